From an optimization exercise on the open Yosys and OpenROAD flow, aimed at small area and a short achievable clock period; shortcuts taken in it are not production practice.
Where RTL was checked, it was by simulation tests only, not by an equivalence proof against the original.
Runs are listed by start time; runs that overlapped did not see each other's results, and the first one shown may already differ from the original design.
Some runs may be left out. An edit can pass the tests and still lose a function that they never use.
For runs 3 to 8, only the layout was checked, not whether the RTL still works.

==> design/flow/design.v <==
module ALU( clk, rst, sw, c, d, led, dp );
  input [15:0] sw;  
  input clk;
  input rst;
  output reg dp;
  output reg [0:6] c;
  output reg [3:0] d;
  output [15:0] led;  
  reg [2:0] cmd;
  reg signed [5:0] A, B;
  reg [15:0] out;  
  reg [15:0] res;      
  reg [15:0] nxt;      
  reg        nxt_set;
  reg [15:0] out_d;
  reg [5:0] temp;
  reg [13:0] factorial;
  reg [5:0] i;
  reg negFlag;
  reg led15, led14, led13;
  reg led15_d, led14_d, led13_d;
  reg [31:0] count;
  reg [31:0] num;
  reg [1:0] cycle;
  reg [31:0] digit;
  reg [31:0] aboveRadix;
  reg [31:0] belowRadix;
  assign led = {led15, led14, led13, 13'b0};
  always @* begin
    A = sw[15:10];
    B = sw[9:4];
    cmd = sw[3:1];
    factorial = 1;
    negFlag = 0;
    temp = 0;
    aboveRadix = 0;
    belowRadix = 0;
    res = out;
    nxt = 0;
    nxt_set = 0;
    if( (cmd == 3'b010 || cmd == 3'b011) && sw[0] == 1 ) begin
        if( sw[15] == 1 && sw[9] == 1 ) begin
            negFlag = 0;
            A = A * -1;
            B = B * -1;
        end
        if( sw[15] == 1 && sw[9] == 0 ) begin
            negFlag = 1;
            A = A * -1;
        end
        if( sw[15] == 0 && sw[9] == 1 ) begin
            negFlag = 1;
            B = B * -1;
        end
    end
    case(cmd)
      3'b000 : begin  
        nxt = A + B; nxt_set = 1;
      end
      3'b001 : begin  
        nxt = A - B; nxt_set = 1;
      end
      3'b010 : begin  
        nxt = A * B; nxt_set = 1;
        if( sw[0] == 1 )
            res = out >>> 3;
      end
      3'b011 : begin  
        if( B != 0 )
            nxt = A / B;
        nxt_set = 1;
        if( sw[0] == 1 )
            res = out <<< 3;
      end
      3'b100 : begin  
        if( B != 0 )
            nxt = A % B;
        nxt_set = 1;
      end
      3'b101 : begin  
        nxt = A >>> B; nxt_set = 1;
        if( B == 0 )
            res = A;
      end
      3'b110 : begin  
        nxt = A <<< B; nxt_set = 1;
        if( B == 0 )
            res = A;
      end
      default : begin  
        temp = A;
        for( i = 0; i < 50; i=i+1 ) begin
            if( i < A-1 ) begin
               factorial = factorial*temp;
               temp = temp - 1;
            end
        end
        if( A == 0 )
           factorial = 1;
        if( A < 8 )
            res = factorial;
        else
            res = 10000;
      end
    endcase
    if( res[15] == 1 ) begin
        res = (res*-1);
        negFlag = 1;
    end
    led13_d = negFlag;
    if( res > 9999 ) begin
        led15_d = 1;
        nxt = 0; nxt_set = 1;
    end
    else
        led15_d = 0;
    if( cmd == 3'b011 && B == 0 ) begin
        led14_d = 1;
        nxt = 0; nxt_set = 1;
    end
    else
        led14_d = 0;
    if( sw[0] == 1 ) begin
        aboveRadix = res >> 3;
        case(res[2:0])
            3'b000 : belowRadix = 0;
            3'b001 : belowRadix = 12;
            3'b010 : belowRadix = 25;
            3'b011 : belowRadix = 37;
            3'b100 : belowRadix = 50;
            3'b101 : belowRadix = 52;
            3'b110 : belowRadix = 75;
            3'b111 : belowRadix = 87;
            default : belowRadix = 0;
        endcase
        res = aboveRadix*100 + belowRadix;
    end
    out_d = nxt_set ? nxt : res;
  end
  function [0:6] seg( input [31:0] n );
        case( n )
            32'd0: seg = 7'b0000001;
            32'd1: seg = 7'b1001111;
            32'd2: seg = 7'b0010010;
            32'd3: seg = 7'b0000110;
            32'd4: seg = 7'b1001100;
            32'd5: seg = 7'b0100100;
            32'd6: seg = 7'b0100000;
            32'd7: seg = 7'b0001111;
            32'd8: seg = 7'b0000000;
            32'd9: seg = 7'b0000100;
            default: seg = 7'b0000001;
        endcase
  endfunction
  always @ ( posedge clk ) begin
    if( rst ) begin
        out <= 0;
        num <= 0;
        led15 <= 0;
        led14 <= 0;
        led13 <= 0;
        count <= 0;
        cycle <= 0;
        c <= 0;
        d <= 4'b1111;
        dp <= 1;
    end
    else begin
        out <= out_d;
        num <= res;
        led15 <= led15_d;
        led14 <= led14_d;
        led13 <= led13_d;
        count <= count + 32'd1;
        cycle <= count[5:4];
        if( (count%32'd10 == 0) ) begin
            case( cycle )
                2'b00: begin
                    digit = num%32'd10;
                    c <= seg( digit );
                    d <= 4'b1110;
                    dp <= 1;
                end
                2'b01: begin
                    digit = ( num%32'd100 )/32'd10;
                    c <= seg( digit );
                    d <= 4'b1101;
                    dp <= 1;
                end
                2'b10: begin
                    digit = ( num%32'd1000 )/32'd100;
                    c <= seg( digit );
                    d <= 4'b1011;
                    dp <= (sw[0]==1) ? 0 : 1;
                end
                default: begin
                    digit = ( num%32'd10000 )/32'd1000;
                    c <= seg( digit );
                    d <= 4'b0111;
                    dp <= 1;
                end
            endcase
        end
    end
  end
endmodule
==> design/flow/run.sh <==
#!/bin/bash
# synth_recipe.tcl (not shown) runs the flow's synth.tcl, then flattens the netlist and writes it again
# the make line also repeats each setting of config.mk as NAME=value (left out here)
make -C /OpenROAD-flow-scripts/flow DESIGN_CONFIG=/design/flow/config.mk WORK_HOME=/design/flow/orfs CLKGATE_MAP_FILE= SYNTH_SCRIPT=/design/flow/synth_recipe.tcl finish
==> design/flow/config.mk <==
export PLATFORM = sky130hd
export DESIGN_NAME = ALU
export DESIGN_NICKNAME = ALU
export VERILOG_FILES = /design/flow/design.v
export SDC_FILE = /design/flow/constraint.sdc
export NUM_CORES = 4
export LEC_CHECK = 0
export CAP_MARGIN = 20
export CORE_MARGIN = 2
export CORE_UTILIZATION = 40
export SLEW_MARGIN = 20
==> design/flow/constraint.sdc <==
create_clock -name core_clock -period 180.0 [get_ports {clk}]
set_input_delay 36.0000 -clock core_clock [delete_from_list [all_inputs] [get_ports {clk}]]
set_output_delay 36.0000 -clock core_clock [all_outputs]
set_load 0.01 [all_outputs]
==> qor.yml, run 1 <==
clocking:
  clk_pin_slew_ns: 0.07
  cts_tree: "built"
  cts_root_buffer: "clkbuf_16"
  cts.sinks: 81
  insertion_delay_ns: 0.39
  htree_levels: 3
  numCtsBuffers: 9
  ctsLongestPathBuffers: 2
final_layout:
  finalCoreUtilization: 0.426
  fin_nets: 20647
  multiInputGateArea_um2: 122000
  n_fill_cell: 34170
  syn2layout_area_growth_pct: 5.79
  ff_latch_area_um2: 1620
  layout-drive-gt1-share: 0.0587
drt:
  routed_wl_um: 415000
  route.detailed.drc: 0
  met3_length_um: 23000
  wl_per_cell_um: 18.9
  vias: 122038
  firstDrtPassIters: 8
  dr.max_layer_used: "met5"
  drt_iter0_markers: 9535
  met1_length_um: 186000
  viasPerCell: 5.55
  wl_met2_um: 193000
  postRouteAntennaNets: 0
min_path:
  min_delay_path_depth: 2
  hp-class: "flip-flop to flip-flop"
  hp-start: "c[6]$_SDFFE_PP0N_"
  min_to: "c[6]$_SDFFE_PP0N_"
synth:
  synthDominantCellAreaShare: 0.282
  yosysMostFrequentCell: "nor2_1"
  ys_types: 134
  ys_seq_area_frac: 0.0122
  ys.flop_type: "dfxtp_1"
  ys_ff_latch: 81
  synth_area_um2: 133000
  yosys_warnings: 1
  synth-edff-count: 0
  ys_top_cells_by_area: "fa_1 (28%), ha_1 (11%), xnor2_1 (7.5%)"
  async_flop_share: 0
  syn_avg_cell_area_um2: 7.52
  synth_common_cells: "nor2_1 (2415), nand2_1 (2284), inv_1 (2115)"
  synth_area_leader_cell: "fa_1"
  synthCells: 17705
timing:
  final-hold-violation-count: 0
  slew_headroom: 0.223
  skew_ns: 0.00954
  fin_crit_ns: 173.55
  maxSlewViolCount: 0
  worstMarginPinSlew_ns: 1.15
  period_share: 0.964
  rsz0062_at_grt: "false"
  fmax_mhz: 5.76
  fin_ws_ns: 6.45
  setup_viol: 0
placed_design:
  dp_hpwl_um: 342000
  place_congestion: 0.922
  dp_slack_ns: -0.398
  portBuffers: 32
critical_path:
  timing.rr.end: "c[4]$_SDFFE_PP0N_"
  crit_required_ns: 180.26
  path_max_fanout: 28
  end_kind: "flip-flop"
  path_common_cell: "fa_1"
  reg2reg_slack_ns: 161.81
  path_class: "input port to flip-flop"
  cp_slowest_stage_delay_ns: 0.81
  r2r-start: "num[11]$_SDFF_PP0_"
  cpMaxStageDelayCell: "clkdlybuf4s50_1"
  r2r_cells: 55
  critical_path_arrival_ns: 173.81
  worstSetupStartpointType: "input port"
outcome:
  status: "finished clean"
global_route:
  grt_start_max_net_pins: 64
  grt_use_total: 0.245
  grt-ovfl-total: 0
  grt_first_pass_wirelength_um: 678000
  antenna_found_initial: 5
  grt_pass1_vias: 122260
floorplan:
  io-pin-count: 46
  dieArea_um2: 338000
  die_x_um: 581
  initial_core_util: 0.403
  rows: 211
  core_area_um2: 331000
  dieHeight_um: 581
flow_run:
  maxCapViolCount: 0
## worst max path at each step
stage / startpoint / cells past startpoint / end / slack, ns
floorplan: sw[10] / 515 / num[15]$_SDFF_PP0_ / 13.64
global placement: sw[10] / 502 / num[15]$_SDFF_PP0_ / 0.19
detailed placement: sw[10] / 502 / num[15]$_SDFF_PP0_ / -0.40
CTS: sw[10] / 502 / num[15]$_SDFF_PP0_ / 0.21
global route: sw[10] / 546 / out[14]$_SDFF_PP0_ / 0.04
finish: sw[9] / 497 / num[15]$_SDFF_PP0_ / 6.45
## cell usage in the layout, fill, tap and decap left out, drive strengths merged, types with 130 or more instances in the layout
cell type / Yosys / layout
nor2: 2417 / 2417
nand2: 2288 / 2288
inv: 2143 / 2145
fa: 1874 / 1874
xnor2: 1205 / 1205
ha: 1143 / 1143
a21oi: 948 / 948
o21ai: 613 / 613
buf: 129 / 352
nor3: 344 / 344
nand2b: 330 / 330
o21bai: 264 / 264
nand3: 255 / 255
xor2: 254 / 254
and2: 233 / 233
a21o: 227 / 227
o21a: 211 / 211
conb: 2 / 181
or2: 167 / 167
nor2b: 139 / 139
mux2i: 130 / 130
## layout make-up
| cell class | count | share of cell area |
|---|---|---|
| antenna | 1 | 0.0000178 |
| clock buffer | 10 | 0.00162 |
| clock inverter | 6 | 0.000364 |
| inverter | 2170 | 0.0579 |
| multi-input combinational | 14968 | 0.869 |
| sequential | 81 | 0.0115 |
| tap | 4366 | 0.0388 |
| timing repair buffer | 382 | 0.0211 |
## sequential cells by signal, summed over array words and instances (netlist names)
name,count
led15,1
out,16
count,32
c,7
d,4
num,16
dp,1
led13,1
led14,1
cycle,2
## kinds of logic after synthesis
kind of cell / count (synthesis) / synth area share
other cells: 2 / 0.0000564
xor+xnor: 1482 / 0.108
compound gates: 3401 / 0.170
mux: 217 / 0.0173
fa+ha+maj: 3045 / 0.391
simple gates: 6642 / 0.221
flops: 81 / 0.0122
buf+inv: 2835 / 0.0811
## routing by layer
layer  track usage  up-vias
met1         0.339    59787
met5             0        -
met3        0.0196      649
li1              -    58045
met4        0.0706        8
met2         0.407     3549
## through the flow
step                area (µm²)  TNS, ns  hold slack, ns  std cells
floorplan               134000        0           0.441      17884
global placement        140000        0           0.477      21952
detailed placement      140000    -1.30           0.474      21952
CTS                     140000        0           0.484      21968
global route            141000        0           0.515      21983
finish                  141000        0           0.486      21984
## repair_timing
item / in CTS / in global routing
resized for setup: 2 / 157
buffers inserted: 0 / 15
hold buffers: 0 / 0
endpoints found under the setup margin: 4 / 28
pin swaps: 0 / 6
## worst max-delay path, delay by kind of cell
kind | cells | cell delay (ns)
adders and majority gates | 206 | 93.07
and+or+nand+nor | 115 | 17.60
AOI/OAI and AO/OA | 54 | 12.14
xor gates and xnor gates | 54 | 9.41
buffers and inverters | 64 | 4.10
muxes | 4 | 1.14
Power of run 1 is not shown: default switching activity piles up to over one toggle a cycle in this logic, so the estimate is an artifact.
==> inputs of run 2 (changes only) <==
==> design/flow/design.v (replaced) <==
module ALU( clk, rst, sw, c, d, led, dp );
  input [15:0] sw;
  input clk;
  input rst;
  output reg dp;
  output reg [0:6] c;
  output reg [3:0] d;
  output [15:0] led;
  reg led15, led14, led13;
  assign led = {led15, led14, led13, 13'b0};
  reg [15:0] s;       
  reg [15:0] p;       
  reg [3:0]  m;       
  reg [4:0]  k;       
  wire first = (m == 4'd10);
  function [16:0] addc(input [15:0] a, input [15:0] b, input ci);
    integer i;
    reg cy;
    begin
      cy = ci;
      for (i = 0; i < 16; i = i + 1) begin
        addc[i] = a[i] ^ b[i] ^ cy;
        cy = (a[i] & b[i]) | (cy & (a[i] ^ b[i]));
      end
      addc[16] = cy;
    end
  endfunction
  function [11:0] cneg12(input [11:0] a, input ng);
    integer i;
    reg cy;
    begin
      cy = ng;
      for (i = 0; i < 12; i = i + 1) begin
        cneg12[i] = (a[i] ^ ng) ^ cy;
        cy = cy & (a[i] ^ ng);
      end
    end
  endfunction
  function [15:0] cneg16(input [15:0] a, input ng);
    integer i;
    reg cy;
    begin
      cy = ng;
      for (i = 0; i < 16; i = i + 1) begin
        cneg16[i] = (a[i] ^ ng) ^ cy;
        cy = cy & (a[i] ^ ng);
      end
    end
  endfunction
  function ovf(input [15:0] x);
    begin
      if (x[15])
        ovf = (x[14:0] <= 15'd22768);
      else
        ovf = (x[14:0] >= 15'd10000);
    end
  endfunction
  wire [5:0] sa = s[15:10];
  wire [5:0] sb = s[9:4];
  wire [2:0] scmd = s[3:1];
  wire       sfp  = s[0];
  wire       fpmd = sfp & (scmd[2:1] == 2'b01);
  wire [5:0] ua = cneg12({6'b0, sa}, sa[5]);    
  wire [5:0] ub = cneg12({6'b0, sb}, sb[5]);
  wire sa32 = (sa == 6'b100000);
  wire sb32 = (sb == 6'b100000);
  wire qneg = fpmd ? (sa32 ^ sb32) : (sa[5] ^ sb[5]);
  reg [10:0] mag_mul;
  always @* begin : mulblk
    reg [10:0] acc;
    integer i;
    acc = 0;
    for (i = 0; i < 5; i = i + 1)
      if (ub[i]) acc = addc({5'b0, acc}, {11'b0, ua[4:0]} << i, 1'b0);
    if (ua[5]) acc = {ub[4:0], 5'b0} | {ub[5], 10'b0};
    else if (ub[5]) acc = {ua[4:0], 5'b0};
    mag_mul = acc;
  end
  reg [5:0] uq;
  reg [5:0] ur;
  always @* begin : divblk
    reg [6:0] r;
    reg [16:0 ] t;
    integer j;
    r = 0;
    for (j = 5; j >= 0; j = j - 1) begin
      r = {r[5:0], ua[j]};
      t = addc({9'b0, r}, {9'h1ff, ~{1'b0, ub}}, 1'b1);    
      uq[j] = t[16];
      if (t[16]) r = t[6:0];
    end
    ur = r[5:0];
  end
  wire [11:0] mag = (scmd == 3'd2) ? {1'b0, mag_mul} :
                    (scmd == 3'd3) ? {6'b0, uq} :
                    (sb == 6'd0)   ? 12'd0 : {6'b0, ur};
  wire        mneg = (scmd == 3'd4) ? sa[5] : qneg;
  wire [11:0] mres = cneg12(mag, mneg);
  wire [16:0] as_full = addc({{10{sa[5]}}, sa}, {{10{sb[5]}}, sb} ^ {16{scmd[0]}}, scmd[0]);
  wire [6:0]  asr = as_full[6:0];
  reg [5:0] shr;
  always @* begin : shrblk
    integer i;
    for (i = 0; i < 6; i = i + 1)
      shr[i] = ({26'b0, sb} + i <= 5) ? sa[i + sb] : sa[5];
  end
  wire [15:0] sxa = {{10{sa[5]}}, sa};
  wire [15:0] shl = sxa << sb;
  reg [15:0] fct;
  always @* begin
    case (sa[2:0])
      3'd0, 3'd1: fct = sfp ? 16'd12    : 16'd1;
      3'd2: fct = sfp ? 16'd25    : 16'd2;
      3'd3: fct = sfp ? 16'd75    : 16'd6;
      3'd4: fct = sfp ? 16'd300   : 16'd24;
      3'd5: fct = sfp ? 16'd1500  : 16'd120;
      3'd6: fct = sfp ? 16'd9000  : 16'd720;
      default: fct = sfp ? 16'd63000 : 16'd5040;
    endcase
  end
  reg [15:0] arith;
  always @* begin
    case (scmd)
      3'd0, 3'd1: arith = {{9{asr[6]}}, asr};
      3'd2, 3'd3, 3'd4: arith = {{4{mres[11]}}, mres};
      3'd5: arith = {{10{shr[5]}}, shr};
      3'd6: arith = shl;
      default: arith = (sa[5:3] == 3'b000) ? fct : 16'd0;
    endcase
  end
  wire [15:0] out = (first | led15 | led14) ? 16'd0 : arith;
  wire [5:0] A = sw[15:10];
  wire [5:0] B = sw[9:4];
  wire [2:0] cmd = sw[3:1];
  wire fp = sw[0];
  wire ov_out  = ovf(out);
  wire ov_outl = ovf({out[12:0], 3'b000});
  wire bz = (B == 6'd0);
  wire sgn = A[5] ^ B[5];
  reg ov, neg;
  always @* begin
    ov  = ov_out;
    neg = out[15];
    case (cmd)
      3'd7: begin ov = ~A[5] & (A[4] | A[3]); neg = 1'b0; end
      3'd5, 3'd6: if (bz) begin ov = 1'b0; neg = A[5]; end
      3'd2: if (fp) begin ov = 1'b0; neg = sgn; end
      3'd3: if (fp) begin ov = ov_outl; neg = sgn | out[12]; end
      default: ;
    endcase
  end
  reg [15:0] res;
  always @* begin
    res = p;
    case (scmd)
      3'd7: res = sa[5] ? 16'd0 : (sa[4:3] != 2'b00) ? 16'd10000 :
                  (sa[2:0] == 3'd0 || sa[2:0] == 3'd1) ? 16'd1 :
                  (sa[2:0] == 3'd2) ? 16'd2 : (sa[2:0] == 3'd3) ? 16'd6 :
                  (sa[2:0] == 3'd4) ? 16'd24 : (sa[2:0] == 3'd5) ? 16'd120 :
                  (sa[2:0] == 3'd6) ? 16'd720 : 16'd5040;
      3'd5, 3'd6: if (sb == 6'd0) res = {{10{sa[5]}}, sa};
      3'd2: if (sfp) res = {3'b000, p[15:3]};
      3'd3: if (sfp) res = {p[12:0], 3'b000};
      default: ;
    endcase
  end
  wire [15:0] ab = cneg16(res, res[15]);
  reg [4:0] fq;    
  always @* begin
    case (ab[2:0])
      3'd0: fq = 5'd0;     
      3'd1: fq = 5'd3;     
      3'd2: fq = 5'd6;     
      3'd3: fq = 5'd9;     
      3'd4: fq = 5'd12;    
      3'd5: fq = 5'd13;    
      3'd6: fq = 5'd18;    
      default: fq = 5'd21;  
    endcase
  end
  reg [1:0] f01;   
  always @* begin
    case (ab[2:0])
      3'd2, 3'd3: f01 = 2'd1;
      3'd4: f01 = 2'd2;
      3'd6, 3'd7: f01 = 2'd3;
      default: f01 = 2'd0;
    endcase
  end
  wire [15:0] y = {3'b000, ab[15:3]};
  wire [16:0] t1 = addc(y, {y[11:0], 4'b0}, 1'b0);
  wire [16:0] t2 = addc(t1[15:0], {y[12:0], 3'b0}, 1'b0);
  wire [16:0] t3 = addc(t2[15:0], {11'b0, fq}, 1'b0);
  wire [15:0] num = sfp ? {t3[13:0], f01} : ab;
  function [4:0] dcell(input [3:0] r, input b);
    begin
      dcell[4] = r[3] | (r[2] & (r[1] | r[0]));
      dcell[3] = (r[2] & ~r[1] & ~r[0]) | (r[3] & r[0]);
      dcell[2] = (r[1] & (~r[2] | r[0])) | (r[3] & ~r[0]);
      dcell[1] = (~r[3] & ~r[2] & r[0]) | (r[2] & r[1] & ~r[0]) | (r[3] & ~r[0]);
      dcell[0] = b;
    end
  endfunction
  reg [3:0] r0, r1, r2, r3;
  always @* begin : bcdblk
    reg [12:0] q1;
    reg [9:0] q2;
    reg [6:0] q3;
    reg [4:0] o;
    integer i;
    r0 = {1'b0, num[15:13]};
    for (i = 12; i >= 0; i = i - 1) begin o = dcell(r0, num[i]); q1[i] = o[4]; r0 = o[3:0]; end
    r1 = {1'b0, q1[12:10]};
    for (i = 9; i >= 0; i = i - 1) begin o = dcell(r1, q1[i]); q2[i] = o[4]; r1 = o[3:0]; end
    r2 = {1'b0, q2[9:7]};
    for (i = 6; i >= 0; i = i - 1) begin o = dcell(r2, q2[i]); q3[i] = o[4]; r2 = o[3:0]; end
    r3 = {1'b0, q3[6:4]};
    for (i = 3; i >= 0; i = i - 1) begin o = dcell(r3, q3[i]); r3 = o[3:0]; end
  end
  reg [1:0] sel;
  always @* begin
    case (k)
      5'd0, 5'd5, 5'd6, 5'd12, 5'd18, 5'd19, 5'd25, 5'd31: sel = 2'd3;
      5'd4, 5'd10, 5'd11, 5'd17, 5'd23, 5'd24, 5'd29, 5'd30: sel = 2'd2;
      5'd2, 5'd3, 5'd9, 5'd15, 5'd16, 5'd21, 5'd22, 5'd28: sel = 2'd1;
      default: sel = 2'd0;
    endcase
    if (first) sel = 2'd0;
  end
  wire [3:0] dig = first ? 4'd0 :
                   (sel == 2'd0) ? r0 : (sel == 2'd1) ? r1 : (sel == 2'd2) ? r2 : r3;
  function [0:6] seg( input [3:0] x );
    case( x )
      4'd0: seg = 7'b0000001;
      4'd1: seg = 7'b1001111;
      4'd2: seg = 7'b0010010;
      4'd3: seg = 7'b0000110;
      4'd4: seg = 7'b1001100;
      4'd5: seg = 7'b0100100;
      4'd6: seg = 7'b0100000;
      4'd7: seg = 7'b0001111;
      4'd8: seg = 7'b0000000;
      4'd9: seg = 7'b0000100;
      default: seg = 7'b0000001;
    endcase
  endfunction
  wire refresh = (m == 4'd0) | first;
  always @(posedge clk) begin
    s <= sw;
    p <= out;
    if (rst) begin
      led15 <= 0;
      led14 <= 0;
      led13 <= 0;
      m <= 4'd10;
      k <= 5'd0;
      c <= 0;
      d <= 4'b1111;
      dp <= 1;
    end else begin
      led15 <= ov;
      led14 <= (cmd == 3'd3) & bz;
      led13 <= neg;
      m <= (m == 4'd9) ? 4'd0 : (first ? 4'd1 : m + 4'd1);
      if (m == 4'd9) k <= k + 5'd1;
      if (refresh) begin
        c <= seg(dig);
        d <= ~(4'b0001 << sel);
        dp <= ~((sel == 2'd2) & fp);
      end
    end
  end
endmodule
--- a/design/flow/config.mk
+++ b/design/flow/config.mk
@@ -6,4 +6,5 @@
 export NUM_CORES = 4
 export LEC_CHECK = 0
+export ABC_AREA = 1
 export CAP_MARGIN = 20
 export CORE_MARGIN = 2
==> run 2 against run 1 <==
Net effect: fmax grew to 4.6 times the previous value; setup slack better by 140 ns; via count fell by 90%; first-iteration DRC count decreased by 92%; global-route usage is 3.7 points lower; hold slack worse by 0.034 ns; cell count down 90%; wire length shrank 93%; largest cell class unchanged; die area decreased by 91%; area after synthesis down 92%; clock-buffer cell count is 1 lower; synthesized cell count shrank 90%; still clean on timing, DRC and antenna.
==> qor.yml, run 2 <==
global_route:
  grt_use_met1: 0.261
  grt-ovfl-total: 0
  grtUsageMet2: 0.380
  grt_use_total: 0.208
  grt_start_max_net_pins: 49
  grt_first_pass_wirelength_um: 50600
  antenna_found_initial: 0
  grt_pass1_vias: 10970
  busiest_layer: "met2"
  grt_use_met3: 0.0197
synth:
  synth-edff-count: 0
  syn_avg_cell_area_um2: 6.22
  ys.flop_type: "dfxtp_1"
  synth_common_cells: "nand2_1 (463), inv_1 (217), nor2_1 (170)"
  async_flop_share: 0
  synthDominantCellAreaShare: 0.154
  ys_types: 58
  synth_area_um2: 11300
  ys_top_cells_by_area: "nand2_1 (15%), fa_1 (12%), ha_1 (11%)"
  synth_area_leader_cell: "nand2_1"
  ys_seq_area_frac: 0.103
  synthCells: 1816
  yosysMostFrequentCell: "nand2_1"
  ys_ff_latch: 58
  yosys_warnings: 1
final_layout:
  layout-drive-gt1-share: 0.0750
  finish.instance_area_um2: 12200
  layout_commonest_cell: "nand2_1"
  mostFrequentLayoutCells: "nand2_1 (463), inv_1 (217), nor2_1 (170)"
  top_regs: "p x16, s x16, c x7"
  n_antenna_cell: 0
  syn2layout_area_growth_pct: 8.18
  n_fill_cell: 2952
  fin_nets: 2003
critical_path:
  end_kind: "flip-flop"
  r2r-start: "s[4]$_DFF_P_"
  reg2reg_slack_ns: 160.66
  startpoint: "rst"
  critical_path_arrival_ns: 38.20
  crit_required_ns: 180.21
  worstSetupStartpointType: "input port"
  path_class: "input port to flip-flop"
  path_max_fanout: 16
timing:
  fin_crit_ns: 37.99
  fin_ws_ns: 142.01
  worstMarginPinSlew_ns: 1.03
  maxSlewViolCount: 0
  setup_viol: 0
  skew_ns: 0.00726
  rsz0062_at_grt: "false"
  slew_headroom: 0.308
  final-hold-violation-count: 0
  fmax_mhz: 26.3
  period_share: 0.211
  final.setup.tns_ns: 0
drt:
  routed_wl_um: 30500
  wl_per_cell_um: 13.8
  drt_iter0_markers: 738
  firstDrtPassIters: 6
  vias: 11628
  viasPerCell: 5.27
  postRouteAntennaNets: 0
  route.detailed.drc: 0
placed_design:
  dp_slack_ns: 141.69
  place_congestion: 0.952
  portBuffers: 32
  placed_area_um2: 11900
  dp_hpwl_um: 24600
clocking:
  ctsLongestPathBuffers: 2
  cts_tree: "built"
  cts.sinks: 58
  insertion_delay_ns: 0.33
  postCtsHoldBufs: 0
  numCtsBuffers: 9
  cts_resized: 0
  htree_levels: 3
  post-cts-setup-buffers: 0
  cts_root_buffer: "clkbuf_16"
  clk_pin_slew_ns: 0.05
floorplan:
  dieArea_um2: 29600
  core_area_um2: 27800
  io-pin-count: 46
  rows: 61
  initial_core_util: 0.406
  dieHeight_um: 172
  die_x_um: 172
outcome:
  status: "finished clean"
min_path:
  hp-start: "d[2]$_SDFFE_PP1P_"
  hp-class: "flip-flop to flip-flop"
flow_run:
  maxCapViolCount: 0
run 2: changes by cell type after synthesis, sizes merged, moves of 330 or more:
cell,delta
nand2b,-330
xnor2,-1183
fa,-1808
ha,-1046
o21ai,-456
clkbuf,-500
a21oi,-864
nand2,-1794
nor2,-2232
inv,-1899
run 2: path summary, 6_finish.rpt:
kind	endpoint	cells past startpoint
setup / recovery	flip-flop	11
hold reg to reg	d[2]$_SDFFE_PP1P_	2
setup reg to reg	led15$_SDFF_PP0_	86
hold / removal	d[2]$_SDFFE_PP1P_	2
run 2: logic make-up after synthesis:
family	synth area share
adder cells (fa/ha/maj)	0.225
XOR/XNOR	0.0341
other	0.000332
AO/OA/AOI/OAI	0.180
AND/OR/NAND/NOR	0.349
multiplexers	0.000887
flip-flops	0.103
buffers and inverters	0.108
run 2: through the flow:
stage	cells	util	hold slack, ns
2_1_floorplan	1828	-	0.474
3_3_place_gp	2189	0.429	0.444
3_5_place_dp	2189	0.429	0.441
4_1_cts	2205	0.440	0.452
5_1_grt	2205	0.440	0.481
6_report	2205	0.440	0.452
run 2: critical path: stages:
cell	delay [ns]
clkdlybuf4s50_1	0.89
clkinv_1	0.46
nand2_1	0.17
nor2_1	0.06
inv_1	0.10
nor2_1	0.07
inv_1	0.08
nand2_1	0.05
a21oi_1	0.10
o21ai_0	0.08
and3_1	0.14
run 2: final cells by class:
| cell class | count | area (µm²) | area share |
|---|---|---|---|
| clock buffers | 9 | 225 | 0.0184 |
| clock inverters | 7 | 77.6 | 0.00635 |
| inverters | 252 | 946 | 0.0775 |
| multi-input cells | 1461 | 8950 | 0.733 |
| flip-flops and latches | 58 | 1160 | 0.0951 |
| well taps | 378 | 473 | 0.0387 |
| repair buffers | 40 | 380 | 0.0312 |
run 2: layer usage:
| layer | wire, µm | part of all wire |
|---|---|---|
| met1 | 13500 | 0.44 |
| met2 | 15000 | 0.49 |
| met3 | 1300 | 0.042 |
| met4 | 756 | 0.025 |
| met5 | 0 | 0 |
Power of run 2 is left out for the same reason.
==> inputs of run 3 (changes only) <==
--- a/design/flow/design.v
+++ b/design/flow/design.v
@@ -6,7 +6,7 @@
   output reg [0:6] c;
   output reg [3:0] d;
-  output [15:0] led;
-  reg led15, led14, led13;
-  assign led = {led15, led14, led13, 13'b0};
+  output reg [15:0] led;    
+  wire led15 = led[15];
+  wire led14 = led[14];
   reg [15:0] s;       
   reg [15:0] p;       
@@ -250,7 +250,5 @@
     p <= out;
     if (rst) begin
-      led15 <= 0;
-      led14 <= 0;
-      led13 <= 0;
+      led <= 16'd0;
       m <= 4'd10;
       k <= 5'd0;
@@ -259,7 +257,5 @@
       dp <= 1;
     end else begin
-      led15 <= ov;
-      led14 <= (cmd == 3'd3) & bz;
-      led13 <= neg;
+      led <= {ov, (cmd == 3'd3) & bz, neg, 13'b0};
       m <= (m == 4'd9) ? 4'd0 : (first ? 4'd1 : m + 4'd1);
       if (m == 4'd9) k <= k + 5'd1;
==> design/flow/flow/run.sh (new file) <==
#!/bin/bash
# Own layout flow: the standard synthesis, then the combinational logic
# re-mapped with a stronger ABC script (registers and their names kept),
# then the standard layout from the re-mapped netlist.
set -euo pipefail
W=$(pwd)
R=$W/orfs/results/$FLOW_PLATFORM/ALU/base
YOSYS=$(command -v yosys || echo "$FLOW_HOME/../tools/install/yosys/bin/yosys")
bash standard.sh synth > "$W/std_synth.log" 2>&1
cp "$R/1_2_yosys.v" "$W/std_1_2_yosys.v"
export REMAP_LIB=$FLOW_HOME/platforms/$FLOW_PLATFORM/lib/sky130_fd_sc_hd__tt_025C_1v80.lib
export REMAP_IN=$W/std_1_2_yosys.v
export REMAP_OUT=$W/remap_1_2_yosys.v
export REMAP_SCRIPT=$W/flow/abc.script
export REMAP_TOP=$FLOW_TOP
export REMAP_DONT_USE="$(sed -n '/DONT_USE_CELLS += /,/^#/p' "$FLOW_HOME/platforms/$FLOW_PLATFORM/config.mk" | grep -o 'sky130_fd_sc_hd__[a-z0-9_]*' | tr '\n' ' ')"
"$YOSYS" -c "$W/flow/remap.tcl" > "$W/remap.log" 2>&1
cp "$REMAP_OUT" "$R/1_2_yosys.v"
rm -f "$R/1_synth.odb" "$R/1_synth.sdc"
bash standard.sh > "$W/layout.log" 2>&1
==> design/flow/flow/abc.script (new file) <==
strash
balance
rewrite
refactor
balance
rewrite
rewrite -z
balance
refactor -z
rewrite -z
balance
dch -f
amap
==> design/flow/flow/remap.tcl (new file) <==
# Re-map the combinational logic of the standard synthesis netlist with a
# stronger ABC script. Registers (and their instance names) are kept as is.
set lib $::env(REMAP_LIB)
set in  $::env(REMAP_IN)
set out $::env(REMAP_OUT)
set scr $::env(REMAP_SCRIPT)
set dont_use {}
foreach c $::env(REMAP_DONT_USE) { lappend dont_use -dont_use $c }
yosys read_liberty -ignore_miss_func $lib
yosys read_verilog $in
yosys hierarchy -top $::env(REMAP_TOP)
# keep sequential and tie cells as they are
set fh [open $in r]
set text [read $fh]
close $fh
set keep {}
foreach name [lsort -unique [regexp -all -inline {sky130_fd_sc_hd__[a-z0-9_]+} $text]] {
  if {[regexp {__(e?s?df|dl)} $name]} { lappend keep $name }
}
foreach m $keep { yosys blackbox $m }
yosys stat -liberty $lib
yosys flatten
yosys rename -hide {w:*.*}
yosys opt_clean -purge
yosys techmap
yosys opt -fast
yosys abc -liberty $lib {*}$dont_use -script $scr
yosys opt_clean -purge
yosys read_liberty -lib -ignore_redef $lib
yosys hilomap -hicell sky130_fd_sc_hd__conb_1 HI -locell sky130_fd_sc_hd__conb_1 LO
yosys splitnets
yosys opt_clean -purge
yosys insbuf -buf sky130_fd_sc_hd__buf_4 A X
yosys opt_clean -purge
yosys opt_clean -purge
yosys stat -liberty $lib
yosys check -assert
yosys write_verilog -noattr -noexpr -nohex -nodec $out
==> design/flow/standard.sh (new file) <==
#!/bin/bash
# synth_recipe.tcl (not shown) runs the flow's synth.tcl, then flattens the netlist and writes it again
# the make line also repeats each setting of config.mk as NAME=value (left out here)
make -C /OpenROAD-flow-scripts/flow DESIGN_CONFIG=/design/flow/config.mk WORK_HOME=/design/flow/orfs CLKGATE_MAP_FILE= SYNTH_SCRIPT=/design/flow/synth_recipe.tcl "${@:-finish}"
removed: design/flow/run.sh
==> run 3 against run 2 <==
Net effect: still clean; non-clock buffer count increased by 1; flip-flop and latch count did not move; sequential share of layout area up 3.0 points; critical path depth fell by 4; first-iteration DRC count is 21% higher; cell count is 15% lower; fmax up 0.62%; global-route usage up 2.6 points; largest cell class unchanged; highest routed layer unchanged.
==> qor.yml, run 3 <==
clocking:
  cts_tree: "built"
  post-cts-setup-buffers: 0
  clk_pin_slew_ns: 0.05
  numCtsBuffers: 9
  htree_levels: 3
  postCtsHoldBufs: 0
  cts_root_buffer: "clkbuf_16"
  insertion_delay_ns: 0.33
  cts.sinks: 58
  cts_resized: 0
  ctsLongestPathBuffers: 2
drt:
  drt_iter0_markers: 894
  viasPerCell: 5.74
  met3_length_um: 2000
  postRouteAntennaNets: 0
  route.detailed.drc: 0
  wl_met2_um: 11000
  vias: 10708
  firstDrtPassIters: 5
  wl_per_cell_um: 14.0
  dr.max_layer_used: "met4"
  met1_length_um: 12500
  routed_wl_um: 26200
synth:
  synthCells: 1540
  synth_area_um2: 8300
  yosys_warnings: 1
  syn_avg_cell_area_um2: 5.39
critical_path:
  crit_required_ns: 180.21
  critical_path_arrival_ns: 37.96
  end_kind: "flip-flop"
  path_class: "input port to flip-flop"
  path_max_fanout: 12
  worstSetupStartpointType: "input port"
global_route:
  grt-ovfl-total: 0
  grt_start_max_net_pins: 33
  grt_pass1_vias: 9115
  grt_first_pass_wirelength_um: 43400
  grt_use_total: 0.234
  antenna_found_initial: 0
timing:
  fin_crit_ns: 37.75
  final-hold-violation-count: 0
  rsz0062_at_grt: "false"
  fmax_mhz: 26.5
  worstMarginPinSlew_ns: 0.903
  slew_headroom: 0.398
  skew_ns: 0.0103
  setup_viol: 0
  period_share: 0.210
  maxSlewViolCount: 0
  final.setup.tns_ns: 0
flow_run:
  maxCapViolCount: 0
floorplan:
  initial_core_util: 0.409
  dieHeight_um: 148
  rows: 52
  dieArea_um2: 21900
  die_x_um: 148
  core_area_um2: 20300
  io-pin-count: 46
min_path:
  hp-class: "flip-flop to flip-flop"
final_layout:
  layout_commonest_cell: "nor2_1"
  n_antenna_cell: 0
  mostFrequentLayoutCells: "nor2_1 (449), clkinv_1 (179), a21oi_1 (156)"
  n_fill_cell: 2193
  top_regs: "p x16, s x16, c x7"
  layout-drive-gt1-share: 0.0150
  syn2layout_area_growth_pct: 12.0
  fin_nets: 1608
placed_design:
  place_congestion: 0.991
  portBuffers: 32
  dp_hpwl_um: 20600
outcome:
  status: "finished clean"
## run 3: cell type report
type	count	area [µm²]	share of cell area
Timing Repair Buffer	41	388	0.0417
Multi-Input combinational cell	1301	6450	0.694
Inverter	179	672	0.0723
Clock buffer	10	229	0.0246
Sequential cell	58	1160	0.125
Tap cell	270	338	0.0363
Clock inverter	6	57.6	0.00619
## run 3: metal layers
layer | track usage | vias to the layer above
met2 | 0.365 | 445
met1 | 0.338 | 4645
met4 | 0.0714 | 0
li1 | - | 5558
met3 | 0.0282 | 60
met5 | 0 | -
## run 3: worst paths after layout
| kind | slack (ns) | end | cells past startpoint | start |
|---|---|---|---|---|
| worst max-delay path | 142.25 | flip-flop | 7 | rst |
| worst min-delay path | 0.45 | m[0]$_SDFF_PP0_ | 1 | m[0]$_SDFF_PP0_ |
| worst max register to register | 163.70 | c[3]$_SDFFE_PP0P_ | 78 | s[1]$_DFF_P_ |
| worst min register to register | 0.45 | m[0]$_SDFF_PP0_ | 1 | m[0]$_SDFF_PP0_ |
## run 3: per-stage QoR
| stage | util | cells | hold WS (ns) | worst slack, ns | cell area [µm²] |
|---|---|---|---|---|---|
| final | 0.458 | 1865 | 0.449 | 142.25 | 9300 |
| after detailed placement | 0.444 | 1849 | 0.440 | 141.91 | 9010 |
| after global routing | 0.458 | 1865 | 0.487 | 142.05 | 9300 |
| after CTS | 0.458 | 1865 | 0.448 | 142.24 | 9300 |
| after global placement | 0.444 | 1849 | 0.428 | 141.87 | 9010 |
| after floorplan | - | 1540 | 0.415 | 142.77 | 8300 |
## run 3: critical path: stages
cell             delay [ns]
clkdlybuf4s50_1        0.68
clkinv_1               0.42
o211ai_1               0.31
or2_0                  0.18
o21ai_0                0.09
a211oi_1               0.18
nor3_1                 0.09
Power of run 3 is left out for the same reason.
==> inputs of run 4 (changes only) <==
--- a/design/flow/design.v
+++ b/design/flow/design.v
@@ -165,9 +165,12 @@
     endcase
   end
-  wire [15:0] ab = cneg16(res, res[15]);
+  wire        ng = res[15];
+  wire [15:0] v  = res ^ {16{ng}};
+  wire [2:0]  x3 = v[2:0] + {2'b00, ng};           
+  wire        cy = ng & (v[2:0] == 3'b111);        
   reg [4:0] fq;    
   always @* begin
-    case (ab[2:0])
-      3'd0: fq = 5'd0;     
+    case (x3)
+      3'd0: fq = cy ? 5'd25 : 5'd0;   
       3'd1: fq = 5'd3;     
       3'd2: fq = 5'd6;     
@@ -181,5 +184,5 @@
   reg [1:0] f01;   
   always @* begin
-    case (ab[2:0])
+    case (x3)
       3'd2, 3'd3: f01 = 2'd1;
       3'd4: f01 = 2'd2;
@@ -188,34 +191,56 @@
     endcase
   end
-  wire [15:0] y = {3'b000, ab[15:3]};
+  wire [15:0] y = {3'b000, v[15:3]};
   wire [16:0] t1 = addc(y, {y[11:0], 4'b0}, 1'b0);
   wire [16:0] t2 = addc(t1[15:0], {y[12:0], 3'b0}, 1'b0);
   wire [16:0] t3 = addc(t2[15:0], {11'b0, fq}, 1'b0);
-  wire [15:0] num = sfp ? {t3[13:0], f01} : ab;
-  function [4:0] dcell(input [3:0] r, input b);
-    begin
-      dcell[4] = r[3] | (r[2] & (r[1] | r[0]));
-      dcell[3] = (r[2] & ~r[1] & ~r[0]) | (r[3] & r[0]);
-      dcell[2] = (r[1] & (~r[2] | r[0])) | (r[3] & ~r[0]);
-      dcell[1] = (~r[3] & ~r[2] & r[0]) | (r[2] & r[1] & ~r[0]) | (r[3] & ~r[0]);
-      dcell[0] = b;
-    end
-  endfunction
-  reg [3:0] r0, r1, r2, r3;
+  wire [15:0] num = sfp ? {t3[13:0], f01} : v;
+  wire        inc = ~sfp & ng;                     
+  function [2:0] mupd(input [2:0] m, input b);    
+    begin
+      mupd[0] = (m[1] ^ b) | m[2];
+      mupd[1] = (m[0] & ~m[1] & ~b) | (m[0] & ~m[2] & b);
+      mupd[2] = (~m[0] & m[1] & ~b) | (m[2] & b);
+    end
+  endfunction
+  function par(input [2:0] m);                     
+    par = m[0] & ~m[2];
+  endfunction
+  function [2:0] enc(input [2:0] x);               
+    case (x)
+      3'd0, 3'd5: enc = 3'b000;
+      3'd1, 3'd6: enc = 3'b001;
+      3'd2, 3'd7: enc = 3'b010;
+      3'd3: enc = 3'b011;
+      default: enc = 3'b101;
+    endcase
+  endfunction
+  function [2:0] minc(input [2:0] m);              
+    case (m)
+      3'b000: minc = 3'b001;
+      3'b001: minc = 3'b010;
+      3'b010: minc = 3'b011;
+      3'b011: minc = 3'b101;
+      default: minc = 3'b000;
+    endcase
+  endfunction
+  reg [2:0] M0, M1, M2, M3;
+  reg [12:0] q1;
+  reg [9:0] q2;
+  reg [6:0] q3;
   always @* begin : bcdblk
-    reg [12:0] q1;
-    reg [9:0] q2;
-    reg [6:0] q3;
-    reg [4:0] o;
-    integer i;
-    r0 = {1'b0, num[15:13]};
-    for (i = 12; i >= 0; i = i - 1) begin o = dcell(r0, num[i]); q1[i] = o[4]; r0 = o[3:0]; end
-    r1 = {1'b0, q1[12:10]};
-    for (i = 9; i >= 0; i = i - 1) begin o = dcell(r1, q1[i]); q2[i] = o[4]; r1 = o[3:0]; end
-    r2 = {1'b0, q2[9:7]};
-    for (i = 6; i >= 0; i = i - 1) begin o = dcell(r2, q2[i]); q3[i] = o[4]; r2 = o[3:0]; end
-    r3 = {1'b0, q3[6:4]};
-    for (i = 3; i >= 0; i = i - 1) begin o = dcell(r3, q3[i]); r3 = o[3:0]; end
-  end
+    integer i;
+    M0 = enc(num[15:13]);
+    for (i = 12; i >= 0; i = i - 1) begin q1[i] = par(M0) ^ num[i+1]; M0 = mupd(M0, num[i]); end
+    M1 = enc(q1[12:10]);
+    for (i = 9; i >= 0; i = i - 1) begin q2[i] = par(M1) ^ q1[i+1]; M1 = mupd(M1, q1[i]); end
+    M2 = enc(q2[9:7]);
+    for (i = 6; i >= 0; i = i - 1) begin q3[i] = par(M2) ^ q2[i+1]; M2 = mupd(M2, q2[i]); end
+    M3 = enc(q3[6:4]);
+    for (i = 3; i >= 0; i = i - 1) M3 = mupd(M3, q3[i]);
+  end
+  wire n0 = (M0 == 3'b101) & num[0];    
+  wire n1 = (M1 == 3'b101) & q1[0];
+  wire n2 = (M2 == 3'b101) & q2[0];
   reg [1:0] sel;
   always @* begin
@@ -228,19 +253,30 @@
     if (first) sel = 2'd0;
   end
-  wire [3:0] dig = first ? 4'd0 :
-                   (sel == 2'd0) ? r0 : (sel == 2'd1) ? r1 : (sel == 2'd2) ? r2 : r3;
-  function [0:6] seg( input [3:0] x );
-    case( x )
-      4'd0: seg = 7'b0000001;
-      4'd1: seg = 7'b1001111;
-      4'd2: seg = 7'b0010010;
-      4'd3: seg = 7'b0000110;
-      4'd4: seg = 7'b1001100;
-      4'd5: seg = 7'b0100100;
-      4'd6: seg = 7'b0100000;
-      4'd7: seg = 7'b0001111;
-      4'd8: seg = 7'b0000000;
-      4'd9: seg = 7'b0000100;
-      default: seg = 7'b0000001;
+  reg [2:0] Ms;
+  reg ps, cs;
+  always @* begin
+    case (sel)
+      2'd0: begin Ms = M0; ps = num[0]; cs = 1'b1; end
+      2'd1: begin Ms = M1; ps = q1[0];  cs = n0; end
+      2'd2: begin Ms = M2; ps = q2[0];  cs = n0 & n1; end
+      default: begin Ms = M3; ps = q3[0]; cs = n0 & n1 & n2; end
+    endcase
+  end
+  wire       up = inc & cs;
+  wire [2:0] Md = first ? 3'b000 : up ? minc(Ms) : Ms;
+  wire       pd = ~first & (ps ^ up);
+  function [0:6] segm( input [2:0] m, input p );
+    case ({m, p})
+      4'b0000: segm = 7'b0000001;   
+      4'b0011: segm = 7'b1001111;   
+      4'b0100: segm = 7'b0010010;   
+      4'b0111: segm = 7'b0000110;   
+      4'b1010: segm = 7'b1001100;   
+      4'b0001: segm = 7'b0100100;   
+      4'b0010: segm = 7'b0100000;   
+      4'b0101: segm = 7'b0001111;   
+      4'b0110: segm = 7'b0000000;   
+      4'b1011: segm = 7'b0000100;   
+      default: segm = 7'b0000001;
     endcase
   endfunction
@@ -261,5 +297,5 @@
       if (m == 4'd9) k <= k + 5'd1;
       if (refresh) begin
-        c <= seg(dig);
+        c <= segm(Md, pd);
         d <= ~(4'b0001 << sel);
         dp <= ~((sel == 2'd2) & fp);
--- a/design/flow/flow/run.sh
+++ b/design/flow/flow/run.sh
@@ -13,4 +13,5 @@
 export REMAP_OUT=$W/remap_1_2_yosys.v
 export REMAP_SCRIPT=$W/flow/abc.script
+export REMAP_SCRIPT_IN=$W/flow/abc_in.script
 export REMAP_TOP=$FLOW_TOP
 export REMAP_DONT_USE="$(sed -n '/DONT_USE_CELLS += /,/^#/p' "$FLOW_HOME/platforms/$FLOW_PLATFORM/config.mk" | grep -o 'sky130_fd_sc_hd__[a-z0-9_]*' | tr '\n' ' ')"
@@ -18,3 +19,3 @@
 cp "$REMAP_OUT" "$R/1_2_yosys.v"
 rm -f "$R/1_synth.odb" "$R/1_synth.sdc"
-bash standard.sh > "$W/layout.log" 2>&1
+bash standard.sh BUFFER_PORTS_ARGS="-buffer_cell sky130_fd_sc_hd__buf_1" finish > "$W/layout.log" 2>&1
==> design/flow/flow/abc_in.script (new file) <==
strash
dch -f
map
topo
--- a/design/flow/flow/remap.tcl
+++ b/design/flow/flow/remap.tcl
@@ -25,4 +25,10 @@
 yosys techmap
 yosys opt -fast
+# logic fed by the input ports (up to the registers) is mapped on its own,
+# so that the inputs stay close to the registers they feed
+set ffsel {}
+foreach m $keep { lappend ffsel -$m }
+yosys select -set incone i:* %co*:[join $ffsel :]
+yosys abc -liberty $lib {*}$dont_use -script $::env(REMAP_SCRIPT_IN) @incone
 yosys abc -liberty $lib {*}$dont_use -script $scr
 yosys opt_clean -purge
--- a/design/flow/config.mk
+++ b/design/flow/config.mk
@@ -10,3 +10,4 @@
 export CORE_MARGIN = 2
 export CORE_UTILIZATION = 40
+export CTS_BUF_LIST = sky130_fd_sc_hd__clkbuf_4
 export SLEW_MARGIN = 20
==> run 4 against run 3 <==
Net effect: die area decreased by 1.4%; highest routed layer unchanged; fmax rose by 2.2%; sequential share of layout area up 0.57 points; clock skew rose by 0.0090 ns; flip-flop and latch count is the same; wire length shrank 0.35%.
==> qor.yml, run 4 <==
final_layout:
  syn2layout_area_growth_pct: 8.70
  layout-drive-gt1-share: 0.0208
  layout_commonest_cell: "nor2_1"
  mostFrequentLayoutCells: "nor2_1 (409), clkinv_1 (161), nand2_1 (159)"
  finalCoreUtilization: 0.441
  top_regs: "p x16, s x16, c x7"
  fin_nets: 1554
drt:
  wl_per_cell_um: 14.4
  firstDrtPassIters: 7
  postRouteAntennaNets: 0
  routed_wl_um: 26100
  viasPerCell: 5.79
  vias: 10494
  route.detailed.drc: 0
  drt_iter0_markers: 1038
floorplan:
  io-pin-count: 46
  dieArea_um2: 21600
  dieHeight_um: 147
  die_x_um: 147
  rows: 52
  initial_core_util: 0.406
  core_area_um2: 20200
global_route:
  grt_first_pass_wirelength_um: 43400
  grt-ovfl-total: 0
  grt_pass1_vias: 9076
  antenna_found_initial: 1
  grt_start_max_net_pins: 44
  grt_use_total: 0.236
clocking:
  postCtsHoldBufs: 0
  cts_tree: "built"
  htree_levels: 3
  numCtsBuffers: 9
  post-cts-setup-buffers: 0
  cts_root_buffer: "clkbuf_4"
  cts.sinks: 58
  clk_pin_slew_ns: 0.12
  cts_resized: 0
  ctsLongestPathBuffers: 2
  insertion_delay_ns: 0.42
timing:
  fmax_mhz: 27.1
  fin_crit_ns: 36.93
  maxSlewViolCount: 0
  whs_ns: 0.514
  skew_ns: 0.0194
  worstMarginPinSlew_ns: 0.933
  final.setup.tns_ns: 0
  fin_ws_ns: 143.07
  final-hold-violation-count: 0
  slew_headroom: 0.374
  setup_viol: 0
  rsz0062_at_grt: "false"
  period_share: 0.205
placed_design:
  dp_hpwl_um: 20100
  dp_slack_ns: 142.66
  portBuffers: 32
  place_congestion: 0.978
min_path:
  hp-class: "flip-flop to flip-flop"
synth:
  yosys_warnings: 1
  syn_avg_cell_area_um2: 5.52
  synth_area_um2: 8180
  synthCells: 1483
critical_path:
  critical_path_arrival_ns: 0.93
  end_kind: "primary output"
  worstSetupStartpointType: "flip-flop"
  cp_cell_sequence: "buf_1"
  cpMaxStageDelayCell: "dfxtp_1"
  cp_slowest_stage_delay_ns: 0.36
  path_max_fanout: 2
  crit_required_ns: 144.00
  critPathBufInv: 1
  crit_family: "flip-flops"
  path_class: "flip-flop to primary output"
outcome:
  status: "finished clean"
flow_run:
  maxCapViolCount: 0
## run 4: path summary, 6_finish.rpt
path / start / to / slack (ns) / cells after the start
worst min register to register: c[0]$_SDFFE_PP0P_ / c[0]$_SDFFE_PP0P_ / 0.51 / 2
worst max register to register: s[6]$_DFF_P_ / c[3]$_SDFFE_PP0P_ / 164.12 / 73
worst max-delay path: d[1]$_SDFFE_PP1P_ / d[1] / 143.07 / 1
worst min-delay path: c[0]$_SDFFE_PP0P_ / c[0]$_SDFFE_PP0P_ / 0.51 / 2
## run 4: final cells by class
type / instances / area (µm²)
Antenna cell: 1 / 2.50
Clock buffer: 9 / 67.6
Clock inverter: 7 / 101
Fill cell: 2248 / 11300
Inverter: 161 / 604
Multi-Input combinational cell: 1262 / 6410
Sequential cell: 58 / 1160
Tap cell: 270 / 338
Timing Repair Buffer: 44 / 210
## run 4: metal layers
layer	global-route usage	vias up	wire, µm
met5	0	-	0
met4	0.0625	0	444
met3	0.0304	49	2080
met2	0.373	414	11200
met1	0.341	4605	12400
li1	-	5426	-
## run 4: per-stage QoR
stage / cells / area (µm²)
2_1_floorplan: 1483 / 8180
3_3_place_gp: 1795 / 8720
3_5_place_dp: 1795 / 8720
4_1_cts: 1811 / 8890
5_1_grt: 1812 / 8890
6_report: 1812 / 8890
Power of run 4 is left out for the same reason.
==> inputs of run 5 (changes only) <==
--- a/design/flow/flow/run.sh
+++ b/design/flow/flow/run.sh
@@ -19,3 +19,3 @@
 cp "$REMAP_OUT" "$R/1_2_yosys.v"
 rm -f "$R/1_synth.odb" "$R/1_synth.sdc"
-bash standard.sh BUFFER_PORTS_ARGS="-buffer_cell sky130_fd_sc_hd__buf_1" finish > "$W/layout.log" 2>&1
+bash standard.sh BUFFER_PORTS_ARGS="-buffer_cell sky130_fd_sc_hd__buf_1" CTS_ARGS="-sink_clustering_enable -repair_clock_nets -buf_list {sky130_fd_sc_hd__clkbuf_4 sky130_fd_sc_hd__clkbuf_8} -dont_use_dummy_load" finish > "$W/layout.log" 2>&1
==> design/flow/flow/abc.script (replaced) <==
strash
balance
rewrite
refactor
balance
rewrite
rewrite -z
balance
refactor -z
rewrite -z
balance
&get -n
&deepsyn -T 120
&put
dch -f
amap
--- a/design/flow/config.mk
+++ b/design/flow/config.mk
@@ -10,4 +10,5 @@
 export CORE_MARGIN = 2
 export CORE_UTILIZATION = 40
-export CTS_BUF_LIST = sky130_fd_sc_hd__clkbuf_4
+export CTS_BUF_LIST = sky130_fd_sc_hd__clkbuf_4 sky130_fd_sc_hd__clkbuf_8
+export GPL_TIMING_DRIVEN = 0
 export SLEW_MARGIN = 20
==> run 5 against run 4 <==
Net effect: wire length is 5.3% lower; via count is 6.8% lower; non-clock buffer count is 10 lower; global-route usage hardly changed; critical path type is now input port to flip-flop.
==> qor.yml, run 5 <==
timing:
  fmax_mhz: 26.6
  setup_viol: 0
  maxSlewViolCount: 0
  period_share: 0.209
  rsz0062_at_grt: "false"
  fin_crit_ns: 37.61
  skew_ns: 0.0245
  final.setup.tns_ns: 0
  slew_headroom: 0.259
  final-hold-violation-count: 0
  worstMarginPinSlew_ns: 1.08
clocking:
  cts_tree: "built"
  cts.sinks: 58
  clk_pin_slew_ns: 0.08
  cts_root_buffer: "clkbuf_8"
  insertion_delay_ns: 0.36
  htree_levels: 3
  postCtsHoldBufs: 0
  ctsLongestPathBuffers: 2
  post-cts-setup-buffers: 0
  numCtsBuffers: 9
  cts_resized: 0
final_layout:
  mostFrequentLayoutCells: "nor2_1 (365), clkinv_1 (174), nand2_1 (158)"
  finish.instance_area_um2: 8330
  finalCoreUtilization: 0.441
  syn2layout_area_growth_pct: 7.42
  fin_nets: 1466
  n_antenna_cell: 0
  layout_commonest_cell: "nor2_1"
  top_regs: "p x16, s x16, c x7"
  layout-drive-gt1-share: 0.0104
global_route:
  grt_pass1_vias: 8200
  grt_start_max_net_pins: 26
  antenna_found_initial: 0
  grtUsageMet2: 0.357
  grt_use_met3: 0.0369
  grt_first_pass_wirelength_um: 39800
  grt-ovfl-total: 0
  busiest_layer: "met2"
  grt_use_met1: 0.344
  grt_use_total: 0.236
placed_design:
  placed_area_um2: 8200
  place_congestion: 1.02
  portBuffers: 32
  dp_hpwl_um: 19200
floorplan:
  die_x_um: 143
  dieArea_um2: 20500
  dieHeight_um: 143
  io-pin-count: 46
  core_area_um2: 18900
  rows: 50
  initial_core_util: 0.411
drt:
  wl_per_cell_um: 14.5
  vias: 9777
  route.detailed.drc: 0
  postRouteAntennaNets: 0
  routed_wl_um: 24700
  firstDrtPassIters: 6
  drt_iter0_markers: 771
  viasPerCell: 5.73
critical_path:
  worstSetupStartpointType: "input port"
  end_kind: "flip-flop"
  path_class: "input port to flip-flop"
  timing.rr.end: "c[6]$_SDFFE_PP0P_"
  cp_cell_sequence: "buf_1, clkinv_1, nand3b_1, nand2_1, o2111ai_1, o2111a_1"
  cpMaxStageDelayCell: "buf_1"
  startpoint: "rst"
  reg2reg_slack_ns: 161.15
  r2r-start: "s[6]$_DFF_P_"
  path_max_fanout: 22
  crit_required_ns: 180.30
  r2r_cells: 97
  critical_path_arrival_ns: 37.91
  cp_slowest_stage_delay_ns: 0.71
synth:
  synth_area_um2: 7760
  synthCells: 1405
  syn_avg_cell_area_um2: 5.52
  yosys_warnings: 1
outcome:
  status: "finished clean"
min_path:
  min_delay_path_depth: 2
  hp-class: "flip-flop to flip-flop"
flow_run:
  maxCapViolCount: 0
-- run 5: area by class of cell --
type                    instances  area (µm²)
multi-input cells            1171        5930
repair buffers                 32         120
inverters                     174         653
well taps                     260         325
flip-flops and latches         58        1160
fillers                      2091       10600
clock buffers                   9         124
plain buffers                   2        15.0
-- run 5: critical path: cells and delay by family --
kind | cells | cell delay [ns]
compound gates | 2 | 0.32
buf+inv | 2 | 1.22
simple gates | 2 | 0.36
-- run 5: worst min path at each step --
| stage | startpoint | end | slack, ns |
|---|---|---|---|
| 2_1_floorplan | m[0]$_SDFF_PP0_ | m[0]$_SDFF_PP0_ | 0.51 |
| 3_3_place_gp | c[0]$_SDFFE_PP0P_ | c[0]$_SDFFE_PP0P_ | 0.49 |
| 3_5_place_dp | c[0]$_SDFFE_PP0P_ | c[0]$_SDFFE_PP0P_ | 0.49 |
| 4_1_cts | c[0]$_SDFFE_PP0P_ | c[0]$_SDFFE_PP0P_ | 0.50 |
| 5_1_grt | c[0]$_SDFFE_PP0P_ | c[0]$_SDFFE_PP0P_ | 0.52 |
| 6_report | c[0]$_SDFFE_PP0P_ | c[0]$_SDFFE_PP0P_ | 0.50 |
-- run 5: through the flow --
stage / setup WS (ns) / cells / hold WS [ns]
2_1_floorplan: 143.13 / 1405 / 0.510
3_3_place_gp: 142.02 / 1697 / 0.490
3_5_place_dp: 142.01 / 1697 / 0.489
4_1_cts: 142.39 / 1706 / 0.501
5_1_grt: 142.25 / 1706 / 0.524
6_report: 142.39 / 1706 / 0.496
-- run 5: metal layers --
| metal | up-vias | routed length (µm) | share of wire |
|---|---|---|---|
| met3 | 36 | 1950 | 0.079 |
| met5 | - | 0 | 0 |
| li1 | 5063 | - | - |
| met2 | 388 | 10200 | 0.41 |
| met4 | 0 | 448 | 0.018 |
| met1 | 4290 | 12100 | 0.49 |
Power of run 5 is left out for the same reason.
==> inputs of run 6 (changes only) <==
--- a/design/flow/flow/run.sh
+++ b/design/flow/flow/run.sh
@@ -13,5 +13,4 @@
 export REMAP_OUT=$W/remap_1_2_yosys.v
 export REMAP_SCRIPT=$W/flow/abc.script
-export REMAP_SCRIPT_IN=$W/flow/abc_in.script
 export REMAP_TOP=$FLOW_TOP
 export REMAP_DONT_USE="$(sed -n '/DONT_USE_CELLS += /,/^#/p' "$FLOW_HOME/platforms/$FLOW_PLATFORM/config.mk" | grep -o 'sky130_fd_sc_hd__[a-z0-9_]*' | tr '\n' ' ')"
--- a/design/flow/flow/remap.tcl
+++ b/design/flow/flow/remap.tcl
@@ -25,10 +25,4 @@
 yosys techmap
 yosys opt -fast
-# logic fed by the input ports (up to the registers) is mapped on its own,
-# so that the inputs stay close to the registers they feed
-set ffsel {}
-foreach m $keep { lappend ffsel -$m }
-yosys select -set incone i:* %co*:[join $ffsel :]
-yosys abc -liberty $lib {*}$dont_use -script $::env(REMAP_SCRIPT_IN) @incone
 yosys abc -liberty $lib {*}$dont_use -script $scr
 yosys opt_clean -purge
removed: design/flow/flow/abc_in.script
==> run 6 against run 5 <==
Net effect: core utilization is 0.088 points higher; cell count fell by 5.5%; die area down 3.6%; critical path depth up 3; setup slack worse by 0.032 ns; wire length fell by 2.0%; first-iteration DRC count down 2.7%; synthesized cell count is 4.5% lower; still clean on timing, DRC and antenna; via count shrank 2.7%.
==> qor.yml, run 6 <==
outcome:
  status: "finished clean"
clocking:
  insertion_delay_ns: 0.34
  clk_pin_slew_ns: 0.07
  ctsLongestPathBuffers: 2
  post-cts-setup-buffers: 0
  numCtsBuffers: 9
  cts_root_buffer: "clkbuf_8"
  htree_levels: 3
  cts_tree: "built"
  postCtsHoldBufs: 0
  cts_resized: 0
  cts.sinks: 58
final_layout:
  layout-drive-gt1-share: 0.0101
  ff_latch_area_um2: 1160
  layout_commonest_cell: "nor2_1"
  top_regs: "p x16, s x16, c x7"
  mostFrequentLayoutCells: "nor2_1 (306), clkinv_1 (174), o21ai_0 (164)"
  finalCoreUtilization: 0.442
  fin_nets: 1404
  n_antenna_cell: 0
  fin_cells: 1613
  n_fill_cell: 1995
  syn2layout_area_growth_pct: 7.32
  multiInputGateArea_um2: 5650
timing:
  fmax_mhz: 26.6
  setup_viol: 0
  period_share: 0.209
  final.setup.tns_ns: 0
  final-hold-violation-count: 0
  fin_crit_ns: 37.64
  worstMarginPinSlew_ns: 0.976
  slew_headroom: 0.333
  rsz0062_at_grt: "false"
  skew_ns: 0.0181
  maxSlewViolCount: 0
critical_path:
  critPathBufInv: 2
  timing.rr.end: "c[6]$_SDFFE_PP0P_"
  path_max_fanout: 4
  critical_path_arrival_ns: 37.82
  cp-endpoint: "led[15]$_SDFF_PP0_"
  path_class: "input port to flip-flop"
  crit_family: "compound AO/OA/AOI/OAI gates"
  reg2reg_slack_ns: 162.09
  worstSetupStartpointType: "input port"
  r2r_cells: 92
  crit_required_ns: 180.18
  cpMaxStageDelayCell: "a2111oi_0"
  r2r-start: "s[4]$_DFF_P_"
  cp_slowest_stage_delay_ns: 0.61
  cp.depth: 9
  startpoint: "sw[9]"
  path_common_cell: "a21oi_1"
  end_kind: "flip-flop"
  cp_cell_sequence: "buf_1, nor4_1, nand2_1, a2111oi_0, clkinv_1, nand3_1, nor3_1, a21oi_1, a21oi_1"
placed_design:
  dp_cells: 1604
  portBuffers: 32
  dp_hpwl_um: 19100
  place_congestion: 0.991
global_route:
  antenna_found_initial: 0
  grt_use_total: 0.237
  grt_first_pass_wirelength_um: 39300
  grt-ovfl-total: 0
  grt_pass1_vias: 8157
  grt_start_max_net_pins: 28
drt:
  vias: 9510
  postRouteAntennaNets: 0
  viasPerCell: 5.90
  route.detailed.drc: 0
  firstDrtPassIters: 6
  drt_iter0_markers: 750
  routed_wl_um: 24200
  wl_per_cell_um: 15.0
floorplan:
  dieHeight_um: 141
  io-pin-count: 46
  initial_core_util: 0.412
  rows: 49
  die_x_um: 141
  core_area_um2: 18100
  dieArea_um2: 19800
synth:
  syn_avg_cell_area_um2: 5.57
  synthCells: 1342
  synth_area_um2: 7470
  yosys_warnings: 1
min_path:
  hp-class: "flip-flop to flip-flop"
flow_run:
  maxCapViolCount: 0
[run 6: through the flow]
step | hold WS [ns] | worst slack [ns] | cell area, µm²
2_1_floorplan | 0.437 | 142.67 | 7470
3_3_place_gp | 0.446 | 142.11 | 7880
3_5_place_dp | 0.462 | 142.09 | 7880
4_1_cts | 0.471 | 142.41 | 8010
5_1_grt | 0.498 | 142.10 | 8020
6_report | 0.468 | 142.36 | 8020
[run 6: worst min-delay path: stages, from the launching register on]
cell and delay, ns:
dfxtp_1 0.32, nand2_1 0.05, o31ai_1 0.05
[run 6: how the worst min path moves through the flow]
stage                       from           endpoint  slack (ns)  cells after the start
6_report       c[1]$_SDFFE_PP0P_  c[1]$_SDFFE_PP0P_        0.47                      2
3_3_place_gp   c[2]$_SDFFE_PP0P_  c[2]$_SDFFE_PP0P_        0.45                      2
4_1_cts        c[1]$_SDFFE_PP0P_  c[1]$_SDFFE_PP0P_        0.47                      2
5_1_grt        c[1]$_SDFFE_PP0P_  c[1]$_SDFFE_PP0P_        0.50                      2
3_5_place_dp   c[1]$_SDFFE_PP0P_  c[1]$_SDFFE_PP0P_        0.46                      2
2_1_floorplan    m[0]$_SDFF_PP0_    m[0]$_SDFF_PP0_        0.44                      1
[run 6: layer usage]
| layer | vias up | routed length, µm | part of all wire | GRT usage |
|---|---|---|---|---|
| met5 | - | 0 | 0 | 0 |
| met4 | 0 | 537 | 0.022 | 0.0732 |
| met3 | 46 | 1780 | 0.074 | 0.0306 |
| met2 | 397 | 10500 | 0.43 | 0.374 |
| met1 | 4177 | 11400 | 0.47 | 0.335 |
| li1 | 4890 | - | - | - |
[run 6: cell type report]
| type | count | area share |
|---|---|---|
| timing repair buffer | 33 | 0.0156 |
| tap | 229 | 0.0357 |
| sequential | 58 | 0.145 |
| inverter | 174 | 0.0814 |
| buffer | 2 | 0.00187 |
| multi-input combinational | 1108 | 0.705 |
| clock buffer | 9 | 0.0154 |
Power of run 6 is left out for the same reason.
==> inputs of run 7 (changes only) <==
--- a/design/flow/flow/run.sh
+++ b/design/flow/flow/run.sh
@@ -18,3 +18,3 @@
 cp "$REMAP_OUT" "$R/1_2_yosys.v"
 rm -f "$R/1_synth.odb" "$R/1_synth.sdc"
-bash standard.sh BUFFER_PORTS_ARGS="-buffer_cell sky130_fd_sc_hd__buf_1" CTS_ARGS="-sink_clustering_enable -repair_clock_nets -buf_list {sky130_fd_sc_hd__clkbuf_4 sky130_fd_sc_hd__clkbuf_8} -dont_use_dummy_load" finish > "$W/layout.log" 2>&1
+bash standard.sh BUFFER_PORTS_ARGS="-buffer_cell sky130_fd_sc_hd__buf_2" CTS_ARGS="-sink_clustering_enable -repair_clock_nets -buf_list {sky130_fd_sc_hd__clkbuf_4 sky130_fd_sc_hd__clkbuf_8} -dont_use_dummy_load" finish > "$W/layout.log" 2>&1
==> run 7 against run 6 <==
Net effect: still clean; global-route usage grew 0.25 points; via count increased by 0.17%; hold slack worse by 0.015 ns; wire length rose by 0.24%; area after synthesis is the same; critical path depth is the same; cell count unchanged; fmax rose by 0.64%; cell area grew 0.42%.
==> qor.yml, run 7 <==
global_route:
  grt-ovfl-total: 0
  grt_pass1_vias: 8383
  grt_first_pass_wirelength_um: 39900
  antenna_found_initial: 0
  grt_use_total: 0.239
  grt_start_max_net_pins: 28
placed_design:
  place_congestion: 0.966
  dp_cells: 1604
  dp_hpwl_um: 19300
  portBuffers: 32
clocking:
  cts.sinks: 58
  ctsLongestPathBuffers: 2
  post-cts-setup-buffers: 0
  htree_levels: 3
  cts_resized: 0
  cts_tree: "built"
  postCtsHoldBufs: 0
  clk_pin_slew_ns: 0.06
  cts_root_buffer: "clkbuf_8"
  numCtsBuffers: 9
  insertion_delay_ns: 0.34
drt:
  drt_iter0_markers: 754
  route.detailed.drc: 0
  routed_wl_um: 24300
  postRouteAntennaNets: 0
  wl_per_cell_um: 15.0
  vias: 9526
  firstDrtPassIters: 6
  viasPerCell: 5.91
critical_path:
  path_max_fanout: 4
  timing.rr.end: "c[6]$_SDFFE_PP0P_"
  startpoint: "sw[9]"
  critPathBufInv: 2
  reg2reg_slack_ns: 162.03
  path_common_cell: "a21oi_1"
  end_kind: "flip-flop"
  cp_slowest_stage_delay_ns: 0.48
  r2r_cells: 94
  critical_path_arrival_ns: 37.59
  cpMaxStageDelayCell: "a2111oi_0"
  crit_required_ns: 180.19
  cp.depth: 9
  cp_cell_sequence: "buf_2, nor4_1, nand2_1, a2111oi_0, clkinv_1, nand3_1, nor3_1, a21oi_1, a21oi_1"
  cp-endpoint: "led[15]$_SDFF_PP0_"
  path_class: "input port to flip-flop"
  worstSetupStartpointType: "input port"
  r2r-start: "s[4]$_DFF_P_"
  crit_family: "compound AO/OA/AOI/OAI gates"
synth:
  synthCells: 1342
  yosys_warnings: 1
  synth_area_um2: 7470
  syn_avg_cell_area_um2: 5.57
timing:
  final-hold-violation-count: 0
  rsz0062_at_grt: "false"
  fin_crit_ns: 37.40
  final.setup.tns_ns: 0
  maxSlewViolCount: 0
  skew_ns: 0.0240
  fmax_mhz: 26.7
  slew_headroom: 0.254
  period_share: 0.208
  worstMarginPinSlew_ns: 1.12
  setup_viol: 0
  whs_ns: 0.453
final_layout:
  syn2layout_area_growth_pct: 7.77
  layout_commonest_cell: "nor2_1"
  n_antenna_cell: 0
  top_regs: "p x16, s x16, c x7"
  finalCoreUtilization: 0.444
  fin_nets: 1404
  fin_cells: 1613
  layout-drive-gt1-share: 0.0325
  mostFrequentLayoutCells: "nor2_1 (306), clkinv_1 (174), o21ai_0 (164)"
min_path:
  hp-class: "flip-flop to flip-flop"
  hp-start: "c[2]$_SDFFE_PP0P_"
floorplan:
  rows: 49
  die_x_um: 141
  dieArea_um2: 19800
  io-pin-count: 46
  dieHeight_um: 141
  initial_core_util: 0.412
  core_area_um2: 18100
outcome:
  status: "finished clean"
flow_run:
  maxCapViolCount: 0
[run 7: changes by cell type in the layout (fill, tap and decap cells not counted)]
cell / change
buf_1: -32
o22ai_1: +1
o22ai_2: -1
buf_2: +32
[run 7: layout make-up]
| cell class | instances | area, µm² |
|---|---|---|
| plain buffers | 2 | 15.0 |
| clock buffers | 9 | 124 |
| fillers | 1976 | 10100 |
| inverters | 174 | 653 |
| multi-input cells | 1108 | 5650 |
| flip-flops and latches | 58 | 1160 |
| well taps | 229 | 287 |
| repair buffers | 33 | 165 |
[run 7: worst register-to-register path, delay by kind of cell, from the launching register on]
family / cells / cell delay [ns]
compound gates: 38 / 8.20
buf+inv: 12 / 2.24
flops: 1 / 0.55
simple gates: 44 / 6.86
[run 7: layer usage]
metal | up-vias | wire length [µm] | track usage
met2 | 376 | 10600 | 0.387
met4 | 0 | 611 | 0.0795
met1 | 4203 | 11300 | 0.334
li1 | 4892 | - | -
met3 | 55 | 1740 | 0.0234
met5 | - | 0 | 0
[run 7: how the worst min path moves through the flow]
| stage | to | slack, ns | depth (start not counted) |
|---|---|---|---|
| floorplan | m[0]$_SDFF_PP0_ | 0.44 | 1 |
| global placement | c[2]$_SDFFE_PP0P_ | 0.44 | 2 |
| detailed placement | c[2]$_SDFFE_PP0P_ | 0.45 | 2 |
| CTS | c[2]$_SDFFE_PP0P_ | 0.46 | 2 |
| global route | m[0]$_SDFF_PP0_ | 0.50 | 1 |
| finish | c[2]$_SDFFE_PP0P_ | 0.45 | 2 |
[run 7: metrics by stage]
step                area (µm²)  setup slack, ns
detailed placement        7920           142.26
floorplan                 7470           142.67
global placement          7920           142.19
global route              8050           142.32
finish                    8050           142.60
CTS                       8050           142.57
Power of run 7 is left out for the same reason.
==> inputs of run 8 (changes only) <==
--- a/design/flow/flow/run.sh
+++ b/design/flow/flow/run.sh
@@ -18,3 +18,3 @@
 cp "$REMAP_OUT" "$R/1_2_yosys.v"
 rm -f "$R/1_synth.odb" "$R/1_synth.sdc"
-bash standard.sh BUFFER_PORTS_ARGS="-buffer_cell sky130_fd_sc_hd__buf_2" CTS_ARGS="-sink_clustering_enable -repair_clock_nets -buf_list {sky130_fd_sc_hd__clkbuf_4 sky130_fd_sc_hd__clkbuf_8} -dont_use_dummy_load" finish > "$W/layout.log" 2>&1
+bash standard.sh BUFFER_PORTS_ARGS="-buffer_cell sky130_fd_sc_hd__buf_1" CTS_ARGS="-sink_clustering_enable -repair_clock_nets -buf_list {sky130_fd_sc_hd__clkbuf_4 sky130_fd_sc_hd__clkbuf_8} -dont_use_dummy_load" SETUP_SLACK_MARGIN=143.0 finish > "$W/layout.log" 2>&1
==> run 8 against run 7 <==
Net effect: non-clock buffer count up 2; global-route usage decreased by 0.41 points; clock skew rose by 0.00059 ns; hold slack gained 0.013 ns; synthesized cell count unchanged; wire length fell by 1.9%; core utilization up 0.35 points; first-iteration DRC count is 1.9% lower; sequential share of layout area fell by 0.11 points; clock-buffer cell count stayed put.
==> qor.yml, run 8 <==
timing:
  fmax_mhz: 27.0
  final.setup.tns_ns: 0
  period_share: 0.206
  worstMarginPinSlew_ns: 1.09
  skew_ns: 0.0246
  maxSlewViolCount: 0
  final-hold-violation-count: 0
  slew_headroom: 0.274
  setup_viol: 0
  fin_crit_ns: 37.00
  rsz0062_at_grt: "true"
critical_path:
  critical_path_arrival_ns: 37.22
  r2r_cells: 96
  timing.rr.end: "c[6]$_SDFFE_PP0P_"
  startpoint: "sw[5]"
  path_max_fanout: 2
  worstSetupStartpointType: "input port"
  end_kind: "flip-flop"
  r2r-start: "s[4]$_DFF_P_"
  cp-endpoint: "led[15]$_SDFF_PP0_"
  crit_required_ns: 180.22
  path_class: "input port to flip-flop"
  reg2reg_slack_ns: 162.14
floorplan:
  dieArea_um2: 19800
  rows: 49
  dieHeight_um: 141
  core_area_um2: 18100
  die_x_um: 141
  io-pin-count: 46
  initial_core_util: 0.412
drt:
  route.detailed.drc: 0
  routed_wl_um: 23800
  postRouteAntennaNets: 0
  viasPerCell: 5.88
  firstDrtPassIters: 5
  drt_iter0_markers: 740
  vias: 9493
  wl_per_cell_um: 14.7
clocking:
  cts_tree: "built"
  postCtsHoldBufs: 0
  cts.sinks: 58
  cts_root_buffer: "clkbuf_8"
  numCtsBuffers: 9
  insertion_delay_ns: 0.34
  clk_pin_slew_ns: 0.08
  ctsLongestPathBuffers: 2
  htree_levels: 3
global_route:
  grt-ovfl-total: 0
  grt_start_max_net_pins: 28
  grt_first_pass_wirelength_um: 39300
  grt_use_total: 0.235
  antenna_found_initial: 0
  grt_pass1_vias: 8285
synth:
  yosys_warnings: 1
  syn_avg_cell_area_um2: 5.57
  synth_area_um2: 7470
  synthCells: 1342
final_layout:
  n_antenna_cell: 0
  top_regs: "p x16, s x16, c x7"
  layout-drive-gt1-share: 0.0209
  fin_nets: 1406
  n_fill_cell: 1996
  syn2layout_area_growth_pct: 8.62
  mostFrequentLayoutCells: "nor2_1 (304), clkinv_1 (171), o21ai_0 (164)"
  layout_commonest_cell: "nor2_1"
flow_run:
  maxCapViolCount: 0
min_path:
  hp-start: "c[2]$_SDFFE_PP0P_"
  hp-class: "flip-flop to flip-flop"
  min_delay_path_depth: 2
outcome:
  status: "finished clean"
placed_design:
  portBuffers: 32
  dp_hpwl_um: 19000
  place_congestion: 1.00
run 8: cell type report:
class	count	area (µm²)	share of cell area
well taps	229	287	0.0353
repair buffers	35	165	0.0203
flip-flops and latches	58	1160	0.143
inverters	174	654	0.0806
plain buffers	2	15.0	0.00185
clock buffers	9	124	0.0153
multi-input cells	1108	5710	0.704
run 8: per-layer routing:
metal	up-vias	routed length, µm	GRT usage
met5	-	0	0
met4	0	512	0.0632
met3	44	1510	0.0262
met2	363	10400	0.380
met1	4188	11400	0.333
li1	4898	-	-
run 8: repair_timing:
action | 4_1_cts | 5_1_grt
buffers inserted | 2 | 1
resized for setup | 10 | 12
pin swaps | 0 | 7
endpoints found under the setup margin | 8 | 5
cloned | 0 | 0
hold endpoints to repair | 0 | 0
run 8: per-stage QoR:
| stage | instance area (µm²) | util | setup slack [ns] | std cells | hold slack (ns) |
|---|---|---|---|---|---|
| after floorplan | 7490 | - | 142.88 | 1342 | 0.437 |
| after global placement | 7900 | 0.435 | 142.08 | 1603 | 0.450 |
| after detailed placement | 7900 | 0.435 | 142.14 | 1603 | 0.450 |
| after CTS | 8070 | 0.444 | 142.97 | 1614 | 0.468 |
| after global routing | 8120 | 0.447 | 142.90 | 1615 | 0.498 |
| final | 8120 | 0.447 | 143.00 | 1615 | 0.465 |
run 8: critical path, cell delays in order:
cell and delay [ns]:
buf_6 0.10, nor4_4 0.27, nand2_2 0.11, a2111oi_4 0.32
inv_2 0.07, nand3_2 0.07, nor3_2 0.04, a21oi_1 0.15
a21oi_1 0.08
run 8: worst min-delay path by stage:
stage / to / slack, ns
floorplan: m[0]$_SDFF_PP0_ / 0.44
global placement: c[2]$_SDFFE_PP0P_ / 0.45
detailed placement: c[2]$_SDFFE_PP0P_ / 0.45
CTS: c[2]$_SDFFE_PP0P_ / 0.47
global route: c[2]$_SDFFE_PP0P_ / 0.50
finish: c[2]$_SDFFE_PP0P_ / 0.47
Power of run 8 is left out for the same reason.
==> inputs of run 9 (changes only) <==
--- a/design/flow/design.v
+++ b/design/flow/design.v
@@ -288,5 +288,4 @@
       led <= 16'd0;
       m <= 4'd10;
-      k <= 5'd0;
       c <= 0;
       d <= 4'b1111;
@@ -295,5 +294,6 @@
       led <= {ov, (cmd == 3'd3) & bz, neg, 13'b0};
       m <= (m == 4'd9) ? 4'd0 : (first ? 4'd1 : m + 4'd1);
-      if (m == 4'd9) k <= k + 5'd1;
+      if (first) k <= 5'd0;
+      else if (m == 4'd9) k <= k + 5'd1;
       if (refresh) begin
         c <= segm(Md, pd);
--- a/design/flow/flow/run.sh
+++ b/design/flow/flow/run.sh
@@ -18,3 +18,3 @@
 cp "$REMAP_OUT" "$R/1_2_yosys.v"
 rm -f "$R/1_synth.odb" "$R/1_synth.sdc"
-bash standard.sh BUFFER_PORTS_ARGS="-buffer_cell sky130_fd_sc_hd__buf_1" CTS_ARGS="-sink_clustering_enable -repair_clock_nets -buf_list {sky130_fd_sc_hd__clkbuf_4 sky130_fd_sc_hd__clkbuf_8} -dont_use_dummy_load" SETUP_SLACK_MARGIN=143.0 finish > "$W/layout.log" 2>&1
+bash standard.sh BUFFER_PORTS_ARGS="-buffer_cell sky130_fd_sc_hd__buf_1" CTS_ARGS="-sink_clustering_enable -repair_clock_nets -buf_list {sky130_fd_sc_hd__clkbuf_4 sky130_fd_sc_hd__clkbuf_8} -dont_use_dummy_load" SETUP_SLACK_MARGIN=143.1 finish > "$W/layout.log" 2>&1
==> run 9 against run 8 <==
Net effect: clock skew rose by 0.0013 ns; via count rose by 1.8%; fmax rose by 0.31%; area after synthesis rose by 1.1%; highest routed layer unchanged; wire length rose by 3.6%; hold slack got worse by 0.011 ns; register-to-register slack got worse by 0.11 ns; clock-buffer cell count did not move; critical path depth fell by 7.
==> qor.yml, run 9 <==
outcome:
  status: "finished clean"
synth:
  synth_area_um2: 7560
  yosys_warnings: 1
  synthCells: 1359
  syn_avg_cell_area_um2: 5.56
clocking:
  cts.sinks: 58
  cts_root_buffer: "clkbuf_8"
  numCtsBuffers: 9
  ctsLongestPathBuffers: 2
  postCtsHoldBufs: 0
  insertion_delay_ns: 0.34
  cts_tree: "built"
  htree_levels: 3
  clk_pin_slew_ns: 0.07
flow_run:
  maxCapViolCount: 0
floorplan:
  dieHeight_um: 141
  dieArea_um2: 20000
  core_area_um2: 18600
  die_x_um: 141
  initial_core_util: 0.405
  rows: 50
  io-pin-count: 46
drt:
  met3_length_um: 1580
  route.detailed.drc: 0
  vias: 9668
  postRouteAntennaNets: 0
  wl_per_cell_um: 15.1
  dr.max_layer_used: "met4"
  met1_length_um: 10800
  wl_met2_um: 11300
  routed_wl_um: 24700
  viasPerCell: 5.91
  firstDrtPassIters: 6
  drt_iter0_markers: 961
critical_path:
  r2r_cells: 86
  crit_required_ns: 144.00
  cp_slowest_stage_delay_ns: 0.33
  critical_path_arrival_ns: 0.89
  worstSetupStartpointType: "flip-flop"
  cpMaxStageDelayCell: "dfxtp_2"
  end_kind: "primary output"
  cp_cell_sequence: "buf_6, buf_6"
  path_common_cell: "buf_6"
  reg2reg_slack_ns: 162.03
  path_class: "flip-flop to primary output"
  path_max_fanout: 2
final_layout:
  top_regs: "p x16, s x16, c x7"
  fin_nets: 1423
  syn2layout_area_growth_pct: 8.64
  layout_commonest_cell: "nor2_1"
  n_fill_cell: 2033
  layout-drive-gt1-share: 0.0214
  n_antenna_cell: 0
  mostFrequentLayoutCells: "nor2_1 (370), clkinv_1 (179), nand2_1 (136)"
timing:
  rsz0062_at_grt: "true"
  period_share: 0.205
  fin_crit_ns: 36.89
  final.setup.tns_ns: 0
  setup_viol: 0
  final-hold-violation-count: 0
  slew_headroom: 0.273
  skew_ns: 0.0259
  worstMarginPinSlew_ns: 1.08
  maxSlewViolCount: 0
  fmax_mhz: 27.1
min_path:
  min_delay_path_depth: 1
  hp-class: "flip-flop to flip-flop"
global_route:
  grt_use_total: 0.242
  grt_first_pass_wirelength_um: 40200
  antenna_found_initial: 0
  grt_pass1_vias: 8501
  grt-ovfl-total: 0
  grt_start_max_net_pins: 24
placed_design:
  dp_hpwl_um: 19400
  portBuffers: 32
  place_congestion: 0.996
==> run 9: critical path, delay by kind of cell (launching register included) <==
kind / cells / cell delay, ns
buf+inv: 2 / 0.22
flops: 1 / 0.33
==> run 9: layer usage <==
layer | GRT usage | vias to the layer above
li1 | - | 4951
met1 | 0.309 | 4249
met2 | 0.417 | 396
met3 | 0.0300 | 72
met4 | 0.0937 | 0
met5 | 0 | -
==> run 9: through the flow <==
stage	setup slack [ns]	area, µm²	hold WS (ns)	instances	utilization
floorplan	143.11	7560	0.417	1359	-
global placement	142.33	7970	0.433	1625	0.428
detailed placement	142.31	7980	0.445	1626	0.428
CTS	143.10	8150	0.457	1637	0.437
global route	143.07	8210	0.478	1637	0.440
finish	143.11	8210	0.454	1637	0.440
==> run 9: area by class of cell <==
type	instances	area, µm²	share of cell area
plain buffers	2	22.5	0.00274
repair buffers	35	168	0.0204
inverters	181	682	0.0831
well taps	234	293	0.0357
multi-input cells	1118	5710	0.695
flip-flops and latches	58	1210	0.148
clock buffers	9	124	0.0151
==> run 9: timing repair <==
| item | in CTS | in global routing |
|---|---|---|
| gates resized for setup | 9 | 13 |
| setup endpoints to repair | 14 | 6 |
| hold endpoints to repair | 0 | 0 |
| setup buffers | 2 | 0 |
| pin swaps | 1 | 5 |
==> run 9: worst paths after layout <==
path                           start                end
setup / recovery  led[14]$_SDFF_PP0_            led[14]
hold / removal       m[0]$_SDFF_PP0_    m[0]$_SDFF_PP0_
setup reg to reg        s[6]$_DFF_P_  c[6]$_SDFFE_PP0P_
hold reg to reg      m[0]$_SDFF_PP0_    m[0]$_SDFF_PP0_
Power of run 9 is left out for the same reason.
==> inputs of run 10 (changes only) <==
--- a/design/flow/flow/run.sh
+++ b/design/flow/flow/run.sh
@@ -18,3 +18,3 @@
 cp "$REMAP_OUT" "$R/1_2_yosys.v"
 rm -f "$R/1_synth.odb" "$R/1_synth.sdc"
-bash standard.sh BUFFER_PORTS_ARGS="-buffer_cell sky130_fd_sc_hd__buf_1" CTS_ARGS="-sink_clustering_enable -repair_clock_nets -buf_list {sky130_fd_sc_hd__clkbuf_4 sky130_fd_sc_hd__clkbuf_8} -dont_use_dummy_load" SETUP_SLACK_MARGIN=143.1 finish > "$W/layout.log" 2>&1
+bash standard.sh BUFFER_PORTS_ARGS="-buffer_cell sky130_fd_sc_hd__buf_1" CTS_ARGS="-sink_clustering_enable -repair_clock_nets -buf_list {sky130_fd_sc_hd__clkbuf_4 sky130_fd_sc_hd__clkbuf_8} -dont_use_dummy_load" SETUP_SLACK_MARGIN=143.4 finish > "$W/layout.log" 2>&1
==> run 10 against run 9 <==
Net effect: core utilization is 0.93 points higher; cell count hardly changed; still clean on timing, DRC and antenna; critical endpoint is now led[15]; global-route usage is 0.44 points lower; sequential share of layout area is 0.13 points lower; clock-buffer cell count stayed put; wire length is 0.42% higher.
==> qor.yml, run 10 <==
outcome:
  status: "finished clean"
drt:
  firstDrtPassIters: 8
  drt_iter0_markers: 921
  vias: 9608
  viasPerCell: 5.87
  wl_per_cell_um: 15.1
  routed_wl_um: 24800
  route.detailed.drc: 0
  postRouteAntennaNets: 0
placed_design:
  dp_hpwl_um: 19500
  dp_cells: 1626
  place_congestion: 1.03
  dp_slack_ns: 142.59
  portBuffers: 32
critical_path:
  crit_required_ns: 144.00
  cp_cell_sequence: "buf_6, buf_6"
  path_common_cell: "buf_6"
  critPathBufInv: 2
  worstSetupStartpointType: "flip-flop"
  r2r-start: "s[6]$_DFF_P_"
  cpMaxStageDelayCell: "dfxtp_2"
  path_class: "flip-flop to primary output"
  startpoint: "led[15]$_SDFF_PP0_"
  crit_family: "flip-flops"
  critical_path_arrival_ns: 0.87
  path_max_fanout: 2
  cp_slowest_stage_delay_ns: 0.32
  end_kind: "primary output"
global_route:
  grt_first_pass_wirelength_um: 39500
  grt-ovfl-total: 0
  grt_start_max_net_pins: 24
  grt_use_total: 0.238
  grt_pass1_vias: 8344
  antenna_found_initial: 0
clocking:
  ctsLongestPathBuffers: 2
  postCtsHoldBufs: 0
  numCtsBuffers: 9
  cts_tree: "built"
  insertion_delay_ns: 0.34
  cts_root_buffer: "clkbuf_8"
  htree_levels: 3
  cts.sinks: 58
  clk_pin_slew_ns: 0.06
timing:
  fmax_mhz: 27.1
  final-hold-violation-count: 0
  skew_ns: 0.0145
  period_share: 0.205
  final.setup.tns_ns: 0
  fin_ws_ns: 143.13
  maxSlewViolCount: 0
  whs_ns: 0.474
  slew_headroom: 0.377
  fin_crit_ns: 36.87
  setup_viol: 0
  rsz0062_at_grt: "true"
  worstMarginPinSlew_ns: 0.928
final_layout:
  fin_nets: 1424
  layout_commonest_cell: "nor2_1"
  mostFrequentLayoutCells: "nor2_1 (369), clkinv_1 (179), nand2_1 (136)"
  n_antenna_cell: 0
  top_regs: "p x16, s x16, c x7"
  fin_cells: 1638
  layout-drive-gt1-share: 0.0427
  syn2layout_area_growth_pct: 10.9
flow_run:
  maxCapViolCount: 0
min_path:
  hp-class: "flip-flop to flip-flop"
  hp-start: "m[0]$_SDFF_PP0_"
synth:
  yosys_warnings: 1
  synth_area_um2: 7560
  syn_avg_cell_area_um2: 5.56
  synthCells: 1359
floorplan:
  io-pin-count: 46
  core_area_um2: 18600
  dieHeight_um: 141
  rows: 50
  initial_core_util: 0.405
  die_x_um: 141
  dieArea_um2: 20000
## run 10: layer usage
layer	vias up	global-route usage	part of all wire
met2	329	0.412	0.47
met5	-	0	0
met1	4289	0.303	0.45
met4	0	0.0789	0.030
li1	4926	-	-
met3	64	0.0344	0.054
## run 10: layout make-up
class                   instances  area (µm²)
fillers                      2041       10300
multi-input cells            1119        5740
flip-flops and latches         58        1230
inverters                     181         707
well taps                     234         293
repair buffers                 35         270
clock buffers                   9         124
plain buffers                   2        22.5
## run 10: per-stage QoR
| stage | util | instance area [µm²] |
|---|---|---|
| after floorplan | - | 7610 |
| after global placement | 0.431 | 8030 |
| after detailed placement | 0.431 | 8040 |
| after CTS | 0.448 | 8350 |
| after global routing | 0.450 | 8380 |
| final | 0.450 | 8380 |
## run 10: final timing paths
check | to | slack [ns] | cells past startpoint
setup / recovery | led[15] | 143.13 | 2
hold / removal | m[0]$_SDFF_PP0_ | 0.47 | 1
setup reg to reg | c[1]$_SDFFE_PP0P_ | 162.61 | 86
hold reg to reg | m[0]$_SDFF_PP0_ | 0.47 | 1
## run 10: repair_timing
action	CTS	global route
cloned	0	1
resized for setup	59	4
buffers inserted	1	0
pin swaps	7	6
endpoints found under the setup margin	37	20
Power of run 10 is left out for the same reason.
==> inputs of run 11 (changes only) <==
--- a/design/flow/flow/run.sh
+++ b/design/flow/flow/run.sh
@@ -18,3 +18,3 @@
 cp "$REMAP_OUT" "$R/1_2_yosys.v"
 rm -f "$R/1_synth.odb" "$R/1_synth.sdc"
-bash standard.sh BUFFER_PORTS_ARGS="-buffer_cell sky130_fd_sc_hd__buf_1" CTS_ARGS="-sink_clustering_enable -repair_clock_nets -buf_list {sky130_fd_sc_hd__clkbuf_4 sky130_fd_sc_hd__clkbuf_8} -dont_use_dummy_load" SETUP_SLACK_MARGIN=143.4 finish > "$W/layout.log" 2>&1
+bash standard.sh BUFFER_PORTS_ARGS="-buffer_cell sky130_fd_sc_hd__buf_1" CTS_ARGS="-sink_clustering_enable -repair_clock_nets -buf_list {sky130_fd_sc_hd__clkbuf_4 sky130_fd_sc_hd__clkbuf_8} -dont_use_dummy_load" SETUP_SLACK_MARGIN=143.1 finish > "$W/layout.log" 2>&1
--- a/design/flow/config.mk
+++ b/design/flow/config.mk
@@ -9,5 +9,5 @@
 export CAP_MARGIN = 20
 export CORE_MARGIN = 2
-export CORE_UTILIZATION = 40
+export CORE_UTILIZATION = 65
 export CTS_BUF_LIST = sky130_fd_sc_hd__clkbuf_4 sky130_fd_sc_hd__clkbuf_8
 export GPL_TIMING_DRIVEN = 0
==> run 11 against run 10 <==
Net effect: largest cell class unchanged; die area down 38%; non-clock buffer count increased by 2; cell area decreased by 3.6%; global-route usage grew 14 points; wire length is 2.3% lower; clock-buffer cell count unchanged; sequential share of layout area increased by 0.39 points; via count rose by 3.9%.
==> qor.yml, run 11 <==
critical_path:
  path_class: "flip-flop to primary output"
  path_max_fanout: 2
  cp.depth: 2
  crit_required_ns: 144.00
  path_common_cell: "buf_6"
  crit_family: "flip-flops"
  critPathBufInv: 2
  critical_path_arrival_ns: 0.88
  cp_cell_sequence: "buf_6, buf_6"
  cpMaxStageDelayCell: "dfxtp_2"
  r2r_cells: 86
  end_kind: "primary output"
  cp_slowest_stage_delay_ns: 0.32
  worstSetupStartpointType: "flip-flop"
drt:
  postRouteAntennaNets: 0
  routed_wl_um: 24200
  drt_iter0_markers: 1177
  wl_per_cell_um: 15.6
  route.detailed.drc: 0
  firstDrtPassIters: 9
  viasPerCell: 6.45
  vias: 9980
final_layout:
  mostFrequentLayoutCells: "nor2_1 (370), clkinv_1 (180), nand2_1 (137)"
  n_antenna_cell: 0
  fin_nets: 1425
  ff_latch_area_um2: 1220
  multiInputGateArea_um2: 5680
  finalCoreUtilization: 0.711
  layout-drive-gt1-share: 0.0249
  layout_commonest_cell: "nor2_1"
  n_fill_cell: 1083
  top_regs: "p x16, s x16, c x7"
  syn2layout_area_growth_pct: 6.92
global_route:
  grt_pass1_vias: 8695
  grt_start_max_net_pins: 24
  grt_use_total: 0.375
  grt-ovfl-total: 0
  grt_first_pass_wirelength_um: 39500
  antenna_found_initial: 0
timing:
  fin_crit_ns: 36.88
  maxSlewViolCount: 0
  fmax_mhz: 27.1
  final-hold-violation-count: 0
  skew_ns: 0.0160
  final.setup.tns_ns: 0
  slew_headroom: 0.249
  worstMarginPinSlew_ns: 1.12
  setup_viol: 0
  period_share: 0.205
  rsz0062_at_grt: "true"
clocking:
  cts_tree: "built"
  numCtsBuffers: 9
  cts.sinks: 58
  insertion_delay_ns: 0.35
  postCtsHoldBufs: 0
  clk_pin_slew_ns: 0.06
  cts_root_buffer: "clkbuf_8"
  ctsLongestPathBuffers: 2
  htree_levels: 3
floorplan:
  rows: 39
  dieHeight_um: 112
  die_x_um: 112
  dieArea_um2: 12500
  initial_core_util: 0.665
  io-pin-count: 46
  core_area_um2: 11400
synth:
  yosys_warnings: 1
  synthCells: 1359
  synth_area_um2: 7560
  syn_avg_cell_area_um2: 5.56
outcome:
  status: "finished clean"
placed_design:
  place_congestion: 1.05
  dp_hpwl_um: 18700
  portBuffers: 32
flow_run:
  maxCapViolCount: 0
min_path:
  hp-class: "flip-flop to flip-flop"
  min_delay_path_depth: 1
## run 11: worst paths after layout
kind                       from                end  slack, ns
max          led[14]$_SDFF_PP0_            led[14]     143.12
min             m[0]$_SDFF_PP0_    m[0]$_SDFF_PP0_       0.46
max reg2reg        s[6]$_DFF_P_  c[0]$_SDFFE_PP0P_     162.14
min reg2reg     m[0]$_SDFF_PP0_    m[0]$_SDFF_PP0_       0.46
## run 11: metrics by stage
stage          std cells  setup WS (ns)  cell area, µm²  hold WS (ns)
2_1_floorplan       1359         143.11            7560         0.417
3_3_place_gp        1534         142.47            7860         0.430
3_5_place_dp        1535         142.44            7870         0.452
4_1_cts             1544         143.10            8000         0.467
5_1_grt             1548         143.10            8080         0.518
6_report            1548         143.12            8080         0.461
## run 11: repair_timing
| item | 4_1_cts | 5_1_grt |
|---|---|---|
| pin swaps | 0 | 2 |
| endpoints found under the setup margin | 9 | 12 |
| gates resized for setup | 4 | 17 |
| hold endpoints to repair | 0 | 0 |
| setup buffers | 0 | 3 |
## run 11: final cells by class
cell class	instances	area share
Buffer	2	0.00279
Tap cell	143	0.0221
Inverter	181	0.0844
Multi-Input combinational cell	1118	0.703
Timing Repair Buffer	37	0.0221
Clock buffer	9	0.0153
Sequential cell	58	0.151
## run 11: per-layer routing
metal / wire length, µm / track usage / up-vias / share of wire
met3: 1920 / 0.0577 / 109 / 0.079
met1: 9830 / 0.470 / 4396 / 0.41
met5: 0 / 0 / - / 0
met2: 11400 / 0.635 / 526 / 0.47
met4: 1070 / 0.174 / 0 / 0.044
li1: - / - / 4949 / -
Power of run 11 is left out for the same reason.
==> inputs of run 12 (changes only) <==
--- a/design/flow/design.v
+++ b/design/flow/design.v
@@ -134,6 +134,8 @@
   wire [2:0] cmd = sw[3:1];
   wire fp = sw[0];
-  wire ov_out  = ovf(out);
-  wire ov_outl = ovf({out[12:0], 3'b000});
+  wire zo = first | led15 | led14;
+  wire ov_out  = ~zo & (scmd == 3'd6) & ovf(shl);
+  wire ov_outl = ~zo & (((scmd == 3'd6) & ovf({shl[12:0], 3'b000})) |
+                        ((scmd == 3'd7) & (sa == 6'd7 || (sfp && sa == 6'd5))));
   wire bz = (B == 6'd0);
   wire sgn = A[5] ^ B[5];
@@ -288,4 +290,5 @@
       led <= 16'd0;
       m <= 4'd10;
+      k <= 5'd0;
       c <= 0;
       d <= 4'b1111;
@@ -294,6 +297,5 @@
       led <= {ov, (cmd == 3'd3) & bz, neg, 13'b0};
       m <= (m == 4'd9) ? 4'd0 : (first ? 4'd1 : m + 4'd1);
-      if (first) k <= 5'd0;
-      else if (m == 4'd9) k <= k + 5'd1;
+      if (m == 4'd9) k <= k + 5'd1;
       if (refresh) begin
         c <= segm(Md, pd);
--- a/design/flow/config.mk
+++ b/design/flow/config.mk
@@ -9,5 +9,5 @@
 export CAP_MARGIN = 20
 export CORE_MARGIN = 2
-export CORE_UTILIZATION = 65
+export CORE_UTILIZATION = 40
 export CTS_BUF_LIST = sky130_fd_sc_hd__clkbuf_4 sky130_fd_sc_hd__clkbuf_8
 export GPL_TIMING_DRIVEN = 0
==> run 12 against run 11 <==
Net effect: global-route usage fell by 13 points; sequential share of layout area fell by 0.87 points; setup slack got worse by 0.23 ns; cell count rose by 1.9%; fmax fell by 0.61%; wire length rose by 2.2%; die area rose by 55%; synthesized cell count fell by 5.0%.
==> qor.yml, run 12 <==
global_route:
  grt_start_max_net_pins: 24
  grt-ovfl-total: 0
  grt_use_total: 0.245
  grt_pass1_vias: 8166
  grt_first_pass_wirelength_um: 39800
  antenna_found_initial: 0
critical_path:
  path_max_fanout: 3
  critPathBufInv: 2
  path_class: "input port to flip-flop"
  crit_required_ns: 180.29
  worstSetupStartpointType: "input port"
  end_kind: "flip-flop"
  cp_cell_sequence: "buf_16, clkinv_16, o21ai_4, nor3_4, nor3_4, nor3_2, o21a_1, o21ai_2, nor2_2, o21a_1, a211o_1"
  cpMaxStageDelayCell: "nor3_4"
  critical_path_arrival_ns: 37.39
  cp_slowest_stage_delay_ns: 0.27
  crit_family: "simple AND/OR/NAND/NOR gates"
drt:
  route.detailed.drc: 0
  firstDrtPassIters: 5
  drt_iter0_markers: 803
  routed_wl_um: 24700
  viasPerCell: 5.91
  postRouteAntennaNets: 0
  wl_per_cell_um: 15.7
  vias: 9321
final_layout:
  n_antenna_cell: 0
  layout_commonest_cell: "nor2_1"
  mostFrequentLayoutCells: "nor2_1 (307), clkinv_1 (150), o21ai_0 (138)"
  layout-drive-gt1-share: 0.0445
  top_regs: "p x16, s x16, c x7"
  n_fill_cell: 1951
  syn2layout_area_growth_pct: 12.4
  fin_nets: 1368
floorplan:
  rows: 49
  dieHeight_um: 139
  core_area_um2: 17900
  io-pin-count: 46
  dieArea_um2: 19300
  die_x_um: 139
  initial_core_util: 0.407
placed_design:
  dp_slack_ns: 141.49
  dp_hpwl_um: 19300
  portBuffers: 32
  place_congestion: 0.997
timing:
  slew_headroom: 0.215
  final-hold-violation-count: 0
  fmax_mhz: 27.0
  worstMarginPinSlew_ns: 1.16
  fin_ws_ns: 142.90
  rsz0062_at_grt: "true"
  setup_viol: 0
  skew_ns: 0.0183
  final.setup.tns_ns: 0
  fin_crit_ns: 37.10
  period_share: 0.206
  maxSlewViolCount: 0
clocking:
  insertion_delay_ns: 0.35
  cts_root_buffer: "clkbuf_8"
  htree_levels: 3
  numCtsBuffers: 9
  cts_tree: "built"
  ctsLongestPathBuffers: 2
  cts.sinks: 58
  clk_pin_slew_ns: 0.06
synth:
  synthCells: 1291
  yosys_warnings: 1
  syn_avg_cell_area_um2: 5.65
  synth_area_um2: 7290
min_path:
  hp-class: "flip-flop to flip-flop"
flow_run:
  maxCapViolCount: 0
outcome:
  status: "finished clean"
run 12: timing repair:
item / in CTS / in global routing
gates cloned: 0 / 0
pin swaps: 7 / 8
hold buffers: 0 / 0
resized for setup: 21 / 26
buffers inserted: 9 / 6
endpoints found under the setup margin: 16 / 17
run 12: metrics by stage:
stage	util	hold slack, ns	instances	cell area (µm²)
5_1_grt	0.458	0.481	1577	8190
2_1_floorplan	-	0.425	1291	7380
4_1_cts	0.451	0.450	1571	8070
6_report	0.458	0.455	1577	8190
3_3_place_gp	0.435	0.439	1552	7790
3_5_place_dp	0.436	0.441	1553	7810
run 12: path summary, 6_finish.rpt:
path / startpoint / end / slack [ns] / cells past startpoint
setup / recovery: rst / c[3]$_SDFFE_PP0P_ / 142.90 / 11
hold / removal: c[2]$_SDFFE_PP0P_ / c[2]$_SDFFE_PP0P_ / 0.45 / 2
setup reg to reg: s[2]$_DFF_P_ / c[3]$_SDFFE_PP0P_ / 162.06 / 89
hold reg to reg: c[2]$_SDFFE_PP0P_ / c[2]$_SDFFE_PP0P_ / 0.45 / 2
run 12: metal layers:
| layer | track usage | up-vias | part of all wire | wire length, µm |
|---|---|---|---|---|
| met4 | 0.0835 | 0 | 0.027 | 667 |
| met2 | 0.419 | 358 | 0.47 | 11700 |
| li1 | - | 4754 | - | - |
| met1 | 0.321 | 4154 | 0.44 | 10800 |
| met3 | 0.0269 | 55 | 0.063 | 1560 |
| met5 | 0 | - | 0 | 0 |
run 12: cell type report:
type / count / area, µm² / area share
clock buffers: 9 / 124 / 0.0151
inverters: 153 / 604 / 0.0738
multi-input cells: 1078 / 5690 / 0.694
well taps: 229 / 287 / 0.0350
plain buffers: 2 / 18.8 / 0.00229
flip-flops and latches: 58 / 1160 / 0.142
repair buffers: 48 / 309 / 0.0377
run 12: worst reg2reg max path: cells and delay by family, from the launching register on:
kind,cells,cell delay [ns]
AND/OR/NAND/NOR,46,7.23
AO/OA/AOI/OAI,32,7.72
flip-flops,1,0.49
buffers and inverters,11,2.36
Power of run 12 is left out for the same reason.
==> inputs of run 13 (changes only) <==
==> design/flow/flow/abc.script (replaced) <==
strash
balance
rewrite
refactor
balance
rewrite
rewrite -z
balance
refactor -z
rewrite -z
balance
&get -n
&deepsyn -I 3 -T 200
&put
dch -f
amap
==> run 13 against run 12 <==
Net effect: largest cell class unchanged; synthesized cell count did not move; global-route usage did not move; die area unchanged; clock skew unchanged; wire length unchanged; cell area stayed put; clock-buffer cell count stayed put; via count unchanged; non-clock buffer count did not move; still clean on timing, DRC and antenna; hold slack unchanged; first-iteration DRC count unchanged; highest routed layer unchanged; register-to-register slack is essentially flat.
==> qor.yml, run 13 <==
clocking:
  ctsLongestPathBuffers: 2
  cts_tree: "built"
  cts_root_buffer: "clkbuf_8"
  insertion_delay_ns: 0.35
  cts.sinks: 58
  numCtsBuffers: 9
  htree_levels: 3
  clk_pin_slew_ns: 0.06
  postCtsHoldBufs: 0
timing:
  slew_headroom: 0.215
  fmax_mhz: 27.0
  final.setup.tns_ns: 0
  rsz0062_at_grt: "true"
  skew_ns: 0.0183
  fin_crit_ns: 37.10
  final-hold-violation-count: 0
  setup_viol: 0
  period_share: 0.206
  maxSlewViolCount: 0
  worstMarginPinSlew_ns: 1.16
floorplan:
  io-pin-count: 46
  core_area_um2: 17900
  dieHeight_um: 139
  die_x_um: 139
  rows: 49
  dieArea_um2: 19300
  initial_core_util: 0.407
critical_path:
  path_max_fanout: 3
  cp_slowest_stage_delay_ns: 0.27
  cpMaxStageDelayCell: "nor3_4"
  crit_required_ns: 180.29
  cp_cell_sequence: "buf_16, clkinv_16, o21ai_4, nor3_4, nor3_4, nor3_2, o21a_1, o21ai_2, nor2_2, o21a_1, a211o_1"
  end_kind: "flip-flop"
  worstSetupStartpointType: "input port"
  critical_path_arrival_ns: 37.39
  path_class: "input port to flip-flop"
  reg2reg_slack_ns: 162.06
min_path:
  hp-class: "flip-flop to flip-flop"
global_route:
  grt_first_pass_wirelength_um: 39800
  antenna_found_initial: 0
  grt_use_total: 0.245
  grt-ovfl-total: 0
  grt_pass1_vias: 8166
  grt_start_max_net_pins: 24
final_layout:
  fin_nets: 1368
  n_antenna_cell: 0
  layout_commonest_cell: "nor2_1"
  top_regs: "p x16, s x16, c x7"
  syn2layout_area_growth_pct: 12.4
  layout-drive-gt1-share: 0.0445
  mostFrequentLayoutCells: "nor2_1 (307), clkinv_1 (150), o21ai_0 (138)"
placed_design:
  portBuffers: 32
  place_congestion: 0.997
  dp_hpwl_um: 19300
drt:
  drt_iter0_markers: 803
  dr.max_layer_used: "met4"
  wl_per_cell_um: 15.7
  route.detailed.drc: 0
  routed_wl_um: 24700
  met3_length_um: 1560
  met1_length_um: 10800
  firstDrtPassIters: 5
  vias: 9321
  postRouteAntennaNets: 0
  wl_met2_um: 11700
  viasPerCell: 5.91
outcome:
  status: "finished clean"
flow_run:
  maxCapViolCount: 0
synth:
  yosys_warnings: 1
  syn_avg_cell_area_um2: 5.65
  synthCells: 1291
  synth_area_um2: 7290
## run 13: cell type report
| class | instances | area [µm²] |
|---|---|---|
| buffer | 2 | 18.8 |
| clock buffer | 9 | 124 |
| fill | 1951 | 9710 |
| inverter | 153 | 604 |
| multi-input combinational | 1078 | 5690 |
| sequential | 58 | 1160 |
| tap | 229 | 287 |
| timing repair buffer | 48 | 309 |
## run 13: metrics by stage
stage,setup WS (ns),cells,hold slack (ns),area (µm²),utilization
final,142.90,1577,0.455,8190,0.458
after global routing,142.82,1577,0.481,8190,0.458
after CTS,142.96,1571,0.450,8070,0.451
after detailed placement,141.49,1553,0.441,7810,0.436
after global placement,141.45,1552,0.439,7790,0.435
after floorplan,142.62,1291,0.425,7380,-
## run 13: worst max-delay path, delay by kind of cell
kind | cells | cell delay (ns)
buffers and inverters | 2 | 0.16
AOI/OAI and AO/OA | 5 | 0.55
and+or+nand+nor | 4 | 0.65
## run 13: worst paths after layout
kind,startpoint,to,depth (start not counted)
worst max-delay path,rst,c[3]$_SDFFE_PP0P_,11
worst min-delay path,c[2]$_SDFFE_PP0P_,c[2]$_SDFFE_PP0P_,2
worst max register to register,s[2]$_DFF_P_,c[3]$_SDFFE_PP0P_,89
worst min register to register,c[2]$_SDFFE_PP0P_,c[2]$_SDFFE_PP0P_,2
## run 13: routing by layer
layer,vias up,track usage
met4,0,0.0835
li1,4754,-
met1,4154,0.321
met5,-,0
met3,55,0.0269
met2,358,0.419
## run 13: timing repair
action	4_1_cts	5_1_grt
setup endpoints to repair	16	17
gates resized for setup	21	26
pin swaps	7	8
setup buffers	9	6
Power of run 13 is left out for the same reason.
==> inputs of run 14 (changes only) <==
--- a/design/flow/design.v
+++ b/design/flow/design.v
@@ -134,8 +134,6 @@
   wire [2:0] cmd = sw[3:1];
   wire fp = sw[0];
-  wire zo = first | led15 | led14;
-  wire ov_out  = ~zo & (scmd == 3'd6) & ovf(shl);
-  wire ov_outl = ~zo & (((scmd == 3'd6) & ovf({shl[12:0], 3'b000})) |
-                        ((scmd == 3'd7) & (sa == 6'd7 || (sfp && sa == 6'd5))));
+  wire ov_out  = ovf(out);
+  wire ov_outl = ovf({out[12:0], 3'b000});
   wire bz = (B == 6'd0);
   wire sgn = A[5] ^ B[5];
@@ -290,5 +288,4 @@
       led <= 16'd0;
       m <= 4'd10;
-      k <= 5'd0;
       c <= 0;
       d <= 4'b1111;
@@ -297,5 +294,6 @@
       led <= {ov, (cmd == 3'd3) & bz, neg, 13'b0};
       m <= (m == 4'd9) ? 4'd0 : (first ? 4'd1 : m + 4'd1);
-      if (m == 4'd9) k <= k + 5'd1;
+      if (first) k <= 5'd0;
+      else if (m == 4'd9) k <= k + 5'd1;
       if (refresh) begin
         c <= segm(Md, pd);
--- a/design/flow/flow/run.sh
+++ b/design/flow/flow/run.sh
@@ -18,3 +18,3 @@
 cp "$REMAP_OUT" "$R/1_2_yosys.v"
 rm -f "$R/1_synth.odb" "$R/1_synth.sdc"
-bash standard.sh BUFFER_PORTS_ARGS="-buffer_cell sky130_fd_sc_hd__buf_1" CTS_ARGS="-sink_clustering_enable -repair_clock_nets -buf_list {sky130_fd_sc_hd__clkbuf_4 sky130_fd_sc_hd__clkbuf_8} -dont_use_dummy_load" SETUP_SLACK_MARGIN=143.1 finish > "$W/layout.log" 2>&1
+bash standard.sh BUFFER_PORTS_ARGS="-buffer_cell sky130_fd_sc_hd__buf_1" CTS_ARGS="-sink_clustering_enable -repair_clock_nets -buf_list {sky130_fd_sc_hd__clkbuf_4 sky130_fd_sc_hd__clkbuf_8} -dont_use_dummy_load -sink_clustering_size 30 -sink_clustering_max_diameter 300" SETUP_SLACK_MARGIN=143.1 finish > "$W/layout.log" 2>&1
==> design/flow/flow/abc.script (replaced) <==
strash
balance
rewrite
refactor
balance
rewrite
rewrite -z
balance
refactor -z
rewrite -z
balance
&get -n
&deepsyn -T 120
&put
dch -f
amap
==> run 14 against run 13 <==
Net effect: still clean on timing, DRC and antenna; flip-flop and latch count unchanged; via count increased by 3.7%; setup slack improved by 0.21 ns; cell area increased by 0.20%; hold slack about the same; global-route usage decreased by 0.27 points; critical path depth decreased by 9.
==> qor.yml, run 14 <==
drt:
  drt_iter0_markers: 961
  firstDrtPassIters: 6
  vias: 9668
  postRouteAntennaNets: 0
  wl_per_cell_um: 15.1
  viasPerCell: 5.91
  routed_wl_um: 24700
  route.detailed.drc: 0
final_layout:
  ff_latch_area_um2: 1210
  top_regs: "p x16, s x16, c x7"
  multiInputGateArea_um2: 5710
  layout-drive-gt1-share: 0.0214
  n_antenna_cell: 0
  fin_nets: 1423
  n_fill_cell: 2033
  syn2layout_area_growth_pct: 8.64
  mostFrequentLayoutCells: "nor2_1 (370), clkinv_1 (179), nand2_1 (136)"
  layout_commonest_cell: "nor2_1"
synth:
  syn_avg_cell_area_um2: 5.56
  synthCells: 1359
  yosys_warnings: 1
  synth_area_um2: 7560
clocking:
  ctsLongestPathBuffers: 2
  cts_root_buffer: "clkbuf_8"
  cts.sinks: 58
  cts_tree: "built"
  clk_pin_slew_ns: 0.07
  postCtsHoldBufs: 0
  htree_levels: 3
  numCtsBuffers: 9
  insertion_delay_ns: 0.34
timing:
  fin_crit_ns: 36.89
  final-hold-violation-count: 0
  skew_ns: 0.0259
  final.setup.tns_ns: 0
  period_share: 0.205
  rsz0062_at_grt: "true"
  maxSlewViolCount: 0
  setup_viol: 0
  worstMarginPinSlew_ns: 1.08
  slew_headroom: 0.273
  fmax_mhz: 27.1
global_route:
  grt_start_max_net_pins: 24
  antenna_found_initial: 0
  grt_first_pass_wirelength_um: 40200
  grt_pass1_vias: 8501
  grt_use_met1: 0.309
  grt_use_met3: 0.0300
  grt-ovfl-total: 0
  grtUsageMet2: 0.417
  busiest_layer: "met2"
  grt_use_total: 0.242
placed_design:
  place_congestion: 0.996
  dp_hpwl_um: 19400
  portBuffers: 32
critical_path:
  path_max_fanout: 2
  path_common_cell: "buf_6"
  cp_slowest_stage_delay_ns: 0.33
  path_class: "flip-flop to primary output"
  critical_path_arrival_ns: 0.89
  cp_cell_sequence: "buf_6, buf_6"
  cpMaxStageDelayCell: "dfxtp_2"
  end_kind: "primary output"
  crit_required_ns: 144.00
  worstSetupStartpointType: "flip-flop"
floorplan:
  dieHeight_um: 141
  rows: 50
  core_area_um2: 18600
  io-pin-count: 46
  dieArea_um2: 20000
  initial_core_util: 0.405
  die_x_um: 141
flow_run:
  maxCapViolCount: 0
min_path:
  hp-class: "flip-flop to flip-flop"
outcome:
  status: "finished clean"
run 14: critical path, delay by kind of cell, from the launching register on:
kind     cells  cell delay, ns
flops        1            0.33
buf+inv      2            0.22
run 14: final timing paths:
path / start / cells after the start / to / slack, ns
max: led[14]$_SDFF_PP0_ / 2 / led[14] / 143.11
min: m[0]$_SDFF_PP0_ / 1 / m[0]$_SDFF_PP0_ / 0.45
max reg2reg: s[6]$_DFF_P_ / 86 / c[6]$_SDFFE_PP0P_ / 162.03
min reg2reg: m[0]$_SDFF_PP0_ / 1 / m[0]$_SDFF_PP0_ / 0.45
run 14: metrics by stage:
stage	std cells	area [µm²]	utilization	hold WS (ns)	setup slack, ns
after global routing	1637	8210	0.440	0.478	143.07
after floorplan	1359	7560	-	0.417	143.11
after global placement	1625	7970	0.428	0.433	142.33
final	1637	8210	0.440	0.454	143.11
after detailed placement	1626	7980	0.428	0.445	142.31
after CTS	1637	8150	0.437	0.457	143.10
run 14: what timing repair did:
action / in CTS / in global routing
buffers inserted: 2 / 0
endpoints found under the setup margin: 14 / 6
gates resized for setup: 9 / 13
pin swaps: 1 / 5
hold endpoints to repair: 0 / 0
run 14: cell type report:
type	count	share of cell area
buffer	2	0.00274
tap	234	0.0357
inverter	181	0.0831
multi-input combinational	1118	0.695
timing repair buffer	35	0.0204
sequential	58	0.148
clock buffer	9	0.0151
run 14: layer usage:
layer,up-vias,share of wire
met5,-,0
met4,0,0.041
met3,72,0.064
met2,396,0.46
met1,4249,0.44
li1,4951,-
Power of run 14 is left out for the same reason.
==> inputs of run 15 (changes only) <==
--- a/design/flow/design.v
+++ b/design/flow/design.v
@@ -134,6 +134,8 @@
   wire [2:0] cmd = sw[3:1];
   wire fp = sw[0];
-  wire ov_out  = ovf(out);
-  wire ov_outl = ovf({out[12:0], 3'b000});
+  wire zo = first | led15 | led14;
+  wire ov_out  = ~zo & (scmd == 3'd6) & ovf(shl);
+  wire ov_outl = ~zo & (((scmd == 3'd6) & ovf({shl[12:0], 3'b000})) |
+                        ((scmd == 3'd7) & (sa == 6'd7 || (sfp && sa == 6'd5))));
   wire bz = (B == 6'd0);
   wire sgn = A[5] ^ B[5];
@@ -288,4 +290,5 @@
       led <= 16'd0;
       m <= 4'd10;
+      k <= 5'd0;
       c <= 0;
       d <= 4'b1111;
@@ -294,6 +297,5 @@
       led <= {ov, (cmd == 3'd3) & bz, neg, 13'b0};
       m <= (m == 4'd9) ? 4'd0 : (first ? 4'd1 : m + 4'd1);
-      if (first) k <= 5'd0;
-      else if (m == 4'd9) k <= k + 5'd1;
+      if (m == 4'd9) k <= k + 5'd1;
       if (refresh) begin
         c <= segm(Md, pd);
==> run 15 against run 14 <==
Net effect: clock skew decreased by 0.0076 ns; register-to-register slack improved by 0.03 ns; via count decreased by 3.6%; hold slack about the same; synthesized cell count decreased by 5.0%; flip-flop and latch count unchanged; die area decreased by 3.4%; first-iteration DRC count decreased by 16%; largest cell class unchanged; still clean on timing, DRC and antenna.
==> qor.yml, run 15 <==
outcome:
  status: "finished clean"
critical_path:
  r2r-start: "s[2]$_DFF_P_"
  path_max_fanout: 3
  cpMaxStageDelayCell: "nor3_4"
  crit_required_ns: 180.29
  path_class: "input port to flip-flop"
  timing.rr.end: "c[3]$_SDFFE_PP0P_"
  worstSetupStartpointType: "input port"
  r2r_cells: 89
  critPathBufInv: 2
  crit_family: "simple AND/OR/NAND/NOR gates"
  cp_cell_sequence: "buf_16, clkinv_16, o21ai_4, nor3_4, nor3_4, nor3_2, o21a_1, o21ai_2, nor2_2, o21a_1, a211o_1"
  cp_slowest_stage_delay_ns: 0.27
  critical_path_arrival_ns: 37.39
  reg2reg_slack_ns: 162.06
  end_kind: "flip-flop"
timing:
  slew_headroom: 0.215
  setup_viol: 0
  period_share: 0.206
  fmax_mhz: 27.0
  rsz0062_at_grt: "true"
  skew_ns: 0.0183
  fin_crit_ns: 37.10
  worstMarginPinSlew_ns: 1.16
  final-hold-violation-count: 0
  maxSlewViolCount: 0
  final.setup.tns_ns: 0
  whs_ns: 0.455
global_route:
  antenna_found_initial: 0
  grt_use_total: 0.245
  grt-ovfl-total: 0
  grt_first_pass_wirelength_um: 39800
  grt_pass1_vias: 8166
  grt_start_max_net_pins: 24
synth:
  synth_area_um2: 7290
  synthCells: 1291
  syn_avg_cell_area_um2: 5.65
  yosys_warnings: 1
min_path:
  hp-class: "flip-flop to flip-flop"
  min_delay_path_depth: 2
  min_to: "c[2]$_SDFFE_PP0P_"
  hp-start: "c[2]$_SDFFE_PP0P_"
floorplan:
  die_x_um: 139
  rows: 49
  initial_core_util: 0.407
  io-pin-count: 46
  dieHeight_um: 139
  core_area_um2: 17900
  dieArea_um2: 19300
final_layout:
  n_antenna_cell: 0
  finalCoreUtilization: 0.458
  syn2layout_area_growth_pct: 12.4
  top_regs: "p x16, s x16, c x7"
  mostFrequentLayoutCells: "nor2_1 (307), clkinv_1 (150), o21ai_0 (138)"
  fin_nets: 1368
  layout-drive-gt1-share: 0.0445
  layout_commonest_cell: "nor2_1"
clocking:
  htree_levels: 3
  cts_root_buffer: "clkbuf_8"
  numCtsBuffers: 9
  ctsLongestPathBuffers: 2
  cts_tree: "built"
  insertion_delay_ns: 0.35
  cts.sinks: 58
  postCtsHoldBufs: 0
  clk_pin_slew_ns: 0.06
drt:
  drt_iter0_markers: 803
  route.detailed.drc: 0
  firstDrtPassIters: 5
  routed_wl_um: 24700
  viasPerCell: 5.91
  postRouteAntennaNets: 0
  wl_per_cell_um: 15.7
  vias: 9321
placed_design:
  place_congestion: 0.997
  dp_hpwl_um: 19300
  portBuffers: 32
flow_run:
  maxCapViolCount: 0
==> run 15: per-stage QoR <==
step                      setup slack (ns)  std cells  instance area [µm²]
after floorplan                     142.62       1291                 7380
after global placement              141.45       1552                 7790
after detailed placement            141.49       1553                 7810
after CTS                           142.96       1571                 8070
after global routing                142.82       1577                 8190
final                               142.90       1577                 8190
==> run 15: layout make-up <==
cell class              count  area, µm²
well taps                 229        287
repair buffers             48        309
fillers                  1951       9710
clock buffers               9        124
plain buffers               2       18.8
flip-flops and latches     58       1160
multi-input cells        1078       5690
inverters                 153        604
==> run 15: routing by layer <==
| layer | global-route usage | share of wire |
|---|---|---|
| met3 | 0.0269 | 0.063 |
| met2 | 0.419 | 0.47 |
| met1 | 0.321 | 0.44 |
| met5 | 0 | 0 |
| met4 | 0.0835 | 0.027 |
==> run 15: worst max path at each step <==
stage	start	endpoint	slack (ns)	cells past startpoint
after detailed placement	rst	c[3]$_SDFFE_PP0P_	141.49	11
after floorplan	rst	c[3]$_SDFFE_PP0P_	142.62	10
after CTS	rst	c[3]$_SDFFE_PP0P_	142.96	11
after global routing	rst	c[3]$_SDFFE_PP0P_	142.82	11
after global placement	rst	c[3]$_SDFFE_PP0P_	141.45	11
final	rst	c[3]$_SDFFE_PP0P_	142.90	11
==> run 15: repair_timing <==
| action | CTS | global route |
|---|---|---|
| gates resized for setup | 21 | 26 |
| gates cloned | 0 | 0 |
| setup endpoints to repair | 16 | 17 |
| pin swaps | 7 | 8 |
| buffers inserted | 9 | 6 |
==> run 15: tightest hold or removal path: stages (launching register included) <==
cell and delay, ns:
dfxtp_1 0.33, nand2_1 0.06, o21ai_2 0.04
Power of run 15 is left out for the same reason.
==> inputs of run 16 (changes only) <==
--- a/design/flow/design.v
+++ b/design/flow/design.v
@@ -134,8 +134,6 @@
   wire [2:0] cmd = sw[3:1];
   wire fp = sw[0];
-  wire zo = first | led15 | led14;
-  wire ov_out  = ~zo & (scmd == 3'd6) & ovf(shl);
-  wire ov_outl = ~zo & (((scmd == 3'd6) & ovf({shl[12:0], 3'b000})) |
-                        ((scmd == 3'd7) & (sa == 6'd7 || (sfp && sa == 6'd5))));
+  wire ov_out  = ovf(out);
+  wire ov_outl = ovf({out[12:0], 3'b000});
   wire bz = (B == 6'd0);
   wire sgn = A[5] ^ B[5];
@@ -290,5 +288,4 @@
       led <= 16'd0;
       m <= 4'd10;
-      k <= 5'd0;
       c <= 0;
       d <= 4'b1111;
@@ -297,5 +294,6 @@
       led <= {ov, (cmd == 3'd3) & bz, neg, 13'b0};
       m <= (m == 4'd9) ? 4'd0 : (first ? 4'd1 : m + 4'd1);
-      if (m == 4'd9) k <= k + 5'd1;
+      if (first) k <= 5'd0;
+      else if (m == 4'd9) k <= k + 5'd1;
       if (refresh) begin
         c <= segm(Md, pd);
--- a/design/flow/flow/run.sh
+++ b/design/flow/flow/run.sh
@@ -18,3 +18,3 @@
 cp "$REMAP_OUT" "$R/1_2_yosys.v"
 rm -f "$R/1_synth.odb" "$R/1_synth.sdc"
-bash standard.sh BUFFER_PORTS_ARGS="-buffer_cell sky130_fd_sc_hd__buf_1" CTS_ARGS="-sink_clustering_enable -repair_clock_nets -buf_list {sky130_fd_sc_hd__clkbuf_4 sky130_fd_sc_hd__clkbuf_8} -dont_use_dummy_load -sink_clustering_size 30 -sink_clustering_max_diameter 300" SETUP_SLACK_MARGIN=143.1 finish > "$W/layout.log" 2>&1
+bash standard.sh BUFFER_PORTS_ARGS="-buffer_cell sky130_fd_sc_hd__buf_1" CTS_ARGS="-sink_clustering_enable -repair_clock_nets -buf_list {sky130_fd_sc_hd__clkbuf_4 sky130_fd_sc_hd__clkbuf_8} -dont_use_dummy_load" SETUP_SLACK_MARGIN=143.1 finish > "$W/layout.log" 2>&1
==> design/flow/flow/abc.script (replaced) <==
strash
balance
rewrite
refactor
balance
rewrite
rewrite -z
balance
refactor -z
rewrite -z
balance
&get -n
&deepsyn -I 5 -T 300
&put
dch -f
amap
==> run 16 against run 15 <==
Net effect: first-iteration DRC count is 10% higher; critical path type unchanged; fmax is 0.43% higher; clock skew is 0.00068 ns lower; register-to-register slack better by 0.50 ns; hold slack better by 0.0018 ns; flip-flop and latch count stayed put; highest routed layer unchanged; setup slack better by 0.16 ns.
==> qor.yml, run 16 <==
timing:
  fmax_mhz: 27.1
  period_share: 0.205
  rsz0062_at_grt: "true"
  setup_viol: 0
  slew_headroom: 0.216
  final-hold-violation-count: 0
  worstMarginPinSlew_ns: 1.15
  maxSlewViolCount: 0
  skew_ns: 0.0176
  final.setup.tns_ns: 0
  fin_crit_ns: 36.94
clocking:
  htree_levels: 3
  numCtsBuffers: 9
  cts_tree: "built"
  cts.sinks: 58
  clk_pin_slew_ns: 0.06
  insertion_delay_ns: 0.33
  cts_root_buffer: "clkbuf_8"
  ctsLongestPathBuffers: 2
synth:
  yosys_warnings: 1
  synthCells: 1286
  syn_avg_cell_area_um2: 5.74
  synth_area_um2: 7380
drt:
  firstDrtPassIters: 5
  route.detailed.drc: 0
  vias: 9276
  postRouteAntennaNets: 0
  routed_wl_um: 23900
  drt_iter0_markers: 884
  viasPerCell: 5.95
  wl_per_cell_um: 15.3
critical_path:
  worstSetupStartpointType: "input port"
  critical_path_arrival_ns: 37.16
  path_class: "input port to flip-flop"
  path_max_fanout: 2
  crit_required_ns: 180.22
  end_kind: "flip-flop"
global_route:
  grt_use_total: 0.241
  antenna_found_initial: 0
  grt_first_pass_wirelength_um: 40100
  grt_pass1_vias: 8238
  grt_start_max_net_pins: 29
  grt-ovfl-total: 0
floorplan:
  die_x_um: 140
  dieArea_um2: 19500
  core_area_um2: 18000
  initial_core_util: 0.409
  dieHeight_um: 140
  rows: 49
  io-pin-count: 46
final_layout:
  top_regs: "p x16, s x16, c x7"
  n_antenna_cell: 0
  mostFrequentLayoutCells: "nor2_1 (304), clkinv_1 (164), o21ai_0 (135)"
  n_fill_cell: 1950
  fin_nets: 1350
  syn2layout_area_growth_pct: 8.72
  layout-drive-gt1-share: 0.0241
  layout_commonest_cell: "nor2_1"
placed_design:
  dp_hpwl_um: 18700
  place_congestion: 0.971
  portBuffers: 32
min_path:
  hp-class: "flip-flop to flip-flop"
outcome:
  status: "finished clean"
flow_run:
  maxCapViolCount: 0
==> run 16: worst paths after layout <==
kind                                            to  cells past startpoint  slack, ns       startpoint
worst max-delay path            led[15]$_SDFF_PP0_                      9     143.06            sw[8]
worst min-delay path               m[0]$_SDFF_PP0_                      1       0.46  m[0]$_SDFF_PP0_
worst max register to register   c[1]$_SDFFE_PP0P_                     81     162.56     s[0]$_DFF_P_
worst min register to register     m[0]$_SDFF_PP0_                      1       0.46  m[0]$_SDFF_PP0_
==> run 16: per-stage QoR <==
step	hold slack, ns	util	setup WS (ns)	instances	instance area (µm²)
floorplan	0.417	-	143.00	1286	7410
global placement	0.439	0.433	142.55	1547	7810
detailed placement	0.443	0.434	142.55	1548	7830
CTS	0.456	0.443	143.01	1559	7990
global route	0.475	0.445	142.94	1559	8020
finish	0.456	0.445	143.06	1559	8020
==> run 16: cell type report <==
type | instances | area (µm²) | area share
multi-input combinational | 1060 | 5580 | 0.696
sequential | 58 | 1210 | 0.151
inverter | 166 | 626 | 0.0780
tap | 229 | 287 | 0.0357
timing repair buffer | 35 | 173 | 0.0215
clock buffer | 9 | 124 | 0.0154
buffer | 2 | 18.8 | 0.00234
==> run 16: what timing repair did <==
| item | 4_1_cts | 5_1_grt |
|---|---|---|
| hold buffers | 0 | 0 |
| resized for setup | 10 | 11 |
| cloned | 0 | 0 |
| buffers inserted | 2 | 0 |
| setup endpoints to repair | 12 | 3 |
| pin swaps | 3 | 6 |
==> run 16: layer usage <==
metal | global-route usage | part of all wire | vias to the layer above
met3 | 0.0317 | 0.076 | 55
met5 | 0 | 0 | -
met1 | 0.349 | 0.48 | 4057
met2 | 0.369 | 0.42 | 409
met4 | 0.0784 | 0.025 | 0
li1 | - | - | 4755
==> run 16: worst max-delay path: stages <==
cell and delay, ns:
buf_8 0.10, nor4_4 0.27, nand2_2 0.10, o21ai_2 0.17, nor2_2 0.07, o31ai_2 0.06, a31oi_1 0.07, a311oi_1 0.25
nor2_1 0.08
Power of run 16 is left out for the same reason.
==> inputs of run 17 (changes only) <==
--- a/design/flow/design.v
+++ b/design/flow/design.v
@@ -134,6 +134,8 @@
   wire [2:0] cmd = sw[3:1];
   wire fp = sw[0];
-  wire ov_out  = ovf(out);
-  wire ov_outl = ovf({out[12:0], 3'b000});
+  wire zo = first | led15 | led14;
+  wire ov_out  = ~zo & (scmd == 3'd6) & ovf(shl);
+  wire ov_outl = ~zo & (((scmd == 3'd6) & ovf({shl[12:0], 3'b000})) |
+                        ((scmd == 3'd7) & (sa == 6'd7 || (sfp && sa == 6'd5))));
   wire bz = (B == 6'd0);
   wire sgn = A[5] ^ B[5];
@@ -288,4 +290,5 @@
       led <= 16'd0;
       m <= 4'd10;
+      k <= 5'd0;
       c <= 0;
       d <= 4'b1111;
@@ -294,6 +297,5 @@
       led <= {ov, (cmd == 3'd3) & bz, neg, 13'b0};
       m <= (m == 4'd9) ? 4'd0 : (first ? 4'd1 : m + 4'd1);
-      if (first) k <= 5'd0;
-      else if (m == 4'd9) k <= k + 5'd1;
+      if (m == 4'd9) k <= k + 5'd1;
       if (refresh) begin
         c <= segm(Md, pd);
--- a/design/flow/flow/run.sh
+++ b/design/flow/flow/run.sh
@@ -18,3 +18,3 @@
 cp "$REMAP_OUT" "$R/1_2_yosys.v"
 rm -f "$R/1_synth.odb" "$R/1_synth.sdc"
-bash standard.sh BUFFER_PORTS_ARGS="-buffer_cell sky130_fd_sc_hd__buf_1" CTS_ARGS="-sink_clustering_enable -repair_clock_nets -buf_list {sky130_fd_sc_hd__clkbuf_4 sky130_fd_sc_hd__clkbuf_8} -dont_use_dummy_load" SETUP_SLACK_MARGIN=143.1 finish > "$W/layout.log" 2>&1
+bash standard.sh BUFFER_PORTS_ARGS="-buffer_cell sky130_fd_sc_hd__buf_1" CTS_ARGS="-sink_clustering_enable -repair_clock_nets -buf_list {sky130_fd_sc_hd__clkbuf_4 sky130_fd_sc_hd__clkbuf_8} -dont_use_dummy_load" SETUP_SLACK_MARGIN=142.9 finish > "$W/layout.log" 2>&1
==> design/flow/flow/abc.script (replaced) <==
strash
balance
rewrite
refactor
balance
rewrite
rewrite -z
balance
refactor -z
rewrite -z
balance
&get -n
&deepsyn -T 120
&put
dch -f
amap
==> run 17 against run 16 <==
Net effect: die area down 1.2%; cell area up 0.31%; wire length increased by 1.6%; area after synthesis fell by 1.2%; register-to-register slack worse by 0.24 ns; synthesized cell count is 0.39% higher; setup slack worse by 0.15 ns; first-iteration DRC count shrank 8.6%; flip-flop and latch count is the same; critical path type unchanged.
==> qor.yml, run 17 <==
critical_path:
  path_common_cell: "o21a_1"
  r2r-start: "s[2]$_DFF_P_"
  cp_slowest_stage_delay_ns: 0.26
  startpoint: "rst"
  critPathBufInv: 2
  timing.rr.end: "c[3]$_SDFFE_PP0P_"
  end_kind: "flip-flop"
  cpMaxStageDelayCell: "a211o_1"
  worstSetupStartpointType: "input port"
  crit_required_ns: 180.23
  path_max_fanout: 5
  reg2reg_slack_ns: 162.32
  critical_path_arrival_ns: 37.32
  crit_family: "compound AO/OA/AOI/OAI gates"
  cp_cell_sequence: "buf_16, buf_4, nor3_4, nor3_2, o21a_1, o21ai_2, nor2_2, o21a_1, a211o_1"
  r2r_cells: 91
  path_class: "input port to flip-flop"
timing:
  skew_ns: 0.0269
  period_share: 0.206
  maxSlewViolCount: 0
  setup_viol: 0
  fmax_mhz: 27.0
  slew_headroom: 0.377
  fin_crit_ns: 37.10
  rsz0062_at_grt: "true"
  final-hold-violation-count: 0
  final.setup.tns_ns: 0
  worstMarginPinSlew_ns: 0.910
min_path:
  min_to: "c[0]$_SDFFE_PP0P_"
  min_delay_path_depth: 1
  hp-class: "flip-flop to flip-flop"
  hp-start: "c[0]$_SDFFE_PP0P_"
drt:
  viasPerCell: 5.87
  route.detailed.drc: 0
  firstDrtPassIters: 6
  vias: 9241
  postRouteAntennaNets: 0
  routed_wl_um: 24300
  drt_iter0_markers: 808
  wl_per_cell_um: 15.4
global_route:
  grt-ovfl-total: 0
  grt_use_total: 0.245
  antenna_found_initial: 0
  grt_start_max_net_pins: 24
  grt_pass1_vias: 8189
  grt_first_pass_wirelength_um: 39800
floorplan:
  die_x_um: 139
  dieArea_um2: 19300
  initial_core_util: 0.407
  rows: 49
  dieHeight_um: 139
  core_area_um2: 17900
  io-pin-count: 46
synth:
  syn_avg_cell_area_um2: 5.65
  synthCells: 1291
  yosys_warnings: 1
  synth_area_um2: 7290
clocking:
  ctsLongestPathBuffers: 2
  postCtsHoldBufs: 0
  cts_tree: "built"
  cts.sinks: 58
  clk_pin_slew_ns: 0.05
  htree_levels: 3
  cts_root_buffer: "clkbuf_8"
  numCtsBuffers: 9
  insertion_delay_ns: 0.36
final_layout:
  n_fill_cell: 1946
  n_antenna_cell: 0
  syn2layout_area_growth_pct: 10.4
  finish.instance_area_um2: 8050
  mostFrequentLayoutCells: "nor2_1 (309), clkinv_1 (152), o21ai_0 (142)"
  top_regs: "p x16, s x16, c x7"
  layout-drive-gt1-share: 0.0283
  fin_nets: 1365
  layout_commonest_cell: "nor2_1"
placed_design:
  portBuffers: 32
  place_congestion: 0.981
  dp_hpwl_um: 19100
  placed_area_um2: 7800
flow_run:
  maxCapViolCount: 0
outcome:
  status: "finished clean"
[run 17: changes by cell type in the layout (fill, tap and decap cells not counted), sizes merged, moves of 7 or more]
cell    change
a31oi      +13
o22ai      -11
a21oi      +17
o21ai       +9
a22oi       -8
o21a       +13
nand2       +7
buf         +9
clkinv     -13
nand3       -7
or2        +10
a221oi      -8
[run 17: worst max path at each step]
| stage | to | slack [ns] | depth (start not counted) |
|---|---|---|---|
| 2_1_floorplan | c[3]$_SDFFE_PP0P_ | 142.62 | 10 |
| 3_3_place_gp | c[3]$_SDFFE_PP0P_ | 141.47 | 11 |
| 3_5_place_dp | c[3]$_SDFFE_PP0P_ | 141.45 | 11 |
| 4_1_cts | c[3]$_SDFFE_PP0P_ | 142.91 | 11 |
| 5_1_grt | c[3]$_SDFFE_PP0P_ | 142.86 | 11 |
| 6_report | c[3]$_SDFFE_PP0P_ | 142.91 | 9 |
[run 17: metrics by stage]
stage / instances / utilization / setup slack, ns / hold WS (ns)
final: 1574 / 0.449 / 142.91 / 0.464
after global routing: 1574 / 0.449 / 142.86 / 0.482
after CTS: 1568 / 0.446 / 142.91 / 0.466
after detailed placement: 1554 / 0.436 / 141.45 / 0.450
after global placement: 1552 / 0.434 / 141.47 / 0.438
after floorplan: 1291 / - / 142.62 / 0.425
[run 17: area by class of cell]
cell class | instances | area, µm² | share of cell area
well taps | 229 | 287 | 0.0356
flip-flops and latches | 58 | 1160 | 0.144
clock buffers | 9 | 124 | 0.0154
plain buffers | 2 | 15.0 | 0.00187
inverters | 153 | 601 | 0.0747
repair buffers | 45 | 236 | 0.0294
multi-input cells | 1078 | 5620 | 0.699
[run 17: worst reg2reg max path: cells and delay by family (launching register included)]
family                 cells  cell delay [ns]
AO/OA/AOI/OAI             33             7.34
AND/OR/NAND/NOR           44             6.78
buffers and inverters     14             2.90
flip-flops                 1             0.50
[run 17: routing by layer]
metal  up-vias  GRT usage  routed length (µm)
met5         -          0                   0
met4         0     0.0957                 890
met3        61     0.0321                1470
met2       364      0.409               11000
met1      4049      0.322               10900
li1       4767          -                   -
[run 17: what timing repair did]
action / CTS / global route
gates resized for setup: 9 / 4
buffers inserted: 5 / 5
endpoints found under the setup margin: 13 / 4
hold endpoints to repair: 0 / 0
pin swaps: 6 / 1
Power of run 17 is left out for the same reason.
==> inputs of run 18 (changes only) <==
==> design/flow/flow/abc.script (replaced) <==
strash
balance
rewrite
refactor
balance
rewrite
rewrite -z
balance
refactor -z
rewrite -z
balance
&get -n
&deepsyn -I 5 -T 300
&put
dch -f
amap
==> run 18 against run 17 <==
Net effect: wire length did not move; cell count unchanged; first-iteration DRC count is the same; highest routed layer unchanged; critical path depth unchanged; fmax unchanged.
==> qor.yml, run 18 <==
clocking:
  cts.sinks: 58
  insertion_delay_ns: 0.36
  clk_pin_slew_ns: 0.05
  numCtsBuffers: 9
  ctsLongestPathBuffers: 2
  htree_levels: 3
  postCtsHoldBufs: 0
  cts_root_buffer: "clkbuf_8"
  cts_tree: "built"
placed_design:
  dp_hpwl_um: 19100
  place_congestion: 0.981
  portBuffers: 32
  dp_cells: 1554
critical_path:
  crit_family: "compound AO/OA/AOI/OAI gates"
  critical_path_arrival_ns: 37.32
  timing.rr.end: "c[3]$_SDFFE_PP0P_"
  r2r-start: "s[2]$_DFF_P_"
  crit_required_ns: 180.23
  cp_slowest_stage_delay_ns: 0.26
  path_max_fanout: 5
  worstSetupStartpointType: "input port"
  critPathBufInv: 2
  path_class: "input port to flip-flop"
  end_kind: "flip-flop"
  reg2reg_slack_ns: 162.32
  path_common_cell: "o21a_1"
  cpMaxStageDelayCell: "a211o_1"
  r2r_cells: 91
  cp_cell_sequence: "buf_16, buf_4, nor3_4, nor3_2, o21a_1, o21ai_2, nor2_2, o21a_1, a211o_1"
floorplan:
  rows: 49
  initial_core_util: 0.407
  io-pin-count: 46
  dieArea_um2: 19300
  dieHeight_um: 139
  die_x_um: 139
  core_area_um2: 17900
timing:
  fmax_mhz: 27.0
  fin_crit_ns: 37.10
  setup_viol: 0
  rsz0062_at_grt: "true"
  final-hold-violation-count: 0
  worstMarginPinSlew_ns: 0.910
  skew_ns: 0.0269
  period_share: 0.206
  slew_headroom: 0.377
  maxSlewViolCount: 0
  final.setup.tns_ns: 0
final_layout:
  fin_cells: 1574
  n_antenna_cell: 0
  layout_commonest_cell: "nor2_1"
  mostFrequentLayoutCells: "nor2_1 (309), clkinv_1 (152), o21ai_0 (142)"
  layout-drive-gt1-share: 0.0283
  fin_nets: 1365
  top_regs: "p x16, s x16, c x7"
  syn2layout_area_growth_pct: 10.4
global_route:
  grt_use_total: 0.245
  antenna_found_initial: 0
  grt_first_pass_wirelength_um: 39800
  grt_start_max_net_pins: 24
  grt_pass1_vias: 8189
  grt-ovfl-total: 0
synth:
  synthCells: 1291
  yosys_warnings: 1
  synth_area_um2: 7290
  syn_avg_cell_area_um2: 5.65
drt:
  route.detailed.drc: 0
  wl_per_cell_um: 15.4
  vias: 9241
  viasPerCell: 5.87
  firstDrtPassIters: 6
  routed_wl_um: 24300
  postRouteAntennaNets: 0
  drt_iter0_markers: 808
flow_run:
  maxCapViolCount: 0
outcome:
  status: "finished clean"
min_path:
  hp-start: "c[0]$_SDFFE_PP0P_"
  hp-class: "flip-flop to flip-flop"
  min_delay_path_depth: 1
  min_to: "c[0]$_SDFFE_PP0P_"
run 18: cell counts in the layout (fill, tap and decap cells not counted):
No cell type changed its count.
run 18: how the worst max path moves through the flow:
stage / cells after the start / startpoint / slack [ns] / endpoint
6_report: 9 / rst / 142.91 / c[3]$_SDFFE_PP0P_
5_1_grt: 11 / rst / 142.86 / c[3]$_SDFFE_PP0P_
4_1_cts: 11 / rst / 142.91 / c[3]$_SDFFE_PP0P_
3_5_place_dp: 11 / rst / 141.45 / c[3]$_SDFFE_PP0P_
3_3_place_gp: 11 / rst / 141.47 / c[3]$_SDFFE_PP0P_
2_1_floorplan: 10 / rst / 142.62 / c[3]$_SDFFE_PP0P_
run 18: routing by layer:
layer | vias to the layer above | share of wire | track usage
met5 | - | 0 | 0
met4 | 0 | 0.037 | 0.0957
met3 | 61 | 0.061 | 0.0321
met2 | 364 | 0.45 | 0.409
met1 | 4049 | 0.45 | 0.322
li1 | 4767 | - | -
run 18: cell type report:
class                      instances  area (µm²)
buffer                             2        15.0
clock buffer                       9         124
fill                            1946        9860
inverter                         153         601
multi-input combinational       1078        5620
sequential                        58        1160
tap                              229         287
timing repair buffer              45         236
run 18: what timing repair did:
item	4_1_cts	5_1_grt
pin swaps	6	1
buffers inserted	5	5
endpoints found under the setup margin	13	4
gates resized for setup	9	4
run 18: per-stage QoR:
stage	hold slack (ns)	instance area (µm²)	util	worst slack [ns]
floorplan	0.425	7360	-	142.62
global route	0.482	8050	0.449	142.86
detailed placement	0.450	7800	0.436	141.45
CTS	0.466	7980	0.446	142.91
finish	0.464	8050	0.449	142.91
global placement	0.438	7760	0.434	141.47
Power of run 18 is left out for the same reason.

## re-timing with driven ports
The results above use ideal ports. As a check the final layouts listed here were re-extracted and re-timed, cells and wires unchanged. Step 1 sets driving cells, clkbuf_16 on the clock port and buf_2 on the other inputs (assumed; they add their load-dependent delay and slew). Step 2 times the ports against the registers' clock, not the clock port: input delays grow and output delays shrink by t, the midpoint of the rising clock arrivals with the driver on. a / b / c = ideal ports / drivers / drivers and shift; a / b = the first two.
| run | t, ns | slack for setup (ns) | worst setup path after step 2 | worst register clock-pin slew, ns | pins driven straight from the clock port |
|---|---|---|---|---|---|
| run 1 | 0.439 | 6.447 / 6.478 / 6.039 | input to register | 0.08 / 0.08 | 1 |
| run 2 | 0.364 | 142.014 / 142.029 / 141.665 | input to register | 0.06 / 0.06 | 1 |
| run 3 | 0.355 | 142.249 / 142.260 / 141.905 | input to register | 0.05 / 0.05 | 1 |
| run 4 | 0.441 | 143.073 / 143.039 / 142.657 | input to register | 0.12 / 0.12 | 1 |
| run 5 | 0.381 | 142.390 / 142.398 / 142.018 | input to register | 0.08 / 0.08 | 1 |
| run 6 | 0.359 | 142.358 / 142.367 / 142.008 | input to register | 0.07 / 0.07 | 1 |
| run 7 | 0.353 | 142.599 / 142.607 / 142.255 | input to register | 0.07 / 0.07 | 1 |
| run 8 | 0.359 | 142.998 / 142.996 / 142.637 | input to register | 0.08 / 0.08 | 1 |
| run 9 | 0.369 | 143.111 / 143.073 / 142.840 | input to register | 0.07 / 0.07 | 1 |
| run 10 | 0.365 | 143.129 / 143.097 / 142.890 | input to register | 0.07 / 0.07 | 1 |
| run 11 | 0.376 | 143.124 / 143.092 / 142.803 | input to register | 0.07 / 0.07 | 1 |
| run 12 | 0.374 | 142.898 / 142.872 / 142.498 | input to register | 0.07 / 0.07 | 1 |
| run 13 | 0.374 | 142.898 / 142.872 / 142.498 | input to register | 0.07 / 0.07 | 1 |
| run 14 | 0.369 | 143.111 / 143.073 / 142.840 | input to register | 0.07 / 0.07 | 1 |
| run 15 | 0.374 | 142.898 / 142.872 / 142.498 | input to register | 0.07 / 0.07 | 1 |
| run 16 | 0.362 | 143.058 / 143.053 / 142.691 | input to register | 0.07 / 0.07 | 1 |
| run 17 | 0.376 | 142.905 / 142.856 / 142.481 | input to register | 0.08 / 0.08 | 1 |
| run 18 | 0.376 | 142.905 / 142.856 / 142.481 | input to register | 0.08 / 0.08 | 1 |
After both steps every run listed still meets setup and hold.
